Context: an optimization exercise on an open-source flow, tuned for small area, a short achievable clock period and few clock cycles per item. The choices shown serve that exercise and are no tape-out recipe. Where RTL was checked, it was by simulation tests only, not by an equivalence proof against the original. Runs are listed by start time; runs that overlapped did not see each other's results, and the first one shown may already differ from the original design. Some runs may be left out. An edit can pass the tests and still lose a function that they never use. Only the layout flow was run in runs 2 to 8; the RTL was not checked for function there. No activity file was given, so power comes from the tool's default toggle rates.

==> flow/design.v <==
module iterative_unit(
	input wire aj,
	input wire gj,
	input wire t_i1_j1,
	input wire t_i1_m1,
	input wire b_mi,
	output wire out_t_i1_m1,
	output wire out_b_mi,
	output wire t_i_j
);
assign out_t_i1_m1 = t_i1_m1;
assign out_b_mi = b_mi;
assign t_i_j = (t_i1_m1&gj)^(b_mi&aj)^t_i1_j1;
endmodule  
module single_bit_b_pe(
	input wire b,
	input wire [163 - 1 : 0] a,
	input wire [163 - 1 : 0] g,
	input wire t_i1_m1,
	input wire [163 - 1 : 0] t_i1_j1,
	output wire [163 - 1 : 0] t_i_j
);
generate
	genvar j;
	for(j = 163 - 1; j >= 0; j = j - 1)
	begin: unit
		iterative_unit inst(
			.aj(a[j]),
			.gj(g[j]),
			.t_i1_j1(t_i1_j1[j]),
			.t_i1_m1(t_i1_m1),
			.b_mi(b),
			.out_t_i1_m1(),
			.out_b_mi(),
	 		.t_i_j(t_i_j[j])
			);
	end
endgenerate
endmodule  
module N_serial(
	input wire [8 - 1:0] b,
	input wire [163 - 1 : 0] a,
	input wire [163 - 1 : 0] g,
	input wire [163 - 1 : 0] t_i1_j1,
	output wire [163 - 1 : 0] t_i_j
);
generate
	genvar j;
	for(j = 0; j< 8 + 1; j = j + 1)
	begin : interconnector
		wire [163 - 1 : 0] t_i_j_wire;
	end
endgenerate
assign t_i_j = interconnector[8].t_i_j_wire;
assign interconnector[0].t_i_j_wire = t_i1_j1;
generate
	genvar i;
	for(i = 0; i < 8; i = i + 1)
	begin: array
		single_bit_b_pe inst_pe(
			.b(b[8 - i - 1]),
			.a(a),
			.g(g),
			.t_i1_m1(interconnector[i].t_i_j_wire[163 - 1]),
			.t_i1_j1({interconnector[i].t_i_j_wire[163 - 2:0], 1'b0}),
			.t_i_j(interconnector[i + 1].t_i_j_wire)
			);
	end
endgenerate
endmodule  
module N_bit_wrapper(
	input wire clk,
	input wire rst_n,
	input wire start,
	input wire [163 - 1 : 0] a,
	input wire [163 - 1 : 0] g,
	input wire [8 - 1 : 0] b,
	output reg [163 - 1 : 0] t_i_j,
	output reg done
);
parameter ITERATION_NUMBER = 163 / 8;
parameter IDLE = 1'b0;
parameter CAL  = 1'b1;
reg state;
reg [12:0] counter;
wire [163 - 1 : 0] wire_t_i_j;
N_serial N_serial_wrapper(
	.b(b),
	.a(a),
	.g(g),
	.t_i1_j1(t_i_j),		 
	.t_i_j(wire_t_i_j)
);
always @(posedge clk or negedge rst_n) begin
	if(!rst_n) begin
		counter <= 0;
	end else begin
		case (state)
			IDLE: begin  
				counter <= 6'd0;
			end
			CAL: begin 
				if( counter < ITERATION_NUMBER) 
					counter <= counter + 1;
				else 
					counter <= 6'd0;
			end		
			default : ;
		endcase
	end
end
always @(posedge clk or negedge rst_n) begin
	if(!rst_n) begin
		t_i_j <= 0;
	end else begin
		case (state)
			IDLE : t_i_j <= 0;
			CAL : t_i_j <= wire_t_i_j;			 
			default : t_i_j <= 0;
		endcase
	end
end
always @(posedge clk or negedge rst_n) begin
	if(!rst_n) begin
		done <= 0;
	end else begin
		case (state)
			IDLE : done <= 0;
			CAL : begin 
				if( counter < ITERATION_NUMBER) 
					done <= 0;
				else 
					done <= 1'b1;
			end	
			default : done <= 0;
		endcase
	end
end
always @(posedge clk or negedge rst_n) begin
	if(!rst_n) begin
		state <= IDLE;
	end else begin
		case (state)
			IDLE: begin
				if (start)
					state <= CAL;
				else
					state <= state;
			end
			CAL: begin
				if ( counter < ITERATION_NUMBER)
					state <= CAL;
				else
					state <= IDLE;
			end
			default : state <= IDLE;
		endcase
	end
end
endmodule  
module systolic_multiplier(
	input wire clk,
	input wire rst_n,
	input wire start,
	input wire [163 - 1 : 0] a,
	input wire [163 - 1 : 0] g,
	input wire [BWIDTH - 1:0] b,
	output reg [163 - 1 : 0] t_i_j,
	output reg done
);
parameter ITERATION_NUMBER = 163 / 8;
parameter BWIDTH = (ITERATION_NUMBER + 1)*8;
parameter IDLE = 2'b00;
parameter CAL  = 2'b01;
parameter DONE = 2'b10;
reg state;
reg [12:0] counter;
reg [163 - 1 : 0] reg_a;
reg [163 - 1 : 0] reg_g;
reg [BWIDTH - 1:0] reg_b;
wire [8 - 1:0] N_bit_b_in;
wire [163 - 1 : 0] out_t_i_j;
wire wire_done;
N_bit_wrapper inst(
	.clk(clk),
	.rst_n(rst_n),
	.start(start),
	.a(reg_a),
	.g(reg_g),
	.b(N_bit_b_in),
	.t_i_j(out_t_i_j),
	.done(wire_done)
);
always @(posedge clk or negedge rst_n) begin
	if(!rst_n) begin
		done <= 0;
	end else begin
		case (wire_done)
			1'b0: done <= 1'b0;
			1'b1: done <= 1'b1;	
			default : done <= done;
		endcase
	end
end
always @(posedge clk or negedge rst_n) begin
	if(!rst_n) begin
		t_i_j <= 0;
	end else begin
		case (wire_done)
			1'b0: t_i_j <= t_i_j;
			1'b1: t_i_j <= out_t_i_j;
			default : t_i_j <= t_i_j;
		endcase
	end
end
always @(posedge clk or negedge rst_n) begin
	if(!rst_n) begin
		counter <= 0;
	end else begin
		case (state)
			IDLE: begin 
				counter <= 12'd0;
			end
			CAL: begin 
				if(counter < ITERATION_NUMBER)
					counter <= counter + 1;
				else
					counter <= 12'd0;
			end
			default : counter <= 12'd0;
		endcase
	end
end
assign N_bit_b_in = reg_b[(ITERATION_NUMBER + 1 - counter)*8 - 1  -: 8];
always @(posedge clk or negedge rst_n) begin
	if(!rst_n) begin
		reg_a <= 0;
	end else begin
		case (state)
			IDLE: begin 
				if(start)
					reg_a <= a;
				else
					reg_a <= 0;
			end		
			default : reg_a <= reg_a;
		endcase
	end
end
always @(posedge clk or negedge rst_n) begin
	if(!rst_n) begin
		reg_b <= 0;
	end else begin
		case (state)
			IDLE: begin 
				if(start)
					reg_b <= b;
				else
					reg_b <= 0;
			end		
			default : reg_b <= reg_b;
		endcase
	end
end
always @(posedge clk or negedge rst_n) begin
	if(!rst_n) begin
		reg_g <= 0;
	end else begin
		case (state)
			IDLE: begin 
				if(start)
					reg_g <= g;
				else
					reg_g <= 0;
			end	 
		 	default : reg_g <= reg_g;
		 endcase 
	end
end
always @(posedge clk or negedge rst_n) begin
	if(!rst_n) begin
		state <= IDLE;
	end else begin
		 case (state)
		 	IDLE: begin 
		 		if(start) begin
		 			state <= CAL;
		 		end
		 		else begin 
		 			state <= state;
		 		end
		 	end
		 	CAL: begin 
		 		if (counter < ITERATION_NUMBER)
		 			state <= CAL;
		 		else 
		 			state <= DONE;
		 	end
		 	DONE: begin
		 		state <= DONE;
		 	end 
		 	default : state <= IDLE;
		 endcase
	end
end
endmodule  
==> flow/run.sh <==
#!/bin/bash
# synth_recipe.tcl (not shown) runs the flow's synth.tcl, then flattens the netlist and writes it again
# the make line also repeats each setting of config.mk as NAME=value (left out here)
make -C /OpenROAD-flow-scripts/flow DESIGN_CONFIG=/design/flow/config.mk WORK_HOME=/design/flow/orfs CLKGATE_MAP_FILE= SYNTH_SCRIPT=/design/flow/synth_recipe.tcl finish
==> flow/config.mk <==
export PLATFORM = sky130hd
export DESIGN_NAME = systolic_multiplier
export DESIGN_NICKNAME = systolic_multiplier
export VERILOG_FILES = /design/flow/design.v
export SDC_FILE = /design/flow/constraint.sdc
export NUM_CORES = 4
export LEC_CHECK = 0
export CAP_MARGIN = 20
export CORE_MARGIN = 2
export CORE_UTILIZATION = 40
export SLEW_MARGIN = 20
==> flow/constraint.sdc <==
create_clock -name core_clock -period 7.0 [get_ports {clk}]
set_input_delay 1.4000 -clock core_clock [delete_from_list [all_inputs] [get_ports {clk}]]
set_output_delay 1.4000 -clock core_clock [all_outputs]
set_load 0.01 [all_outputs]
==> results by group, run 1 <==
Status
  – Outcome: complete, no violations

Placed design
  – Gp weighted congestion: 0.9253
  – Dpl hpwl: around 200000 um
  – IO buf count: 660
  – Pre-CTS WS: ~0.38 ns

Floorplan
  – CORE AREA: 175900 um^2
  – Starting Density: approximately 40%
  – Die area: between 150000 and 200000 um^2
  – Io pins: between 600 and 700
  – DIE WIDTH: around 420 um
  – Die H: 424.4 um
  – Row count: roughly 150

Worst hold path
  – Hold WC Path Type: reg2reg

Global routing
  – GR peak layer: met2
  – Vias in the first global route: roughly 60000
  – Largest net degree at the start of global routing: 190
  – Met1 usage: 34.93%
  – First-pass GRT wire length: approximately 420000 um
  – Met2 Use GR: a little over half
  – Initial antenna violation count: 18
  – Gr ovfl total: 0
  – Global-route track usage on met3: 4.925%
  – Total track usage: between 30% and 40%

STA
  – Tmin final: between 6 and 7 ns
  – Final setup fails: 0
  – Final period utilization: a little over nine tenths
  – Least-Margin Pin Slew: roughly 1.1 ns
  – Fin. Hold Viols: 0
  – Setup TNS: 0 ns
  – Worst slew margin: between 20% and 30%
  – WHS: about 0.46 ns
  – RSZ-0062 raised after global routing: no
  – Final Slew Violations: 0
  – Fmax: around 0.15 GHz
  – Final setup margin: just under 0.3 ns
  – Worst Skew: 0.05708 ns

Yosys
  – Syn Inst Count: ~8000
  – Mapped Area: a little over 70000 um^2
  – Cell taking the most area after synthesis: dfrtp_1
  – Number of synthesized flops with an enable pin: 0
  – Register area share after synthesis: about 30%
  – Post-synth top cells: 1926 x nand2_1, 1523 x xnor2_1, 850 x dfrtp_1
  – Synth Area in XOR/XNOR: between 30% and 40%
  – Main synth FF type: dfrtp_1
  – Netlist cell types: slightly above 80
  – Adder-cell share of the synthesized area: 0.07079%
  – Yosys warns: 2
  – Ys async rst share: 100.0%
  – Mux cell area share after synthesis: between 4 and 5%
  – Synth Register Bits: 850
  – Post-synthesis area per instance: approximately 9 um^2
  – Post-Synth Simple-Gate Area: between 15 and 20%
  – Synth Area in Compound Gates: ~11%
  – Most common cell in the netlist: nand2_1
  – Main combinational cell family by area after synthesis: XOR/XNOR gates
  – Top cell type's share of synthesized area: 30.09%
  – Ranking of synthesized cells by area: dfrtp_1 30%, xnor2_1 19%, nand2_1 10%

Routing
  – Drt wl/cell: 27.22 um
  – Drt first pass iters: 6
  – Via count: about 60000
  – DR DRC count: 0
  – Vias per cell: between 5 and 6
  – Final ANT Viol Nets: 0
  – Drt total wl: about 290000 um
  – 1st-iter DRT viols: around 6000

Worst setup path
  – Setup crit end kind: register
  – Crit path launch: counter[2]
  – FF-to-FF Start: counter[2]
  – Worst EP arrival: approximately 7.3 ns
  – Critical path type: reg2reg
  – Register-to-register setup slack: 0.29 ns
  – CP endpoint: inst.t_i_j[76]
  – Crit start category: register
  – Req. time, crit path: around 7.6 ns
  – Max Fanout on Critical Path: around 140
  – Reg2reg path depth: 19
  – Worst r2r dst: inst.t_i_j[76]

Cells and area
  – Fillcell total: 16720
  – Area delta synth->final: 15.98%
  – Post-layout util: a little under half
  – Share of cells above drive strength 1: approximately 8.0%
  – Layout net count: ~8600

Clock network
  – Clk slew on worst S/H paths: about 0.060 ns
  – TritonCTS clock tree: yes
  – CTS-repair resized insts: 0
  – CTS HTree Levels: 3
  – Root Buffer Master: clkbuf_16
  – Hold Buf Count CTS: 0
  – Post-CTS setup buffers: 0
  – TritonCTS buffer count: between 90 and 100
  – CTS max path bufs: 3
  – Clk sink count: 850
  – Skew-Pair Late Insertion Delay: around 0.81 ns

Job
  – Max Cap Viol: 0

Pwr
  – Worst VDD drop: 568.3 uV
  – PwrDens: around 330 nW/um^2
  – Lkg Pwr: between 30 and 40 nW
[routing by layer]
layer	up-vias	routed length, um	share of wire (%)
met4	12	23390	8.2
met3	745	18850	6.6
met1	29820	101900	36
li1	26660	-	-
met2	2748	141900	50
met5	-	80	0.028
[through the flow]
stage | cells | area (um^2) | total power, mW
after floorplan | 8037 | 70760 | 17.65
after global placement | 10320 | 78600 | 21.58
after detailed placement | 10320 | 78620 | 21.77
after CTS | 10500 | 81970 | 27.28
after global routing | 10500 | 81980 | 28.61
final | 10510 | 81990 | 27.32
[power breakdown]
part / leakage, nW / switching [mW] / internal [mW]
clock: 1.64 / 2.36 / 3.06
combinational: 19.7 / 7.81 / 7.13
sequential: 11.2 / 1.29 / 5.69
[cells by family after synthesis]
group | after synthesis
compound gates | 1055
xor+xnor | 2141
fa+ha+maj | 4
buf+inv | 903
flops | 850
mux | 229
other cells | 1
simple gates | 2839
[worst max-delay path, stage by stage (launching register included)]
cell      delay, ns
dfrtp_1        0.46
ha_2           0.57
buf_12         0.26
nand2_1        0.31
o311ai_4       0.30
buf_4          0.22
nand3_4        0.12
or3_2          0.52
buf_4          0.29
a31o_2         0.34
a211oi_1       0.29
o211ai_1       0.17
a211oi_1       0.57
o22a_4         0.46
o21ai_2        0.14
xnor2_2        0.19
xnor2_4        0.38
buf_12         0.40
and3_1         0.27
nor3_1         0.06
[sequential cells by signal (all words and copies together) (netlist names)]
signal        cells
inst.done         1
reg_a           163
inst.counter     13
t_i_j           163
state             1
inst.state        1
reg_g           163
counter          13
inst.t_i_j      163
done              1
reg_b           168
[layout by cell type (no fill, tap or decap), types with 18 or more instances in the layout]
cell / Yosys / routed
clkinv_2: 0 / 21
mux2_2: 169 / 169
o21ai_0: 234 / 234
xnor2_1: 1523 / 1523
nor3_1: 72 / 68
xnor3_1: 276 / 276
a21o_1: 44 / 44
buf_4: 11 / 118
a21oi_1: 176 / 176
buf_12: 2 / 42
xor2_1: 323 / 322
mux4_2: 26 / 26
and3_1: 139 / 135
clkbuf_16: 0 / 99
clkbuf_1: 628 / 18
clkdlybuf4s50_1: 0 / 659
dfrtp_1: 850 / 846
nand2_1: 1926 / 1925
nor3_2: 65 / 69
a22o_1: 497 / 497
nand3_1: 181 / 181
inv_1: 21 / 20
o211ai_1: 21 / 21
nor2_1: 221 / 214
nand4_1: 193 / 193
mux2i_1: 33 / 33
[layout make-up]
class / count / area (um^2) / share of cell area, %
Sequential cell: 850 / 21290 / 25.96
Tap cell: 2340 / 2928 / 3.571
Inverter: 23 / 91.34 / 0.1114
Clock buffer: 133 / 2765 / 3.372
Clock inverter: 48 / 585.6 / 0.7141
Timing Repair Buffer: 821 / 8353 / 10.19
Multi-Input combinational cell: 6284 / 45960 / 56.05
Antenna cell: 11 / 27.53 / 0.03357
[how the worst min path moves through the flow]
stage          slack (ns)         endpoint       startpoint  cells after the start
2_1_floorplan        0.35             done        inst.done                      0
3_3_place_gp         0.44  inst.counter[0]  inst.counter[0]                      1
3_5_place_dp         0.46  inst.counter[0]  inst.counter[0]                      1
4_1_cts              0.47  inst.counter[0]  inst.counter[0]                      1
5_1_grt              0.50  inst.counter[0]  inst.counter[0]                      1
6_report             0.46  inst.counter[0]  inst.counter[0]                      1
Testbench counts, summed over its fixed seeds: cycles 36,808, items 1,600.
==> run 2: changes to the inputs <==
==> flow/design.v (replaced) <==
module systolic_multiplier(
	input wire clk,
	input wire rst_n,
	input wire start,
	input wire [163 - 1 : 0] a,
	input wire [163 - 1 : 0] g,
	input wire [BWIDTH - 1:0] b,
	output wire [163 - 1 : 0] t_i_j,
	output reg done
);
localparam W = 163;
localparam D = 12;
localparam BWIDTH = 168;
localparam R0 = 0;
localparam K = (BWIDTH - R0 + D - 1) / D;           
localparam BW = K * D;                              
localparam CW = $clog2(K);
reg  [W - 1 : 0] reg_a;
reg  [W - 1 : 0] reg_g;
reg  [BW - 1 : 0] reg_b;
reg  [W - 1 : 0] t;
reg  busy;
reg  [CW - 1 : 0] counter;
wire ld = ~busy;    
assign t_i_j = t;
always @(posedge clk or negedge rst_n) begin
	if (!rst_n) begin
		busy <= 1'b0;
		counter <= 0;
		done <= 1'b0;
	end else begin
		done <= busy && (counter == K - 1);
		if (busy) begin
			if (counter == K - 1) begin
				busy <= 1'b0;
				counter <= 0;
			end else
				counter <= counter + 1'b1;
		end else if (start) begin
			busy <= 1'b1;
			counter <= 0;
		end
	end
end
wire [D - 1 : 0] dig = reg_b[BW - 1 -: D];
reg [D - 1 : 0] c;       
reg [D - 1 : 0] hq;      
reg [D - 1 : 0] q;       
reg [W - 1 : 0] nt;      
integer i, j, k;
reg [D - 1 : 0] fac [0 : 3];
reg [D - 1 : 0] pr01, pr23;
always @* begin
	for (k = 0; k < 4; k = k + 1) begin
		fac[k] = 0;
		fac[k][0] = 1'b1;
		for (j = 1; j < D; j = j + 1)
			if ((j << k) < D)
				fac[k][j << k] = reg_g[W - j];
	end
	pr01 = 0; pr23 = 0; c = 0;
	for (i = 0; i < D; i = i + 1)
		for (j = 0; j <= i; j = j + 1) begin
			pr01[i] = pr01[i] ^ (fac[0][j] & fac[1][i - j]);
			pr23[i] = pr23[i] ^ (fac[2][j] & fac[3][i - j]);
		end
	for (i = 0; i < D; i = i + 1)
		for (j = 0; j <= i; j = j + 1)
			c[i] = c[i] ^ (pr01[j] & pr23[i - j]);
end
always @* begin
	for (i = 0; i < D; i = i + 1) begin
		hq[i] = t[W + i - D];
		for (j = 0; j < D; j = j + 1)
			if (W + i - j <= W - 1)
				hq[i] = hq[i] ^ (dig[j] & reg_a[W + i - j]);
	end
	for (i = 0; i < D; i = i + 1) begin
		q[i] = 1'b0;
		for (k = 0; k < D - i; k = k + 1)
			q[i] = q[i] ^ (c[k] & hq[i + k]);
	end
	for (i = 0; i < W; i = i + 1) begin
		nt[i] = (i >= D) ? t[i - D] : 1'b0;
		for (j = 0; j < D; j = j + 1)
			if (i >= j)
				nt[i] = nt[i] ^ (dig[j] & reg_a[i - j]) ^ (q[j] & reg_g[i - j]);
	end
end
wire [W - 1 : 0] t_init;
generate
	if (R0 == 1) begin : first_bit
		assign t_init = b[BWIDTH - 1] ? a : {W{1'b0}};
	end else begin : no_first
		assign t_init = {W{1'b0}};
	end
endgenerate
always @(posedge clk) begin
	if (ld) begin
		reg_a <= a;
		reg_g <= g;
		reg_b <= {{(BW - BWIDTH + R0){1'b0}}, b[BWIDTH - R0 - 1 : 0]};
		t <= t_init;
	end else begin
		reg_b <= reg_b << D;
		t <= nt;
	end
end
endmodule  
==> run 2 against run 1 <==
Still clean on timing, DRC and antenna. Register-to-register slack improved by 1.1 ns. Wire length decreased by 8.9%. Fmax increased by 19%. Via count increased by 1.3%. Sequential share of layout area decreased by 6.5 points. Final area increased by 4.3%. Count of clock-buffer cells in the layout decreased by 28. Clock skew increased by 0.029 ns. Flip-flop and latch count decreased by 187. Core utilization decreased by 0.93 points. Critical path type unchanged.
==> results by group, run 2 <==
Routing
  – 1st-iter DRT viols: roughly 5600
  – DR DRC count: 0
  – Drt total wl: roughly 260000 um
  – Drt wl/cell: ~22 um
  – Final ANT Viol Nets: 0
  – Vias per cell: about 5.2
  – Drt first pass iters: 6
  – Via count: 60780

Global routing
  – Vias in the first global route: about 60000
  – Total track usage: 26.58%
  – Gr ovfl total: 0
  – Largest net degree at the start of global routing: slightly below 200
  – Initial antenna violation count: 15
  – First-pass GRT wire length: 391200 um

STA
  – Least-Margin Pin Slew: ~1.1 ns
  – Fin. Hold Viols: 0
  – Worst Skew: just under 0.09 ns
  – Final period utilization: 80.59%
  – Setup TNS: 0 ns
  – Final Slew Violations: 0
  – Fmax: 0.1773 GHz
  – RSZ-0062 raised after global routing: no
  – Final setup fails: 0
  – Tmin final: between 5 and 6 ns
  – Worst slew margin: 23.71%

Floorplan
  – Row count: 159
  – DIE WIDTH: ~440 um
  – Starting Density: approximately 40%
  – CORE AREA: approximately 190000 um^2
  – Io pins: between 600 and 700
  – Die H: ~440 um
  – Die area: 191100 um^2

Cells and area
  – Post-layout util: 45.68%
  – Area delta synth->final: 13.93%
  – Fillcell total: roughly 18000
  – Area of the multi-input gates: between 50000 and 60000 um^2
  – Largest Register: reg_b
  – Commonest non-fill, non-tap cell in the layout: nand2_1
  – Sequential Area: ~17000 um^2
  – Share of cells above drive strength 1: 4.375%
  – Fin area: ~86000 um^2
  – Commonest non-fill, non-tap cells in the layout: 3727 x nand2_1, 2275 x xnor2_1, 660 x clkdlybuf4s50_1
  – Max reg flops: around 170
  – Layout net count: 9715

Yosys
  – Ys async rst share: less than 1%
  – Register area share after synthesis: between 20% and 30%
  – Yosys warns: 2
  – Ranking of synthesized cells by area: xnor2_1 27%, nand2_1 19%, xnor3_1 15%
  – Netlist cell types: 39
  – Post-synth top cells: 3727 x nand2_1, 2276 x xnor2_1, 644 x xor2_1
  – Most common cell in the netlist: nand2_1
  – Top cell type's share of synthesized area: around a quarter
  – Synth Register Bits: around 660
  – Number of synthesized flops with an enable pin: about 330
  – Cell taking the most area after synthesis: xnor2_1
  – Main synth FF type: dfxtp_1
  – Syn Inst Count: approximately 9200
  – Mapped Area: approximately 75000 um^2
  – Post-synthesis area per instance: between 8 and 9 um^2

Worst setup path
  – FF-to-FF Start: reg_g[162]
  – Crit path launch: reg_g[162]
  – Worst EP arrival: between 6 and 7 ns
  – Max Fanout on Critical Path: 40
  – Crit start category: register
  – Critical path type: reg2reg
  – Req. time, crit path: between 7 and 8 ns
  – Setup crit end kind: register

Clock network
  – TritonCTS clock tree: yes
  – Skew-Pair Late Insertion Delay: 0.78 ns
  – CTS HTree Levels: 3
  – CTS max path bufs: 3
  – Root Buffer Master: clkbuf_16
  – TritonCTS buffer count: 84
  – Post-CTS setup buffers: 0
  – Hold Buf Count CTS: 0
  – CTS-repair resized insts: 0
  – Clk sink count: 663
  – Clk slew on worst S/H paths: 0.07 ns

Status
  – Outcome: complete, no violations

Placed design
  – Post-DP Area: between 80000 and 90000 um^2
  – Gp weighted congestion: approximately 0.86
  – IO buf count: 660
  – Dpl hpwl: around 170000 um

Worst hold path
  – Hold WC Path Type: reg2reg
  – Hold_sp: reg_b[23]

Job
  – Max Cap Viol: 0
run 2: cell count changes after synthesis, sizes merged, moves of 320 or more:
cell,previous run,this run
edfxtp,0,326
dfrtp,850,6
xnor2,1526,2279
xor2,324,644
a22o,497,0
dfxtp,0,331
nand2,1926,3727
run 2: layout make-up:
class	instances	area share, %
inverters	6	0.03511
clock inverters	52	0.7725
flip-flops and latches	663	19.43
multi-input cells	7720	64.70
clock buffers	105	2.733
diodes	11	0.03219
well taps	2495	3.650
repair buffers	733	8.644
run 2: path summary, 6_finish.rpt:
check / endpoint / slack, ns / cells past startpoint
setup / recovery: t[122] / 1.36 / 16
hold / removal: reg_b[35] / 0.43 / 1
hold reg to reg: reg_b[35] / 0.43 / 1
min in group asynchronous: counter[1] / 0.89 / 1
setup reg to reg: t[122] / 1.36 / 16
max in group asynchronous: busy / 5.83 / 1
run 2: cells by family (layout without fill, tap and decap cells):
kind of cell | after synthesis | count (layout) | synth area share (%)
adders and majority gates | 10 | 10 | 0.1667
buffers and inverters | 792 | 896 | 4.277
AOI/OAI and AO/OA | 13 | 13 | 0.1150
and+or+nand+nor | 4112 | 4112 | 21.74
xor gates and xnor gates | 3427 | 3427 | 49.26
other | 0 | 11 | 0
muxes | 158 | 158 | 2.369
DFF | 663 | 663 | 22.07
run 2: worst max-delay path, stage by stage, from the launching register on:
cell,delay [ns]
edfxtp_1,0.79
clkinv_1,0.40
ha_1,0.32
xor2_1,0.16
ha_1,0.23
xnor2_1,0.14
xnor2_1,0.29
xnor2_1,0.20
nand2_1,0.10
xnor2_1,0.19
xnor3_1,0.33
xnor3_4,0.88
buf_4,0.44
nand2_1,0.11
xnor3_1,0.41
xnor3_1,0.22
and2_1,0.17
run 2: metrics by stage:
step                hold slack [ns]  instances  worst slack (ns)
finish                       0.4312      11790             1.359
global route                 0.4599      11780             1.010
CTS                          0.4409      11770             1.389
detailed placement           0.4411      11620             1.493
global placement             0.4349      11620             1.590
floorplan                    0.4329       9175             1.569
run 2: routing by layer:
metal | up-vias | track usage, % | part of all wire [%]
li1 | 27970 | - | -
met1 | 29700 | 33.89 | 41
met2 | 2592 | 44.45 | 48
met3 | 517 | 3.347 | 6.6
met4 | 2 | 12.79 | 5.0
met5 | - | 0 | 0.0027
Power of run 2 is not shown: default switching activity piles up to over one toggle a cycle in this logic, so the estimate is an artifact.
==> run 3: changes to the inputs <==
--- a/flow/design.v
+++ b/flow/design.v
@@ -44,4 +44,5 @@
 end
 wire [D - 1 : 0] dig = reg_b[BW - 1 -: D];
+reg [D - 1 : 0] c_in;    
 reg [D - 1 : 0] c;       
 reg [D - 1 : 0] hq;      
@@ -57,7 +58,7 @@
 		for (j = 1; j < D; j = j + 1)
 			if ((j << k) < D)
-				fac[k][j << k] = reg_g[W - j];
+				fac[k][j << k] = g[W - j];
 	end
-	pr01 = 0; pr23 = 0; c = 0;
+	pr01 = 0; pr23 = 0; c_in = 0;
 	for (i = 0; i < D; i = i + 1)
 		for (j = 0; j <= i; j = j + 1) begin
@@ -67,5 +68,5 @@
 	for (i = 0; i < D; i = i + 1)
 		for (j = 0; j <= i; j = j + 1)
-			c[i] = c[i] ^ (pr01[j] & pr23[i - j]);
+			c_in[i] = c_in[i] ^ (pr01[j] & pr23[i - j]);
 end
 always @* begin
@@ -100,4 +101,5 @@
 		reg_a <= a;
 		reg_g <= g;
+		c <= c_in;
 		reg_b <= {{(BW - BWIDTH + R0){1'b0}}, b[BWIDTH - R0 - 1 : 0]};
 		t <= t_init;
==> run 3 against run 2 <==
Still clean on timing, DRC and antenna. Sequential share of layout area grew 1.1 points. Cell count rose by 3.1%. Worst hold slack improved by 0.021 ns. Critical path type unchanged. Highest routed layer is now met4.
==> results by group, run 3 <==
Worst setup path
  – Max Fanout on Critical Path: between 60 and 70
  – Crit start category: register
  – Worst Path Buf+Inv: 3
  – Req. time, crit path: between 7 and 8 ns
  – Cell mode on critical path: xnor2_1
  – Critical path's slowest cell: buf_4
  – Critical path type: reg2reg
  – FF-to-FF Start: reg_b[166]
  – Crit path launch: reg_b[166]
  – Register-to-register setup slack: ~2.1 ns
  – CP peak stage delay: 0.66 ns
  – Critical path cell sequence: buf_4 -> nand2_1 -> xnor2_1 -> xnor2_1 -> xnor2_2 -> nand2_1 -> xor2_1 -> xnor3_1 -> xnor2_4 -> buf_4 -> buf_4 -> nand2_1 -> xnor2_1 -> xnor2_1 -> nor2_1
  – Top cell family by delay on the critical path: XOR/XNOR gates
  – Worst EP arrival: between 5 and 6 ns
  – Setup crit end kind: register

Cells and area
  – Sequential Area: between 15000 and 20000 um^2
  – Largest Register: reg_b
  – Fillcell total: 17590
  – Area of the multi-input gates: roughly 52000 um^2
  – Commonest non-fill, non-tap cell in the layout: nand2_1
  – Max reg flops: 168
  – Area delta synth->final: 13.81%
  – Commonest non-fill, non-tap cells in the layout: 3917 x nand2_1, 3064 x xnor2_1, 795 x xor2_1
  – Share of cells above drive strength 1: between 3 and 4%
  – Layout net count: around 10000
  – Leading registers by flop count: reg_b x168, reg_a x163, t x163

Clock network
  – CTS max path bufs: 3
  – TritonCTS clock tree: yes
  – Hold Buf Count CTS: 0
  – Skew-Pair Late Insertion Delay: between 0.7 and 0.8 ns
  – CTS-repair resized insts: 0
  – TritonCTS buffer count: 86
  – Clk sink count: just under 700
  – CTS HTree Levels: 3
  – Post-CTS setup buffers: 0
  – Clk slew on worst S/H paths: 0.06 ns
  – Root Buffer Master: clkbuf_16

Yosys
  – Main synth FF type: edfxtp_1
  – Ranking of synthesized cells by area: xnor2_1 37%, nand2_1 20%, edfxtp_1 14%
  – Yosys warns: 2
  – Post-synthesis area per instance: between 7 and 8 um^2
  – Netlist cell types: 35
  – Synth Register Bits: approximately 670
  – Most common cell in the netlist: nand2_1
  – Post-synth top cells: 3917 x nand2_1, 3066 x xnor2_1, 795 x xor2_1
  – Ys async rst share: less than 1%
  – Top cell type's share of synthesized area: a little under two fifths
  – Number of synthesized flops with an enable pin: around 340
  – Syn Inst Count: a little under 10000
  – Register area share after synthesis: a little under a quarter
  – Mapped Area: 72420 um^2
  – Cell taking the most area after synthesis: xnor2_1

Routing
  – Vias per cell: between 5 and 6
  – Drt total wl: between 200000 and 250000 um
  – Via count: just over 60000
  – Final ANT Viol Nets: 0
  – DR DRC count: 0
  – Drt first pass iters: 5
  – Drt wl/cell: 20.31 um
  – 1st-iter DRT viols: between 5000 and 6000

STA
  – Tmin final: about 4.9 ns
  – Setup TNS: 0 ns
  – Least-Margin Pin Slew: ~1.2 ns
  – Final Slew Violations: 0
  – Fin. Hold Viols: 0
  – Final setup fails: 0
  – RSZ-0062 raised after global routing: no
  – Worst Skew: 0.07040 ns
  – Fmax: between 0.2 and 0.25 GHz
  – Worst slew margin: 21.44%
  – Final period utilization: about 70%

Floorplan
  – Starting Density: between 40% and 50%
  – Die area: 184500 um^2
  – Row count: roughly 160
  – DIE WIDTH: approximately 430 um
  – Io pins: 661
  – Die H: approximately 430 um
  – CORE AREA: 180400 um^2

Global routing
  – First-pass GRT wire length: between 300000 and 400000 um
  – Largest net degree at the start of global routing: 165
  – Vias in the first global route: a little over 60000
  – Total track usage: between 20% and 30%
  – Initial antenna violation count: 24
  – Gr ovfl total: 0

Placed design
  – IO buf count: 660
  – Gp weighted congestion: 0.8601
  – Dpl hpwl: around 160000 um

Status
  – Outcome: complete, no violations

Worst hold path
  – Hold WC Path Type: reg2reg
  – Hold_sp: reg_b[53]

Job
  – Max Cap Viol: 0
[run 3: cell types whose count changed in the layout (fill, tap and decap cells not counted), sizes merged, moves of 151 or more]
cell and change:
xor2 +151, and2 -153, nor2b -165, xnor2 +797, xnor3 -472, nand2 +190
[run 3: worst paths after layout]
kind                        endpoint  cells after the start
setup reg to reg               t[89]                     15
hold reg to reg            reg_b[65]                      1
hold / removal             reg_b[65]                      1
setup / recovery               t[89]                     15
min in group asynchronous       done                      1
max in group asynchronous       busy                      1
[run 3: final cells by class]
type,instances,area share (%)
Multi-Input combinational cell,8193,63.36
Sequential cell,673,20.53
Timing Repair Buffer,719,8.785
Tap cell,2370,3.598
Clock buffer,108,2.822
Clock inverter,50,0.7863
Antenna cell,22,0.06679
Inverter,10,0.05465
[run 3: kinds of logic (layout without fill, tap and decap cells)]
logic type | after synthesis | in the layout | synth area share, %
AND/OR/NAND/NOR | 4104 | 4104 | 21.35
XOR/XNOR | 3901 | 3901 | 47.87
buffers and inverters | 793 | 887 | 4.690
flip-flops | 673 | 673 | 23.29
multiplexers | 159 | 159 | 2.471
AO/OA/AOI/OAI | 19 | 19 | 0.1555
adder cells (fa/ha/maj) | 10 | 10 | 0.1728
other | 0 | 22 | 0
[run 3: stage by stage]
step                      hold WS (ns)  utilization (%)  instance area [um^2]  setup slack, ns  cells
after floorplan                 0.4329                -                 72420            1.638   9659
after global placement          0.4355            44.02                 79390            2.331  11970
after detailed placement        0.4383            44.02                 79390            2.194  11970
after CTS                       0.4558            45.67                 82370            2.110  12120
after global routing            0.4638            45.70                 82420            1.813  12140
final                           0.4524            45.70                 82420            2.112  12150
[run 3: routing by layer]
| metal | global-route usage [%] | share of wire, % | up-vias |
|---|---|---|---|
| li1 | - | - | 28960 |
| met1 | 31.79 | 40 | 29470 |
| met2 | 43.83 | 48 | 2604 |
| met3 | 3.516 | 6.6 | 599 |
| met4 | 14.86 | 5.5 | 0 |
| met5 | 0 | 0 | - |
Power of run 3 is left out for the same reason.
==> run 4: changes to the inputs <==
==> flow/design.v (replaced) <==
module systolic_multiplier(
	input wire clk,
	input wire rst_n,
	input wire start,
	input wire [163 - 1 : 0] a,
	input wire [163 - 1 : 0] g,
	input wire [BWIDTH - 1:0] b,
	output wire [163 - 1 : 0] t_i_j,
	output reg done
);
localparam W = 163;
localparam D = 12;
localparam BWIDTH = 168;
localparam K = (BWIDTH + D - 1) / D;                
localparam BW = K * D;                              
localparam CW = $clog2(K);
reg  [W - 1 : 0] reg_a;
reg  [W - 1 : 0] reg_g;
reg  [BW - 1 : 0] reg_b;
reg  [W - 1 : 0] tr;        
reg  [D - 1 : 0] q;         
reg  [D - 1 : 0] qn;        
reg  [D - 1 : 0] hb;        
reg  busy;                  
reg  fix;                   
reg  [CW - 1 : 0] counter;
wire ld = ~(busy | fix);    
assign t_i_j = tr;
always @(posedge clk or negedge rst_n) begin
	if (!rst_n) begin
		busy <= 1'b0;
		fix <= 1'b0;
		counter <= 0;
		done <= 1'b0;
	end else begin
		done <= fix;
		fix <= busy && (counter == K - 1);
		if (busy) begin
			if (counter == K - 1) begin
				busy <= 1'b0;
				counter <= 0;
			end else
				counter <= counter + 1'b1;
		end else if (start && !fix) begin
			busy <= 1'b1;
			counter <= 0;
		end
	end
end
wire [D - 1 : 0] dig = reg_b[BW - 1 -: D];
wire [D - 1 : 0] dig_nx = reg_b[BW - D - 1 -: D];
reg [D - 1 : 0] fac [0 : 3];
reg [D - 1 : 0] pr01, pr23, c;
integer i, j, k;
always @* begin
	for (k = 0; k < 4; k = k + 1) begin
		fac[k] = 0;
		fac[k][0] = 1'b1;
		for (j = 1; j < D; j = j + 1)
			if ((j << k) < D)
				fac[k][j << k] = reg_g[W - j];
	end
	pr01 = 0; pr23 = 0; c = 0;
	for (i = 0; i < D; i = i + 1)
		for (j = 0; j <= i; j = j + 1) begin
			pr01[i] = pr01[i] ^ (fac[0][j] & fac[1][i - j]);
			pr23[i] = pr23[i] ^ (fac[2][j] & fac[3][i - j]);
		end
	for (i = 0; i < D; i = i + 1)
		for (j = 0; j <= i; j = j + 1)
			c[i] = c[i] ^ (pr01[j] & pr23[i - j]);
end
reg [W - 1 : 0] ta;           
reg [W - 1 : 0] ba;           
reg [D - 1 : 0] hq;           
reg [D - 1 : 0] q_new;        
reg [D - 1 : 0] hb_in, hb_nx;  
always @* begin
	for (i = 0; i < W; i = i + 1) begin
		ta[i] = tr[i];
		ba[i] = 1'b0;
		for (j = 0; j < D; j = j + 1)
			if (i >= j) begin
				ta[i] = ta[i] ^ (q[j] & reg_g[i - j]);
				ba[i] = ba[i] ^ (dig[j] & reg_a[i - j]);
			end
	end
	for (i = 0; i < D; i = i + 1) begin
		hq[i] = tr[W + i - D] ^ hb[i];
		for (j = 0; j < D; j = j + 1)
			if (W + i - D >= j)
				hq[i] = hq[i] ^ (~qn[j] & reg_g[W + i - D - j]);
		hb_in[i] = 1'b0;
		hb_nx[i] = 1'b0;
		for (j = 0; j < D; j = j + 1)
			if (W + i - j <= W - 1) begin
				hb_in[i] = hb_in[i] ^ (b[BW - 1 - (D - 1) + j] & a[W + i - j]);
				hb_nx[i] = hb_nx[i] ^ (dig_nx[j] & reg_a[W + i - j]);
			end
	end
	for (i = 0; i < D; i = i + 1) begin
		q_new[i] = 1'b0;
		for (k = 0; k < D - i; k = k + 1)
			q_new[i] = q_new[i] ^ (c[k] & hq[i + k]);
	end
end
always @(posedge clk) begin
	if (ld) begin
		reg_a <= a;
		reg_g <= g;
		reg_b <= {{(BW - BWIDTH){1'b0}}, b};
		tr <= {W{1'b0}};
		q <= {D{1'b0}};
		qn <= {D{1'b1}};
		hb <= hb_in;
	end else begin
		reg_b <= reg_b << D;
		tr <= fix ? ta : ({ta[W - D - 1 : 0], {D{1'b0}}} ^ ba);
		q <= q_new;
		qn <= ~q_new;
		hb <= hb_nx;
	end
end
endmodule  
==> run 4 against run 3 <==
Cell count increased by 9.1%. Synthesized cell count increased by 11%. Setup slack improved by 1.2 ns. Global-route usage increased by 3.2 points.
==> results by group, run 4 <==
Cells and area
  – Sequential Area: around 17000 um^2
  – Area of the multi-input gates: about 56000 um^2
  – Share of cells above drive strength 1: ~2.2%
  – Commonest non-fill, non-tap cells in the layout: 4599 x nand2_1, 2952 x xnor2_1, 1117 x xor2_1
  – Fillcell total: 18960
  – Max reg flops: roughly 170
  – Layout net count: 11140
  – Commonest non-fill, non-tap cell in the layout: nand2_1
  – Area delta synth->final: 13.43%
  – Largest Register: reg_b
  – Post-layout util: 45.57%

Routing
  – Final ANT Viol Nets: 0
  – Drt first pass iters: 7
  – Via count: approximately 69000
  – Drt total wl: 297100 um
  – Vias per cell: between 5 and 6
  – Drt wl/cell: ~22 um
  – 1st-iter DRT viols: about 7800
  – DR DRC count: 0

Worst hold path
  – Hold endpoint: reg_b[156]
  – Hold_sp: reg_b[144]
  – Hold depth: 2
  – Hold WC Path Type: reg2reg

Yosys
  – Top cell type's share of synthesized area: between 30% and 40%
  – Main synth FF type: dfxtp_1
  – Synth Register Bits: 699
  – Most common cell in the netlist: nand2_1
  – Ys async rst share: 1.001%
  – Post-synthesis area per instance: 7.203 um^2
  – Cell taking the most area after synthesis: xnor2_1
  – Number of synthesized flops with an enable pin: around 330
  – Post-synth top cells: 4600 x nand2_1, 2952 x xnor2_1, 1117 x xor2_1
  – Netlist cell types: 35
  – Syn Inst Count: around 11000
  – Register area share after synthesis: about 22%
  – Ranking of synthesized cells by area: xnor2_1 34%, nand2_1 22%, edfxtp_1 13%
  – Yosys warns: 2
  – Mapped Area: a little under 80000 um^2

Status
  – Outcome: complete, no violations

Floorplan
  – Die area: a little under 200000 um^2
  – Die H: roughly 440 um
  – Io pins: 661
  – Row count: 161
  – Starting Density: about 40%
  – DIE WIDTH: approximately 440 um
  – CORE AREA: 192000 um^2

Worst setup path
  – Register-to-register setup slack: roughly 3.3 ns
  – FF-to-FF Start: reg_g[162]
  – Req. time, crit path: around 7.7 ns
  – Worst EP arrival: approximately 4.4 ns
  – Cell mode on critical path: xnor2_1
  – Critical path cell sequence: inv_1 -> ha_1 -> nor2_1 -> xnor2_1 -> xnor3_1 -> xnor2_1 -> nand2_1 -> xor2_1 -> xnor2_1 -> xnor3_1 -> and2_1
  – Critical path type: reg2reg
  – Setup crit end kind: register
  – Critical path's slowest cell: edfxtp_1
  – Crit start category: register
  – Worst r2r dst: q[0]
  – CP peak stage delay: 0.86 ns
  – Worst Path Buf+Inv: 1
  – Max Fanout on Critical Path: 23
  – Reg2reg path depth: 11
  – Top cell family by delay on the critical path: XOR/XNOR gates

Clock network
  – Clk slew on worst S/H paths: approximately 0.060 ns
  – TritonCTS buffer count: just over 90
  – CTS HTree Levels: 3
  – Skew-Pair Late Insertion Delay: ~0.79 ns
  – CTS-repair resized insts: 0
  – CTS max path bufs: 3
  – Hold Buf Count CTS: 0
  – Post-CTS setup buffers: 0
  – Clk sink count: between 600 and 700
  – Root Buffer Master: clkbuf_16
  – TritonCTS clock tree: yes

STA
  – Final Slew Violations: 0
  – Fin. Hold Viols: 0
  – Final setup margin: around 3.3 ns
  – Least-Margin Pin Slew: 1.357 ns
  – Final setup fails: 0
  – RSZ-0062 raised after global routing: no
  – Tmin final: 3.683 ns
  – Worst Skew: approximately 0.06 ns
  – Worst slew margin: a little under a tenth
  – Final period utilization: between 50% and 60%
  – Fmax: approximately 0.27 GHz
  – Setup TNS: 0 ns

Global routing
  – First-pass GRT wire length: between 400000 and 500000 um
  – Vias in the first global route: 66500
  – Gr ovfl total: 0
  – Largest net degree at the start of global routing: between 150 and 200
  – Total track usage: 29.24%
  – Initial antenna violation count: 25

Placed design
  – Gp weighted congestion: between 0.9 and 1
  – Pre-CTS WS: approximately 3.3 ns
  – IO buf count: 660
  – Dpl hpwl: 195500 um

Job
  – Max Cap Viol: 0
## run 4: stage by stage
step | area [um^2] | hold WS [ns] | instances
finish | 87490 | 0.4197 | 13260
global route | 87480 | 0.4376 | 13260
CTS | 87440 | 0.4084 | 13240
detailed placement | 84290 | 0.4050 | 13070
global placement | 84290 | 0.4038 | 13070
floorplan | 77130 | 0.3519 | 10710
## run 4: final cells by class
cell class                 instances  share of cell area (%)
antenna                           20                 0.05721
clock inverter                    45                  0.6507
tap                             2526                   3.613
sequential                       699                   19.87
multi-input combinational       9115                   64.45
inverter                          12                 0.06293
timing repair buffer             713                   8.349
clock buffer                     126                   2.940
## run 4: cells by family after synthesis
| family | count (synthesis) | synth area share [%] |
|---|---|---|
| adder cells (fa/ha/maj) | 10 | 0.1622 |
| buffers and inverters | 893 | 4.478 |
| multiplexers | 2 | 0.02596 |
| XOR/XNOR | 4103 | 47.17 |
| AND/OR/NAND/NOR | 4816 | 24.09 |
| AO/OA/AOI/OAI | 184 | 1.656 |
| flip-flops | 699 | 22.42 |
## run 4: worst max path at each step
stage / endpoint / slack [ns] / from / cells after the start
after floorplan: reg_a[0] / 1.31 / busy / 5
after global placement: q[0] / 3.34 / reg_g[162] / 11
after detailed placement: q[0] / 3.34 / reg_g[162] / 11
after CTS: q[0] / 3.34 / reg_g[162] / 11
after global routing: q[0] / 3.00 / reg_g[162] / 11
final: q[0] / 3.32 / reg_g[162] / 11
## run 4: worst min-delay path, stage by stage (launching register included)
cell and delay [ns]:
dfxtp_1 0.30, nand2_1 0.05, nand2_1 0.04
## run 4: per-layer routing
metal	vias up	GRT usage, %	part of all wire, %
met1	33250	40.24	42
met5	-	0	0.016
met3	571	5.533	9.5
met4	8	15.17	5.4
met2	3412	43.20	43
li1	31940	-	-
Power of run 4 is left out for the same reason.
==> run 5: changes to the inputs <==
--- a/flow/config.mk
+++ b/flow/config.mk
@@ -9,3 +9,4 @@
 export CORE_MARGIN = 2
 export CORE_UTILIZATION = 40
+export SETUP_SLACK_MARGIN = 4.2
 export SLEW_MARGIN = 20
==> run 5 against run 4 <==
Still clean on timing, DRC and antenna. Via count rose by 3.9%. Worst hold slack got worse by 0.0070 ns. Synthesized area did not move. Wire length rose by 8.6%.
==> results by group, run 5 <==
Global routing
  – Met2 Use GR: between 40% and 50%
  – Total track usage: 30.89%
  – Initial antenna violation count: 31
  – Largest net degree at the start of global routing: roughly 160
  – Met1 usage: between 40% and 50%
  – Vias in the first global route: between 60000 and 70000
  – First-pass GRT wire length: approximately 460000 um
  – Global-route track usage on met3: just over 6%
  – Gr ovfl total: 0
  – GR peak layer: met2

Clock network
  – Clk sink count: around 700
  – Hold Buf Count CTS: 0
  – CTS max path bufs: 3
  – Root Buffer Master: clkbuf_16
  – Clk slew on worst S/H paths: about 0.06 ns
  – TritonCTS buffer count: between 80 and 90
  – TritonCTS clock tree: yes
  – Skew-Pair Late Insertion Delay: slightly below 0.8 ns
  – CTS HTree Levels: 3

Yosys
  – Adder-cell share of the synthesized area: less than 1%
  – Ranking of synthesized cells by area: xnor2_1 34%, nand2_1 22%, edfxtp_1 13%
  – Register area share after synthesis: between 20% and 30%
  – Mapped Area: 77130 um^2
  – Mux cell area share after synthesis: less than 1%
  – Post-synthesis area per instance: between 7 and 8 um^2
  – Most common cell in the netlist: nand2_1
  – Synth Register Bits: approximately 700
  – Yosys warns: 2
  – Main synth FF type: dfxtp_1
  – Post-synth top cells: 4600 x nand2_1, 2952 x xnor2_1, 1117 x xor2_1
  – Synth Area in XOR/XNOR: between 40 and 50%
  – Syn Inst Count: ~11000
  – Main combinational cell family by area after synthesis: XOR/XNOR gates
  – Cell taking the most area after synthesis: xnor2_1
  – Number of synthesized flops with an enable pin: ~330
  – Synth Area in Compound Gates: about 1.7%
  – Netlist cell types: 35
  – Top cell type's share of synthesized area: between 30 and 40%
  – Ys async rst share: ~1%
  – Post-Synth Simple-Gate Area: between 20% and 30%

STA
  – Worst slew margin: about a third
  – Final setup fails: 0
  – Tmin final: between 3 and 4 ns
  – Final Slew Violations: 0
  – Fin. Hold Viols: 0
  – Worst Skew: approximately 0.052 ns
  – Setup TNS: 0 ns
  – Fmax: 0.3317 GHz
  – RSZ-0062 raised after global routing: yes
  – Final period utilization: between 40% and 50%
  – Least-Margin Pin Slew: ~1.0 ns

Worst setup path
  – Worst EP arrival: around 3.7 ns
  – Critical path type: reg2reg
  – Crit start category: register
  – CP endpoint: q[1]
  – Crit path launch: reg_g[162]
  – Max Fanout on Critical Path: 3
  – Req. time, crit path: 7.66 ns
  – Register-to-register setup slack: approximately 4 ns
  – Worst r2r dst: q[1]
  – Reg2reg path depth: 14
  – Setup crit end kind: register
  – FF-to-FF Start: reg_g[162]

Floorplan
  – Row count: about 160
  – DIE WIDTH: 443.1 um
  – Die area: ~200000 um^2
  – Io pins: approximately 660
  – CORE AREA: roughly 190000 um^2
  – Starting Density: between 40% and 50%
  – Die H: 443.1 um

Cells and area
  – Fillcell total: 18520
  – Share of cells above drive strength 1: around 8.6%
  – Commonest non-fill, non-tap cells in the layout: 4592 x nand2_1, 2819 x xnor2_1, 1117 x xor2_1
  – Area of the multi-input gates: 57600 um^2
  – Layout net count: about 11000
  – Commonest non-fill, non-tap cell in the layout: nand2_1
  – Sequential Area: between 15000 and 20000 um^2
  – Area delta synth->final: 18.76%
  – Largest Register: reg_b
  – Max reg flops: between 150 and 200

Routing
  – DR DRC count: 0
  – Drt first pass iters: 6
  – 1st-iter DRT viols: around 9200
  – Final ANT Viol Nets: 0
  – Via count: roughly 72000
  – Drt wl/cell: 23.99 um
  – Drt total wl: around 320000 um
  – Vias per cell: between 5 and 6

Worst hold path
  – Hold depth: 2
  – Hold WC Path Type: reg2reg

Placed design
  – IO buf count: 660
  – Dpl hpwl: 198000 um
  – Gp weighted congestion: about 0.95

Job
  – Max Cap Viol: 0

Status
  – Outcome: complete, no violations
==> run 5: metal layers <==
layer  share of wire [%]  wire length [um]
met5               0.068               220
met4                 6.5             20990
met2                  43            139200
met3                  11             35080
met1                  39            127300
==> run 5: worst min-delay path by stage <==
| stage | to | start | slack [ns] |
|---|---|---|---|
| after floorplan | done | fix | 0.35 |
| after global placement | reg_b[46] | reg_b[34] | 0.41 |
| after detailed placement | reg_b[156] | reg_b[144] | 0.40 |
| after CTS | reg_b[110] | reg_b[98] | 0.41 |
| after global routing | reg_b[156] | reg_b[144] | 0.42 |
| final | reg_b[156] | reg_b[144] | 0.41 |
==> run 5: critical path, stage by stage (launching register included) <==
cell	delay [ns]
edfxtp_1	0.42
buf_12	0.16
ha_4	0.17
xnor2_2	0.13
xnor2_1	0.13
ha_2	0.20
xnor2_2	0.22
xnor2_2	0.13
xnor2_2	0.24
buf_4	0.16
nand2_4	0.05
xor2_2	0.17
xor2_1	0.20
xnor3_1	0.36
and2_1	0.17
==> run 5: layout make-up <==
cell class / count / area share (%)
antenna: 13 / 0.03552
clock buffer: 106 / 2.660
clock inverter: 57 / 0.7923
inverter: 12 / 0.07650
multi-input combinational: 9115 / 62.89
sequential: 699 / 19.47
tap: 2526 / 3.451
timing repair buffer: 925 / 10.60
timing repair inverter: 2 / 0.01913
==> run 5: what timing repair did <==
item | in CTS | in global routing
setup endpoints to repair | 836 | 440
gates resized for setup | 1080 | 134
pin swaps | 39 | 52
gates cloned | 10 | 12
setup buffers | 157 | 35
==> run 5: logic make-up (layout without fill, tap and decap cells) <==
group | after synthesis | in the layout
and+or+nand+nor | 4816 | 4816
xor gates and xnor gates | 4103 | 4103
buffers and inverters | 893 | 1102
DFF | 699 | 699
AOI/OAI and AO/OA | 184 | 184
adders and majority gates | 10 | 10
muxes | 2 | 2
other | 0 | 13
==> run 5: stage by stage <==
stage | instances | hold slack, ns | util, % | area, um^2 | worst slack (ns)
2_1_floorplan | 10710 | 0.3519 | - | 77140 | 4.197
3_3_place_gp | 13070 | 0.4056 | 43.92 | 84310 | 3.390
3_5_place_dp | 13070 | 0.4022 | 43.92 | 84310 | 3.313
4_1_cts | 13400 | 0.4089 | 46.93 | 90090 | 4.029
5_1_grt | 13450 | 0.4241 | 47.70 | 91580 | 3.909
6_report | 13460 | 0.4127 | 47.71 | 91590 | 3.985
Power of run 5 is left out for the same reason.
==> run 6: changes to the inputs <==
--- a/flow/design.v
+++ b/flow/design.v
@@ -51,5 +51,7 @@
 wire [D - 1 : 0] dig_nx = reg_b[BW - D - 1 -: D];
 reg [D - 1 : 0] fac [0 : 3];
-reg [D - 1 : 0] pr01, pr23, c;
+reg [D - 1 : 0] pr01, pr23, c_in;
+reg [D - 1 : 1] c_r;        
+wire [D - 1 : 0] c = {c_r, 1'b1};
 integer i, j, k;
 always @* begin
@@ -59,7 +61,7 @@
 		for (j = 1; j < D; j = j + 1)
 			if ((j << k) < D)
-				fac[k][j << k] = reg_g[W - j];
+				fac[k][j << k] = g[W - j];
 	end
-	pr01 = 0; pr23 = 0; c = 0;
+	pr01 = 0; pr23 = 0; c_in = 0;
 	for (i = 0; i < D; i = i + 1)
 		for (j = 0; j <= i; j = j + 1) begin
@@ -69,5 +71,5 @@
 	for (i = 0; i < D; i = i + 1)
 		for (j = 0; j <= i; j = j + 1)
-			c[i] = c[i] ^ (pr01[j] & pr23[i - j]);
+			c_in[i] = c_in[i] ^ (pr01[j] & pr23[i - j]);
 end
 reg [W - 1 : 0] ta;           
@@ -109,4 +111,5 @@
 		reg_a <= a;
 		reg_g <= g;
+		c_r <= c_in[D - 1 : 1];
 		reg_b <= {{(BW - BWIDTH){1'b0}}, b};
 		tr <= {W{1'b0}};
--- a/flow/config.mk
+++ b/flow/config.mk
@@ -8,5 +8,6 @@
 export CAP_MARGIN = 20
 export CORE_MARGIN = 2
-export CORE_UTILIZATION = 40
-export SETUP_SLACK_MARGIN = 4.2
+export CORE_UTILIZATION = 55
+export PLACE_DENSITY = 0.68
+export SETUP_SLACK_MARGIN = 4.5
 export SLEW_MARGIN = 20
==> run 6 against run 5 <==
Still clean. Worst hold slack gained 0.0059 ns. Critical path depth shrank 4. Cell count shrank 2.4%. Synthesized area grew 0.35%. Synthesized cell count is essentially flat. Flip-flop and latch count grew 10. Register-to-register slack gained 0.07 ns. Global-route usage grew 11 points. Setup slack gained 0.070 ns. Fmax grew 2.4%. Largest cell class unchanged. Highest routed layer unchanged.
==> results by group, run 6 <==
Status
  – Outcome: complete, no violations

Routing
  – Via count: between 70000 and 80000
  – Final ANT Viol Nets: 0
  – Drt total wl: 343200 um
  – DR DRC count: 0
  – Drt first pass iters: 14
  – Vias per cell: around 6.0
  – Drt wl/cell: 26.14 um
  – 1st-iter DRT viols: 13300

Worst setup path
  – Setup crit end kind: register
  – Max Fanout on Critical Path: 5
  – Worst r2r dst: q[0]
  – Worst EP arrival: between 3 and 4 ns
  – Register-to-register setup slack: ~4.1 ns
  – Reg2reg path depth: 10
  – FF-to-FF Start: reg_g[149]
  – Req. time, crit path: between 7 and 8 ns
  – Critical path type: reg2reg
  – Crit start category: register

Floorplan
  – Die H: around 380 um
  – Die area: between 100000 and 150000 um^2
  – DIE WIDTH: roughly 380 um
  – CORE AREA: ~140000 um^2
  – Starting Density: 55.47%
  – Io pins: 661
  – Row count: about 140

Global routing
  – Total track usage: 41.83%
  – Largest net degree at the start of global routing: 106
  – Vias in the first global route: ~72000
  – Initial antenna violation count: 28
  – First-pass GRT wire length: 454300 um
  – Gr ovfl total: 0

Yosys
  – Syn Inst Count: approximately 11000
  – Ys async rst share: 0.9873%
  – Register area share after synthesis: between 20% and 30%
  – Top cell type's share of synthesized area: about 33%
  – Synth Register Bits: ~710
  – Post-synthesis area per instance: approximately 7.2 um^2
  – Yosys warns: 2
  – Cell taking the most area after synthesis: xnor2_1
  – Post-synth top cells: 4618 x nand2_1, 2948 x xnor2_1, 1122 x xor2_1
  – Number of synthesized flops with an enable pin: around 340
  – Ranking of synthesized cells by area: xnor2_1 33%, nand2_1 22%, edfxtp_1 13%
  – Netlist cell types: 37
  – Most common cell in the netlist: nand2_1
  – Mapped Area: approximately 77000 um^2
  – Main synth FF type: dfxtp_1

Clock network
  – CTS max path bufs: 3
  – Skew-Pair Late Insertion Delay: roughly 0.80 ns
  – Root Buffer Master: clkbuf_16
  – CTS HTree Levels: 3
  – TritonCTS clock tree: yes
  – TritonCTS buffer count: 86
  – Clk sink count: roughly 710
  – Hold Buf Count CTS: 0
  – Clk slew on worst S/H paths: roughly 0.060 ns

STA
  – Final Slew Violations: 0
  – Final setup fails: 0
  – Least-Margin Pin Slew: 1.022 ns
  – RSZ-0062 raised after global routing: yes
  – Fin. Hold Viols: 0
  – Worst slew margin: 31.87%
  – Fmax: approximately 0.34 GHz
  – Setup TNS: 0 ns
  – Worst Skew: roughly 0.097 ns
  – Final period utilization: a little over two fifths
  – Tmin final: ~2.9 ns

Cells and area
  – Max reg flops: 168
  – Leading registers by flop count: reg_b x168, reg_a x163, tr x163
  – Layout net count: 11670
  – Largest Register: reg_b
  – Commonest non-fill, non-tap cell in the layout: nand2_1
  – Commonest non-fill, non-tap cells in the layout: 4597 x nand2_1, 2752 x xnor2_1, 1116 x xor2_1
  – Area delta synth->final: 24.71%
  – Share of cells above drive strength 1: between 10% and 20%

Job
  – Max Cap Viol: 0

Placed design
  – Gp weighted congestion: just over 0.9
  – IO buf count: 660
  – Dpl hpwl: 180400 um

Worst hold path
  – Hold depth: 2
  – Hold_sp: reg_b[144]
  – Hold WC Path Type: reg2reg
  – Hold endpoint: reg_b[156]
## run 6: area by class of cell
cell class	count	area [um^2]
diodes	21	52.55
clock buffers	104	2291
clock inverters	57	653.1
fillers	11060	43020
inverters	13	90.09
multi-input cells	9119	58230
flip-flops and latches	709	18170
well taps	1876	2347
repair buffers	1230	14670
repair inverters	2	17.52
## run 6: routing by layer
| layer | GRT usage (%) | routed length, um | vias to the layer above |
|---|---|---|---|
| li1 | - | - | 33070 |
| met1 | 53.73 | 118600 | 36290 |
| met2 | 59.73 | 135800 | 6926 |
| met3 | 14.88 | 59260 | 1913 |
| met4 | 25.11 | 29210 | 18 |
| met5 | 0 | 305 | - |
## run 6: logic make-up after synthesis
family | share of synthesized area [%]
simple gates | 23.97
xor+xnor | 47.01
buf+inv | 4.428
flops | 22.73
compound gates | 1.667
fa+ha+maj | 0.1617
mux | 0.02748
## run 6: how the worst max path moves through the flow
stage	from	endpoint	slack [ns]	cells past startpoint
final	reg_g[149]	q[0]	4.06	10
after global placement	g[162]	c_r[11]	2.99	9
after detailed placement	g[162]	c_r[11]	2.99	9
after CTS	reg_g[155]	qn[3]	4.12	10
after floorplan	g[160]	c_r[11]	4.34	8
after global routing	reg_g[154]	qn[3]	3.98	10
## run 6: repair_timing
action                      CTS  global route
gates cloned                 25            59
setup buffers               215           225
pin swaps                    45            96
setup endpoints to repair   869           675
gates resized for setup    1383           210
## run 6: per-stage QoR
stage / utilization, % / worst slack (ns) / hold WS, ns / instances / cell area (um^2)
6_report: 69.17 / 4.055 / 0.4187 / 13130 / 96520
5_1_grt: 69.15 / 3.978 / 0.4365 / 13120 / 96490
4_1_cts: 65.60 / 4.125 / 0.4192 / 12830 / 91530
3_5_place_dp: 60.06 / 2.990 / 0.4066 / 12430 / 83810
3_3_place_gp: 60.06 / 2.988 / 0.4030 / 12430 / 83810
2_1_floorplan: - / 4.338 / 0.3519 / 10720 / 77540
## run 6: critical path: stages (launching register included)
cell and delay, ns:
edfxtp_1 0.50, buf_6 0.17, nor2b_4 0.11, xnor2_1 0.18
xnor3_1 0.39, xnor3_2 0.45, nand2_2 0.09, xor2_1 0.18
xnor2_1 0.16, xnor3_1 0.49, and2_1 0.17
Power of run 6 is left out for the same reason.
==> run 7: changes to the inputs <==
--- a/flow/config.mk
+++ b/flow/config.mk
@@ -8,6 +8,5 @@
 export CAP_MARGIN = 20
 export CORE_MARGIN = 2
-export CORE_UTILIZATION = 55
-export PLACE_DENSITY = 0.68
+export CORE_UTILIZATION = 40
 export SETUP_SLACK_MARGIN = 4.5
 export SLEW_MARGIN = 20
==> run 7 against run 6 <==
Wire length decreased by 0.38%. Sequential share of layout area fell by 0.18 points. Cell count increased by 4.9%. Critical path type unchanged. First-iteration DRC count decreased by 21%. Fmax is 1.2% higher. Flip-flop and latch count did not move. Global-route usage shrank 10 points. Critical endpoint is now qn[3].
==> results by group, run 7 <==
Floorplan
  – DIE WIDTH: approximately 440 um
  – Io pins: between 600 and 700
  – CORE AREA: a little under 200000 um^2
  – Die H: around 440 um
  – Row count: around 160
  – Die area: slightly below 200000 um^2
  – Starting Density: 40.23%

STA
  – Final period utilization: between 40% and 50%
  – Final setup fails: 0
  – Least-Margin Pin Slew: about 0.90 ns
  – Tmin final: 2.911 ns
  – Fin. Hold Viols: 0
  – Worst slew margin: 40.26%
  – Fmax: about 0.34 GHz
  – Worst Skew: 0.07753 ns
  – Final Slew Violations: 0
  – Setup TNS: 0 ns
  – RSZ-0062 raised after global routing: yes

Worst setup path
  – Crit path launch: reg_g[156]
  – Crit start category: register
  – CP peak stage delay: about 0.53 ns
  – Max Fanout on Critical Path: 4
  – Critical path's slowest cell: edfxtp_1
  – Cell mode on critical path: xnor2_1
  – Worst EP arrival: roughly 3.6 ns
  – Worst Path Buf+Inv: 1
  – Setup crit end kind: register
  – Top cell family by delay on the critical path: XOR/XNOR gates
  – Critical path cell sequence: buf_6 -> nor2b_2 -> xnor2_1 -> xnor2_1 -> xnor3_2 -> nand2_2 -> xor2_2 -> xnor2_2 -> xnor3_1 -> or2_1
  – FF-to-FF Start: reg_g[156]
  – Critical path type: reg2reg
  – Req. time, crit path: 7.65 ns

Worst hold path
  – Hold WC Path Type: reg2reg
  – Hold_sp: reg_b[138]

Placed design
  – Gp weighted congestion: about 0.93
  – IO buf count: 660
  – Dpl hpwl: 195300 um

Yosys
  – Yosys warns: 2
  – Number of synthesized flops with an enable pin: 336
  – Syn Inst Count: 10720
  – Netlist cell types: 37
  – Ys async rst share: less than 1%
  – Top cell type's share of synthesized area: around a third
  – Post-synthesis area per instance: slightly above 7 um^2
  – Cell taking the most area after synthesis: xnor2_1
  – Post-synth top cells: 4618 x nand2_1, 2948 x xnor2_1, 1122 x xor2_1
  – Most common cell in the netlist: nand2_1
  – Ranking of synthesized cells by area: xnor2_1 33%, nand2_1 22%, edfxtp_1 13%
  – Mapped Area: slightly below 80000 um^2
  – Main synth FF type: dfxtp_1
  – Synth Register Bits: a little over 700
  – Register area share after synthesis: a little under a quarter

Clock network
  – TritonCTS clock tree: yes
  – CTS max path bufs: 3
  – CTS HTree Levels: 3
  – Hold Buf Count CTS: 0
  – Clk slew on worst S/H paths: ~0.06 ns
  – Skew-Pair Late Insertion Delay: approximately 0.81 ns
  – Root Buffer Master: clkbuf_16
  – TritonCTS buffer count: 93
  – Clk sink count: approximately 710

Routing
  – 1st-iter DRT viols: around 10000
  – DR DRC count: 0
  – Vias per cell: 5.430
  – Drt wl/cell: between 20 and 25 um
  – Final ANT Viol Nets: 0
  – Drt total wl: 341900 um
  – Via count: 74800
  – Drt first pass iters: 12

Cells and area
  – Largest Register: reg_b
  – Area delta synth->final: 25.97%
  – Commonest non-fill, non-tap cell in the layout: nand2_1
  – Share of cells above drive strength 1: between 10% and 20%
  – Max reg flops: 168
  – Commonest non-fill, non-tap cells in the layout: 4595 x nand2_1, 2723 x xnor2_1, 1116 x xor2_1
  – Area of the multi-input gates: 58370 um^2
  – Layout net count: around 12000
  – Leading registers by flop count: reg_b x168, reg_a x163, tr x163
  – Sequential Area: 18180 um^2
  – Fillcell total: 17830

Global routing
  – Vias in the first global route: a little under 70000
  – Largest net degree at the start of global routing: between 150 and 200
  – Initial antenna violation count: 43
  – Gr ovfl total: 0
  – First-pass GRT wire length: about 470000 um
  – Total track usage: 31.54%

Job
  – Max Cap Viol: 0

Status
  – Outcome: complete, no violations
==> run 7: cell counts after synthesis <==
No cell type changed its count.
==> run 7: kinds of logic (layout without fill, tap and decap cells) <==
logic type	Yosys count	count (layout)	synth area share [%]
other	0	22	0
XOR/XNOR	4105	4105	47.01
AND/OR/NAND/NOR	4816	4816	23.97
multiplexers	2	2	0.02748
flip-flops	709	709	22.73
buffers and inverters	889	1400	4.428
adder cells (fa/ha/maj)	10	10	0.1617
AO/OA/AOI/OAI	186	186	1.667
==> run 7: final cells by class <==
class                   count  share of cell area [%]
well taps                2526                   3.242
clock buffers             111                   2.583
repair buffers           1212                   14.57
diodes                     22                 0.05647
multi-input cells        9119                   59.87
flip-flops and latches    709                   18.65
inverters                  13                 0.08470
clock inverters            64                  0.9497
==> run 7: path summary, 6_finish.rpt <==
check	to	slack, ns	cells after the start
worst min register to register	reg_b[150]	0.39	2
worst min-delay path	reg_b[150]	0.39	2
worst max register to register	qn[3]	4.09	10
max in group asynchronous	counter[3]	5.84	1
min in group asynchronous	fix	0.86	1
worst max-delay path	qn[3]	4.09	10
==> run 7: what timing repair did <==
| action | in CTS | in global routing |
|---|---|---|
| setup buffers | 245 | 192 |
| pin swaps | 31 | 103 |
| resized for setup | 1424 | 233 |
| endpoints found under the setup margin | 864 | 749 |
| cloned | 23 | 36 |
==> run 7: through the flow <==
step / std cells / setup WS, ns / instance area, um^2 / utilization [%] / hold WS [ns]
3_5_place_dp: 13080 / 2.964 / 84700 / 44.03 / 0.4041
3_3_place_gp: 13080 / 2.895 / 84700 / 44.03 / 0.4040
4_1_cts: 13530 / 4.099 / 93190 / 48.44 / 0.4004
6_report: 13780 / 4.089 / 97490 / 50.68 / 0.3895
5_1_grt: 13770 / 4.006 / 97480 / 50.67 / 0.4203
2_1_floorplan: 10720 / 4.338 / 77540 / - / 0.3519
==> run 7: per-layer routing <==
metal	global-route usage (%)	wire [um]	vias up	part of all wire (%)
met3	7.339	43290	1232	13
li1	-	-	33050	-
met4	19.74	27300	42	8.0
met2	46.98	143700	5185	42
met1	41.06	127300	35290	37
met5	0	266	-	0.078
==> run 7: worst reg2reg max path, cell delays in order (launching register included) <==
cell and delay, ns:
edfxtp_1 0.53, buf_6 0.19, nor2b_2 0.15, xnor2_1 0.19
xnor2_1 0.16, xnor3_2 0.45, nand2_2 0.12, xor2_2 0.24
xnor2_2 0.16, xnor3_1 0.35, or2_1 0.22
Power of run 7 is left out for the same reason.
==> run 8: changes to the inputs <==
--- a/flow/config.mk
+++ b/flow/config.mk
@@ -9,4 +9,4 @@
 export CORE_MARGIN = 2
 export CORE_UTILIZATION = 40
-export SETUP_SLACK_MARGIN = 4.5
+export SETUP_SLACK_MARGIN = 4.1
 export SLEW_MARGIN = 20
==> run 8 against run 7 <==
Final area is 7.3% lower. Die area stayed put. Synthesized area stayed put. Register-to-register slack got worse by 0.11 ns. Flip-flop and latch count unchanged. Still clean on timing, DRC and antenna. Critical path depth is the same. First-iteration DRC count fell by 14%. Largest cell class unchanged. Setup slack lost 0.11 ns. Clock skew shrank 0.015 ns. Core utilization decreased by 3.7 points. Fmax fell by 3.7%.
==> results by group, run 8 <==
Routing
  – Drt total wl: approximately 310000 um
  – 1st-iter DRT viols: 9006
  – Vias per cell: ~5.3
  – Via count: a little over 70000
  – Drt first pass iters: 8
  – DR DRC count: 0
  – Drt wl/cell: about 23 um
  – Final ANT Viol Nets: 0

Clock network
  – Clk sink count: 709
  – Hold Buf Count CTS: 0
  – Root Buffer Master: clkbuf_16
  – TritonCTS buffer count: just over 90
  – TritonCTS clock tree: yes
  – CTS HTree Levels: 3
  – CTS max path bufs: 3
  – Skew-Pair Late Insertion Delay: between 0.7 and 0.8 ns
  – Clk slew on worst S/H paths: around 0.070 ns

Worst setup path
  – Crit path launch: tr[159]
  – Max Fanout on Critical Path: 5
  – Setup crit end kind: register
  – Worst Path Buf+Inv: 1
  – Top cell family by delay on the critical path: XOR/XNOR gates
  – Critical path's slowest cell: xnor3_2
  – FF-to-FF Start: tr[159]
  – Crit start category: register
  – Worst EP arrival: between 3 and 4 ns
  – Req. time, crit path: 7.67 ns
  – Critical path type: reg2reg
  – CP peak stage delay: around 0.54 ns
  – Critical path cell sequence: xor2_1 -> xnor2_1 -> xnor2_1 -> xnor3_2 -> buf_4 -> nand2_1 -> xnor2_2 -> xnor3_1 -> xnor2_2 -> and2_1

Cells and area
  – Fillcell total: between 15000 and 20000
  – Area delta synth->final: 16.75%
  – Layout net count: 11270
  – Leading registers by flop count: reg_b x168, reg_a x163, tr x163
  – Area of the multi-input gates: about 57000 um^2
  – Sequential Area: ~18000 um^2
  – Share of cells above drive strength 1: 6.007%
  – Largest Register: reg_b
  – Max reg flops: approximately 170
  – Commonest non-fill, non-tap cell in the layout: nand2_1
  – Commonest non-fill, non-tap cells in the layout: 4610 x nand2_1, 2853 x xnor2_1, 1122 x xor2_1

Yosys
  – Most common cell in the netlist: nand2_1
  – Ys async rst share: less than 1%
  – Yosys warns: 2
  – Main synth FF type: dfxtp_1
  – Synth Register Bits: about 700
  – Register area share after synthesis: a little under a quarter
  – Cell taking the most area after synthesis: xnor2_1
  – Top cell type's share of synthesized area: 33.36%
  – Mapped Area: between 70000 and 80000 um^2
  – Netlist cell types: 37
  – Post-synthesis area per instance: 7.222 um^2
  – Post-synth top cells: 4618 x nand2_1, 2948 x xnor2_1, 1122 x xor2_1
  – Syn Inst Count: roughly 11000
  – Ranking of synthesized cells by area: xnor2_1 33%, nand2_1 22%, edfxtp_1 13%
  – Number of synthesized flops with an enable pin: roughly 340

Global routing
  – First-pass GRT wire length: between 400000 and 500000 um
  – Initial antenna violation count: 42
  – Largest net degree at the start of global routing: between 150 and 200
  – Gr ovfl total: 0
  – Total track usage: between 20 and 30%
  – Vias in the first global route: between 60000 and 70000

STA
  – Tmin final: approximately 3.0 ns
  – Worst slew margin: between 20% and 30%
  – Final period utilization: between 40% and 50%
  – Worst Skew: slightly above 0.06 ns
  – RSZ-0062 raised after global routing: yes
  – Fmax: between 0.3 and 0.4 GHz
  – Fin. Hold Viols: 0
  – Setup TNS: 0 ns
  – Final setup fails: 0
  – Least-Margin Pin Slew: roughly 1.1 ns
  – Final Slew Violations: 0

Floorplan
  – Io pins: about 660
  – Row count: 161
  – Die H: approximately 440 um
  – DIE WIDTH: around 440 um
  – CORE AREA: a little under 200000 um^2
  – Starting Density: 40.23%
  – Die area: 197000 um^2

Placed design
  – Dpl hpwl: 197500 um
  – IO buf count: 660
  – Gp weighted congestion: about 0.98

Worst hold path
  – Hold WC Path Type: reg2reg
  – Hold_sp: reg_b[73]

Status
  – Outcome: complete, no violations

Job
  – Max Cap Viol: 0
-- run 8: worst paths after layout --
kind	cells past startpoint	to	slack, ns
worst max-delay path	10	q[2]	3.98
max in group asynchronous	1	fix	5.76
worst min-delay path	2	reg_b[85]	0.42
min in group asynchronous	1	fix	0.93
worst min register to register	2	reg_b[85]	0.42
worst max register to register	10	q[2]	3.98
-- run 8: per-stage QoR --
step | instance area [um^2] | setup WS [ns] | utilization [%] | hold WS [ns] | std cells
6_report | 90360 | 3.978 | 46.97 | 0.4203 | 13380
5_1_grt | 90350 | 3.958 | 46.96 | 0.4293 | 13370
4_1_cts | 89140 | 4.100 | 46.33 | 0.4203 | 13310
3_5_place_dp | 84530 | 3.239 | 43.94 | 0.4048 | 13070
3_3_place_gp | 84510 | 3.156 | 43.93 | 0.4057 | 13070
2_1_floorplan | 77400 | 4.199 | - | 0.3519 | 10720
-- run 8: area by class of cell --
cell class	count	area share [%]
clock buffer	114	2.739
timing repair buffer	822	9.640
tap	2526	3.498
inverter	13	0.08862
multi-input combinational	9121	63.28
sequential	709	19.86
antenna	14	0.03877
clock inverter	58	0.8571
-- run 8: metal layers --
layer	vias up	global-route usage (%)	part of all wire [%]
met5	-	0	0.11
met4	54	15.85	6.2
met3	714	6.679	11
met2	4042	44.92	43
met1	33950	39.70	40
li1	32250	-	-
-- run 8: logic make-up (layout without fill, tap and decap cells) --
group	after synthesis	in the layout	synth area share, %
mux	2	2	0.02748
other cells	0	14	0
fa+ha+maj	10	10	0.1617
buf+inv	889	1007	4.428
simple gates	4816	4816	23.97
compound gates	186	186	1.667
flops	709	709	22.73
xor+xnor	4105	4107	47.01
-- run 8: repair_timing --
item	in CTS	in global routing
cloned	3	8
pin swaps	1	25
gates resized for setup	616	104
buffers inserted	64	43
setup endpoints to repair	761	414
-- run 8: worst reg2reg max path, delay by kind of cell, from the launching register on --
kind / cells / cell delay [ns]
XOR/XNOR: 7 / 2.05
buffers and inverters: 1 / 0.18
flip-flops: 1 / 0.41
AND/OR/NAND/NOR: 2 / 0.28
Power of run 8 is left out for the same reason.
==> run 9: changes to the inputs <==
--- a/flow/design.v
+++ b/flow/design.v
@@ -14,5 +14,5 @@
 localparam K = (BWIDTH + D - 1) / D;                
 localparam BW = K * D;                              
-localparam CW = $clog2(K);
+localparam CW = 4;                               
 reg  [W - 1 : 0] reg_a;
 reg  [W - 1 : 0] reg_g;
@@ -51,7 +51,5 @@
 wire [D - 1 : 0] dig_nx = reg_b[BW - D - 1 -: D];
 reg [D - 1 : 0] fac [0 : 3];
-reg [D - 1 : 0] pr01, pr23, c_in;
-reg [D - 1 : 1] c_r;        
-wire [D - 1 : 0] c = {c_r, 1'b1};
+reg [D - 1 : 0] pr01, pr23, c;
 integer i, j, k;
 always @* begin
@@ -61,7 +59,7 @@
 		for (j = 1; j < D; j = j + 1)
 			if ((j << k) < D)
-				fac[k][j << k] = g[W - j];
+				fac[k][j << k] = reg_g[W - j];
 	end
-	pr01 = 0; pr23 = 0; c_in = 0;
+	pr01 = 0; pr23 = 0; c = 0;
 	for (i = 0; i < D; i = i + 1)
 		for (j = 0; j <= i; j = j + 1) begin
@@ -71,5 +69,5 @@
 	for (i = 0; i < D; i = i + 1)
 		for (j = 0; j <= i; j = j + 1)
-			c_in[i] = c_in[i] ^ (pr01[j] & pr23[i - j]);
+			c[i] = c[i] ^ (pr01[j] & pr23[i - j]);
 end
 reg [W - 1 : 0] ta;           
@@ -111,5 +109,4 @@
 		reg_a <= a;
 		reg_g <= g;
-		c_r <= c_in[D - 1 : 1];
 		reg_b <= {{(BW - BWIDTH){1'b0}}, b};
 		tr <= {W{1'b0}};
--- a/flow/config.mk
+++ b/flow/config.mk
@@ -9,4 +9,4 @@
 export CORE_MARGIN = 2
 export CORE_UTILIZATION = 40
-export SETUP_SLACK_MARGIN = 4.1
+export SETUP_SLACK_MARGIN = 4.2
 export SLEW_MARGIN = 20
==> run 9 against run 8 <==
Register-to-register slack barely moved. Worst hold slack got worse by 0.0075 ns. Highest routed layer unchanged. Non-clock buffer count rose by 103. Sequential share of layout area fell by 0.39 points. First-iteration DRC count rose by 2.0%. Flip-flop and latch count fell by 10. Final area rose by 1.4%. Global-route usage rose by 1.0 points. Largest cell class unchanged.
==> results by group, run 9 <==
Worst setup path
  – Worst EP arrival: around 3.7 ns
  – Worst r2r dst: q[1]
  – Crit path launch: reg_g[162]
  – Reg2reg path depth: 14
  – Req. time, crit path: about 7.7 ns
  – Crit start category: register
  – Setup crit end kind: register
  – FF-to-FF Start: reg_g[162]
  – Max Fanout on Critical Path: 3
  – Critical path type: reg2reg
  – Register-to-register setup slack: 3.99 ns
  – CP endpoint: q[1]

Yosys
  – Yosys warns: 2
  – Top cell type's share of synthesized area: between 30% and 40%
  – Most common cell in the netlist: nand2_1
  – Post-synth top cells: 4600 x nand2_1, 2952 x xnor2_1, 1117 x xor2_1
  – Synth Register Bits: approximately 700
  – Post-synthesis area per instance: around 7.2 um^2
  – Syn Inst Count: ~11000
  – Number of synthesized flops with an enable pin: around 330
  – Ranking of synthesized cells by area: xnor2_1 34%, nand2_1 22%, edfxtp_1 13%
  – Main synth FF type: dfxtp_1
  – Register area share after synthesis: between 20 and 25%
  – Ys async rst share: 1.001%
  – Netlist cell types: 35
  – Mapped Area: 77130 um^2
  – Cell taking the most area after synthesis: xnor2_1

Routing
  – Vias per cell: 5.343
  – Via count: ~72000
  – Drt first pass iters: 6
  – Final ANT Viol Nets: 0
  – DR DRC count: 0
  – Drt wl/cell: around 24 um
  – 1st-iter DRT viols: around 9200
  – Drt total wl: roughly 320000 um

Cells and area
  – Layout net count: around 11000
  – Largest Register: reg_b
  – Share of cells above drive strength 1: 8.556%
  – Commonest non-fill, non-tap cell in the layout: nand2_1
  – Max reg flops: between 150 and 200
  – Commonest non-fill, non-tap cells in the layout: 4592 x nand2_1, 2819 x xnor2_1, 1117 x xor2_1
  – Post-layout util: about 48%
  – Area delta synth->final: 18.76%
  – Fillcell total: approximately 19000

STA
  – Least-Margin Pin Slew: roughly 1 ns
  – Final Slew Violations: 0
  – Final period utilization: 43.07%
  – WHS: 0.4127 ns
  – Setup TNS: 0 ns
  – Worst slew margin: about a third
  – Worst Skew: 0.05207 ns
  – Tmin final: between 3 and 4 ns
  – RSZ-0062 raised after global routing: yes
  – Fin. Hold Viols: 0
  – Final setup margin: between 3 and 4 ns
  – Final setup fails: 0
  – Fmax: approximately 0.33 GHz

Floorplan
  – Io pins: roughly 660
  – Row count: roughly 160
  – CORE AREA: 192000 um^2
  – Starting Density: between 40% and 50%
  – DIE WIDTH: approximately 440 um
  – Die H: 443.1 um
  – Die area: slightly below 200000 um^2

Placed design
  – Gp weighted congestion: roughly 0.95
  – IO buf count: 660
  – Pre-CTS WS: roughly 3.3 ns
  – Dpl hpwl: slightly below 200000 um

Clock network
  – CTS HTree Levels: 3
  – Clk sink count: ~700
  – Root Buffer Master: clkbuf_16
  – TritonCTS buffer count: 88
  – Clk slew on worst S/H paths: about 0.060 ns
  – CTS max path bufs: 3
  – TritonCTS clock tree: yes
  – Skew-Pair Late Insertion Delay: between 0.7 and 0.8 ns

Job
  – Max Cap Viol: 0

Global routing
  – Vias in the first global route: 68770
  – Initial antenna violation count: 31
  – Gr ovfl total: 0
  – First-pass GRT wire length: around 460000 um
  – Total track usage: 30.89%
  – Largest net degree at the start of global routing: ~160

Status
  – Outcome: complete, no violations

Worst hold path
  – Hold WC Path Type: reg2reg
==> run 9: area by class of cell <==
class                      count  area, um^2  share of cell area (%)
clock buffer                 106        2436                   2.660
timing repair buffer         925        9713                   10.60
tap                         2526        3161                   3.451
inverter                      12       70.07                 0.07650
clock inverter                57       725.7                  0.7923
sequential                   699       17830                   19.47
multi-input combinational   9115       57600                   62.89
antenna                       13       32.53                 0.03552
timing repair inverter         2       17.52                 0.01913
==> run 9: how the worst min path moves through the flow <==
stage                    start    endpoint  slack (ns)  cells after the start
floorplan                  fix        done        0.35                      0
global placement     reg_b[34]   reg_b[46]        0.41                      2
detailed placement  reg_b[144]  reg_b[156]        0.40                      2
CTS                  reg_b[98]  reg_b[110]        0.41                      2
global route        reg_b[144]  reg_b[156]        0.42                      2
finish              reg_b[144]  reg_b[156]        0.41                      2
==> run 9: critical path, cell delays in order (launching register included) <==
cell and delay (ns):
edfxtp_1 0.42, buf_12 0.16, ha_4 0.17, xnor2_2 0.13
xnor2_1 0.13, ha_2 0.20, xnor2_2 0.22, xnor2_2 0.13
xnor2_2 0.24, buf_4 0.16, nand2_4 0.05, xor2_2 0.17
xor2_1 0.20, xnor3_1 0.36, and2_1 0.17
==> run 9: cell families (layout without fill, tap and decap cells) <==
| family | Yosys count | after routing | synth area share [%] |
|---|---|---|---|
| buffers and inverters | 893 | 1102 | 4.478 |
| multiplexers | 2 | 2 | 0.02596 |
| other | 0 | 13 | 0 |
| adder cells (fa/ha/maj) | 10 | 10 | 0.1622 |
| flip-flops | 699 | 699 | 22.42 |
| XOR/XNOR | 4103 | 4103 | 47.17 |
| AO/OA/AOI/OAI | 184 | 184 | 1.656 |
| AND/OR/NAND/NOR | 4816 | 4816 | 24.09 |
==> run 9: per-layer routing <==
| metal | track usage [%] | wire length (um) |
|---|---|---|
| met4 | 17.63 | 20990 |
| met1 | 41.15 | 127300 |
| met3 | 6.213 | 35080 |
| met2 | 46.31 | 139200 |
| met5 | 0 | 220 |
==> run 9: repair_timing <==
item,4_1_cts,5_1_grt
gates cloned,10,12
setup endpoints to repair,836,440
pin swaps,39,52
hold buffers,0,0
resized for setup,1080,134
setup buffers,157,35
==> run 9: per-stage QoR <==
stage               cell area [um^2]  cells
finish                         91590  13460
global route                   91580  13450
CTS                            90090  13400
detailed placement             84310  13070
global placement               84310  13070
floorplan                      77140  10710
Testbench counts for the RTL of run 9, summed over its fixed seeds: cycles 25,608, items 1,600.
Power of run 9 is left out for the same reason.
==> run 10: changes to the inputs <==
--- a/flow/design.v
+++ b/flow/design.v
@@ -51,5 +51,7 @@
 wire [D - 1 : 0] dig_nx = reg_b[BW - D - 1 -: D];
 reg [D - 1 : 0] fac [0 : 3];
-reg [D - 1 : 0] pr01, pr23, c;
+reg [D - 1 : 0] pr01, pr23, c_in;
+reg [D - 1 : 1] c_r;        
+wire [D - 1 : 0] c = {c_r, 1'b1};
 integer i, j, k;
 always @* begin
@@ -59,7 +61,7 @@
 		for (j = 1; j < D; j = j + 1)
 			if ((j << k) < D)
-				fac[k][j << k] = reg_g[W - j];
+				fac[k][j << k] = g[W - j];
 	end
-	pr01 = 0; pr23 = 0; c = 0;
+	pr01 = 0; pr23 = 0; c_in = 0;
 	for (i = 0; i < D; i = i + 1)
 		for (j = 0; j <= i; j = j + 1) begin
@@ -69,5 +71,5 @@
 	for (i = 0; i < D; i = i + 1)
 		for (j = 0; j <= i; j = j + 1)
-			c[i] = c[i] ^ (pr01[j] & pr23[i - j]);
+			c_in[i] = c_in[i] ^ (pr01[j] & pr23[i - j]);
 end
 reg [W - 1 : 0] ta;           
@@ -109,4 +111,5 @@
 		reg_a <= a;
 		reg_g <= g;
+		c_r <= c_in[D - 1 : 1];
 		reg_b <= {{(BW - BWIDTH){1'b0}}, b};
 		tr <= {W{1'b0}};
==> flow/flow/run.sh (new file) <==
#!/bin/bash
# The standard layout, with the port buffers inserted as buf_1 cells
# (ORFS's buffer_ports otherwise picks clkdlybuf4s50_1). Timing repair
# still resizes the ones on critical paths.
set -euo pipefail
export BUFFER_PORTS_ARGS="-buffer_cell sky130_fd_sc_hd__buf_1"
bash standard.sh > standard_flow.log 2>&1
==> flow/standard.sh (new file) <==
#!/bin/bash
# synth_recipe.tcl (not shown) runs the flow's synth.tcl, then flattens the netlist and writes it again
# the make line also repeats each setting of config.mk as NAME=value (left out here)
make -C /OpenROAD-flow-scripts/flow DESIGN_CONFIG=/design/flow/config.mk WORK_HOME=/design/flow/orfs CLKGATE_MAP_FILE= SYNTH_SCRIPT=/design/flow/synth_recipe.tcl "${@:-finish}"
--- a/flow/config.mk
+++ b/flow/config.mk
@@ -9,4 +9,4 @@
 export CORE_MARGIN = 2
 export CORE_UTILIZATION = 40
-export SETUP_SLACK_MARGIN = 4.2
+export SETUP_SLACK_MARGIN = 4.1
 export SLEW_MARGIN = 20
removed: flow/run.sh
==> run 10 against run 9 <==
Clock skew up 0.043 ns. Die area grew 0.35%. Wire length is 3.5% lower. Via count fell by 1.4%. Register-to-register slack improved by 0.12 ns. Sequential share of layout area is 1.2 points higher. Critical path depth fell by 6.
==> results by group, run 10 <==
Worst setup path
  – Max Fanout on Critical Path: 49
  – Req. time, crit path: between 7 and 8 ns
  – Critical path type: reg2reg
  – Worst EP arrival: approximately 3.6 ns
  – Crit start category: register
  – Setup crit end kind: register

Yosys
  – Netlist cell types: 37
  – Syn Inst Count: approximately 11000
  – Post-synth top cells: 4618 x nand2_1, 2948 x xnor2_1, 1122 x xor2_1
  – Main synth FF type: dfxtp_1
  – Yosys warns: 2
  – Post-synthesis area per instance: roughly 7.2 um^2
  – Cell taking the most area after synthesis: xnor2_1
  – Top cell type's share of synthesized area: 33.36%
  – Number of synthesized flops with an enable pin: 336
  – Ranking of synthesized cells by area: xnor2_1 33%, nand2_1 22%, edfxtp_1 13%
  – Synth Register Bits: between 700 and 800
  – Register area share after synthesis: 22.73%
  – Ys async rst share: less than 1%
  – Most common cell in the netlist: nand2_1
  – Mapped Area: between 70000 and 80000 um^2

STA
  – Worst slew margin: about 29%
  – Fmax: between 0.3 and 0.4 GHz
  – Final setup fails: 0
  – Tmin final: 2.891 ns
  – Setup TNS: 0 ns
  – Final period utilization: approximately 41%
  – Final Slew Violations: 0
  – RSZ-0062 raised after global routing: yes
  – Fin. Hold Viols: 0
  – Least-Margin Pin Slew: approximately 1.1 ns
  – Worst Skew: roughly 0.095 ns

Cells and area
  – Max reg flops: approximately 170
  – Layout net count: 11250
  – Share of cells above drive strength 1: around 4.8%
  – Leading registers by flop count: reg_b x168, reg_a x163, tr x163
  – Sequential Area: between 15000 and 20000 um^2
  – Area delta synth->final: 11.08%
  – Fillcell total: 18980
  – Largest Register: reg_b
  – Commonest non-fill, non-tap cells in the layout: 4616 x nand2_1, 2883 x xnor2_1, 1121 x xor2_1
  – Area of the multi-input gates: about 57000 um^2
  – Commonest non-fill, non-tap cell in the layout: nand2_1

Placed design
  – IO buf count: 660
  – Gp weighted congestion: around 0.95
  – Dpl hpwl: a little under 200000 um

Floorplan
  – Die H: 443.9 um
  – CORE AREA: 192400 um^2
  – Starting Density: just over 40%
  – Io pins: approximately 660
  – DIE WIDTH: about 440 um
  – Row count: 161
  – Die area: a little under 200000 um^2

Clock network
  – Skew-Pair Late Insertion Delay: 0.82 ns
  – TritonCTS clock tree: yes
  – Clk slew on worst S/H paths: 0.06 ns
  – CTS max path bufs: 3
  – Root Buffer Master: clkbuf_16
  – CTS HTree Levels: 3
  – TritonCTS buffer count: 89
  – Clk sink count: 709

Global routing
  – Vias in the first global route: just under 70000
  – First-pass GRT wire length: between 400000 and 500000 um
  – Gr ovfl total: 0
  – Largest net degree at the start of global routing: 159
  – Initial antenna violation count: 19
  – Total track usage: around 30%

Routing
  – 1st-iter DRT viols: about 8700
  – WL met1: 125000 um
  – Drt first pass iters: 6
  – Drt total wl: roughly 310000 um
  – Met2 routed WL: 131800 um
  – Top Metal Used: met5
  – Via count: slightly above 70000
  – Final ANT Viol Nets: 0
  – Met3 wire length: ~34000 um
  – DR DRC count: 0
  – Drt wl/cell: approximately 23 um
  – Vias per cell: between 5 and 6

Worst hold path
  – Hold WC Path Type: reg2reg

Status
  – Outcome: complete, no violations

Job
  – Max Cap Viol: 0
[run 10: changes by cell type in the layout (fill, tap and decap cells not counted), sizes merged, moves of 8 or more]
| cell | before | now |
|---|---|---|
| clkdlybuf4s50 | 496 | 0 |
| buf | 371 | 802 |
| nor2b | 126 | 107 |
| nand2 | 4601 | 4621 |
| edfxtp | 326 | 336 |
| and2b | 6 | 14 |
| clkdlybuf4s15 | 38 | 0 |
[run 10: path summary, 6_finish.rpt]
path                            start         end  slack [ns]  cells past startpoint
setup / recovery           reg_b[165]     tr[129]        4.11                      8
hold / removal             reg_b[116]  reg_b[128]        0.42                      2
setup reg to reg           reg_b[165]     tr[129]        4.11                      8
hold reg to reg            reg_b[116]  reg_b[128]        0.42                      2
max in group asynchronous       rst_n         fix        6.17                      1
min in group asynchronous       rst_n  counter[1]        0.49                      1
[run 10: area by class of cell]
cell class | count | share of cell area (%)
multi-input combinational | 9119 | 66.17
timing repair buffer | 812 | 5.609
clock buffer | 118 | 2.838
tap | 2526 | 3.676
inverter | 13 | 0.09314
antenna | 9 | 0.02620
clock inverter | 49 | 0.9300
sequential | 709 | 20.66
[run 10: per-stage QoR]
stage	instances	setup slack, ns	hold WS, ns	utilization, %	instance area, um^2
2_1_floorplan	10720	4.199	0.3519	-	77400
3_3_place_gp	13080	3.481	0.4058	41.82	80460
3_5_place_dp	13080	3.421	0.4042	41.82	80460
4_1_cts	13310	4.097	0.4199	44.17	84980
5_1_grt	13360	4.062	0.4344	44.69	85970
6_report	13360	4.109	0.4184	44.69	85970
[run 10: cells by family after synthesis]
family | synth area share [%]
mux | 0.02748
compound gates | 1.667
fa+ha+maj | 0.1617
flops | 22.73
xor+xnor | 47.01
simple gates | 23.97
buf+inv | 4.428
[run 10: what timing repair did]
item	4_1_cts	5_1_grt
hold buffers	0	0
pin swaps	0	11
endpoints found under the setup margin	672	279
buffers inserted	63	25
cloned	3	7
gates resized for setup	154	80
[run 10: worst max-delay path, stage by stage, from the launching register on]
cell and delay [ns]:
dfxtp_4 0.69, clkbuf_16 0.44, nand2_1 0.11, xnor2_1 0.21, xnor2_1 0.15, xnor2_1 0.11, xnor2_1 0.65, xnor2_1 0.20
o31ai_1 0.22
[run 10: per-layer routing]
metal  track usage (%)  vias to the layer above
met4             17.72                       20
met1             39.96                    33710
met3             6.487                      800
met2             44.23                     4135
met5                 0                        -
li1                  -                    32190
Testbench counts for the RTL of run 10, summed over its fixed seeds: cycles 25,608, items 1,600.
Power of run 10 is left out for the same reason.
==> run 11: changes to the inputs <==
--- a/flow/config.mk
+++ b/flow/config.mk
@@ -9,4 +9,4 @@
 export CORE_MARGIN = 2
 export CORE_UTILIZATION = 40
-export SETUP_SLACK_MARGIN = 4.1
+export SETUP_SLACK_MARGIN = 3.7
 export SLEW_MARGIN = 20
==> run 11 against run 10 <==
Critical endpoint is now tr[125]. Setup slack got worse by 0.38 ns. Global-route usage decreased by 0.82 points. Synthesized area unchanged. Register-to-register slack got worse by 0.38 ns. Cell count decreased by 0.59%. Die area unchanged. Still clean. Sequential share of layout area increased by 0.36 points.
==> results by group, run 11 <==
Routing
  – Drt total wl: roughly 300000 um
  – Drt wl/cell: between 20 and 25 um
  – Vias per cell: approximately 5.3
  – Via count: approximately 70000
  – DR DRC count: 0
  – 1st-iter DRT viols: between 7000 and 8000
  – Drt first pass iters: 7
  – Final ANT Viol Nets: 0

Cells and area
  – Max reg flops: roughly 170
  – Layout net count: ~11000
  – Share of cells above drive strength 1: approximately 2.6%
  – Largest Register: reg_b
  – Commonest non-fill, non-tap cell in the layout: nand2_1
  – Area delta synth->final: 8.733%
  – Commonest non-fill, non-tap cells in the layout: 4617 x nand2_1, 2935 x xnor2_1, 1122 x xor2_1
  – Leading registers by flop count: reg_b x168, reg_a x163, tr x163
  – Post-layout util: a little over two fifths
  – Fin area: approximately 84000 um^2

Placed design
  – Pre-CTS WS: 3.421 ns
  – Post-DP Area: between 80000 and 90000 um^2
  – IO buf count: 660
  – Gp weighted congestion: 0.9539
  – Dpl hpwl: about 200000 um

Worst setup path
  – Critical path cell sequence: buf_4 -> nand2_1 -> xor2_1 -> xnor2_1 -> xnor2_1 -> xnor2_1 -> xnor2_1 -> o31ai_1
  – Setup crit end kind: register
  – Crit start category: register
  – Max Fanout on Critical Path: 46
  – Critical path's slowest cell: dfxtp_4
  – Worst Path Buf+Inv: 1
  – CP peak stage delay: between 0.6 and 0.7 ns
  – Req. time, crit path: around 7.7 ns
  – Worst EP arrival: 3.94 ns
  – Cell mode on critical path: xnor2_1
  – Top cell family by delay on the critical path: XOR/XNOR gates
  – Critical path type: reg2reg

Yosys
  – Ys async rst share: less than 1%
  – Main combinational cell family by area after synthesis: XOR/XNOR gates
  – Most common cell in the netlist: nand2_1
  – Register area share after synthesis: between 20% and 30%
  – Yosys warns: 2
  – Ranking of synthesized cells by area: xnor2_1 33%, nand2_1 22%, edfxtp_1 13%
  – Synth Area in Compound Gates: about 1.7%
  – Mapped Area: between 70000 and 80000 um^2
  – Number of synthesized flops with an enable pin: between 300 and 400
  – Synth Register Bits: 709
  – Top cell type's share of synthesized area: around a third
  – Mux cell area share after synthesis: less than 1%
  – Post-Synth Simple-Gate Area: 23.97%
  – Syn Inst Count: between 10000 and 15000
  – Main synth FF type: dfxtp_1
  – Netlist cell types: 37
  – Cell taking the most area after synthesis: xnor2_1
  – Adder-cell share of the synthesized area: less than 1%
  – Synth Area in XOR/XNOR: 47.01%
  – Post-synthesis area per instance: 7.222 um^2
  – Post-synth top cells: 4618 x nand2_1, 2948 x xnor2_1, 1122 x xor2_1

Floorplan
  – Die H: ~440 um
  – Io pins: around 660
  – Die area: 197000 um^2
  – Row count: 161
  – DIE WIDTH: around 440 um
  – Starting Density: 40.23%
  – CORE AREA: roughly 190000 um^2

Global routing
  – First-pass GRT wire length: ~440000 um
  – Total track usage: 29.13%
  – Gr ovfl total: 0
  – Vias in the first global route: roughly 66000
  – Initial antenna violation count: 22
  – Largest net degree at the start of global routing: approximately 160

Clock network
  – Clk sink count: 709
  – TritonCTS buffer count: about 90
  – CTS max path bufs: 3
  – TritonCTS clock tree: yes
  – Hold Buf Count CTS: 0
  – Skew-Pair Late Insertion Delay: approximately 0.8 ns
  – CTS HTree Levels: 3
  – Root Buffer Master: clkbuf_16
  – Clk slew on worst S/H paths: 0.06 ns

STA
  – RSZ-0062 raised after global routing: yes
  – Worst Skew: 0.08648 ns
  – Setup TNS: 0 ns
  – Least-Margin Pin Slew: 1.109 ns
  – Worst slew margin: 26.07%
  – Final period utilization: between 40% and 50%
  – Fin. Hold Viols: 0
  – Final Slew Violations: 0
  – Final setup margin: around 3.7 ns
  – Tmin final: 3.271 ns
  – Fmax: around 0.31 GHz
  – Final setup fails: 0

Job
  – Max Cap Viol: 0

Worst hold path
  – Hold WC Path Type: reg2reg

Status
  – Outcome: complete, no violations
-- run 11: changes by cell type in the layout (fill, tap and decap cells not counted), moves of 36 or more --
cell,delta
buf_4,-36
dfxtp_1,+55
xnor2_2,-52
xnor2_1,+52
buf_2,-45
dfxtp_2,-53
buf_1,+46
-- run 11: stage by stage --
stage	hold slack, ns	instances
detailed placement	0.4042	13080
global route	0.4344	13270
CTS	0.4199	13250
finish	0.4187	13280
floorplan	0.3519	10720
global placement	0.4058	13080
-- run 11: what timing repair did --
item | 4_1_cts | 5_1_grt
gates resized for setup | 6 | 18
setup buffers | 6 | 10
setup endpoints to repair | 244 | 297
gates cloned | 0 | 1
-- run 11: tightest hold or removal path, stage by stage, from the launching register on --
cell and delay (ns):
dfxtp_1 0.30, nand2_1 0.04, nand2_1 0.05
-- run 11: layout make-up --
cell class | count | area [um^2]
repair buffers | 731 | 3493
diodes | 11 | 27.53
clock buffers | 118 | 2440
well taps | 2526 | 3161
flip-flops and latches | 709 | 17690
clock inverters | 49 | 799.5
multi-input cells | 9119 | 56480
fillers | 19140 | 108200
inverters | 13 | 63.81
-- run 11: cells by family (layout without fill, tap and decap cells) --
logic type	count (synthesis)	after routing
simple gates	4816	4816
xor+xnor	4105	4105
buf+inv	889	911
flops	709	709
compound gates	186	186
fa+ha+maj	10	10
mux	2	2
other cells	0	11
-- run 11: worst paths after layout --
| check | endpoint | slack [ns] | startpoint | cells past startpoint |
|---|---|---|---|---|
| worst max-delay path | tr[125] | 3.73 | reg_b[163] | 8 |
| worst min-delay path | reg_b[128] | 0.42 | reg_b[116] | 2 |
| worst max register to register | tr[125] | 3.73 | reg_b[163] | 8 |
| worst min register to register | reg_b[128] | 0.42 | reg_b[116] | 2 |
| max in group asynchronous | fix | 6.16 | rst_n | 1 |
| min in group asynchronous | counter[1] | 0.50 | rst_n | 1 |
-- run 11: routing by layer --
layer  routed length [um]  global-route usage, %
met5                  137                      0
met4                17930                  15.76
met3                30420                  6.116
met2               127300                  42.88
met1               124200                  39.64
Power of run 11 is left out for the same reason.
==> run 12: changes to the inputs <==
--- a/flow/config.mk
+++ b/flow/config.mk
@@ -9,4 +9,5 @@
 export CORE_MARGIN = 2
 export CORE_UTILIZATION = 40
-export SETUP_SLACK_MARGIN = 3.7
+export SETUP_SLACK_MARGIN = 4.1
 export SLEW_MARGIN = 20
+export TNS_END_PERCENT = 10
==> run 12 against run 11 <==
Count of clock-buffer cells in the layout stayed put. Flip-flop and latch count stayed put. Fmax up 5.2%. Via count rose by 1.5%. Cell count rose by 0.69%. Synthesized cell count stayed put. Clock skew up 0.0058 ns. Core utilization up 0.77 points. Critical path depth is 7 lower. Worst hold slack about the same. Sequential share of layout area down 0.34 points. Highest routed layer unchanged.
==> results by group, run 12 <==
Cells and area
  – Commonest non-fill, non-tap cells in the layout: 4615 x nand2_1, 2908 x xnor2_1, 1119 x xor2_1
  – Max reg flops: between 150 and 200
  – Sequential Area: 17710 um^2
  – Layout net count: roughly 11000
  – Share of cells above drive strength 1: 3.924%
  – Commonest non-fill, non-tap cell in the layout: nand2_1
  – Area of the multi-input gates: approximately 57000 um^2
  – Area delta synth->final: 10.65%
  – Fillcell total: ~19000
  – Largest Register: reg_b
  – Leading registers by flop count: reg_b x168, reg_a x163, tr x163

Yosys
  – Top cell type's share of synthesized area: between 30 and 40%
  – Cell taking the most area after synthesis: xnor2_1
  – Post-synth top cells: 4618 x nand2_1, 2948 x xnor2_1, 1122 x xor2_1
  – Register area share after synthesis: a little under a quarter
  – Number of synthesized flops with an enable pin: between 300 and 400
  – Most common cell in the netlist: nand2_1
  – Post-synthesis area per instance: 7.222 um^2
  – Netlist cell types: 37
  – Yosys warns: 2
  – Mapped Area: a little under 80000 um^2
  – Ranking of synthesized cells by area: xnor2_1 33%, nand2_1 22%, edfxtp_1 13%
  – Main synth FF type: dfxtp_1
  – Syn Inst Count: ~11000
  – Ys async rst share: less than 1%
  – Synth Register Bits: roughly 700

Clock network
  – Root Buffer Master: clkbuf_16
  – Clk slew on worst S/H paths: roughly 0.06 ns
  – CTS max path bufs: 3
  – TritonCTS buffer count: 89
  – TritonCTS clock tree: yes
  – CTS HTree Levels: 3
  – Skew-Pair Late Insertion Delay: between 0.8 and 0.9 ns
  – Clk sink count: roughly 700

Floorplan
  – CORE AREA: around 190000 um^2
  – Die H: roughly 440 um
  – Starting Density: between 40% and 50%
  – Io pins: approximately 660
  – Row count: ~160
  – Die area: 197000 um^2
  – DIE WIDTH: 443.9 um

STA
  – RSZ-0062 raised after global routing: yes
  – Tmin final: roughly 3.1 ns
  – Final setup fails: 0
  – Setup TNS: 0 ns
  – Fmax: roughly 0.32 GHz
  – Fin. Hold Viols: 0
  – Worst slew margin: a little under a third
  – Final Slew Violations: 0
  – Worst Skew: approximately 0.092 ns
  – Final period utilization: between 40 and 50%
  – Least-Margin Pin Slew: 1.033 ns

Status
  – Outcome: complete, no violations

Worst setup path
  – Critical path type: reg2out
  – Max Fanout on Critical Path: 2
  – Top cell family by delay on the critical path: buffers and inverters
  – Reg2reg path depth: 8
  – Req. time, crit path: 5.60 ns
  – Critical path cell sequence: buf_1
  – Worst EP arrival: about 1.7 ns
  – Worst r2r dst: tr[133]
  – FF-to-FF Start: reg_b[163]
  – Crit start category: register
  – Register-to-register setup slack: just over 4 ns
  – CP peak stage delay: approximately 0.58 ns
  – Worst Path Buf+Inv: 1
  – Critical path's slowest cell: buf_1
  – Setup crit end kind: output port

Routing
  – Drt total wl: between 300000 and 400000 um
  – DR DRC count: 0
  – Via count: between 70000 and 80000
  – Vias per cell: approximately 5.3
  – Drt wl/cell: 23.18 um
  – 1st-iter DRT viols: 8622
  – Drt first pass iters: 8
  – Final ANT Viol Nets: 0

Global routing
  – Total track usage: between 20% and 30%
  – Largest net degree at the start of global routing: around 160
  – Initial antenna violation count: 20
  – Vias in the first global route: approximately 66000
  – First-pass GRT wire length: about 440000 um
  – Gr ovfl total: 0

Worst hold path
  – Hold endpoint: reg_b[128]
  – Hold depth: 2
  – Hold WC Path Type: reg2reg
  – Hold_sp: reg_b[116]

Placed design
  – Dpl hpwl: ~200000 um
  – Gp weighted congestion: between 0.9 and 1
  – IO buf count: 660

Job
  – Max Cap Viol: 0
## run 12: changes by cell type in the layout (fill, tap and decap cells not counted), sizes merged
cell,before,now
bufbuf,0,1
clkinv,22,23
buf,730,814
clkbuf,119,126
inv,21,20
diode,11,10
## run 12: layout make-up
class | instances | area share (%)
well taps | 2526 | 3.691
multi-input cells | 9119 | 66.23
clock buffers | 118 | 2.849
flip-flops and latches | 709 | 20.68
clock inverters | 49 | 0.9336
diodes | 10 | 0.02922
inverters | 13 | 0.09350
repair buffers | 823 | 5.499
## run 12: metrics by stage
step | hold WS, ns | instances | setup WS [ns] | area [um^2] | util, %
after floorplan | 0.3519 | 10720 | 4.199 | 77400 | -
after global placement | 0.4058 | 13080 | 3.481 | 80460 | 41.82
after detailed placement | 0.4042 | 13080 | 3.421 | 80460 | 41.82
after CTS | 0.4199 | 13270 | 3.926 | 84150 | 43.74
after global routing | 0.4344 | 13370 | 3.903 | 85640 | 44.52
final | 0.4184 | 13370 | 3.890 | 85640 | 44.52
## run 12: timing repair
action                                 in CTS  in global routing
endpoints found under the hold margin       0                  0
setup buffers                              24                 77
resized for setup                          23                102
pin swaps                                   0                  8
hold buffers                                0                  0
cloned                                      1                  7
setup endpoints to repair                 672                606
## run 12: kinds of logic (layout without fill, tap and decap cells)
logic type / after synthesis / in the layout / share of synthesized area, %
flip-flops: 709 / 709 / 22.73
AO/OA/AOI/OAI: 186 / 186 / 1.667
adder cells (fa/ha/maj): 10 / 10 / 0.1617
XOR/XNOR: 4105 / 4105 / 47.01
buffers and inverters: 889 / 1003 / 4.428
other: 0 / 10 / 0
AND/OR/NAND/NOR: 4816 / 4816 / 23.97
multiplexers: 2 / 2 / 0.02748
## run 12: per-layer routing
metal,routed length [um],track usage (%),part of all wire (%)
met5,126,0,0.041
met1,124400,39.78,40
met4,19570,16.44,6.3
met3,33980,6.220,11
met2,131800,43.43,43
## run 12: worst max path at each step
stage | start | endpoint | slack (ns) | depth (start not counted)
4_1_cts | reg_g[143] | q[0] | 3.93 | 9
6_report | tr[120] | t_i_j[120] | 3.89 | 1
5_1_grt | tr[120] | t_i_j[120] | 3.90 | 1
2_1_floorplan | busy | c_r[10] | 4.20 | 5
3_3_place_gp | fix | reg_b[59] | 3.48 | 6
3_5_place_dp | fix | reg_b[77] | 3.42 | 6
Power of run 12 is left out for the same reason.
==> run 13: changes to the inputs <==
--- a/flow/config.mk
+++ b/flow/config.mk
@@ -9,5 +9,6 @@
 export CORE_MARGIN = 2
 export CORE_UTILIZATION = 40
+export CTS_CLUSTER_DIAMETER = 100
+export CTS_CLUSTER_SIZE = 18
 export SETUP_SLACK_MARGIN = 4.1
 export SLEW_MARGIN = 20
-export TNS_END_PERCENT = 10
==> run 13 against run 12 <==
Still clean. Synthesized cell count is the same. First-iteration DRC count is 2.6% lower. Count of clock-buffer cells in the layout is 46 lower. Wire length grew 0.49%. Die area unchanged. Global-route usage grew 0.50 points. Non-clock buffer count down 10. Register-to-register slack got worse by 0.02 ns. Fmax rose by 4.2%. Sequential share of layout area grew 0.32 points.
==> results by group, run 13 <==
Status
  – Outcome: complete, no violations

Routing
  – Top Metal Used: met5
  – Final ANT Viol Nets: 0
  – Drt wl/cell: around 23 um
  – Met2 routed WL: between 100000 and 150000 um
  – Drt total wl: just over 300000 um
  – Via count: 70660
  – WL met1: 124700 um
  – Vias per cell: 5.317
  – DR DRC count: 0
  – 1st-iter DRT viols: 8398
  – Drt first pass iters: 6
  – Met3 wire length: 33360 um

Global routing
  – Vias in the first global route: between 60000 and 70000
  – Total track usage: between 20 and 30%
  – Largest net degree at the start of global routing: around 160
  – First-pass GRT wire length: around 450000 um
  – Initial antenna violation count: 19
  – Gr ovfl total: 0

Yosys
  – Synth Register Bits: about 710
  – Register area share after synthesis: a little under a quarter
  – Ranking of synthesized cells by area: xnor2_1 33%, nand2_1 22%, edfxtp_1 13%
  – Number of synthesized flops with an enable pin: roughly 340
  – Ys async rst share: less than 1%
  – Netlist cell types: 37
  – Post-synth top cells: 4618 x nand2_1, 2948 x xnor2_1, 1122 x xor2_1
  – Top cell type's share of synthesized area: between 30% and 40%
  – Mapped Area: roughly 77000 um^2
  – Most common cell in the netlist: nand2_1
  – Post-synthesis area per instance: between 7 and 8 um^2
  – Main synth FF type: dfxtp_1
  – Syn Inst Count: between 10000 and 15000
  – Yosys warns: 2
  – Cell taking the most area after synthesis: xnor2_1

STA
  – Final period utilization: a little over two fifths
  – Fin. Hold Viols: 0
  – Final Slew Violations: 0
  – Tmin final: around 3 ns
  – Fmax: about 0.34 GHz
  – Least-Margin Pin Slew: around 0.89 ns
  – Final setup fails: 0
  – Setup TNS: 0 ns
  – RSZ-0062 raised after global routing: yes
  – Worst Skew: approximately 0.04 ns
  – Final setup margin: about 4 ns
  – Worst slew margin: around two fifths

Placed design
  – Pre-CTS WS: between 3 and 4 ns
  – Dpl hpwl: roughly 200000 um
  – IO buf count: 660
  – Placed Cells: 13080
  – Gp weighted congestion: between 0.9 and 1

Floorplan
  – Die area: ~200000 um^2
  – Io pins: 661
  – Starting Density: a little over 40%
  – CORE AREA: 192400 um^2
  – Die H: approximately 440 um
  – DIE WIDTH: about 440 um
  – Row count: between 150 and 200

Cells and area
  – Commonest non-fill, non-tap cells in the layout: 4617 x nand2_1, 2889 x xnor2_1, 1120 x xor2_1
  – Share of cells above drive strength 1: 4.110%
  – Area delta synth->final: 9.218%
  – Non-Filler Instances: around 13000
  – Leading registers by flop count: reg_b x168, reg_a x163, tr x163
  – Commonest non-fill, non-tap cell in the layout: nand2_1
  – Fillcell total: between 15000 and 20000
  – Max reg flops: ~170
  – Layout net count: about 11000
  – Largest Register: reg_b

Worst setup path
  – Setup crit end kind: register
  – Worst EP arrival: roughly 3.6 ns
  – CP peak stage delay: approximately 0.70 ns
  – Reg2reg path depth: 8
  – Crit start category: register
  – FF-to-FF Start: q[11]
  – Worst r2r dst: tr[134]
  – Critical path type: reg2reg
  – Critical path's slowest cell: dfxtp_4
  – Cell mode on critical path: xnor2_1
  – Critical path cell sequence: buf_6 -> nand2_1 -> xor2_1 -> xnor2_1 -> xnor2_1 -> xnor2_1 -> xnor2_1 -> o31ai_1
  – Register-to-register setup slack: between 4 and 5 ns
  – Req. time, crit path: between 7 and 8 ns
  – Max Fanout on Critical Path: between 40 and 50

Clock network
  – Root Buffer Master: clkbuf_16
  – TritonCTS clock tree: yes
  – CTS max path bufs: 3
  – CTS HTree Levels: 2
  – Clk slew on worst S/H paths: roughly 0.080 ns
  – Skew-Pair Late Insertion Delay: between 0.7 and 0.8 ns
  – Clk sink count: ~710
  – TritonCTS buffer count: 56

Job
  – Max Cap Viol: 0

Worst hold path
  – Hold endpoint: reg_b[128]
  – Hold WC Path Type: reg2reg
  – Hold_sp: reg_b[116]
  – Hold depth: 2
[run 13: how the worst max path moves through the flow]
stage | start | endpoint | cells after the start
3_5_place_dp | fix | reg_b[77] | 6
5_1_grt | q[11] | tr[134] | 8
3_3_place_gp | fix | reg_b[59] | 6
4_1_cts | tr[44] | t_i_j[44] | 1
2_1_floorplan | busy | c_r[10] | 5
6_report | q[11] | tr[134] | 8
[run 13: cell families after synthesis]
kind of cell | after synthesis | share of synthesized area [%]
adders and majority gates | 10 | 0.1617
muxes | 2 | 0.02748
AOI/OAI and AO/OA | 186 | 1.667
and+or+nand+nor | 4816 | 23.97
xor gates and xnor gates | 4105 | 47.01
DFF | 709 | 22.73
buffers and inverters | 889 | 4.428
[run 13: per-stage QoR]
stage,instance area (um^2),hold slack [ns],utilization [%]
2_1_floorplan,77400,0.3519,-
3_3_place_gp,80460,0.4058,41.82
3_5_place_dp,80460,0.4042,41.82
4_1_cts,83670,0.4154,43.49
5_1_grt,84530,0.4253,43.94
6_report,84530,0.4147,43.94
[run 13: critical path: cells and delay by family (launching register included)]
kind / cells / cell delay (ns)
XOR/XNOR: 5 / 1.15
flip-flops: 1 / 0.70
buffers and inverters: 1 / 0.44
AO/OA/AOI/OAI: 1 / 0.38
AND/OR/NAND/NOR: 1 / 0.12
[run 13: final cells by class]
type                       count  area [um^2]  share of cell area (%)
timing repair buffer         813         4815                   5.696
tap                         2526         3161                   3.739
antenna                        8        20.02                 0.02368
clock buffer                  72         1491                   1.764
inverter                      13        70.07                 0.08289
clock inverter                28        377.9                  0.4470
multi-input combinational   9119        56850                   67.25
sequential                   709        17750                   21.00
[run 13: timing repair]
| item | CTS | global route |
|---|---|---|
| pin swaps | 0 | 5 |
| buffers inserted | 61 | 29 |
| resized for setup | 139 | 66 |
| setup endpoints to repair | 658 | 181 |
| gates cloned | 5 | 4 |
| hold buffers | 0 | 0 |
[run 13: metal layers]
| metal | vias to the layer above | GRT usage (%) |
|---|---|---|
| li1 | 32080 | - |
| met1 | 33710 | 40.11 |
| met2 | 4122 | 44.35 |
| met3 | 728 | 6.318 |
| met4 | 20 | 17.27 |
| met5 | - | 0 |
Power of run 13 is left out for the same reason.
==> run 14: changes to the inputs <==
--- a/flow/design.v
+++ b/flow/design.v
@@ -10,5 +10,5 @@
 );
 localparam W = 163;
-localparam D = 12;
+localparam D = 14;
 localparam BWIDTH = 168;
 localparam K = (BWIDTH + D - 1) / D;                
--- a/flow/config.mk
+++ b/flow/config.mk
@@ -9,6 +9,4 @@
 export CORE_MARGIN = 2
 export CORE_UTILIZATION = 40
-export CTS_CLUSTER_DIAMETER = 100
-export CTS_CLUSTER_SIZE = 18
 export SETUP_SLACK_MARGIN = 4.1
 export SLEW_MARGIN = 20
==> run 14 against run 13 <==
Core utilization grew 0.70 points. Final area increased by 15%. Sequential share of layout area shrank 2.5 points. Wire length is 9.5% higher. Synthesized area increased by 13%. Critical path type unchanged. Largest cell class unchanged. Flip-flop and latch count up 8. Die area rose by 13%. Register-to-register slack lost 0.09 ns.
==> results by group, run 14 <==
Status
  – Outcome: complete, no violations

Routing
  – Vias per cell: roughly 5.2
  – Drt first pass iters: 7
  – Via count: slightly below 80000
  – Drt total wl: about 340000 um
  – Drt wl/cell: roughly 22 um
  – 1st-iter DRT viols: about 9200
  – DR DRC count: 0
  – Final ANT Viol Nets: 0

Cells and area
  – Max reg flops: around 170
  – Area delta synth->final: 10.83%
  – Share of cells above drive strength 1: under 10%
  – Largest Register: reg_b
  – Commonest non-fill, non-tap cells in the layout: 5419 x nand2_1, 3650 x xnor2_1, 1024 x xor2_1
  – Layout net count: around 13000
  – Commonest non-fill, non-tap cell in the layout: nand2_1
  – Leading registers by flop count: reg_b x168, reg_a x163, tr x163

Floorplan
  – Die H: 471.6 um
  – CORE AREA: ~220000 um^2
  – Starting Density: 40.28%
  – Row count: approximately 170
  – Io pins: roughly 660
  – DIE WIDTH: between 400 and 500 um
  – Die area: about 220000 um^2

Yosys
  – Mapped Area: 87470 um^2
  – Most common cell in the netlist: nand2_1
  – Ranking of synthesized cells by area: xnor2_1 38%, nand2_1 23%, edfxtp_1 12%
  – Post-synthesis area per instance: slightly above 7 um^2
  – Top cell type's share of synthesized area: a little under two fifths
  – Synth Register Bits: between 700 and 800
  – Number of synthesized flops with an enable pin: approximately 340
  – Post-synth top cells: 5438 x nand2_1, 3747 x xnor2_1, 1028 x xor2_1
  – Syn Inst Count: 12420
  – Yosys warns: 2
  – Netlist cell types: 32
  – Ys async rst share: less than 1%
  – Cell taking the most area after synthesis: xnor2_1
  – Register area share after synthesis: 20.32%
  – Main synth FF type: dfxtp_1

Global routing
  – Total track usage: around 29%
  – Gr ovfl total: 0
  – Largest net degree at the start of global routing: 160
  – Initial antenna violation count: 24
  – First-pass GRT wire length: slightly below 500000 um
  – Vias in the first global route: between 70000 and 80000

STA
  – RSZ-0062 raised after global routing: yes
  – Least-Margin Pin Slew: just under 1 ns
  – Worst slew margin: between 30 and 40%
  – Final setup fails: 0
  – Fin. Hold Viols: 0
  – Worst Skew: roughly 0.045 ns
  – Tmin final: between 3 and 4 ns
  – Final Slew Violations: 0
  – Final period utilization: around 44%
  – Fmax: about 0.33 GHz
  – Setup TNS: 0 ns

Worst setup path
  – Critical path's slowest cell: edfxtp_1
  – Top cell family by delay on the critical path: XOR/XNOR gates
  – Cell mode on critical path: xnor3_1
  – Max Fanout on Critical Path: 6
  – CP peak stage delay: ~0.48 ns
  – Critical path cell sequence: nor2b_1 -> xnor3_1 -> xnor3_1 -> xnor3_2 -> nand2_2 -> xnor2_2 -> xnor3_1 -> xnor3_1 -> or2_1
  – Worst EP arrival: 3.73 ns
  – Crit path launch: reg_g[152]
  – Worst Path Buf+Inv: 0
  – Critical path type: reg2reg
  – FF-to-FF Start: reg_g[152]
  – Req. time, crit path: 7.66 ns
  – Crit start category: register
  – Setup crit end kind: register

Clock network
  – Clk sink count: around 720
  – Skew-Pair Late Insertion Delay: ~0.80 ns
  – TritonCTS buffer count: just over 90
  – Root Buffer Master: clkbuf_16
  – CTS HTree Levels: 3
  – Hold Buf Count CTS: 0
  – TritonCTS clock tree: yes
  – CTS max path bufs: 3
  – Clk slew on worst S/H paths: around 0.060 ns

Job
  – Max Cap Viol: 0

Placed design
  – Gp weighted congestion: approximately 0.97
  – IO buf count: 660
  – Dpl hpwl: between 200000 and 250000 um

Worst hold path
  – Hold_sp: reg_b[126]
  – Hold WC Path Type: reg2reg
run 14: cell count changes in the layout (fill, tap and decap cells not counted), moves of 14 or more:
cell       delta
xnor2_2      +28
clkbuf_16    +40
nand3_1     +140
xnor3_1      +19
nor2b_1      +53
buf_4        +14
xnor2_1     +761
nand2_1     +802
o31ai_1     -142
buf_6        +21
xor2_1       -96
run 14: tightest hold or removal path, cell delays in order, from the launching register on:
cell and delay (ns):
dfxtp_1 0.31, nand2_1 0.04, nand2_1 0.05
run 14: kinds of logic (layout without fill, tap and decap cells):
group	after synthesis	after routing	synth area share [%]
buffers and inverters	983	1035	4.227
adders and majority gates	9	9	0.1287
and+or+nand+nor	5835	5835	25.92
muxes	2	2	0.02289
DFF	717	717	20.32
AOI/OAI and AO/OA	51	51	0.3104
xor gates and xnor gates	4824	4825	49.07
other	0	3	0
run 14: worst paths after layout:
path / to / slack (ns) / cells after the start
min in group asynchronous: counter[1] / 0.50 / 1
max in group asynchronous: busy / 6.17 / 1
max reg2reg: qn[1] / 3.93 / 9
min: reg_b[140] / 0.41 / 2
max: qn[1] / 3.93 / 9
min reg2reg: reg_b[140] / 0.41 / 2
run 14: per-stage QoR:
step | area [um^2] | worst slack, ns | std cells | hold slack [ns] | util, %
floorplan | 87510 | 4.101 | 12420 | 0.3519 | -
global placement | 90880 | 3.094 | 15040 | 0.4023 | 41.85
detailed placement | 90880 | 3.117 | 15040 | 0.4048 | 41.85
CTS | 95760 | 3.987 | 15300 | 0.4162 | 44.09
global route | 96940 | 3.864 | 15330 | 0.4294 | 44.64
finish | 96950 | 3.930 | 15330 | 0.4111 | 44.64
run 14: layout make-up:
| cell class | instances | area, um^2 |
|---|---|---|
| clock inverter | 46 | 558.0 |
| antenna | 3 | 7.507 |
| multi-input combinational | 10720 | 66970 |
| clock buffer | 128 | 2676 |
| sequential | 717 | 17950 |
| tap | 2854 | 3571 |
| inverter | 12 | 57.56 |
| fill | 21910 | 120200 |
| timing repair buffer | 849 | 5157 |
run 14: what timing repair did:
| action | CTS | global route |
|---|---|---|
| setup endpoints to repair | 322 | 158 |
| pin swaps | 25 | 37 |
| hold endpoints to repair | 0 | 0 |
| cloned | 8 | 4 |
| gates resized for setup | 177 | 161 |
| setup buffers | 79 | 26 |
run 14: per-layer routing:
layer | track usage, % | vias to the layer above | part of all wire (%)
li1 | - | 37000 | -
met1 | 41.01 | 37430 | 42
met2 | 42.22 | 4202 | 42
met3 | 6.490 | 646 | 11
met4 | 12.80 | 38 | 4.7
met5 | 0 | - | 0.065
Testbench counts for the RTL of run 14, summed over its fixed seeds: cycles 22,408, items 1,600.
Power of run 14 is left out for the same reason.
==> run 15: changes to the inputs <==
--- a/flow/design.v
+++ b/flow/design.v
@@ -10,5 +10,5 @@
 );
 localparam W = 163;
-localparam D = 14;
+localparam D = 12;
 localparam BWIDTH = 168;
 localparam K = (BWIDTH + D - 1) / D;                
--- a/flow/config.mk
+++ b/flow/config.mk
@@ -9,4 +9,4 @@
 export CORE_MARGIN = 2
 export CORE_UTILIZATION = 40
-export SETUP_SLACK_MARGIN = 4.1
+export SETUP_SLACK_MARGIN = 4.3
 export SLEW_MARGIN = 20
==> run 15 against run 14 <==
Non-clock buffer count increased by 137. Global-route usage increased by 2.3 points. Core utilization increased by 2.2 points. Final area decreased by 7.1%. Setup slack improved by 0.14 ns. Flip-flop and latch count decreased by 8. Via count decreased by 8.1%. Clock skew increased by 0.0050 ns. Worst hold slack got worse by 0.0070 ns. Cell count decreased by 12%. Highest routed layer unchanged.
==> results by group, run 15 <==
STA
  – Final period utilization: 41.80%
  – RSZ-0062 raised after global routing: yes
  – Tmin final: 2.926 ns
  – Final setup fails: 0
  – Worst Skew: 0.05047 ns
  – Fmax: 0.3417 GHz
  – Final Slew Violations: 0
  – Fin. Hold Viols: 0
  – Setup TNS: 0 ns
  – Worst slew margin: about 26%
  – Least-Margin Pin Slew: 1.114 ns

Yosys
  – Synth Register Bits: 709
  – Post-synthesis area per instance: slightly above 7 um^2
  – Top cell type's share of synthesized area: between 30 and 40%
  – Post-synth top cells: 4618 x nand2_1, 2948 x xnor2_1, 1122 x xor2_1
  – Main synth FF type: dfxtp_1
  – Yosys warns: 2
  – Number of synthesized flops with an enable pin: 336
  – Syn Inst Count: 10720
  – Ranking of synthesized cells by area: xnor2_1 33%, nand2_1 22%, edfxtp_1 13%
  – Netlist cell types: 37
  – Ys async rst share: less than 1%
  – Most common cell in the netlist: nand2_1
  – Register area share after synthesis: between 20% and 30%
  – Cell taking the most area after synthesis: xnor2_1
  – Mapped Area: approximately 77000 um^2

Cells and area
  – Share of cells above drive strength 1: around a tenth
  – Area delta synth->final: 16.32%
  – Leading registers by flop count: reg_b x168, reg_a x163, tr x163
  – Largest Register: reg_b
  – Commonest non-fill, non-tap cell in the layout: nand2_1
  – Commonest non-fill, non-tap cells in the layout: 4605 x nand2_1, 2805 x xnor2_1, 1117 x xor2_1
  – Layout net count: roughly 11000
  – Max reg flops: around 170

Floorplan
  – Row count: 161
  – Die H: between 400 and 500 um
  – Starting Density: 40.23%
  – Die area: just under 200000 um^2
  – Io pins: ~660
  – DIE WIDTH: ~440 um
  – CORE AREA: 192400 um^2

Global routing
  – Total track usage: a little under a third
  – Largest net degree at the start of global routing: ~160
  – Initial antenna violation count: 30
  – First-pass GRT wire length: about 470000 um
  – Gr ovfl total: 0
  – Global-route track usage on met3: a little under 7%
  – Met2 Use GR: a little under half
  – Vias in the first global route: approximately 69000
  – GR peak layer: met2
  – Met1 usage: 41.45%

Worst setup path
  – Reg2reg path depth: 9
  – Req. time, crit path: 7.65 ns
  – Max Fanout on Critical Path: 7
  – Worst EP arrival: about 3.6 ns
  – Critical path type: reg2reg
  – Setup crit end kind: register
  – Crit start category: register

Clock network
  – Clk sink count: roughly 710
  – CTS max path bufs: 3
  – Root Buffer Master: clkbuf_16
  – TritonCTS buffer count: ~90
  – Skew-Pair Late Insertion Delay: approximately 0.79 ns
  – TritonCTS clock tree: yes
  – CTS HTree Levels: 3
  – Clk slew on worst S/H paths: about 0.06 ns

Worst hold path
  – Hold WC Path Type: reg2reg
  – Hold depth: 2

Placed design
  – Gp weighted congestion: roughly 0.96
  – Dpl hpwl: ~200000 um
  – IO buf count: 660

Routing
  – DR DRC count: 0
  – Drt total wl: around 330000 um
  – Via count: 72900
  – 1st-iter DRT viols: ~10000
  – Final ANT Viol Nets: 0
  – Drt first pass iters: 8
  – Vias per cell: roughly 5.4
  – Drt wl/cell: 24.10 um

Status
  – Outcome: complete, no violations

Job
  – Max Cap Viol: 0
-- run 15: cell count changes in the layout (fill, tap and decap cells not counted), sizes merged, moves of 24 or more --
cell   before   now
nand3     154    14
o31ai       0   142
xor2     1028  1124
xnor2    3747  2955
nor2b     168   107
nand2    5438  4621
buf       839   972
xnor3      50    26
-- run 15: layer usage --
layer	vias up	wire, um
met5	-	184
met4	32	22960
met3	865	37840
met2	4660	139200
met1	34790	126100
li1	32560	-
-- run 15: path summary, 6_finish.rpt --
kind                       startpoint  slack, ns    endpoint
max                        reg_g[157]       4.07        q[1]
min                        reg_b[132]       0.40  reg_b[144]
max reg2reg                reg_g[157]       4.07        q[1]
min reg2reg                reg_b[132]       0.40  reg_b[144]
max in group asynchronous       rst_n       6.15        busy
min in group asynchronous       rst_n       0.51  counter[2]
-- run 15: what timing repair did --
| action | in CTS | in global routing |
|---|---|---|
| pin swaps | 14 | 40 |
| gates cloned | 19 | 4 |
| hold buffers | 0 | 0 |
| setup buffers | 190 | 69 |
| resized for setup | 787 | 154 |
| setup endpoints to repair | 850 | 487 |
-- run 15: cell type report --
cell class                 count  area (um^2)
fill                       18730       102300
tap                         2526         3161
antenna                       11        27.53
timing repair inverter         2        17.52
inverter                      13        85.08
multi-input combinational   9119        57660
clock inverter                57        676.9
sequential                   709        18170
timing repair buffer         986         7714
clock buffer                 116         2515
-- run 15: kinds of logic (layout without fill, tap and decap cells) --
group / after synthesis / in the layout / synth area share (%)
other: 0 / 11 / 0
AO/OA/AOI/OAI: 186 / 186 / 1.667
multiplexers: 2 / 2 / 0.02748
adder cells (fa/ha/maj): 10 / 10 / 0.1617
XOR/XNOR: 4105 / 4105 / 47.01
AND/OR/NAND/NOR: 4816 / 4816 / 23.97
buffers and inverters: 889 / 1174 / 4.428
flip-flops: 709 / 709 / 22.73
-- run 15: worst max-delay path, stage by stage (launching register included) --
cell,delay [ns]
edfxtp_1,0.52
nor2b_4,0.23
xnor2_2,0.13
xnor3_1,0.45
xnor3_2,0.43
nand2_2,0.11
xnor2_2,0.15
xnor2_1,0.20
xnor3_1,0.44
and2_1,0.16
-- run 15: metrics by stage --
stage | utilization [%] | worst slack (ns) | hold slack (ns) | instance area, um^2 | instances
2_1_floorplan | - | 4.300 | 0.3519 | 77420 | 10720
3_3_place_gp | 41.81 | 3.533 | 0.4031 | 80430 | 13070
3_5_place_dp | 41.81 | 3.529 | 0.4035 | 80430 | 13070
4_1_cts | 45.99 | 4.205 | 0.3925 | 88470 | 13460
5_1_grt | 46.80 | 4.041 | 0.4120 | 90020 | 13540
6_report | 46.80 | 4.074 | 0.4041 | 90030 | 13540
Testbench counts for the RTL of run 15, summed over its fixed seeds: cycles 25,608, items 1,600.
Power of run 15 is left out for the same reason.
==> run 16: changes to the inputs <==
--- a/flow/config.mk
+++ b/flow/config.mk
@@ -9,4 +9,6 @@
 export CORE_MARGIN = 2
 export CORE_UTILIZATION = 40
-export SETUP_SLACK_MARGIN = 4.3
+export CTS_CLUSTER_DIAMETER = 100
+export CTS_CLUSTER_SIZE = 18
+export SETUP_SLACK_MARGIN = 4.0
 export SLEW_MARGIN = 20
==> run 16 against run 15 <==
Still clean on timing, DRC and antenna. Synthesized area did not move. Global-route usage fell by 1.9 points. Register-to-register slack got worse by 0.03 ns. Final area fell by 6.8%. Highest routed layer unchanged. Clock skew fell by 0.0096 ns. First-iteration DRC count fell by 14%. Non-clock buffer count fell by 198. Flip-flop and latch count did not move. Cell count fell by 2.0%. Sequential share of layout area rose by 0.92 points. Via count fell by 3.6%.
==> results by group, run 16 <==
Clock network
  – CTS max path bufs: 3
  – Clk slew on worst S/H paths: 0.09 ns
  – Skew-Pair Late Insertion Delay: 0.78 ns
  – Root Buffer Master: clkbuf_16
  – TritonCTS buffer count: between 50 and 60
  – Clk sink count: 709
  – TritonCTS clock tree: yes
  – CTS HTree Levels: 2

Cells and area
  – Area delta synth->final: 8.376%
  – Max reg flops: 168
  – Largest Register: reg_b
  – Commonest non-fill, non-tap cells in the layout: 4617 x nand2_1, 2911 x xnor2_1, 1121 x xor2_1
  – Leading registers by flop count: reg_b x168, reg_a x163, tr x163
  – Commonest non-fill, non-tap cell in the layout: nand2_1
  – Fillcell total: a little under 20000
  – Layout net count: 11190
  – Share of cells above drive strength 1: just over 3%

STA
  – Setup TNS: 0 ns
  – RSZ-0062 raised after global routing: no
  – Fin. Hold Viols: 0
  – Final Slew Violations: 0
  – Worst Skew: about 0.041 ns
  – Fmax: between 0.3 and 0.4 GHz
  – Final setup fails: 0
  – Final period utilization: a little over two fifths
  – Tmin final: 3.018 ns
  – Worst slew margin: around a third
  – Least-Margin Pin Slew: 1.021 ns

Global routing
  – Gr ovfl total: 0
  – Vias in the first global route: approximately 66000
  – Total track usage: just under 30%
  – First-pass GRT wire length: between 400000 and 500000 um
  – Largest net degree at the start of global routing: ~160
  – Initial antenna violation count: 19

Worst setup path
  – Critical path type: reg2out
  – Worst Path Buf+Inv: 1
  – Top cell family by delay on the critical path: buffers and inverters
  – Max Fanout on Critical Path: 2
  – Reg2reg path depth: 8
  – Worst path depth: 1
  – Critical path cell sequence: buf_1
  – CP peak stage delay: 0.45 ns
  – Setup crit end kind: output port
  – Worst EP arrival: roughly 1.6 ns
  – Req. time, crit path: 5.60 ns
  – Critical path's slowest cell: buf_1
  – Crit start category: register

Routing
  – 1st-iter DRT viols: roughly 8600
  – Final ANT Viol Nets: 0
  – Vias per cell: 5.298
  – Drt first pass iters: 6
  – Drt total wl: roughly 310000 um
  – Drt wl/cell: 23.15 um
  – DR DRC count: 0
  – Via count: between 70000 and 80000

Placed design
  – Gp weighted congestion: between 0.9 and 1
  – IO buf count: 660
  – Dpl hpwl: about 200000 um

Yosys
  – Ranking of synthesized cells by area: xnor2_1 33%, nand2_1 22%, edfxtp_1 13%
  – Most common cell in the netlist: nand2_1
  – Post-synthesis area per instance: between 7 and 8 um^2
  – Top cell type's share of synthesized area: about 33%
  – Syn Inst Count: about 11000
  – Post-synth top cells: 4618 x nand2_1, 2948 x xnor2_1, 1122 x xor2_1
  – Cell taking the most area after synthesis: xnor2_1
  – Ys async rst share: less than 1%
  – Register area share after synthesis: 22.73%
  – Netlist cell types: 37
  – Yosys warns: 2
  – Synth Register Bits: 709
  – Mapped Area: between 70000 and 80000 um^2
  – Main synth FF type: dfxtp_1
  – Number of synthesized flops with an enable pin: 336

Floorplan
  – Die H: between 400 and 500 um
  – Row count: around 160
  – Io pins: approximately 660
  – Starting Density: just over 40%
  – CORE AREA: between 150000 and 200000 um^2
  – DIE WIDTH: 443.9 um
  – Die area: roughly 200000 um^2

Job
  – Max Cap Viol: 0

Status
  – Outcome: complete, no violations

Worst hold path
  – Hold WC Path Type: reg2reg
  – Hold depth: 2
[run 16: cell counts after synthesis]
No cell type changed its count.
[run 16: cell type report]
cell class              count  area (um^2)  area share (%)
multi-input cells        9119        56670           67.56
flip-flops and latches    709        17700           21.11
repair buffers            788         4379           5.221
well taps                2526         3161           3.768
clock buffers              72         1491           1.778
clock inverters            28        377.9          0.4505
inverters                  13        70.07         0.08354
diodes                      9        22.52         0.02685
[run 16: worst register-to-register path, cell delays in order, from the launching register on]
cell and delay (ns):
dfxtp_4 0.71, buf_6 0.47, nand2_1 0.13, xor2_1 0.19
xnor2_1 0.20, xnor2_1 0.12, xnor2_1 0.42, xnor2_1 0.19
o31ai_1 0.39
[run 16: final timing paths]
check,start,endpoint,slack (ns)
worst max-delay path,tr[16],t_i_j[16],3.98
min in group asynchronous,rst_n,busy,0.57
worst min-delay path,reg_b[116],reg_b[128],0.41
worst min register to register,reg_b[116],reg_b[128],0.41
max in group asynchronous,rst_n,fix,6.10
worst max register to register,q[11],tr[134],4.04
[run 16: metrics by stage]
stage	util, %	setup slack (ns)	instances	hold WS, ns	instance area, um^2
2_1_floorplan	-	4.199	10720	0.3519	77400
3_3_place_gp	41.82	3.481	13080	0.4058	80460
3_5_place_dp	41.82	3.421	13080	0.4042	80460
4_1_cts	43.19	4.003	13220	0.4154	83090
5_1_grt	43.60	3.999	13260	0.4253	83870
6_report	43.60	3.982	13260	0.4142	83880
[run 16: layer usage]
| layer | part of all wire [%] | GRT usage, % |
|---|---|---|
| met1 | 40 | 39.92 |
| met2 | 43 | 43.88 |
| met4 | 6.3 | 16.24 |
| met3 | 11 | 5.966 |
| met5 | 0.038 | 0 |
[run 16: kinds of logic after synthesis]
logic type               synth area share, %
XOR/XNOR                               47.01
AO/OA/AOI/OAI                          1.667
adder cells (fa/ha/maj)               0.1617
buffers and inverters                  4.428
flip-flops                             22.73
AND/OR/NAND/NOR                        23.97
multiplexers                         0.02748
[run 16: repair_timing]
| action | CTS | global route |
|---|---|---|
| pin swaps | 0 | 0 |
| hold buffers | 0 | 0 |
| gates cloned | 2 | 4 |
| endpoints found under the setup margin | 570 | 444 |
| setup buffers | 37 | 31 |
| gates resized for setup | 45 | 59 |
Power of run 16 is left out for the same reason.
==> run 17: changes to the inputs <==
--- a/flow/design.v
+++ b/flow/design.v
@@ -14,4 +14,5 @@
 localparam K = (BWIDTH + D - 1) / D;                
 localparam BW = K * D;                              
+localparam SPLIT = 96;                          
 localparam CW = 4;                               
 reg  [W - 1 : 0] reg_a;
@@ -21,4 +22,5 @@
 reg  [D - 1 : 0] q;         
 reg  [D - 1 : 0] qn;        
+reg  [D - 1 : 0] dign;      
 reg  [D - 1 : 0] hb;        
 reg  busy;                  
@@ -54,4 +56,5 @@
 reg [D - 1 : 1] c_r;        
 wire [D - 1 : 0] c = {c_r, 1'b1};
+wire [D - 1 : 0] c_q = ld ? {D{1'b0}} : c;
 integer i, j, k;
 always @* begin
@@ -84,6 +87,6 @@
 		for (j = 0; j < D; j = j + 1)
 			if (i >= j) begin
-				ta[i] = ta[i] ^ (q[j] & reg_g[i - j]);
-				ba[i] = ba[i] ^ (dig[j] & reg_a[i - j]);
+				ta[i] = ta[i] ^ ((i < SPLIT ? q[j] : ~qn[j]) & reg_g[i - j]);
+				ba[i] = ba[i] ^ ((i < SPLIT ? dig[j] : ~dign[j]) & reg_a[i - j]);
 			end
 	end
@@ -104,8 +107,10 @@
 		q_new[i] = 1'b0;
 		for (k = 0; k < D - i; k = k + 1)
-			q_new[i] = q_new[i] ^ (c[k] & hq[i + k]);
+			q_new[i] = q_new[i] ^ (c_q[k] & hq[i + k]);
 	end
 end
 always @(posedge clk) begin
+	q <= q_new;
+	qn <= ~q_new;
 	if (ld) begin
 		reg_a <= a;
@@ -114,12 +119,10 @@
 		reg_b <= {{(BW - BWIDTH){1'b0}}, b};
 		tr <= {W{1'b0}};
-		q <= {D{1'b0}};
-		qn <= {D{1'b1}};
+		dign <= ~b[BW - 1 -: D];
 		hb <= hb_in;
 	end else begin
 		reg_b <= reg_b << D;
 		tr <= fix ? ta : ({ta[W - D - 1 : 0], {D{1'b0}}} ^ ba);
-		q <= q_new;
-		qn <= ~q_new;
+		dign <= ~dig_nx;
 		hb <= hb_nx;
 	end
--- a/flow/config.mk
+++ b/flow/config.mk
@@ -9,6 +9,4 @@
 export CORE_MARGIN = 2
 export CORE_UTILIZATION = 40
-export CTS_CLUSTER_DIAMETER = 100
-export CTS_CLUSTER_SIZE = 18
-export SETUP_SLACK_MARGIN = 4.0
+export SETUP_SLACK_MARGIN = 4.1
 export SLEW_MARGIN = 20
==> run 17 against run 16 <==
Critical path type is now reg2reg. Core utilization rose by 1.8 points. Clock skew rose by 0.025 ns. Non-clock buffer count rose by 116. Count of clock-buffer cells in the layout rose by 48. Sequential share of layout area fell by 1.0 points. Flip-flop and latch count rose by 12. Synthesized cell count fell by 3.2%. Cell count barely moved.
==> results by group, run 17 <==
Status
  – Outcome: complete, no violations

Yosys
  – Syn Inst Count: around 10000
  – Post-synth top cells: 3229 x xnor2_1, 2979 x nand2_1, 1288 x nor2b_1
  – Main synth FF type: dfxtp_1
  – Post-synthesis area per instance: roughly 7.7 um^2
  – Most common cell in the netlist: xnor2_1
  – Mapped Area: 79430 um^2
  – Synth Area in Compound Gates: about 1.6%
  – Top cell type's share of synthesized area: around 36%
  – Synth Register Bits: about 700
  – Adder-cell share of the synthesized area: less than 1%
  – Yosys warns: 2
  – Synth Area in XOR/XNOR: between 40 and 50%
  – Netlist cell types: 35
  – Post-Synth Simple-Gate Area: between 20% and 30%
  – Main combinational cell family by area after synthesis: XOR/XNOR gates
  – Register area share after synthesis: around 22%
  – Ys async rst share: less than 1%
  – Mux cell area share after synthesis: 0.1654%
  – Cell taking the most area after synthesis: xnor2_1
  – Ranking of synthesized cells by area: xnor2_1 36%, nand2_1 14%, edfxtp_1 13%
  – Number of synthesized flops with an enable pin: about 340

Placed design
  – Post-DP Area: 82700 um^2
  – IO buf count: 660
  – Dpl hpwl: slightly below 200000 um
  – Gp weighted congestion: roughly 0.94

Clock network
  – Skew-Pair Late Insertion Delay: 0.81 ns
  – CTS HTree Levels: 3
  – CTS max path bufs: 3
  – Clk slew on worst S/H paths: 0.06 ns
  – Clk sink count: roughly 700
  – TritonCTS buffer count: 93
  – Hold Buf Count CTS: 0
  – TritonCTS clock tree: yes
  – Root Buffer Master: clkbuf_16

Global routing
  – Gr ovfl total: 0
  – First-pass GRT wire length: roughly 440000 um
  – Largest net degree at the start of global routing: between 150 and 200
  – Vias in the first global route: roughly 66000
  – Total track usage: between 20 and 30%
  – Initial antenna violation count: 33

STA
  – Final period utilization: 44.19%
  – Setup TNS: 0 ns
  – Fmax: 0.3233 GHz
  – Final Slew Violations: 0
  – Worst slew margin: 34.74%
  – Final setup fails: 0
  – Tmin final: just over 3 ns
  – RSZ-0062 raised after global routing: yes
  – Least-Margin Pin Slew: 0.9719 ns
  – Fin. Hold Viols: 0
  – Worst Skew: 0.06605 ns

Worst setup path
  – Crit path launch: reg_g[148]
  – Crit start category: register
  – Req. time, crit path: 7.65 ns
  – CP endpoint: q[2]
  – Worst EP arrival: 3.74 ns
  – Max Fanout on Critical Path: 11
  – FF-to-FF Start: reg_g[148]
  – Worst r2r dst: q[2]
  – Register-to-register setup slack: about 3.9 ns
  – Setup crit end kind: register
  – Critical path type: reg2reg
  – Reg2reg path depth: 10

Floorplan
  – DIE WIDTH: approximately 450 um
  – Row count: about 160
  – Die area: between 200000 and 250000 um^2
  – Starting Density: ~40%
  – CORE AREA: a little under 200000 um^2
  – Io pins: ~660
  – Die H: 449.6 um

Routing
  – Top Metal Used: met5
  – Drt wl/cell: between 20 and 25 um
  – Final ANT Viol Nets: 0
  – DR DRC count: 0
  – Vias per cell: 5.195
  – Met3 wire length: 25940 um
  – WL met1: about 120000 um
  – Drt total wl: 304300 um
  – Drt first pass iters: 5
  – 1st-iter DRT viols: 7609
  – Via count: 68960
  – Met2 routed WL: between 100000 and 150000 um

Cells and area
  – Area delta synth->final: 12.89%
  – Largest Register: reg_b
  – Leading registers by flop count: reg_b x168, reg_a x163, tr x163
  – Commonest non-fill, non-tap cell in the layout: xnor2_1
  – Share of cells above drive strength 1: between 5 and 6%
  – Max reg flops: 168
  – Commonest non-fill, non-tap cells in the layout: 3150 x xnor2_1, 2961 x nand2_1, 1272 x nor2b_1
  – Fin area: between 80000 and 90000 um^2
  – Fillcell total: between 15000 and 20000
  – Layout net count: 11050

Worst hold path
  – Hold WC Path Type: reg2reg

Job
  – Max Cap Viol: 0
-- run 17: cell count changes in the layout (fill, tap and decap cells not counted), sizes merged, moves of 11 or more --
| cell | before | now |
|---|---|---|
| nand2b | 24 | 312 |
| xnor3 | 26 | 47 |
| clkinv | 11 | 33 |
| bufbuf | 2 | 14 |
| buf | 778 | 884 |
| nand2 | 4621 | 2981 |
| dfxtp | 366 | 378 |
| xnor2 | 2955 | 3232 |
| xor2 | 1124 | 670 |
| clkbuf | 80 | 126 |
| nor2b | 107 | 1288 |
| mux2i | 1 | 12 |
-- run 17: worst min path at each step --
stage / start / end / slack, ns / cells after the start
floorplan: reg_b[88] / reg_b[100] / 0.40 / 2
global placement: reg_b[10] / reg_b[22] / 0.41 / 2
detailed placement: reg_b[108] / reg_b[120] / 0.41 / 2
CTS: reg_b[111] / reg_b[123] / 0.42 / 2
global route: reg_b[104] / reg_b[116] / 0.43 / 2
finish: reg_b[104] / reg_b[116] / 0.42 / 2
-- run 17: kinds of logic (layout without fill, tap and decap cells) --
family / after synthesis / in the layout
other: 0 / 15
flip-flops: 721 / 721
AND/OR/NAND/NOR: 4636 / 4636
AO/OA/AOI/OAI: 186 / 186
adder cells (fa/ha/maj): 10 / 10
XOR/XNOR: 3949 / 3949
multiplexers: 13 / 13
buffers and inverters: 860 / 1105
-- run 17: stage by stage --
stage	hold WS, ns	setup slack [ns]	instances	utilization (%)
after floorplan	0.3988	4.132	10380	-
after global placement	0.4053	3.066	12910	41.89
after detailed placement	0.4061	3.022	12910	41.89
after CTS	0.4212	3.935	13200	44.64
after global routing	0.4344	3.834	13270	45.42
final	0.4195	3.907	13280	45.42
-- run 17: timing repair --
action	CTS	global route
setup buffers	103	57
pin swaps	52	50
cloned	14	4
endpoints found under the setup margin	645	353
gates resized for setup	197	177
-- run 17: area by class of cell --
class / count / area, um^2 / share of cell area [%]
multi-input combinational: 8794 / 59240 / 66.07
sequential: 721 / 17990 / 20.06
timing repair buffer: 904 / 5665 / 6.318
tap: 2640 / 3303 / 3.684
clock buffer: 120 / 2541 / 2.834
clock inverter: 56 / 779.5 / 0.8693
inverter: 25 / 111.4 / 0.1242
antenna: 15 / 37.54 / 0.04186
-- run 17: routing by layer --
metal / track usage [%] / vias up
met5: 0 / -
met4: 16.85 / 12
met3: 4.374 / 713
met2: 44.19 / 3581
met1: 37.96 / 33150
li1: - / 31500
-- run 17: critical path, cell delays in order, from the launching register on --
cell and delay, ns:
edfxtp_1 0.40, buf_4 0.20, nor2b_2 0.16, xnor3_1 0.36, xnor3_2 0.44, xnor3_2 0.35, nand2_1 0.09, xnor2_1 0.17
xnor3_1 0.47, xnor2_2 0.17, and2_1 0.15
Testbench counts for the RTL of run 17, summed over its fixed seeds: cycles 25,608, items 1,600.
Power of run 17 is left out for the same reason.

==> separate check: timing with driven ports <==
Ports are ideal in the flow. The routed layouts listed here were re-timed in OpenROAD.
Step 1, drivers: a clkbuf_16 drives clk and a buf_2 each remaining input, both assumed.
Step 2 adds t to the input delays and takes it off the output delays; t is the mean of the earliest and latest rising clock arrival at the registers after step 1. Input paths then give back, and output paths get back, about the clock's delay inside the block.
Three values: ideal, step 1, step 2; two values: the first two.
| run | shift t [ns] | setup slack, ns | worst slew at a driven data input, ns |
|---|---|---|---|
| run 1 | 0.874 | 0.289 / 0.289 / 0.289 | 0.12 |
| run 2 | 0.817 | 1.359 / 1.359 / 1.359 | 0.21 |
| run 3 | 0.812 | 2.112 / 2.112 / 2.112 | 0.24 |
| run 4 | 0.857 | 3.317 / 3.317 / 3.317 | 0.18 |
| run 5 | 0.847 | 3.985 / 3.985 / 3.646 | 0.17 |
| run 6 | 0.840 | 4.055 / 4.055 / 3.823 | 0.11 |
| run 7 | 0.867 | 4.089 / 4.089 / 3.838 | 0.18 |
| run 8 | 0.853 | 3.978 / 3.978 / 3.453 | 0.16 |
| run 9 | 0.847 | 3.985 / 3.985 / 3.646 | 0.17 |
| run 10 | 0.860 | 4.109 / 4.042 / 3.513 | 0.19 |
| run 11 | 0.853 | 3.729 / 3.729 / 3.524 | 0.18 |
| run 12 | 0.854 | 3.890 / 3.799 / 3.495 | 0.18 |
| run 13 | 0.851 | 4.017 / 4.017 / 3.530 | 0.19 |
| run 14 | 0.872 | 3.930 / 3.930 / 3.579 | 0.10 |
| run 15 | 0.855 | 4.074 / 4.074 / 3.740 | 0.17 |
| run 16 | 0.851 | 3.982 / 3.888 / 3.528 | 0.19 |
| run 17 | 0.867 | 3.907 / 3.907 / 3.515 | 0.23 |
After both steps every run listed still meets setup and hold. The setup slack of run 10, which loses most, moves by -0.067 ns with the drivers and by -0.596 ns with both steps.
